This design comes from an exercise in tuning for small area on the open sky130 flow, not from production work. At most, simulation tests tie the RTL to the original design; equivalence was not proved. Order is by start time. A run may have started before the one above it ended, and the first run may already hold edits. The series may have gaps, and a smaller design here may also do less where the tests do not look. For run 12, only the layout was checked, not whether the RTL still works. Power and IR drop assume default switching activity.

--- design/flow/design.v ---
module alu_pipe (
  input  logic        clk,
  input  logic [4:0]  sel,
  input  logic [31:0] data1,
  input  logic [31:0] data2,
  output logic [31:0] result
);
  logic [4:0]  sel_q;
  logic [31:0] data1_q, data2_q, alu_y;
  always_ff @(posedge clk) begin
    sel_q   <= sel;
    data1_q <= data1;
    data2_q <= data2;
    result  <= alu_y;
  end
  alu u_alu (.sel(sel_q), .data1(data1_q), .data2(data2_q), .result(alu_y));
endmodule

module alu (
  input  logic [4:0]  sel,      
  input  logic [31:0] data1,    
  input  logic [31:0] data2,    
  output logic [31:0] result    
);
  always_comb begin
    unique case (sel)
      5'd0: result = $signed(data1) + $signed(data2);   
      5'd1: result = $signed(data1) - $signed(data2);   
      5'd2: result = data1 & data2;                     
      5'd3: result = data1 | data2;                     
      5'd4: result = data1 ^ data2;                     
      5'd5: result = data1 << 1;                        
      5'd6: result = data1 >> 1;                        
      5'd7: result = $signed(data1) >>> 1;              
      5'd8: result = (data1 > data2) ? 32'd1 : 32'd0;   
      5'd9: result = (data2 > data1) ? 32'd1 : 32'd0;   
      default: result = 32'd0;                          
    endcase
  end
endmodule
--- design/flow/run.sh ---
#!/bin/bash
# synth_recipe.tcl (not shown) runs the flow's synth.tcl, then flattens the netlist and writes it again
# the make line also repeats each setting of config.mk as NAME=value (left out here)
make -C /OpenROAD-flow-scripts/flow DESIGN_CONFIG=/design/flow/config.mk WORK_HOME=/design/flow/orfs CLKGATE_MAP_FILE= SYNTH_SCRIPT=/design/flow/synth_recipe.tcl finish
--- design/flow/config.mk ---
export PLATFORM = sky130hd
export DESIGN_NAME = alu_pipe
export DESIGN_NICKNAME = alu_pipe
export VERILOG_FILES = /design/flow/design.v
export SDC_FILE = /design/flow/constraint.sdc
export NUM_CORES = 4
export LEC_CHECK = 0
export CAP_MARGIN = 20
export CORE_MARGIN = 2
export CORE_UTILIZATION = 40
export SLEW_MARGIN = 20
--- design/flow/constraint.sdc ---
create_clock -name core_clock -period 4.0 [get_ports {clk}]
set_input_delay 0.8000 -clock core_clock [delete_from_list [all_inputs] [get_ports {clk}]]
set_output_delay 0.8000 -clock core_clock [all_outputs]
set_load 0.01 [all_outputs]
==> results.toml, run 1 <==
[synthesis]
synthCells = 1010
yosysTopAreaCell = "dfxtp_1"
avgSynthCellArea_sq_um = 7.964
synthesis.nets = 1211
ys_seq_area_share_pct = 25.14
synth_flop_cell = "dfxtp_1"
ys_top_cells_by_area = "dfxtp_1 (25%), ha_1 (20%), a21oi_1 (7.7%)"
synth-edff-count = 0
ys_warn_count = 2
mappedNetlistArea_sq_um = 8044
synth_top_area_share_pct = 25.14
ys_types = 78
async_flop_share_pct = 0
synth-seq-cells = 101

[critical_path]
crit_family = "compound AO/OA/AOI/OAI gates"
critPathBufInv = 2
endpoint_kind = "flop"
r2r_setup_slack_ps = 620
path_class = "reg -> reg"
crit_chain = "inv_1 -> ha_1 -> inv_1 -> fa_1 -> nor2b_1 -> o311ai_1 -> a31oi_1 -> o31ai_1 -> a21oi_1 -> a311o_1 -> a211oi_1 -> mux2i_1 -> nand3_1"
critPathSlowestCell = "a311o_1"
crit_start = "data1_q[0]"
rr_endpoint = "result[28]"
cp.depth = 13
arrival_ps = 3680
crit_path_start_kind = "flop"
crit_path_end = "result[28]"
path_max_fanout = 4
r2r_cells = 13
r2r_start = "data1_q[0]"
crit_top_cell = "inv_1"
max_stage_delay_ps = 420
crit_required_ps = 4300

[power]
leakage_nw = 4.140
p_sw_share_pct = 31.73
p_int_w = 0.002051
power_density_nw_per_um2 = 314.3
p_comb_share_pct = 29.5
clock_power_share_pct = 32.9
peakVddDrop_mv = 0.1899
seqPwrFrac_pct = 37.6
p_switching_w = 0.0009533

[clocking]
clk_path_buf_depth = 2
root_buffer = "clkbuf_16"
ctsHtreeMaxLevel = 3
post-cts-setup-buffer-count = 0
clock-sinks = 101
path_clk_slew_ps = 70
insertion_delay_ps = 360
tritoncts = "yes"
numCtsBuffers = 9
hold_buffers = 0
cts_resized = 0

[layout]
drive_above_1_share_pct = 4.634
final_nets = 1276
final_common_cell = "ha_1"
n_antenna_cell = 0
fillers = 1977
final_cell_mix = "ha_1 (129), a21oi_1 (123), clkdlybuf4s50_1 (101), dfxtp_1 (100), inv_1 (98)"
final_area_sq_um = 9558
syn_to_final_growth_pct = 18.82
layout.cells.non_filler = 1344

[routing]
routed_wl_mm = 23.94
vias_per_cell = 5.575
routed-via-count = 7493
post-route-drc-count = 0
postRouteAntennaNets = 0
wl_per_cell_um = 17.81
drt_iter0_drc = 789
first_pass_iters = 6

[floorplanning]
die_y_um = 145.8
die_x_um = 145.8
pin_count = 102
rows = 51
dieArea_sq_um = 21260
start_util_pct = 41.06
core_area_sq_um = 19590

[job]
cap_violations = 0

[timing]
finalSetupViolCount = 0
tns_ps = 0
worst_hold_slack_ps = 597.5
worstMarginPinSlew_ps = 1135
max_slew_margin_pct = 24.35
drv_slew = 0
max_freq_ghz = 0.2959
finalCriticalPeriod_ps = 3379
setup_ws_ps = 620.5
hold_viol = 0
rsz0062_at_grt = "no"
skew_ps = 9.565
finalCritPeriodShare_pct = 84.49

[worst_hold_path]
hp-class = "reg -> reg"

[global_routing]
grt.overflow.total = 0
gr-usage-all-layers_pct = 22.33
grt_start_max_net_pins = 65
grt_pass1_vias = 7079
antenna_found_initial = 0
grt_pass1_wl_mm = 38.56

[placement]
gp_congestion = 0.9091
post_dp_cell_area_sq_um = 9224
place.port_buffers = 101
pre_cts_ws_ps = 714.1
dp_hpwl_mm = 17.66
place_inst = 1329

[run_status]
status = "no timing/DRC/antenna violations"
==> flip-flops by register name, indices dropped and copies added, names as in the netlist <==
| name | cells |
|---|---|
| data2_q | 32 |
| data1_q | 32 |
| sel_q | 5 |
| result | 32 |
==> cell type report <==
| type | instances | area, sq um | area share [%] |
|---|---|---|---|
| Multi-Input combinational cell | 751 | 5413 | 56.63 |
| Sequential cell | 101 | 2026 | 21.19 |
| Timing Repair Buffer | 108 | 1064 | 11.13 |
| Inverter | 104 | 390.4 | 4.084 |
| Tap cell | 265 | 331.6 | 3.469 |
| Clock buffer | 12 | 266.5 | 2.788 |
| Clock inverter | 3 | 67.56 | 0.7069 |
==> worst register-to-register path, cell delays in order (launching register included) <==
cell	delay, ps
dfxtp_1	340
inv_1	90
ha_1	190
inv_1	60
fa_1	400
nor2b_1	170
o311ai_1	390
a31oi_1	220
o31ai_1	360
a21oi_1	250
a311o_1	420
a211oi_1	260
mux2i_1	110
nand3_1	80
==> how the worst min path moves through the flow <==
stage                 from    endpoint  slack, ps  depth (start not counted)
2_1_floorplan   data1_q[2]   result[1]        510                          2
3_3_place_gp   data1_q[10]   result[9]        560                          2
3_5_place_dp   data1_q[14]  result[13]        580                          2
4_1_cts        data1_q[15]  result[14]        600                          2
5_1_grt        data1_q[15]  result[14]        630                          2
6_report       data1_q[14]  result[13]        600                          2
==> cell usage after synthesis (6+ instances only) <==
library cell / number
ha_1: 129
a21oi_1: 123
dfxtp_1: 101
inv_1: 98
o21ai_0: 74
nor2_1: 67
nand2_1: 52
clkbuf_1: 37
mux2i_1: 26
xnor2_1: 26
o22ai_1: 23
nor3_1: 20
o21bai_1: 16
a211oi_1: 12
o21ai_1: 12
nor2b_1: 11
a31oi_1: 10
buf_2: 10
nand2b_1: 10
nand3_1: 9
o31ai_1: 9
o211ai_1: 8
a221oi_1: 7
buf_1: 6
nand4_1: 6
nor4_1: 6
==> cells by family (layout without fill, tap and decap cells) <==
logic type	Yosys count	count (layout)	share of synthesized area, %
xor+xnor	27	27	2.940
fa+ha+maj	131	131	20.56
buf+inv	158	227	7.575
mux	29	29	3.655
flops	101	101	25.14
compound gates	352	352	27.28
simple gates	212	212	12.85
==> power by group through the flow <==
stage	sequential, W	clock, W	combinational (W)
2_1_floorplan	0.00114	0	0.000578
4_1_cts	0.00113	0.00101	0.000875
5_1_grt	0.00114	0.00105	0.000974
3_5_place_dp	0.00115	0	0.000868
6_report	0.00113	0.000988	0.000885
3_3_place_gp	0.00115	0	0.000874
==> layer usage <==
layer | vias to the layer above | GRT usage [%] | routed length (um) | part of all wire, %
li1 | 3691 | - | - | -
met1 | 3527 | 32.44 | 11790 | 49
met2 | 244 | 34.17 | 10390 | 43
met3 | 31 | 3.260 | 1285 | 5.4
met4 | 0 | 6.520 | 475 | 2.0
met5 | - | 0 | 0 | 0
==> through the flow <==
step / power (W) / util [%]
2_1_floorplan: 0.001721 / -
3_3_place_gp: 0.002028 / 47.08
3_5_place_dp: 0.002021 / 47.08
4_1_cts: 0.003018 / 48.79
5_1_grt: 0.003163 / 48.79
6_report: 0.003004 / 48.79
==> run 2: changes to the inputs <==
==> design/flow/design.v (replaced) <==
module alu_pipe (
  input  logic        clk,
  input  logic [4:0]  sel,
  input  logic [31:0] data1,
  input  logic [31:0] data2,
  output logic [31:0] result
);
  logic [4:0]  sel_q;
  logic [31:0] data1_q, data2_q, alu_y;
  always_ff @(posedge clk) begin
    sel_q   <= sel;
    data1_q <= data1;
    data2_q <= data2;
    result  <= alu_y;
  end
  alu u_alu (.sel(sel_q), .data1(data1_q), .data2(data2_q), .result(alu_y));
endmodule

module alu (
  input  logic [4:0]  sel,
  input  logic [31:0] data1,
  input  logic [31:0] data2,
  output logic [31:0] result
);
  logic lo, arith, inv, cin, s_and, s_or, s_xor, s_shl, s_shr, s_sra, s_gt, s_lt;
  assign lo    = (sel[4:3] == 2'b00);
  assign arith = lo & (sel[2:1] == 2'b00);             
  assign s_and = lo & (sel[2:0] == 3'd2);
  assign s_or  = lo & (sel[2:0] == 3'd3);
  assign s_xor = lo & (sel[2:0] == 3'd4);
  assign s_shl = lo & (sel[2:0] == 3'd5);
  assign s_shr = lo & sel[2] & sel[1];                  
  assign s_sra = lo & (sel[2:0] == 3'd7);
  assign s_gt  = (sel == 5'd8);
  assign s_lt  = (sel == 5'd9);
  assign inv   = (sel == 5'd1) | s_gt | s_lt;
  assign cin   = (sel == 5'd1) | s_lt;
  logic [31:0] a, x, p, g;
  assign a = data1;
  assign x = data2 ^ {32{inv}};
  assign p = a ^ x;
  assign g = a & x;
  localparam int K = 4;
  localparam int NB = 32 / K;
  logic [32:0] c;
  logic [NB:0] cb;
  assign cb[0] = cin;
  genvar i, j;
  generate
    for (i = 0; i < NB; i++) begin : blk
      logic [K-1:0] gc;   
      logic [K-1:0] pc;   
      for (j = 0; j < K; j++) begin : bit_
        if (j == 0) begin
          assign gc[j] = g[i*K];
          assign pc[j] = p[i*K];
        end else begin
          assign gc[j] = g[i*K+j] | (p[i*K+j] & gc[j-1]);
          assign pc[j] = p[i*K+j] & pc[j-1];
        end
      end
      assign cb[i+1] = gc[K-1] | (pc[K-1] & cb[i]);
      assign c[i*K] = cb[i];
      for (j = 1; j < K; j++) begin : rip
        assign c[i*K+j] = g[i*K+j-1] | (p[i*K+j-1] & c[i*K+j-1]);
      end
    end
  endgenerate
  assign c[32] = cb[NB];
  logic [31:0] sum, lg, sh;
  assign sum = p ^ c[31:0];
  assign lg  = ({32{s_and}} & (data1 & data2)) | ({32{s_or}} & (data1 | data2)) | ({32{s_xor}} & p);
  assign sh  = ({32{s_shl}} & {a[30:0], 1'b0}) | ({32{s_shr}} & {a[31] & s_sra, a[31:1]});
  logic cmp;
  assign cmp = (s_gt & c[32]) | (s_lt & ~c[32]);
  assign result = ({32{arith}} & sum) | lg | sh | {31'd0, cmp};
endmodule
==> run 2 against run 1 <==
Now fails the layout checks on negative setup slack; cell area down 22%; first-iteration DRC count down 75%; routed wire length down 44%; critical path type unchanged; largest cell class unchanged; highest routed layer unchanged.
==> results.toml, run 2 <==
[run_status]
status = "failed layout checks"
failed_checks = "negative setup slack"

[synthesis]
synth-edff-count = 0
synthCells = 474
synth.most_common_cell = "dfxtp_1"
async_flop_share_pct = 0
synthesis.nets = 600
ys_top_cells_by_area = "dfxtp_1 (40%), fa_1 (9.6%), ha_1 (8.0%)"
ys_types = 43
synth_top_area_share_pct = 40.24
ys_warn_count = 1
mappedNetlistArea_sq_um = 5025
post_synth_most_frequent_cells = "dfxtp_1 (101), a21oi_1 (39), nor2_1 (38)"
synth_flop_cell = "dfxtp_1"
synth-seq-cells = 101
avgSynthCellArea_sq_um = 10.60
ys_seq_area_share_pct = 40.24
yosysTopAreaCell = "dfxtp_1"

[routing]
post-route-drc-count = 0
routed-via-count = 4253
wl_per_cell_um = 16.30
dr.max_layer_used = "met4"
vias_per_cell = 5.212
wl_met2_mm = 6.301
route.met3.wl_um = 641
wl_met1_mm = 6.153
postRouteAntennaNets = 0
routed_wl_mm = 13.30
first_pass_iters = 4
drt_iter0_drc = 200

[global_routing]
grt_start_max_net_pins = 61
grt_pass1_wl_mm = 21.47
grt_pass1_vias = 4221
grt.overflow.total = 0
antenna_found_initial = 0
gr-usage-all-layers_pct = 20.84

[critical_path]
path_class = "reg -> reg"
crit_required_ps = 4250
arrival_ps = 4410
path_max_fanout = 7
endpoint_kind = "flop"
crit_path_start_kind = "flop"

[timing]
hold_viol = 0
worstMarginPinSlew_ps = 983.8
rsz0062_at_grt = "yes"
max_slew_margin_pct = 33.91
skew_ps = 8.722
finalCriticalPeriod_ps = 4162
setup_ws_ps = -162.4
tns_ps = -621.2
finalSetupViolCount = 9
finalCritPeriodShare_pct = 104.1
worst_hold_slack_ps = 548.5
max_freq_ghz = 0.2402
drv_slew = 0

[floorplanning]
dieArea_sq_um = 13470
core_area_sq_um = 12160
pin_count = 102
rows = 40
die_x_um = 116.1
start_util_pct = 41.32
die_y_um = 116.1

[clocking]
clock-sinks = 101
insertion_delay_ps = 360
clk_path_buf_depth = 2
root_buffer = "clkbuf_16"
ctsHtreeMaxLevel = 3
hold_buffers = 0
path_clk_slew_ps = 60
tritoncts = "yes"
numCtsBuffers = 9

[placement]
post_dp_cell_area_sq_um = 6795
place_inst = 788
gp_congestion = 0.8828
dp_hpwl_mm = 9.429
place.port_buffers = 101

[layout]
n_antenna_cell = 0
top_regs = "data1_q (32), data2_q (32), result (32)"
drive_above_1_share_pct = 25.46
final_nets = 772
final_area_sq_um = 7485
syn_to_final_growth_pct = 48.95
final_cell_mix = "clkdlybuf4s50_1 (101), dfxtp_1 (98), buf_4 (79), nor2_1 (36), a21oi_1 (33)"
layout.cells.non_filler = 816
final_common_cell = "clkdlybuf4s50_1"

[power]
power_density_nw_per_um2 = 362.2
leakage_nw = 3.116
peakVddDrop_mv = 0.3165

[worst_hold_path]
hp-class = "reg -> reg"

[job]
cap_violations = 0
-- run 2: cell count changes after synthesis, sizes merged, moves of 23 or more --
cell and delta:
ha -97, xnor2 -26, nand2 -35, xor2 +31, a21oi -85, o22ai -23, nor2 -29, inv -93
o21ai -73
-- run 2: final cells by class --
cell class	instances	area, sq um
clock buffer	11	242.7
clock inverter	2	60.06
fill	989	4677
inverter	9	33.78
multi-input combinational	340	3214
sequential	101	2026
tap	168	210.2
timing repair buffer	185	1698
-- run 2: cell families after synthesis --
group                      share of synthesized area, %
AOI/OAI and AO/OA                                 18.23
DFF                                               40.24
and+or+nand+nor                                   9.661
adders and majority gates                         19.12
buffers and inverters                             2.589
xor gates and xnor gates                          5.578
muxes                                             4.582
-- run 2: path summary, 6_finish.rpt --
check,end,from,cells after the start,slack (ps)
setup reg to reg,result[27],sel_q[2],20,-160
setup / recovery,result[27],sel_q[2],20,-160
hold reg to reg,result[30],data1_q[31],2,550
hold / removal,result[30],data1_q[31],2,550
-- run 2: critical path: stages (launching register included) --
cell      delay [ps]
dfxtp_2          320
or3_4            400
nor2_4           140
buf_12           150
buf_8            150
xor2_2           180
ha_4             230
buf_4            130
nand4_1          120
or2_4            160
o22a_1           140
buf_4            110
o211ai_2         100
nand2b_4         110
inv_2             40
fa_2             380
fa_2             360
fa_2             340
a32o_1           240
a221oi_2         170
nand2_1           70
-- run 2: repair_timing --
action / in CTS / in global routing
buffers inserted: 10 / 4
endpoints found under the setup margin: 13 / 16
pin swaps: 29 / 31
resized for setup: 30 / 29
gates cloned: 1 / 0
-- run 2: report_power, final --
part	total, W	switching [W]	internal, W
clock network	0.000897	0.000344	0.000554
logic	0.000680	0.000287	0.000394
registers	0.00113	0.0000623	0.00107
total	0.00271	0.000693	0.00202
-- run 2: stage by stage --
stage / setup WS [ps] / utilization (%) / power, W
after floorplan: -291.2 / - / 0.001461
after global placement: -326.5 / 55.87 / 0.001756
after detailed placement: -428.9 / 55.87 / 0.001764
after CTS: -215.5 / 60.06 / 0.002696
after global routing: -345.1 / 61.54 / 0.002852
final: -162.4 / 61.54 / 0.002711
-- run 2: routing by layer --
metal  GRT usage, %  vias to the layer above
met5              0                        -
met4          6.905                        0
met3          4.759                       14
met2          32.87                       98
met1          28.42                     2037
li1               -                     2104
==> run 3: changes to the inputs <==
--- a/design/flow/config.mk
+++ b/design/flow/config.mk
@@ -7,2 +7,3 @@
 export LEC_CHECK = 0
+export ABC_AREA = 1
 export CAP_MARGIN = 20
==> run 3 against run 2 <==
Still fails the layout checks on negative setup slack; sequential power about the same; first-iteration DRC count increased by 19%; core utilization decreased by 2.1 points; synthesized area decreased by 2.0%; largest power group unchanged.
==> results.toml, run 3 <==
[timing]
setup_ws_ps = -130.8
finalCritPeriodShare_pct = 103.3
worst_hold_slack_ps = 512.1
finalCriticalPeriod_ps = 4131
skew_ps = 7.538
hold_viol = 0
finalSetupViolCount = 3
rsz0062_at_grt = "yes"
worstMarginPinSlew_ps = 1037
drv_slew = 0
max_slew_margin_pct = 30.44
max_freq_ghz = 0.2421

[synthesis]
mappedNetlistArea_sq_um = 4926
synthesis.nets = 645
ys_seq_area_share_pct = 41.05
ys_types = 35
ys_top_cells_by_area = "dfxtp_1 (41%), fa_1 (9.8%), ha_1 (8.1%)"
synthCells = 519
synth-edff-count = 0
ys_warn_count = 1
synth_top_area_share_pct = 41.05
post_synth_most_frequent_cells = "dfxtp_1 (101), nand2_1 (63), o21ai_0 (40)"
async_flop_share_pct = 0
synth_flop_cell = "dfxtp_1"
avgSynthCellArea_sq_um = 9.491
synth.most_common_cell = "dfxtp_1"
yosysTopAreaCell = "dfxtp_1"
synth-seq-cells = 101

[power]
peakVddDrop_mv = 0.2673
p_int_w = 0.001964
p_switching_w = 0.0006951
clock_power_share_pct = 35.0
seqPwrFrac_pct = 42.5
power_density_nw_per_um2 = 372.3
p_sw_share_pct = 26.14
leakage_nw = 2.944
p_comb_share_pct = 22.4

[routing]
postRouteAntennaNets = 0
drt_iter0_drc = 238
vias_per_cell = 5.267
post-route-drc-count = 0
routed_wl_mm = 13.31
first_pass_iters = 4
wl_per_cell_um = 16.37
routed-via-count = 4282

[critical_path]
crit_path_start_kind = "flop"
crit_required_ps = 4230
path_max_fanout = 5
path_class = "reg -> reg"
endpoint_kind = "flop"
arrival_ps = 4360

[global_routing]
grt.overflow.total = 0
grt_start_max_net_pins = 34
grt_pass1_wl_mm = 21.11
gr-usage-all-layers_pct = 20.70
antenna_found_initial = 0
grt_pass1_vias = 4283

[clocking]
root_buffer = "clkbuf_16"
ctsHtreeMaxLevel = 3
hold_buffers = 0
tritoncts = "yes"
insertion_delay_ps = 350
clk_path_buf_depth = 2
clock-sinks = 101
path_clk_slew_ps = 70
numCtsBuffers = 9

[layout]
final_common_cell = "clkdlybuf4s50_1"
final_cell_mix = "clkdlybuf4s50_1 (101), dfxtp_1 (97), nand2_1 (57), buf_4 (42), o21ai_0 (39)"
n_antenna_cell = 0
top_regs = "data1_q (32), data2_q (32), result (32)"
final_area_sq_um = 7141
fillers = 1035
drive_above_1_share_pct = 20.72
final_nets = 787
final_core_util_pct = 59.45
syn_to_final_growth_pct = 44.96

[floorplanning]
die_y_um = 115.0
rows = 40
dieArea_sq_um = 13220
die_x_um = 115.0
start_util_pct = 41.01
pin_count = 102
core_area_sq_um = 12010

[run_status]
status = "failed layout checks"
failed_checks = "negative setup slack"

[placement]
pre_cts_ws_ps = -266.5
post_dp_cell_area_sq_um = 6461
dp_hpwl_mm = 9.427
place.port_buffers = 101
gp_congestion = 0.8466

[job]
cap_violations = 0

[worst_hold_path]
hp-class = "reg -> reg"
[run 3: cell types whose count changed after synthesis, moves of 10 or more]
cell | before | now
mux2i_1 | 23 | 0
o21ai_0 | 13 | 40
a21oi_1 | 39 | 19
a31oi_1 | 0 | 10
a221oi_1 | 4 | 15
nor2_1 | 38 | 18
nand2_1 | 17 | 63
inv_1 | 9 | 39
nand2_2 | 0 | 13
o2111ai_1 | 0 | 11
o32ai_1 | 22 | 0
nand3_1 | 8 | 37
a221o_1 | 22 | 0
[run 3: power by group through the flow]
stage | clock (W) | sequential (W) | combinational [W]
floorplan | 0 | 0.00115 | 0.000284
global placement | 0 | 0.00115 | 0.000525
detailed placement | 0 | 0.00115 | 0.000535
CTS | 0.000951 | 0.00113 | 0.000554
global route | 0.000993 | 0.00114 | 0.000657
finish | 0.000931 | 0.00113 | 0.000597
[run 3: kinds of logic after synthesis]
family / Yosys count / share of synthesized area, %
AND/OR/NAND/NOR: 142 / 13.21
buffers and inverters: 57 / 4.445
AO/OA/AOI/OAI: 124 / 16.48
XOR/XNOR: 39 / 6.934
adder cells (fa/ha/maj): 56 / 17.88
flip-flops: 101 / 41.05
[run 3: cell type report]
type	instances	area [sq um]	area share (%)
multi-input combinational	361	3025	42.37
clock buffer	10	239.0	3.347
clock inverter	6	86.33	1.209
sequential	101	2032	28.46
inverter	40	157.7	2.208
timing repair buffer	148	1416	19.84
tap	147	183.9	2.576
[run 3: worst max-delay path, stage by stage, from the launching register on]
cell and delay (ps):
dfxtp_4 370, nor2_4 100, inv_2 50, o22ai_4 140, buf_12 150, buf_12 150, xor2_4 200, ha_4 240
nand2_2 60, nor2_1 50, nand2_2 60, nand3_2 80, nand2_2 80, nand2_2 60, nand2_2 60, nand2_2 50
nand2_2 60, nand2_2 60, nand2_2 60, nand2_2 60, nand2_2 80, nand2_4 60, fa_2 370, fa_2 410
fa_2 390, or2_4 230, a32oi_2 210, nand3_1 100
[run 3: timing repair]
item / in CTS / in global routing
gates resized for setup: 19 / 37
pin swaps: 24 / 22
setup endpoints to repair: 5 / 12
cloned: 1 / 0
buffers inserted: 2 / 4
[run 3: layer usage]
layer  track usage, %  wire length, um  vias up  share of wire, %
li1                 -                -     2102                 -
met1            27.08             5791     2040                44
met2            34.12             6470      130                49
met3            4.692              855       10               6.4
met4            6.586              192        0               1.4
met5                0                0        -                 0
[run 3: path summary, 6_finish.rpt]
| kind | startpoint | end | slack, ps | cells after the start |
|---|---|---|---|---|
| worst min register to register | data2_q[23] | result[23] | 510 | 2 |
| worst max register to register | sel_q[0] | result[27] | -130 | 27 |
| worst min-delay path | data2_q[23] | result[23] | 510 | 2 |
| worst max-delay path | sel_q[0] | result[27] | -130 | 27 |
[run 3: metrics by stage]
step / instances / setup TNS (ps) / total power, W
3_5_place_dp: 790 / -731.0 / 0.001684
6_report: 813 / -232.9 / 0.002659
3_3_place_gp: 790 / -407.9 / 0.001673
5_1_grt: 813 / -1125 / 0.002790
2_1_floorplan: 519 / -51.78 / 0.001434
4_1_cts: 809 / -581.1 / 0.002632
==> run 4: changes to the inputs <==
==> design/flow/flow/run.sh (new file) <==
#!/bin/bash
# Own layout flow: the standard ORFS flow with a few make-variable overrides.
#  - ADDER_MAP_FILE empty: no full/half-adder cell extraction; ABC maps the adder logic.
#  - port buffers use the smallest buffer (buf_1) instead of the resizer's pick.
#  - power/area recovery after global routing.
set -euo pipefail
bash standard.sh \
  ADDER_MAP_FILE= \
  "BUFFER_PORTS_ARGS=-buffer_cell sky130_fd_sc_hd__buf_1" \
  RECOVER_POWER=100 \
  finish > standard_flow.log 2>&1
==> design/flow/standard.sh (new file) <==
#!/bin/bash
# synth_recipe.tcl (not shown) runs the flow's synth.tcl, then flattens the netlist and writes it again
# the make line also repeats each setting of config.mk as NAME=value (left out here)
make -C /OpenROAD-flow-scripts/flow DESIGN_CONFIG=/design/flow/config.mk WORK_HOME=/design/flow/orfs CLKGATE_MAP_FILE= SYNTH_SCRIPT=/design/flow/synth_recipe.tcl "${@:-finish}"
removed: design/flow/run.sh
==> run 4 against run 3 <==
The run now finishes clean; sequential power about the same; clock power decreased by 9.3%; critical path depth decreased by 2; flip-flop and latch count is the same; setup slack better by 630 ps; first-iteration DRC count rose by 40%; routed wire length grew 5.5%; fmax up 18%; critical path type unchanged.
==> results.toml, run 4 <==
[layout]
multi_input_area_sq_um = 2725
syn_to_final_growth_pct = 15.94
drive_above_1_share_pct = 10.68
final_common_cell = "nand2_1"
final_nets = 870
n_antenna_cell = 0
seqCellArea_sq_um = 2022
top_regs = "data1_q (32), data2_q (32), result (32)"
final_cell_mix = "nand2_1 (146), dfxtp_1 (101), buf_1 (101), inv_1 (75), nand3_1 (66)"
fillers = 1293

[routing]
postRouteAntennaNets = 0
post-route-drc-count = 0
first_pass_iters = 5
drt_iter0_drc = 333
routed-via-count = 5036
routed_wl_mm = 14.04
wl_per_cell_um = 14.37
vias_per_cell = 5.155

[synthesis]
post_synth_most_frequent_cells = "nand2_1 (142), dfxtp_1 (101), inv_1 (75)"
mappedNetlistArea_sq_um = 5196
avgSynthCellArea_sq_um = 7.444
ys_types = 47
synthesis.nets = 768
yosysTopAreaCell = "dfxtp_1"
synthCells = 698
synth-edff-count = 0
async_flop_share_pct = 0
synth.most_common_cell = "nand2_1"
ys_top_cells_by_area = "dfxtp_1 (39%), nand2_1 (10%), nand3_1 (6.4%)"
ys_seq_area_share_pct = 38.91
synth_flop_cell = "dfxtp_1"
ys_warn_count = 1
synth-seq-cells = 101
synth_top_area_share_pct = 38.91

[placement]
pre_cts_ws_ps = 587.2
place.port_buffers = 101
dp_hpwl_mm = 10.37
gp_congestion = 0.9485

[run_status]
status = "no timing/DRC/antenna violations"

[clocking]
cts_resized = 0
insertion_delay_ps = 350
tritoncts = "yes"
post-cts-setup-buffer-count = 0
hold_buffers = 0
root_buffer = "clkbuf_16"
clock-sinks = 101
numCtsBuffers = 9
path_clk_slew_ps = 70
clk_path_buf_depth = 2
ctsHtreeMaxLevel = 3

[power]
p_switching_w = 0.0006742
peakVddDrop_mv = 0.2309
leakage_nw = 2.712
p_int_w = 0.001711
p_sw_share_pct = 28.27
seqPwrFrac_pct = 46.7
clock_power_share_pct = 35.4
power.total_w = 0.002385
p_comb_share_pct = 17.9
power_density_nw_per_um2 = 395.9

[global_routing]
grt_start_max_net_pins = 36
grt_pass1_vias = 5077
grt_pass1_wl_mm = 23.65
gr-usage-all-layers_pct = 20.93
grt.overflow.total = 0
antenna_found_initial = 0

[timing]
hold_viol = 0
finalCriticalPeriod_ps = 3503
drv_slew = 0
tns_ps = 0
max_freq_ghz = 0.2855
setup_ws_ps = 497.3
worst_hold_slack_ps = 532.5
finalSetupViolCount = 0
rsz0062_at_grt = "no"
finalCritPeriodShare_pct = 87.57
skew_ps = 6.404
max_slew_margin_pct = 47.41
worstMarginPinSlew_ps = 785.9

[critical_path]
critPathSlowestCell = "nand2_8"
path_max_fanout = 35
arrival_ps = 3770
crit_family = "simple AND/OR/NAND/NOR gates"
endpoint_kind = "flop"
path_class = "reg -> reg"
max_stage_delay_ps = 400
critPathBufInv = 0
crit_required_ps = 4270
crit_path_start_kind = "flop"

[floorplanning]
pin_count = 102
die_y_um = 118.0
die_x_um = 118.0
rows = 41
core_area_sq_um = 12670
dieArea_sq_um = 13920
start_util_pct = 41.01

[job]
cap_violations = 0

[worst_hold_path]
hp-class = "in -> reg"
==> run 4: worst paths after layout <==
path         slack, ps  cells past startpoint  startpoint     endpoint
max                500                     25    sel_q[1]    result[0]
min                530                      1   data1[17]  data1_q[17]
max reg2reg        500                     25    sel_q[1]    result[0]
min reg2reg        570                      2  data1_q[9]    result[9]
==> run 4: metal layers <==
metal | track usage, % | vias up | wire (um)
met5 | 0 | - | 0
met2 | 35.07 | 170 | 6440
met3 | 4.360 | 33 | 837
met1 | 25.57 | 2283 | 6315
li1 | - | 2550 | -
met4 | 10.02 | 0 | 448
==> run 4: layout make-up <==
class	instances	share of cell area (%)
multi-input cells	496	45.23
clock buffers	13	4.652
well taps	172	3.572
repair buffers	112	7.664
clock inverters	3	0.2908
flip-flops and latches	101	33.56
inverters	80	5.026
==> run 4: worst reg2reg max path, cell delays in order, from the launching register on <==
cell and delay (ps):
dfxtp_1 370, nor2_2 190, nand3_2 310, nand2_8 400, nand2_1 130, nand3_1 130, nand2_1 110, nor2_1 110
nand2_1 70, nand2_2 100, nand3_2 70, nand2_1 100, nand2_2 70, nand2_2 70, nand2_2 60, nand2_2 70
nand2_1 60, nand2_2 80, nand2_2 50, nand2_1 100, nand2_1 80, nand2_2 70, nand2_1 90, o21ai_0 310
nand4_1 130, o2111ai_1 100
==> run 4: per-stage QoR <==
stage          cells  util (%)  instance area, sq um
3_3_place_gp     961     45.28                  5737
6_report         977     47.55                  6025
2_1_floorplan    698         -                  5196
5_1_grt          977     47.55                  6025
3_5_place_dp     961     45.28                  5737
4_1_cts          977     47.63                  6035
==> run 4: power by group through the flow <==
stage	Clock (W)	Sequential (W)	Combinational, W
after floorplan	0	0.00114	0.000308
after global placement	0	0.00113	0.000421
after detailed placement	0	0.00113	0.000425
after CTS	0.000870	0.00111	0.000428
after global routing	0.000903	0.00112	0.000486
final	0.000844	0.00111	0.000428
==> run 4: cell families (layout without fill, tap and decap cells) <==
kind of cell | count (synthesis) | count (layout) | share of synthesized area (%)
buffers and inverters | 101 | 208 | 8.500
adders and majority gates | 3 | 3 | 0.5779
DFF | 101 | 101 | 38.91
AOI/OAI and AO/OA | 152 | 152 | 18.06
and+or+nand+nor | 313 | 313 | 28.65
xor gates and xnor gates | 28 | 28 | 5.297
==> run 5: changes to the inputs <==
==> design/flow/design.v (replaced) <==
module alu_pipe (
  input  logic        clk,
  input  logic [4:0]  sel,
  input  logic [31:0] data1,
  input  logic [31:0] data2,
  output logic [31:0] result
);
  logic [4:0]  sel_q;
  logic [31:0] data1_q, data2_q, alu_y;
  always_ff @(posedge clk) begin
    sel_q   <= sel;
    data1_q <= data1;
    data2_q <= data2;
    result  <= alu_y;
  end
  alu u_alu (.sel(sel_q), .data1(data1_q), .data2(data2_q), .result(alu_y));
endmodule

module alu (
  input  logic [4:0]  sel,
  input  logic [31:0] data1,
  input  logic [31:0] data2,
  output logic [31:0] result
);
  logic lo, arith, inv, cin, e_p, e_g, s_shl, s_shr, s_sra, s_gt, s_lt;
  assign lo    = (sel[4:3] == 2'b00);
  assign arith = lo & ~sel[2] & ~sel[1];               
  assign e_g   = lo & ~sel[2] & sel[1];                
  assign e_p   = lo & ((~sel[2] & sel[1] & sel[0]) | (sel[2] & ~sel[1] & ~sel[0]));  
  assign s_shl = lo & sel[2] & ~sel[1] & sel[0];       
  assign s_shr = lo & sel[2] & sel[1];                 
  assign s_sra = sel[0];                               
  assign s_gt  = (sel == 5'd8);
  assign s_lt  = (sel == 5'd9);
  assign inv   = (lo & ~sel[2] & ~sel[1] & sel[0]) | s_gt | s_lt;    
  assign cin   = (lo & ~sel[2] & ~sel[1] & sel[0]) | s_lt;           
  logic [31:0] a, x, p, g;
  assign a = data1;
  assign x = data2 ^ {32{inv}};
  assign p = a ^ x;
  assign g = a & x;
  localparam int NB = 8;
  function automatic int S(input int k);
    case (k)
      0: S = 0;  1: S = 3;  2: S = 7;  3: S = 11; 4: S = 16;
      5: S = 21; 6: S = 26; 7: S = 30; default: S = 32;
    endcase
  endfunction
  logic [32:0] c;
  logic [NB:0] cb;
  assign cb[0] = cin;
  genvar i, j;
  generate
    for (i = 0; i < NB; i++) begin : blk
      assign c[S(i)] = cb[i];
      for (j = S(i); j < S(i+1); j++) begin : rip
        if (j + 1 < S(i+1)) assign c[j+1] = g[j] | (p[j] & c[j]);
      end
      if (i == 0) begin : first
        assign cb[i+1] = g[S(i+1)-1] | (p[S(i+1)-1] & c[S(i+1)-1]);
      end else begin : skip
        logic [S(i+1)-S(i)-1:0] gc, pc;
        for (j = 0; j < S(i+1)-S(i); j++) begin : grp
          if (j == 0) begin
            assign gc[j] = g[S(i)];
            assign pc[j] = p[S(i)];
          end else begin
            assign gc[j] = g[S(i)+j] | (p[S(i)+j] & gc[j-1]);
            assign pc[j] = p[S(i)+j] & pc[j-1];
          end
        end
        assign cb[i+1] = gc[S(i+1)-S(i)-1] | (pc[S(i+1)-S(i)-1] & cb[i]);
      end
    end
  endgenerate
  assign c[32] = cb[NB];
  logic [31:0] s, u, v;
  logic cmp;
  assign s = p ^ c[31:0];
  assign u = ({32{e_p}} & p) | ({32{e_g}} & g);
  assign v = ({32{s_shl}} & {a[30:0], 1'b0}) | ({32{s_shr}} & {a[31] & s_sra, a[31:1]});
  assign cmp = (s_gt & c[32]) | (s_lt & ~c[32]);
  assign result = ({32{arith}} & s) | u | v | {31'd0, cmp};
endmodule
==> run 5 against run 4 <==
Critical path type unchanged; non-clock buffer count decreased by 4; hold slack is essentially flat; synthesized area is 8.8% lower; count of clock-buffer cells in the layout decreased by 1; largest power group unchanged; sequential share of layout area is 2.8 points higher; highest routed layer unchanged; still clean; fmax rose by 3.8%; synthesized cell count fell by 11%.
==> results.toml, run 5 <==
[routing]
routed_wl_mm = 11.13
post-route-drc-count = 0
vias_per_cell = 4.928
drt_iter0_drc = 259
routed-via-count = 4282
postRouteAntennaNets = 0
wl_per_cell_um = 12.81
first_pass_iters = 5

[layout]
final_nets = 791
drive_above_1_share_pct = 8.264
layout.cells.non_filler = 869
final_area_sq_um = 5558
n_antenna_cell = 0
final_cell_mix = "nand2_1 (136), dfxtp_1 (101), buf_1 (101), inv_1 (88), nor2_1 (58)"
final_common_cell = "nand2_1"
syn_to_final_growth_pct = 17.33
top_regs = "data1_q (32), data2_q (32), result (32)"

[synthesis]
async_flop_share_pct = 0
ys_seq_area_share_pct = 42.68
synth.most_common_cell = "nand2_1"
synth-edff-count = 0
post_synth_most_frequent_cells = "nand2_1 (131), dfxtp_1 (101), inv_1 (88)"
avgSynthCellArea_sq_um = 7.653
yosysTopAreaCell = "dfxtp_1"
ys_top_cells_by_area = "dfxtp_1 (43%), nand2_1 (10%), inv_1 (7.0%)"
synth_flop_cell = "dfxtp_1"
synth_top_area_share_pct = 42.68
ys_warn_count = 1
synthCells = 619
synthesis.nets = 689
mappedNetlistArea_sq_um = 4737
ys_types = 42
synth-seq-cells = 101

[clocking]
hold_buffers = 0
tritoncts = "yes"
numCtsBuffers = 9
clk_path_buf_depth = 2
ctsHtreeMaxLevel = 3
insertion_delay_ps = 350
path_clk_slew_ps = 70
clock-sinks = 101
cts_resized = 0
post-cts-setup-buffer-count = 0
root_buffer = "clkbuf_16"

[timing]
finalSetupViolCount = 0
hold_viol = 0
finalCritPeriodShare_pct = 84.35
drv_slew = 0
tns_ps = 0
worstMarginPinSlew_ps = 1171
skew_ps = 9.400
finalCriticalPeriod_ps = 3374
max_slew_margin_pct = 21.65
rsz0062_at_grt = "no"
setup_ws_ps = 625.9
max_freq_ghz = 0.2964

[critical_path]
crit_required_ps = 4240
r2r_start = "sel_q[0]"
arrival_ps = 3610
path_max_fanout = 20
endpoint_kind = "flop"
critPathSlowestCell = "nand2_4"
max_stage_delay_ps = 370
critPathBufInv = 1
crit_start = "sel_q[0]"
crit_top_cell = "nand2_1"
crit_path_start_kind = "flop"
crit_family = "simple AND/OR/NAND/NOR gates"
path_class = "reg -> reg"
r2r_setup_slack_ps = 630

[global_routing]
grt_util_met3_pct = 4.446
gr-usage-all-layers_pct = 17.76
grt.overflow.total = 0
met1_usage_pct = 23.24
grt.busiest_layer = "met2"
grt_pass1_vias = 4007
antenna_found_initial = 0
gr-usage-met2_pct = 27.58
grt_start_max_net_pins = 27
grt_pass1_wl_mm = 18.10

[power]
leakage_nw = 2.506
peakVddDrop_mv = 0.2888
power_density_nw_per_um2 = 443.5

[placement]
place_inst = 853
dp_hpwl_mm = 8.143
post_dp_cell_area_sq_um = 5245
gp_congestion = 0.8720
pre_cts_ws_ps = 747.9
place.port_buffers = 101

[floorplanning]
die_x_um = 112.8
dieArea_sq_um = 12730
die_y_um = 112.8
pin_count = 102
core_area_sq_um = 11470
start_util_pct = 41.31
rows = 39

[job]
cap_violations = 0

[worst_hold_path]
min_from = "data1[13]"
hp-class = "in -> reg"

[run_status]
status = "no timing/DRC/antenna violations"
[run 5: cell types whose count changed in the layout (fill, tap and decap cells not counted), moves of 13 or more]
cell	before	now
nand3_1	66	35
o21ai_0	41	4
or2_2	15	2
xnor2_1	2	24
xor2_1	22	5
inv_1	75	88
nor2_1	42	58
[run 5: worst register-to-register path: cells and delay by family, from the launching register on]
family	cells	cell delay [ps]
flip-flops	1	350
AND/OR/NAND/NOR	30	2880
buffers and inverters	1	60
[run 5: path summary, 6_finish.rpt]
check / to / depth (start not counted)
worst max register to register: result[25] / 31
worst min-delay path: data1_q[13] / 1
worst max-delay path: result[25] / 31
worst min register to register: result[15] / 2
[run 5: cells by family after synthesis]
kind of cell | Yosys count | synth area share, %
xor+xnor | 37 | 8.347
compound gates | 109 | 15.40
buf+inv | 114 | 9.905
simple gates | 258 | 23.67
flops | 101 | 42.68
[run 5: stage by stage]
stage / utilization, % / hold WS, ps / power, W
final: 48.47 / 532.6 / 0.002465
after floorplan: - / 462.0 / 0.001427
after detailed placement: 45.74 / 540.3 / 0.001530
after CTS: 48.65 / 518.2 / 0.002499
after global routing: 48.47 / 523.7 / 0.002592
after global placement: 45.74 / 534.8 / 0.001523
[run 5: layer usage]
layer | wire length [um] | part of all wire, %
met5 | 0 | 0
met4 | 255 | 2.3
met3 | 763 | 6.9
met2 | 5094 | 46
met1 | 5020 | 45
[run 5: layout make-up]
class                      instances  area, sq um
fill                            1141         5909
multi-input combinational        404         2231
tap                              143        178.9
sequential                       101         2022
inverter                          97        364.1
clock inverter                     4        77.57
clock buffer                      12        256.5
timing repair buffer             108        427.9
[run 5: report_power, final]
| part | leakage (nW) | switching, W | internal (W) |
|---|---|---|---|
| combinational | 1.50 | 0.000259 | 0.000148 |
| sequential | 0.845 | 0.0000276 | 0.00107 |
| clock | 0.164 | 0.000374 | 0.000587 |
| total | 2.51 | 0.000660 | 0.00180 |
==> run 6: changes to the inputs <==
==> design/flow/flow/run.sh (replaced) <==
#!/bin/bash
# Own layout flow: the standard ORFS flow (standard.sh) with these changes:
#  - synthesis: the standard flow's synthesis script, with ABC mapping by flow/abc.script
#    (flow/synth_abc.tcl) and no full/half-adder cell extraction (ADDER_MAP_FILE empty);
#  - port buffers are the smallest buffer, buf_1;
#  - clock tree from clkbuf_8 cells, without dummy loads;
#  - power (and so area) recovery after global routing.
# Each tool's full output is in the ORFS logs under orfs/logs/; make's output is in standard_flow.log.
set -euo pipefail
here=$(pwd)
export OWN_ABC_SCRIPT=$here/flow/abc.script
bash standard.sh \
  SYNTH_SCRIPT=$here/flow/synth_abc.tcl \
  ADDER_MAP_FILE= \
  "BUFFER_PORTS_ARGS=-buffer_cell sky130_fd_sc_hd__buf_1" \
  "CTS_ARGS=-sink_clustering_enable -repair_clock_nets -buf_list sky130_fd_sc_hd__clkbuf_8 -root_buf sky130_fd_sc_hd__clkbuf_8 -dont_use_dummy_load" \
  RECOVER_POWER=100 \
  finish > standard_flow.log 2>&1
==> design/flow/flow/abc.script (new file) <==
strash
dch -f
map -B 0.9
topo
stime -c
==> design/flow/flow/synth_abc.tcl (new file) <==
# The standard flow's synthesis script (synth_recipe.tcl), with ABC's technology-mapping script
# replaced by the one named in OWN_ABC_SCRIPT.
proc synth {args} { yosys synth -nofsm -noshare {*}$args }

proc abc {args} {
  set i [lsearch -exact $args -script]
  if { $i >= 0 && [info exists ::env(OWN_ABC_SCRIPT)] } {
    lset args [expr {$i + 1}] $::env(OWN_ABC_SCRIPT)
  }
  puts "abc wrapper: abc $args"
  yosys abc {*}$args
}
source $::env(SCRIPTS_DIR)/synth.tcl
# left out here: clear keep_hierarchy, flatten, clean up, hide names made inside functions, write 1_2_yosys.v
--- a/design/flow/config.mk
+++ b/design/flow/config.mk
@@ -7,3 +7,2 @@
 export LEC_CHECK = 0
-export ABC_AREA = 1
 export CAP_MARGIN = 20
==> run 6 against run 5 <==
Still clean; synthesized area down 5.9%; register-to-register slack worse by 140 ps; count of clock-buffer cells in the layout down 3; routed wire length down 2.3%; total power down 19%; critical endpoint is now result[0]; highest routed layer unchanged.
==> results.toml, run 6 <==
[timing]
finalCritPeriodShare_pct = 87.91
worstMarginPinSlew_ps = 995.7
finalSetupViolCount = 0
worst_hold_slack_ps = 488.0
drv_slew = 0
max_freq_ghz = 0.2844
finalCriticalPeriod_ps = 3516
hold_viol = 0
tns_ps = 0
max_slew_margin_pct = 33.21
skew_ps = 33.31

[clocking]
root_buffer = "clkbuf_8"
ctsHtreeMaxLevel = 3
clk_path_buf_depth = 2
clock-sinks = 101
tritoncts = "yes"
numCtsBuffers = 9
hold_buffers = 0
insertion_delay_ps = 390
path_clk_slew_ps = 100

[layout]
top_regs = "data1_q (32), data2_q (32), result (32)"
drive_above_1_share_pct = 3.217
layout.cells.non_filler = 855
final_cell_mix = "nand2_1 (144), dfxtp_1 (101), buf_1 (101), clkinv_1 (89), nor2_1 (64)"
syn_to_final_growth_pct = 16.62
final_nets = 787
final_common_cell = "nand2_1"
seqCellArea_sq_um = 2022
fillers = 1133
multi_input_area_sq_um = 2111
n_antenna_cell = 0
final_core_util_pct = 47.95

[synthesis]
synth_simple_gate_area_share_pct = 23.41
synthCells = 597
mappedNetlistArea_sq_um = 4457
synth-compound-area-share_pct = 16.45
ys_top_cells_by_area = "dfxtp_1 (45%), nand2_1 (12%), clkinv_1 (7.5%)"
synth-seq-cells = 101
synth_mux_area_share_pct = 0
synth-edff-count = 0
avgSynthCellArea_sq_um = 7.465
synthesis.nets = 667
synth.most_common_cell = "nand2_1"
synthAdderAreaFrac_pct = 0
ys_seq_area_share_pct = 45.37
async_flop_share_pct = 0
post_synth_most_frequent_cells = "nand2_1 (145), dfxtp_1 (101), clkinv_1 (89)"
yosysTopAreaCell = "dfxtp_1"
ys_warn_count = 1
ys_types = 21
synth-xor-area-share_pct = 7.271
synth_flop_cell = "dfxtp_1"
synth_top_area_share_pct = 45.37
synth_top_family_by_area = "simple AND/OR/NAND/NOR gates"

[critical_path]
path_class = "reg -> reg"
path_max_fanout = 14
endpoint_kind = "flop"
rr_endpoint = "result[0]"
arrival_ps = 3820
max_stage_delay_ps = 370
critPathBufInv = 3
r2r_start = "sel_q[0]"
critPathSlowestCell = "dfxtp_1"
crit_chain = "clkinv_1 -> nor2_1 -> nand2_1 -> nand2_4 -> buf_4 -> xnor2_1 -> nand2_1 -> clkinv_1 -> nor2_1 -> nand2_1 -> nor3_1 -> nand2_1 -> nand2_1 -> nand2_1 -> nand2_1 -> nand2_1 -> nand2_1 -> nand2_1 -> nand2_1 -> nand2_1 -> o21ai_1 -> nand3_1 -> a21o_2 -> nand3_1"
crit_top_cell = "nand2_1"
crit_required_ps = 4310
r2r_cells = 24
crit_family = "simple AND/OR/NAND/NOR gates"
crit_path_start_kind = "flop"
crit_start = "sel_q[0]"
r2r_setup_slack_ps = 480

[floorplanning]
dieArea_sq_um = 12000
rows = 38
die_y_um = 109.6
die_x_um = 109.6
pin_count = 102
core_area_sq_um = 10840
start_util_pct = 41.11

[global_routing]
gr-usage-all-layers_pct = 19.18
grt.overflow.total = 0
met1_usage_pct = 22.78
grt.busiest_layer = "met2"
grt_util_met3_pct = 6.106
grt_start_max_net_pins = 33
grt_pass1_wl_mm = 17.71
grt_pass1_vias = 3945
antenna_found_initial = 0
gr-usage-met2_pct = 31.79

[routing]
first_pass_iters = 5
drt_iter0_drc = 169
postRouteAntennaNets = 0
routed_wl_mm = 10.88
routed-via-count = 4241
wl_per_cell_um = 12.73
vias_per_cell = 4.960
post-route-drc-count = 0

[worst_hold_path]
min_from = "data1[5]"
holdPathEnd = "data1_q[5]"
hp-class = "in -> reg"
worstHoldPathCells = 1

[placement]
place.port_buffers = 101
dp_hpwl_mm = 7.929
place_inst = 846
gp_congestion = 0.8385

[power]
peakVddDrop_mv = 0.2322
leakage_nw = 2.035
power_density_nw_per_um2 = 382.0

[run_status]
status = "no timing/DRC/antenna violations"

[job]
cap_violations = 0
## run 6: cell types whose count changed after synthesis, sizes merged, moves of 2 or more
| cell | change |
|---|---|
| inv | -94 |
| nand4 | +2 |
| o22ai | -2 |
| o21ai | +4 |
| o221ai | -4 |
| buf | -4 |
| clkbuf | -13 |
| nor2 | +5 |
| o211ai | +4 |
| clkinv | +86 |
| a221oi | +3 |
| nand2 | -6 |
## run 6: cells by family after synthesis
kind of cell	after synthesis
flip-flops	101
XOR/XNOR	37
AND/OR/NAND/NOR	259
buffers and inverters	89
AO/OA/AOI/OAI	111
## run 6: repair_timing
action                                  4_1_cts  5_1_grt
gates resized for setup                       0        2
endpoints found under the setup margin        0        5
setup buffers                                 0        0
## run 6: worst max path at each step
stage            endpoint  slack [ps]  cells past startpoint
2_1_floorplan  result[31]         160                     24
3_3_place_gp    result[0]         550                     23
5_1_grt         result[0]          -2                     27
4_1_cts         result[0]         260                     23
3_5_place_dp   result[31]         310                     25
6_report        result[0]         480                     24
## run 6: per-stage QoR
stage	power [W]	worst slack (ps)	area, sq um
finish	0.001985	483.6	5197
global route	0.002113	-1.801	5197
floorplan	0.001399	163.7	4457
CTS	0.002009	261.9	5200
detailed placement	0.001509	309.6	5076
global placement	0.001501	545.7	5076
## run 6: area by class of cell
type | count | share of cell area (%)
Tap cell | 140 | 3.370
Inverter | 89 | 6.428
Sequential cell | 101 | 38.90
Clock buffer | 9 | 2.383
Multi-Input combinational cell | 407 | 40.61
Timing Repair Buffer | 109 | 8.305
## run 6: routing by layer
layer	vias up	wire (um)	part of all wire, %
met5	-	0	0
met4	0	232	2.1
met3	24	786	7.2
met2	136	5153	47
met1	1863	4712	43
li1	2218	-	-
## run 6: where the power goes
group	internal, W	switching, W	total, W
Combinational	0.000140	0.000251	0.000391
Sequential	0.00107	0.0000269	0.00110
Clock	0.000202	0.000296	0.000498
Total	0.00141	0.000575	0.00199
==> run 7: changes to the inputs <==
==> design/flow/design.v (replaced) <==
module alu_pipe (
  input  logic        clk,
  input  logic [4:0]  sel,
  input  logic [31:0] data1,
  input  logic [31:0] data2,
  output logic [31:0] result
);
  logic [4:0]  sel_q;
  logic [31:0] data1_q, data2_q, alu_y;
  always_ff @(posedge clk) begin
    sel_q   <= sel;
    data1_q <= data1;
    data2_q <= data2;
    result  <= alu_y;
  end
  alu u_alu (.sel(sel_q), .data1(data1_q), .data2(data2_q), .result(alu_y));
endmodule

module alu (
  input  logic [4:0]  sel,
  input  logic [31:0] data1,
  input  logic [31:0] data2,
  output logic [31:0] result
);
  logic [31:0] a, b;
  assign a = data1;
  assign b = data2;
  logic lo, arith, inv, cin, cinn, e_pn, e_gn, s_shl, s_shr, s_sra, s_gt, s_lt;
  assign lo    = ~sel[4] & ~sel[3];
  assign arith = lo & ~sel[2] & ~sel[1];                  
  assign e_gn  = ~(lo & ~sel[2] & sel[1]);                
  assign e_pn  = ~(lo & ((~sel[2] & sel[1] & sel[0]) | (sel[2] & ~sel[1] & ~sel[0])));   
  assign s_shl = lo & sel[2] & ~sel[1] & sel[0];          
  assign s_shr = lo & sel[2] & sel[1];                    
  assign s_sra = lo & sel[2] & sel[1] & sel[0];           
  assign s_gt  = ~sel[4] & sel[3] & ~sel[2] & ~sel[1] & ~sel[0];   
  assign s_lt  = ~sel[4] & sel[3] & ~sel[2] & ~sel[1] & sel[0];    
  assign inv   = ~sel[4] & ~sel[2] & ~sel[1] & (sel[3] | sel[0]);   
  assign cin   = ~sel[4] & ~sel[2] & ~sel[1] & sel[0];              
  assign cinn  = ~cin;
  logic n1, n2, n3, n4, n5, n6, n7, n8, n9, n10, n11, n12;
  logic n13, n14, n15, n16, n17, n18, n19, n20, n21, n22, n23, n24;
  logic n25, n26, n27, n28, n29, n30, n31, n32, n33, n34, n35, n36;
  logic n37, n38, n39, n40, n41, n42, n43, n44, n45, n46, n47, n48;
  logic n49, n50, n51, n52, n53, n54, n55, n56, n57, n58, n59, n60;
  logic n61, n62, n63, n64, n65, n66, n67, n68, n69, n70, n71, n72;
  logic n73, n74, n75, n76, n77, n78, n79, n80, n81, n82, n83, n84;
  logic n85, n86, n87, n88, n89, n90, n91, n92, n93, n94, n95, n96;
  logic n97, n98, n99, n100, n101, n102, n103, n104, n105, n106, n107, n108;
  logic n109, n110, n111, n112, n113, n114, n115, n116, n117, n118, n119, n120;
  logic n121, n122, n123, n124, n125, n126, n127, n128, n129, n130, n131, n132;
  logic n133, n134, n135, n136, n137, n138, n139, n140, n141, n142, n143, n144;
  logic n145, n146, n147, n148, n149, n150, n151, n152, n153, n154, n155, n156;
  logic n157, n158, n159, n160, n161, n162, n163, n164, n165, n166, n167, n168;
  logic n169, n170, n171, n172, n173, n174, n175, n176, n177, n178, n179, n180;
  logic n181, n182, n183, n184, n185, n186, n187, n188, n189, n190, n191, n192;
  logic n193, n194, n195, n196, n197, n198, n199, n200, n201, n202, n203, n204;
  logic n205, n206, n207, n208, n209, n210, n211, n212, n213, n214, n215, n216;
  logic n217, n218, n219, n220, n221, n222, n223, n224, n226, n227, n229, n230;
  logic n232, n233, n235, n236, n238, n239, n241, n242, n244, n245, n247, n248;
  logic n250, n251, n253, n254, n256, n257, n259, n260, n262, n263, n265, n266;
  logic n268, n269, n271, n272, n274, n275, n277, n278, n280, n281, n283, n284;
  logic n286, n287, n289, n290, n292, n293, n295, n296, n298, n299, n301, n302;
  logic n304, n305, n307, n308, n310, n311, n313, n314, n316, n317;
  alu_xor2 g1 (.A(b[0]), .B(inv), .Y(n1));
  alu_xnor2 g2 (.A(a[0]), .B(n1), .Y(n2));
  alu_nand2 g3 (.A(a[0]), .B(n1), .Y(n3));
  alu_xor2 g4 (.A(b[1]), .B(inv), .Y(n4));
  alu_xnor2 g5 (.A(a[1]), .B(n4), .Y(n5));
  alu_nand2 g6 (.A(a[1]), .B(n4), .Y(n6));
  alu_xor2 g7 (.A(b[2]), .B(inv), .Y(n7));
  alu_xnor2 g8 (.A(a[2]), .B(n7), .Y(n8));
  alu_nand2 g9 (.A(a[2]), .B(n7), .Y(n9));
  alu_xor2 g10 (.A(b[3]), .B(inv), .Y(n10));
  alu_xnor2 g11 (.A(a[3]), .B(n10), .Y(n11));
  alu_nand2 g12 (.A(a[3]), .B(n10), .Y(n12));
  alu_xor2 g13 (.A(b[4]), .B(inv), .Y(n13));
  alu_xnor2 g14 (.A(a[4]), .B(n13), .Y(n14));
  alu_nand2 g15 (.A(a[4]), .B(n13), .Y(n15));
  alu_xor2 g16 (.A(b[5]), .B(inv), .Y(n16));
  alu_xnor2 g17 (.A(a[5]), .B(n16), .Y(n17));
  alu_nand2 g18 (.A(a[5]), .B(n16), .Y(n18));
  alu_xor2 g19 (.A(b[6]), .B(inv), .Y(n19));
  alu_xnor2 g20 (.A(a[6]), .B(n19), .Y(n20));
  alu_nand2 g21 (.A(a[6]), .B(n19), .Y(n21));
  alu_xor2 g22 (.A(b[7]), .B(inv), .Y(n22));
  alu_xnor2 g23 (.A(a[7]), .B(n22), .Y(n23));
  alu_nand2 g24 (.A(a[7]), .B(n22), .Y(n24));
  alu_xor2 g25 (.A(b[8]), .B(inv), .Y(n25));
  alu_xnor2 g26 (.A(a[8]), .B(n25), .Y(n26));
  alu_nand2 g27 (.A(a[8]), .B(n25), .Y(n27));
  alu_xor2 g28 (.A(b[9]), .B(inv), .Y(n28));
  alu_xnor2 g29 (.A(a[9]), .B(n28), .Y(n29));
  alu_nand2 g30 (.A(a[9]), .B(n28), .Y(n30));
  alu_xor2 g31 (.A(b[10]), .B(inv), .Y(n31));
  alu_xnor2 g32 (.A(a[10]), .B(n31), .Y(n32));
  alu_nand2 g33 (.A(a[10]), .B(n31), .Y(n33));
  alu_xor2 g34 (.A(b[11]), .B(inv), .Y(n34));
  alu_xnor2 g35 (.A(a[11]), .B(n34), .Y(n35));
  alu_nand2 g36 (.A(a[11]), .B(n34), .Y(n36));
  alu_xor2 g37 (.A(b[12]), .B(inv), .Y(n37));
  alu_xnor2 g38 (.A(a[12]), .B(n37), .Y(n38));
  alu_nand2 g39 (.A(a[12]), .B(n37), .Y(n39));
  alu_xor2 g40 (.A(b[13]), .B(inv), .Y(n40));
  alu_xnor2 g41 (.A(a[13]), .B(n40), .Y(n41));
  alu_nand2 g42 (.A(a[13]), .B(n40), .Y(n42));
  alu_xor2 g43 (.A(b[14]), .B(inv), .Y(n43));
  alu_xnor2 g44 (.A(a[14]), .B(n43), .Y(n44));
  alu_nand2 g45 (.A(a[14]), .B(n43), .Y(n45));
  alu_xor2 g46 (.A(b[15]), .B(inv), .Y(n46));
  alu_xnor2 g47 (.A(a[15]), .B(n46), .Y(n47));
  alu_nand2 g48 (.A(a[15]), .B(n46), .Y(n48));
  alu_xor2 g49 (.A(b[16]), .B(inv), .Y(n49));
  alu_xnor2 g50 (.A(a[16]), .B(n49), .Y(n50));
  alu_nand2 g51 (.A(a[16]), .B(n49), .Y(n51));
  alu_xor2 g52 (.A(b[17]), .B(inv), .Y(n52));
  alu_xnor2 g53 (.A(a[17]), .B(n52), .Y(n53));
  alu_nand2 g54 (.A(a[17]), .B(n52), .Y(n54));
  alu_xor2 g55 (.A(b[18]), .B(inv), .Y(n55));
  alu_xnor2 g56 (.A(a[18]), .B(n55), .Y(n56));
  alu_nand2 g57 (.A(a[18]), .B(n55), .Y(n57));
  alu_xor2 g58 (.A(b[19]), .B(inv), .Y(n58));
  alu_xnor2 g59 (.A(a[19]), .B(n58), .Y(n59));
  alu_nand2 g60 (.A(a[19]), .B(n58), .Y(n60));
  alu_xor2 g61 (.A(b[20]), .B(inv), .Y(n61));
  alu_xnor2 g62 (.A(a[20]), .B(n61), .Y(n62));
  alu_nand2 g63 (.A(a[20]), .B(n61), .Y(n63));
  alu_xor2 g64 (.A(b[21]), .B(inv), .Y(n64));
  alu_xnor2 g65 (.A(a[21]), .B(n64), .Y(n65));
  alu_nand2 g66 (.A(a[21]), .B(n64), .Y(n66));
  alu_xor2 g67 (.A(b[22]), .B(inv), .Y(n67));
  alu_xnor2 g68 (.A(a[22]), .B(n67), .Y(n68));
  alu_nand2 g69 (.A(a[22]), .B(n67), .Y(n69));
  alu_xor2 g70 (.A(b[23]), .B(inv), .Y(n70));
  alu_xnor2 g71 (.A(a[23]), .B(n70), .Y(n71));
  alu_nand2 g72 (.A(a[23]), .B(n70), .Y(n72));
  alu_xor2 g73 (.A(b[24]), .B(inv), .Y(n73));
  alu_xnor2 g74 (.A(a[24]), .B(n73), .Y(n74));
  alu_nand2 g75 (.A(a[24]), .B(n73), .Y(n75));
  alu_xor2 g76 (.A(b[25]), .B(inv), .Y(n76));
  alu_xnor2 g77 (.A(a[25]), .B(n76), .Y(n77));
  alu_nand2 g78 (.A(a[25]), .B(n76), .Y(n78));
  alu_xor2 g79 (.A(b[26]), .B(inv), .Y(n79));
  alu_xnor2 g80 (.A(a[26]), .B(n79), .Y(n80));
  alu_nand2 g81 (.A(a[26]), .B(n79), .Y(n81));
  alu_xor2 g82 (.A(b[27]), .B(inv), .Y(n82));
  alu_xnor2 g83 (.A(a[27]), .B(n82), .Y(n83));
  alu_nand2 g84 (.A(a[27]), .B(n82), .Y(n84));
  alu_xor2 g85 (.A(b[28]), .B(inv), .Y(n85));
  alu_xnor2 g86 (.A(a[28]), .B(n85), .Y(n86));
  alu_nand2 g87 (.A(a[28]), .B(n85), .Y(n87));
  alu_xor2 g88 (.A(b[29]), .B(inv), .Y(n88));
  alu_xnor2 g89 (.A(a[29]), .B(n88), .Y(n89));
  alu_nand2 g90 (.A(a[29]), .B(n88), .Y(n90));
  alu_xor2 g91 (.A(b[30]), .B(inv), .Y(n91));
  alu_xnor2 g92 (.A(a[30]), .B(n91), .Y(n92));
  alu_nand2 g93 (.A(a[30]), .B(n91), .Y(n93));
  alu_xor2 g94 (.A(b[31]), .B(inv), .Y(n94));
  alu_xnor2 g95 (.A(a[31]), .B(n94), .Y(n95));
  alu_nand2 g96 (.A(a[31]), .B(n94), .Y(n96));
  alu_oai21 g97 (.A1(n2), .A2(cinn), .B1(n3), .Y(n97));
  alu_inv g98 (.A(n97), .Y(n98));
  alu_oai21 g99 (.A1(n5), .A2(n98), .B1(n6), .Y(n99));
  alu_oai21 g100 (.A1(n11), .A2(n9), .B1(n12), .Y(n100));
  alu_nor2 g101 (.A(n11), .B(n8), .Y(n101));
  alu_oai21 g102 (.A1(n17), .A2(n15), .B1(n18), .Y(n102));
  alu_nor2 g103 (.A(n17), .B(n14), .Y(n103));
  alu_oai21 g104 (.A1(n23), .A2(n21), .B1(n24), .Y(n104));
  alu_nor2 g105 (.A(n23), .B(n20), .Y(n105));
  alu_oai21 g106 (.A1(n29), .A2(n27), .B1(n30), .Y(n106));
  alu_nor2 g107 (.A(n29), .B(n26), .Y(n107));
  alu_oai21 g108 (.A1(n35), .A2(n33), .B1(n36), .Y(n108));
  alu_nor2 g109 (.A(n35), .B(n32), .Y(n109));
  alu_oai21 g110 (.A1(n41), .A2(n39), .B1(n42), .Y(n110));
  alu_nor2 g111 (.A(n41), .B(n38), .Y(n111));
  alu_oai21 g112 (.A1(n47), .A2(n45), .B1(n48), .Y(n112));
  alu_nor2 g113 (.A(n47), .B(n44), .Y(n113));
  alu_oai21 g114 (.A1(n53), .A2(n51), .B1(n54), .Y(n114));
  alu_nor2 g115 (.A(n53), .B(n50), .Y(n115));
  alu_oai21 g116 (.A1(n59), .A2(n57), .B1(n60), .Y(n116));
  alu_nor2 g117 (.A(n59), .B(n56), .Y(n117));
  alu_oai21 g118 (.A1(n65), .A2(n63), .B1(n66), .Y(n118));
  alu_nor2 g119 (.A(n65), .B(n62), .Y(n119));
  alu_oai21 g120 (.A1(n71), .A2(n69), .B1(n72), .Y(n120));
  alu_nor2 g121 (.A(n71), .B(n68), .Y(n121));
  alu_oai21 g122 (.A1(n77), .A2(n75), .B1(n78), .Y(n122));
  alu_nor2 g123 (.A(n77), .B(n74), .Y(n123));
  alu_oai21 g124 (.A1(n83), .A2(n81), .B1(n84), .Y(n124));
  alu_nor2 g125 (.A(n83), .B(n80), .Y(n125));
  alu_oai21 g126 (.A1(n89), .A2(n87), .B1(n90), .Y(n126));
  alu_nor2 g127 (.A(n89), .B(n86), .Y(n127));
  alu_oai21 g128 (.A1(n95), .A2(n93), .B1(n96), .Y(n128));
  alu_nor2 g129 (.A(n95), .B(n92), .Y(n129));
  alu_aoi21 g130 (.A1(n101), .A2(n99), .B1(n100), .Y(n130));
  alu_aoi21 g131 (.A1(n105), .A2(n102), .B1(n104), .Y(n131));
  alu_nand2 g132 (.A(n105), .B(n103), .Y(n132));
  alu_aoi21 g133 (.A1(n109), .A2(n106), .B1(n108), .Y(n133));
  alu_nand2 g134 (.A(n109), .B(n107), .Y(n134));
  alu_aoi21 g135 (.A1(n113), .A2(n110), .B1(n112), .Y(n135));
  alu_nand2 g136 (.A(n113), .B(n111), .Y(n136));
  alu_aoi21 g137 (.A1(n117), .A2(n114), .B1(n116), .Y(n137));
  alu_nand2 g138 (.A(n117), .B(n115), .Y(n138));
  alu_aoi21 g139 (.A1(n121), .A2(n118), .B1(n120), .Y(n139));
  alu_nand2 g140 (.A(n121), .B(n119), .Y(n140));
  alu_aoi21 g141 (.A1(n125), .A2(n122), .B1(n124), .Y(n141));
  alu_nand2 g142 (.A(n125), .B(n123), .Y(n142));
  alu_aoi21 g143 (.A1(n129), .A2(n126), .B1(n128), .Y(n143));
  alu_nand2 g144 (.A(n129), .B(n127), .Y(n144));
  alu_oai21 g145 (.A1(n132), .A2(n130), .B1(n131), .Y(n145));
  alu_oai21 g146 (.A1(n136), .A2(n133), .B1(n135), .Y(n146));
  alu_nor2 g147 (.A(n136), .B(n134), .Y(n147));
  alu_oai21 g148 (.A1(n140), .A2(n137), .B1(n139), .Y(n148));
  alu_nor2 g149 (.A(n140), .B(n138), .Y(n149));
  alu_oai21 g150 (.A1(n144), .A2(n141), .B1(n143), .Y(n150));
  alu_nor2 g151 (.A(n144), .B(n142), .Y(n151));
  alu_aoi21 g152 (.A1(n147), .A2(n145), .B1(n146), .Y(n152));
  alu_aoi21 g153 (.A1(n151), .A2(n148), .B1(n150), .Y(n153));
  alu_nand2 g154 (.A(n151), .B(n149), .Y(n154));
  alu_oai21 g155 (.A1(n154), .A2(n152), .B1(n153), .Y(n155));
  alu_inv g156 (.A(n152), .Y(n156));
  alu_aoi21 g157 (.A1(n149), .A2(n156), .B1(n148), .Y(n157));
  alu_inv g158 (.A(n145), .Y(n158));
  alu_oai21 g159 (.A1(n134), .A2(n158), .B1(n133), .Y(n159));
  alu_oai21 g160 (.A1(n138), .A2(n152), .B1(n137), .Y(n160));
  alu_oai21 g161 (.A1(n142), .A2(n157), .B1(n141), .Y(n161));
  alu_inv g162 (.A(n130), .Y(n162));
  alu_aoi21 g163 (.A1(n103), .A2(n162), .B1(n102), .Y(n163));
  alu_aoi21 g164 (.A1(n107), .A2(n145), .B1(n106), .Y(n164));
  alu_aoi21 g165 (.A1(n111), .A2(n159), .B1(n110), .Y(n165));
  alu_aoi21 g166 (.A1(n115), .A2(n156), .B1(n114), .Y(n166));
  alu_aoi21 g167 (.A1(n119), .A2(n160), .B1(n118), .Y(n167));
  alu_inv g168 (.A(n157), .Y(n168));
  alu_aoi21 g169 (.A1(n123), .A2(n168), .B1(n122), .Y(n169));
  alu_aoi21 g170 (.A1(n127), .A2(n161), .B1(n126), .Y(n170));
  alu_inv g171 (.A(n99), .Y(n171));
  alu_oai21 g172 (.A1(n8), .A2(n171), .B1(n9), .Y(n172));
  alu_oai21 g173 (.A1(n14), .A2(n130), .B1(n15), .Y(n173));
  alu_oai21 g174 (.A1(n20), .A2(n163), .B1(n21), .Y(n174));
  alu_oai21 g175 (.A1(n26), .A2(n158), .B1(n27), .Y(n175));
  alu_oai21 g176 (.A1(n32), .A2(n164), .B1(n33), .Y(n176));
  alu_inv g177 (.A(n159), .Y(n177));
  alu_oai21 g178 (.A1(n38), .A2(n177), .B1(n39), .Y(n178));
  alu_oai21 g179 (.A1(n44), .A2(n165), .B1(n45), .Y(n179));
  alu_oai21 g180 (.A1(n50), .A2(n152), .B1(n51), .Y(n180));
  alu_oai21 g181 (.A1(n56), .A2(n166), .B1(n57), .Y(n181));
  alu_inv g182 (.A(n160), .Y(n182));
  alu_oai21 g183 (.A1(n62), .A2(n182), .B1(n63), .Y(n183));
  alu_oai21 g184 (.A1(n68), .A2(n167), .B1(n69), .Y(n184));
  alu_oai21 g185 (.A1(n74), .A2(n157), .B1(n75), .Y(n185));
  alu_oai21 g186 (.A1(n80), .A2(n169), .B1(n81), .Y(n186));
  alu_inv g187 (.A(n161), .Y(n187));
  alu_oai21 g188 (.A1(n86), .A2(n187), .B1(n87), .Y(n188));
  alu_oai21 g189 (.A1(n92), .A2(n170), .B1(n93), .Y(n189));
  alu_xnor2 g190 (.A(n2), .B(cin), .Y(n190));
  alu_xnor2 g191 (.A(n5), .B(n97), .Y(n191));
  alu_xnor2 g192 (.A(n8), .B(n99), .Y(n192));
  alu_xnor2 g193 (.A(n11), .B(n172), .Y(n193));
  alu_xor2 g194 (.A(n14), .B(n130), .Y(n194));
  alu_xnor2 g195 (.A(n17), .B(n173), .Y(n195));
  alu_xor2 g196 (.A(n20), .B(n163), .Y(n196));
  alu_xnor2 g197 (.A(n23), .B(n174), .Y(n197));
  alu_xnor2 g198 (.A(n26), .B(n145), .Y(n198));
  alu_xnor2 g199 (.A(n29), .B(n175), .Y(n199));
  alu_xor2 g200 (.A(n32), .B(n164), .Y(n200));
  alu_xnor2 g201 (.A(n35), .B(n176), .Y(n201));
  alu_xnor2 g202 (.A(n38), .B(n159), .Y(n202));
  alu_xnor2 g203 (.A(n41), .B(n178), .Y(n203));
  alu_xor2 g204 (.A(n44), .B(n165), .Y(n204));
  alu_xnor2 g205 (.A(n47), .B(n179), .Y(n205));
  alu_xor2 g206 (.A(n50), .B(n152), .Y(n206));
  alu_xnor2 g207 (.A(n53), .B(n180), .Y(n207));
  alu_xor2 g208 (.A(n56), .B(n166), .Y(n208));
  alu_xnor2 g209 (.A(n59), .B(n181), .Y(n209));
  alu_xnor2 g210 (.A(n62), .B(n160), .Y(n210));
  alu_xnor2 g211 (.A(n65), .B(n183), .Y(n211));
  alu_xor2 g212 (.A(n68), .B(n167), .Y(n212));
  alu_xnor2 g213 (.A(n71), .B(n184), .Y(n213));
  alu_xor2 g214 (.A(n74), .B(n157), .Y(n214));
  alu_xnor2 g215 (.A(n77), .B(n185), .Y(n215));
  alu_xor2 g216 (.A(n80), .B(n169), .Y(n216));
  alu_xnor2 g217 (.A(n83), .B(n186), .Y(n217));
  alu_xnor2 g218 (.A(n86), .B(n161), .Y(n218));
  alu_xnor2 g219 (.A(n89), .B(n188), .Y(n219));
  alu_xor2 g220 (.A(n92), .B(n170), .Y(n220));
  alu_xnor2 g221 (.A(n95), .B(n189), .Y(n221));
  alu_mux2 g222 (.A0(s_lt), .A1(s_gt), .S(n155), .X(n222));
  alu_oai22 g223 (.A1(e_pn), .A2(n2), .B1(e_gn), .B2(n3), .Y(n223));
  alu_aoi221 g224 (.A1(arith), .A2(n190), .B1(s_shr), .B2(a[1]), .C1(n222), .Y(n224));
  alu_nand2b g225 (.A_N(n223), .B(n224), .Y(result[0]));
  alu_oai22 g226 (.A1(e_pn), .A2(n5), .B1(e_gn), .B2(n6), .Y(n226));
  alu_aoi222 g227 (.A1(arith), .A2(n191), .B1(s_shl), .B2(a[0]), .C1(s_shr), .C2(a[2]), .Y(n227));
  alu_nand2b g228 (.A_N(n226), .B(n227), .Y(result[1]));
  alu_oai22 g229 (.A1(e_pn), .A2(n8), .B1(e_gn), .B2(n9), .Y(n229));
  alu_aoi222 g230 (.A1(arith), .A2(n192), .B1(s_shl), .B2(a[1]), .C1(s_shr), .C2(a[3]), .Y(n230));
  alu_nand2b g231 (.A_N(n229), .B(n230), .Y(result[2]));
  alu_oai22 g232 (.A1(e_pn), .A2(n11), .B1(e_gn), .B2(n12), .Y(n232));
  alu_aoi222 g233 (.A1(arith), .A2(n193), .B1(s_shl), .B2(a[2]), .C1(s_shr), .C2(a[4]), .Y(n233));
  alu_nand2b g234 (.A_N(n232), .B(n233), .Y(result[3]));
  alu_oai22 g235 (.A1(e_pn), .A2(n14), .B1(e_gn), .B2(n15), .Y(n235));
  alu_aoi222 g236 (.A1(arith), .A2(n194), .B1(s_shl), .B2(a[3]), .C1(s_shr), .C2(a[5]), .Y(n236));
  alu_nand2b g237 (.A_N(n235), .B(n236), .Y(result[4]));
  alu_oai22 g238 (.A1(e_pn), .A2(n17), .B1(e_gn), .B2(n18), .Y(n238));
  alu_aoi222 g239 (.A1(arith), .A2(n195), .B1(s_shl), .B2(a[4]), .C1(s_shr), .C2(a[6]), .Y(n239));
  alu_nand2b g240 (.A_N(n238), .B(n239), .Y(result[5]));
  alu_oai22 g241 (.A1(e_pn), .A2(n20), .B1(e_gn), .B2(n21), .Y(n241));
  alu_aoi222 g242 (.A1(arith), .A2(n196), .B1(s_shl), .B2(a[5]), .C1(s_shr), .C2(a[7]), .Y(n242));
  alu_nand2b g243 (.A_N(n241), .B(n242), .Y(result[6]));
  alu_oai22 g244 (.A1(e_pn), .A2(n23), .B1(e_gn), .B2(n24), .Y(n244));
  alu_aoi222 g245 (.A1(arith), .A2(n197), .B1(s_shl), .B2(a[6]), .C1(s_shr), .C2(a[8]), .Y(n245));
  alu_nand2b g246 (.A_N(n244), .B(n245), .Y(result[7]));
  alu_oai22 g247 (.A1(e_pn), .A2(n26), .B1(e_gn), .B2(n27), .Y(n247));
  alu_aoi222 g248 (.A1(arith), .A2(n198), .B1(s_shl), .B2(a[7]), .C1(s_shr), .C2(a[9]), .Y(n248));
  alu_nand2b g249 (.A_N(n247), .B(n248), .Y(result[8]));
  alu_oai22 g250 (.A1(e_pn), .A2(n29), .B1(e_gn), .B2(n30), .Y(n250));
  alu_aoi222 g251 (.A1(arith), .A2(n199), .B1(s_shl), .B2(a[8]), .C1(s_shr), .C2(a[10]), .Y(n251));
  alu_nand2b g252 (.A_N(n250), .B(n251), .Y(result[9]));
  alu_oai22 g253 (.A1(e_pn), .A2(n32), .B1(e_gn), .B2(n33), .Y(n253));
  alu_aoi222 g254 (.A1(arith), .A2(n200), .B1(s_shl), .B2(a[9]), .C1(s_shr), .C2(a[11]), .Y(n254));
  alu_nand2b g255 (.A_N(n253), .B(n254), .Y(result[10]));
  alu_oai22 g256 (.A1(e_pn), .A2(n35), .B1(e_gn), .B2(n36), .Y(n256));
  alu_aoi222 g257 (.A1(arith), .A2(n201), .B1(s_shl), .B2(a[10]), .C1(s_shr), .C2(a[12]), .Y(n257));
  alu_nand2b g258 (.A_N(n256), .B(n257), .Y(result[11]));
  alu_oai22 g259 (.A1(e_pn), .A2(n38), .B1(e_gn), .B2(n39), .Y(n259));
  alu_aoi222 g260 (.A1(arith), .A2(n202), .B1(s_shl), .B2(a[11]), .C1(s_shr), .C2(a[13]), .Y(n260));
  alu_nand2b g261 (.A_N(n259), .B(n260), .Y(result[12]));
  alu_oai22 g262 (.A1(e_pn), .A2(n41), .B1(e_gn), .B2(n42), .Y(n262));
  alu_aoi222 g263 (.A1(arith), .A2(n203), .B1(s_shl), .B2(a[12]), .C1(s_shr), .C2(a[14]), .Y(n263));
  alu_nand2b g264 (.A_N(n262), .B(n263), .Y(result[13]));
  alu_oai22 g265 (.A1(e_pn), .A2(n44), .B1(e_gn), .B2(n45), .Y(n265));
  alu_aoi222 g266 (.A1(arith), .A2(n204), .B1(s_shl), .B2(a[13]), .C1(s_shr), .C2(a[15]), .Y(n266));
  alu_nand2b g267 (.A_N(n265), .B(n266), .Y(result[14]));
  alu_oai22 g268 (.A1(e_pn), .A2(n47), .B1(e_gn), .B2(n48), .Y(n268));
  alu_aoi222 g269 (.A1(arith), .A2(n205), .B1(s_shl), .B2(a[14]), .C1(s_shr), .C2(a[16]), .Y(n269));
  alu_nand2b g270 (.A_N(n268), .B(n269), .Y(result[15]));
  alu_oai22 g271 (.A1(e_pn), .A2(n50), .B1(e_gn), .B2(n51), .Y(n271));
  alu_aoi222 g272 (.A1(arith), .A2(n206), .B1(s_shl), .B2(a[15]), .C1(s_shr), .C2(a[17]), .Y(n272));
  alu_nand2b g273 (.A_N(n271), .B(n272), .Y(result[16]));
  alu_oai22 g274 (.A1(e_pn), .A2(n53), .B1(e_gn), .B2(n54), .Y(n274));
  alu_aoi222 g275 (.A1(arith), .A2(n207), .B1(s_shl), .B2(a[16]), .C1(s_shr), .C2(a[18]), .Y(n275));
  alu_nand2b g276 (.A_N(n274), .B(n275), .Y(result[17]));
  alu_oai22 g277 (.A1(e_pn), .A2(n56), .B1(e_gn), .B2(n57), .Y(n277));
  alu_aoi222 g278 (.A1(arith), .A2(n208), .B1(s_shl), .B2(a[17]), .C1(s_shr), .C2(a[19]), .Y(n278));
  alu_nand2b g279 (.A_N(n277), .B(n278), .Y(result[18]));
  alu_oai22 g280 (.A1(e_pn), .A2(n59), .B1(e_gn), .B2(n60), .Y(n280));
  alu_aoi222 g281 (.A1(arith), .A2(n209), .B1(s_shl), .B2(a[18]), .C1(s_shr), .C2(a[20]), .Y(n281));
  alu_nand2b g282 (.A_N(n280), .B(n281), .Y(result[19]));
  alu_oai22 g283 (.A1(e_pn), .A2(n62), .B1(e_gn), .B2(n63), .Y(n283));
  alu_aoi222 g284 (.A1(arith), .A2(n210), .B1(s_shl), .B2(a[19]), .C1(s_shr), .C2(a[21]), .Y(n284));
  alu_nand2b g285 (.A_N(n283), .B(n284), .Y(result[20]));
  alu_oai22 g286 (.A1(e_pn), .A2(n65), .B1(e_gn), .B2(n66), .Y(n286));
  alu_aoi222 g287 (.A1(arith), .A2(n211), .B1(s_shl), .B2(a[20]), .C1(s_shr), .C2(a[22]), .Y(n287));
  alu_nand2b g288 (.A_N(n286), .B(n287), .Y(result[21]));
  alu_oai22 g289 (.A1(e_pn), .A2(n68), .B1(e_gn), .B2(n69), .Y(n289));
  alu_aoi222 g290 (.A1(arith), .A2(n212), .B1(s_shl), .B2(a[21]), .C1(s_shr), .C2(a[23]), .Y(n290));
  alu_nand2b g291 (.A_N(n289), .B(n290), .Y(result[22]));
  alu_oai22 g292 (.A1(e_pn), .A2(n71), .B1(e_gn), .B2(n72), .Y(n292));
  alu_aoi222 g293 (.A1(arith), .A2(n213), .B1(s_shl), .B2(a[22]), .C1(s_shr), .C2(a[24]), .Y(n293));
  alu_nand2b g294 (.A_N(n292), .B(n293), .Y(result[23]));
  alu_oai22 g295 (.A1(e_pn), .A2(n74), .B1(e_gn), .B2(n75), .Y(n295));
  alu_aoi222 g296 (.A1(arith), .A2(n214), .B1(s_shl), .B2(a[23]), .C1(s_shr), .C2(a[25]), .Y(n296));
  alu_nand2b g297 (.A_N(n295), .B(n296), .Y(result[24]));
  alu_oai22 g298 (.A1(e_pn), .A2(n77), .B1(e_gn), .B2(n78), .Y(n298));
  alu_aoi222 g299 (.A1(arith), .A2(n215), .B1(s_shl), .B2(a[24]), .C1(s_shr), .C2(a[26]), .Y(n299));
  alu_nand2b g300 (.A_N(n298), .B(n299), .Y(result[25]));
  alu_oai22 g301 (.A1(e_pn), .A2(n80), .B1(e_gn), .B2(n81), .Y(n301));
  alu_aoi222 g302 (.A1(arith), .A2(n216), .B1(s_shl), .B2(a[25]), .C1(s_shr), .C2(a[27]), .Y(n302));
  alu_nand2b g303 (.A_N(n301), .B(n302), .Y(result[26]));
  alu_oai22 g304 (.A1(e_pn), .A2(n83), .B1(e_gn), .B2(n84), .Y(n304));
  alu_aoi222 g305 (.A1(arith), .A2(n217), .B1(s_shl), .B2(a[26]), .C1(s_shr), .C2(a[28]), .Y(n305));
  alu_nand2b g306 (.A_N(n304), .B(n305), .Y(result[27]));
  alu_oai22 g307 (.A1(e_pn), .A2(n86), .B1(e_gn), .B2(n87), .Y(n307));
  alu_aoi222 g308 (.A1(arith), .A2(n218), .B1(s_shl), .B2(a[27]), .C1(s_shr), .C2(a[29]), .Y(n308));
  alu_nand2b g309 (.A_N(n307), .B(n308), .Y(result[28]));
  alu_oai22 g310 (.A1(e_pn), .A2(n89), .B1(e_gn), .B2(n90), .Y(n310));
  alu_aoi222 g311 (.A1(arith), .A2(n219), .B1(s_shl), .B2(a[28]), .C1(s_shr), .C2(a[30]), .Y(n311));
  alu_nand2b g312 (.A_N(n310), .B(n311), .Y(result[29]));
  alu_oai22 g313 (.A1(e_pn), .A2(n92), .B1(e_gn), .B2(n93), .Y(n313));
  alu_aoi222 g314 (.A1(arith), .A2(n220), .B1(s_shl), .B2(a[29]), .C1(s_shr), .C2(a[31]), .Y(n314));
  alu_nand2b g315 (.A_N(n313), .B(n314), .Y(result[30]));
  alu_oai22 g316 (.A1(e_pn), .A2(n95), .B1(e_gn), .B2(n96), .Y(n316));
  alu_aoi222 g317 (.A1(arith), .A2(n221), .B1(s_shl), .B2(a[30]), .C1(s_sra), .C2(a[31]), .Y(n317));
  alu_nand2b g318 (.A_N(n316), .B(n317), .Y(result[31]));
endmodule
module alu_xor2 (input logic A, B, output logic Y);
  assign Y = A ^ B;
endmodule
module alu_xnor2 (input logic A, B, output logic Y);
  assign Y = ~(A ^ B);
endmodule
module alu_nand2 (input logic A, B, output logic Y);
  assign Y = ~(A & B);
endmodule
module alu_nor2 (input logic A, B, output logic Y);
  assign Y = ~(A | B);
endmodule
module alu_inv (input logic A, output logic Y);
  assign Y = ~A;
endmodule
module alu_aoi21 (input logic A1, A2, B1, output logic Y);
  assign Y = ~((A1 & A2) | B1);
endmodule
module alu_oai21 (input logic A1, A2, B1, output logic Y);
  assign Y = ~((A1 | A2) & B1);
endmodule
module alu_oai22 (input logic A1, A2, B1, B2, output logic Y);
  assign Y = ~((A1 | A2) & (B1 | B2));
endmodule
module alu_aoi221 (input logic A1, A2, B1, B2, C1, output logic Y);
  assign Y = ~((A1 & A2) | (B1 & B2) | C1);
endmodule
module alu_aoi222 (input logic A1, A2, B1, B2, C1, C2, output logic Y);
  assign Y = ~((A1 & A2) | (B1 & B2) | (C1 & C2));
endmodule
module alu_nand2b (input logic A_N, B, output logic Y);
  assign Y = A_N | ~B;
endmodule
module alu_mux2 (input logic A0, A1, S, output logic X);
  assign X = S ? A1 : A0;
endmodule
--- a/design/flow/flow/run.sh
+++ b/design/flow/flow/run.sh
@@ -2,4 +2,5 @@
 # Own layout flow: the standard ORFS flow (standard.sh) with these changes:
-#  - synthesis: the standard flow's synthesis script, with ABC mapping by flow/abc.script
-#    (flow/synth_abc.tcl) and no full/half-adder cell extraction (ADDER_MAP_FILE empty);
+#  - synthesis (flow/synth_cells.tcl): the standard flow's synthesis script, except that the ALU's gate
+#    modules are mapped one-to-one onto sky130hd cells (flow/cells_map.v) before Yosys's synth,
+#    ABC maps the rest with flow/abc.script, and no full/half-adder cells are extracted;
 #  - port buffers are the smallest buffer, buf_1;
@@ -11,4 +12,5 @@
 export OWN_ABC_SCRIPT=$here/flow/abc.script
+export OWN_CELL_MAP=$here/flow/cells_map.v
 bash standard.sh \
-  SYNTH_SCRIPT=$here/flow/synth_abc.tcl \
+  SYNTH_SCRIPT=$here/flow/synth_cells.tcl \
   ADDER_MAP_FILE= \
==> design/flow/flow/cells_map.v (new file) <==
// Generated by gen/gen2.py map: maps the ALU's gate modules (alu_*) onto sky130hd cells.
module alu_xor2 (input A, B, output Y);
  sky130_fd_sc_hd__xor2_1 _TECHMAP_REPLACE_ (.A(A), .B(B), .X(Y));
endmodule
module alu_xnor2 (input A, B, output Y);
  sky130_fd_sc_hd__xnor2_1 _TECHMAP_REPLACE_ (.A(A), .B(B), .Y(Y));
endmodule
module alu_nand2 (input A, B, output Y);
  sky130_fd_sc_hd__nand2_1 _TECHMAP_REPLACE_ (.A(A), .B(B), .Y(Y));
endmodule
module alu_nor2 (input A, B, output Y);
  sky130_fd_sc_hd__nor2_1 _TECHMAP_REPLACE_ (.A(A), .B(B), .Y(Y));
endmodule
module alu_inv (input A, output Y);
  sky130_fd_sc_hd__inv_1 _TECHMAP_REPLACE_ (.A(A), .Y(Y));
endmodule
module alu_aoi21 (input A1, A2, B1, output Y);
  sky130_fd_sc_hd__a21oi_1 _TECHMAP_REPLACE_ (.A1(A1), .A2(A2), .B1(B1), .Y(Y));
endmodule
module alu_oai21 (input A1, A2, B1, output Y);
  sky130_fd_sc_hd__o21ai_1 _TECHMAP_REPLACE_ (.A1(A1), .A2(A2), .B1(B1), .Y(Y));
endmodule
module alu_oai22 (input A1, A2, B1, B2, output Y);
  sky130_fd_sc_hd__o22ai_1 _TECHMAP_REPLACE_ (.A1(A1), .A2(A2), .B1(B1), .B2(B2), .Y(Y));
endmodule
module alu_aoi22 (input A1, A2, B1, B2, output Y);
  sky130_fd_sc_hd__a22oi_1 _TECHMAP_REPLACE_ (.A1(A1), .A2(A2), .B1(B1), .B2(B2), .Y(Y));
endmodule
module alu_aoi221 (input A1, A2, B1, B2, C1, output Y);
  sky130_fd_sc_hd__a221oi_1 _TECHMAP_REPLACE_ (.A1(A1), .A2(A2), .B1(B1), .B2(B2), .C1(C1), .Y(Y));
endmodule
module alu_aoi222 (input A1, A2, B1, B2, C1, C2, output Y);
  sky130_fd_sc_hd__a222oi_1 _TECHMAP_REPLACE_ (.A1(A1), .A2(A2), .B1(B1), .B2(B2), .C1(C1), .C2(C2), .Y(Y));
endmodule
module alu_nand2b (input A_N, B, output Y);
  sky130_fd_sc_hd__nand2b_1 _TECHMAP_REPLACE_ (.A_N(A_N), .B(B), .Y(Y));
endmodule
module alu_mux2 (input A0, A1, S, output X);
  sky130_fd_sc_hd__mux2_1 _TECHMAP_REPLACE_ (.A0(A0), .A1(A1), .S(S), .X(X));
endmodule
==> design/flow/flow/synth_cells.tcl (new file) <==
# The standard flow's synthesis script (synth_recipe.tcl) with two changes for this design:
#  - before Yosys's first synth pass, the ALU's gate modules (alu_xor2, alu_oai21, ...) are
#    mapped one-to-one onto the sky130hd cells of the same function (OWN_CELL_MAP), so the
#    hand-built adder and output multiplexer keep their structure;
#  - ABC maps the remaining logic (the operation decode) with the script in OWN_ABC_SCRIPT.
set ::own_cells_mapped 0
proc synth {args} {
  if { !$::own_cells_mapped } {
    set ::own_cells_mapped 1
    yosys techmap -map $::env(OWN_CELL_MAP) alu
  }
  yosys synth -nofsm -noshare {*}$args
}
proc abc {args} {
  set i [lsearch -exact $args -script]
  if { $i >= 0 && [info exists ::env(OWN_ABC_SCRIPT)] } {
    lset args [expr {$i + 1}] $::env(OWN_ABC_SCRIPT)
  }
  puts "abc wrapper: abc $args"
  yosys abc {*}$args
}
source $::env(SCRIPTS_DIR)/synth.tcl
# left out here: clear keep_hierarchy, flatten, clean up, hide names made inside functions, write 1_2_yosys.v
removed: design/flow/flow/synth_abc.tcl
==> run 7 against run 6 <==
Sequential share of layout area increased by 1.2 points; critical path depth decreased by 5; synthesized cell count decreased by 26%; die area decreased by 4.8%; critical endpoint is now result[29]; global-route usage decreased by 1.2 points; combinational power increased by 23%; first-iteration DRC count increased by 67%; core utilization increased by 0.91 points.
==> results.toml, run 7 <==
[floorplanning]
dieArea_sq_um = 11430
start_util_pct = 41.03
die_y_um = 106.9
die_x_um = 106.9
pin_count = 102
rows = 37
core_area_sq_um = 10320

[layout]
final_area_sq_um = 5044
multi_input_area_sq_um = 2190
top_regs = "data1_q (32), data2_q (32), result (32)"
final_cell_mix = "dfxtp_1 (101), buf_1 (101), xnor2_1 (54), nand2_1 (47), xor2_1 (42)"
n_antenna_cell = 0
fillers = 1010
final_nets = 639
drive_above_1_share_pct = 4.938
seqCellArea_sq_um = 2022
syn_to_final_growth_pct = 19.08

[timing]
worst_hold_slack_ps = 522.7
skew_ps = 20.05
worstMarginPinSlew_ps = 588.8
hold_viol = 0
tns_ps = 0
max_slew_margin_pct = 60.71
finalSetupViolCount = 0
finalCriticalPeriod_ps = 3627
finalCritPeriodShare_pct = 90.67
setup_ws_ps = 373.4
max_freq_ghz = 0.2757
drv_slew = 0

[clocking]
insertion_delay_ps = 360
ctsHtreeMaxLevel = 3
tritoncts = "yes"
clock-sinks = 101
path_clk_slew_ps = 80
numCtsBuffers = 9
clk_path_buf_depth = 2
root_buffer = "clkbuf_8"
hold_buffers = 0

[synthesis]
avgSynthCellArea_sq_um = 9.539
synth_top_area_share_pct = 47.74
synthesis.nets = 514
synth_flop_cell = "dfxtp_1"
ys_seq_area_share_pct = 47.74
ys_warn_count = 1
synth.most_common_cell = "dfxtp_1"
ys_top_cells_by_area = "dfxtp_1 (48%), xnor2_1 (11%), xor2_1 (8.7%)"
post_synth_most_frequent_cells = "dfxtp_1 (101), xnor2_1 (54), nand2_1 (48)"
yosysTopAreaCell = "dfxtp_1"
synth-seq-cells = 101
async_flop_share_pct = 0
mappedNetlistArea_sq_um = 4235
synthCells = 444
ys_types = 16
synth-edff-count = 0

[placement]
pre_cts_ws_ps = 53.10
post_dp_cell_area_sq_um = 4892
gp_congestion = 0.8120
dp_hpwl_mm = 6.950
place.port_buffers = 101

[critical_path]
crit_path_start_kind = "flop"
path_class = "reg -> reg"
r2r_start = "sel_q[2]"
r2r_cells = 19
r2r_setup_slack_ps = 370
crit_required_ps = 4220
endpoint_kind = "flop"
path_max_fanout = 4
rr_endpoint = "result[29]"
arrival_ps = 3850
crit_start = "sel_q[2]"

[routing]
post-route-drc-count = 0
wl_per_cell_um = 14.11
drt_iter0_drc = 283
routed-via-count = 3661
first_pass_iters = 5
postRouteAntennaNets = 0
routed_wl_mm = 9.920
vias_per_cell = 5.208

[power]
power.total_w = 0.002087
power_density_nw_per_um2 = 413.8
leakage_nw = 1.966
peakVddDrop_mv = 0.2399

[worst_hold_path]
min_from = "data2[19]"
holdPathEnd = "data2_q[19]"
worstHoldPathCells = 1
hp-class = "in -> reg"

[global_routing]
grt_start_max_net_pins = 33
antenna_found_initial = 0
grt.overflow.total = 0
gr-usage-all-layers_pct = 17.95
grt_pass1_wl_mm = 16.30
grt_pass1_vias = 3662

[job]
cap_violations = 0

[run_status]
status = "no timing/DRC/antenna violations"
==> run 7: changes by cell type after synthesis, sizes merged, moves of 24 or more <==
cell	change
xnor2	+24
clkinv	-84
nand3	-34
nor2	-40
o21ai	+30
nand2	-97
xor2	+35
nand2b	+32
a222oi	+31
==> run 7: timing repair <==
item	in CTS	in global routing
setup endpoints to repair	0	11
buffers inserted	0	1
gates resized for setup	0	3
==> run 7: power by group <==
| group | switching, W | internal [W] | leakage, nW | total (W) |
|---|---|---|---|---|
| registers | 0.0000431 | 0.00107 | 0.846 | 0.00112 |
| logic | 0.000276 | 0.000206 | 1.06 | 0.000482 |
| clock network | 0.000285 | 0.000202 | 0.0647 | 0.000487 |
==> run 7: worst max-delay path by stage <==
stage,end,slack (ps),cells past startpoint
after detailed placement,result[31],50,19
after global placement,result[31],150,19
after floorplan,result[31],30,19
after CTS,result[31],20,19
after global routing,result[23],-8,18
final,result[29],370,19
==> run 7: cell type report <==
type                            count  share of cell area (%)
Sequential cell                   101                   40.09
Inverter                           14                   1.042
Timing Repair Buffer              114                   9.625
Clock buffer                        9                   2.456
Multi-Input combinational cell    329                   43.41
Tap cell                          136                   3.374
==> run 7: per-stage QoR <==
step | util, % | instances
global route | 48.85 | 703
detailed placement | 47.39 | 693
CTS | 48.59 | 702
global placement | 47.39 | 693
floorplan | - | 444
finish | 48.85 | 703
==> run 7: layer usage <==
metal  part of all wire (%)  routed length [um]  global-route usage [%]  vias up
met1                     42                4199                   19.87     1694
met4                    1.6                 157                   7.792        0
met2                     51                5018                   32.30      119
met3                    5.5                 544                   4.620       13
met5                      0                   0                       0        -
li1                       -                   -                       -     1835
==> run 7: critical path, cell delays in order (launching register included) <==
cell	delay [ps]
dfxtp_1	350
nor2_1	180
nand3_1	200
nand2_4	150
xor2_1	230
xnor2_1	150
o21ai_1	220
inv_1	60
o21ai_1	240
a21oi_1	150
o21ai_1	210
a21oi_2	100
inv_1	90
a21oi_2	80
o21ai_1	290
inv_1	90
o21ai_1	150
xnor2_1	90
a222oi_1	350
nand2b_1	110
==> run 7: cells by family (layout without fill, tap and decap cells) <==
family	Yosys count	in the layout	synth area share (%)
compound gates	122	122	19.11
mux	1	1	0.2659
buf+inv	14	137	1.241
xor+xnor	96	96	19.85
flops	101	101	47.74
simple gates	110	110	11.79
==> run 8: changes to the inputs <==
--- a/design/flow/config.mk
+++ b/design/flow/config.mk
@@ -10,2 +10,3 @@
 export CORE_UTILIZATION = 40
+export SETUP_SLACK_MARGIN = -0.3
 export SLEW_MARGIN = 20
==> run 8 against run 7 <==
Combinational power barely moved; clock power rose by 2%; sequential power barely moved; synthesized cell count did not move.
==> results.toml, run 8 <==
[power]
power.total_w = 0.002095
power_density_nw_per_um2 = 418.4
peakVddDrop_mv = 0.1594
leakage_nw = 1.952

[synthesis]
synth_flop_cell = "dfxtp_1"
ys_top_cells_by_area = "dfxtp_1 (48%), xnor2_1 (11%), xor2_1 (8.7%)"
synth-edff-count = 0
yosysTopAreaCell = "dfxtp_1"
ys_types = 16
synth.most_common_cell = "dfxtp_1"
synthesis.nets = 514
ys_seq_area_share_pct = 47.74
synthCells = 444
mappedNetlistArea_sq_um = 4235
synth-seq-cells = 101
post_synth_most_frequent_cells = "dfxtp_1 (101), xnor2_1 (54), nand2_1 (48)"
synth_top_area_share_pct = 47.74
ys_warn_count = 1
avgSynthCellArea_sq_um = 9.539
async_flop_share_pct = 0

[clocking]
clock-sinks = 101
path_clk_slew_ps = 90
root_buffer = "clkbuf_8"
insertion_delay_ps = 360
post-cts-setup-buffer-count = 0
tritoncts = "yes"
ctsHtreeMaxLevel = 3
numCtsBuffers = 9
clk_path_buf_depth = 2

[critical_path]
r2r_start = "sel_q[2]"
path_class = "reg -> reg"
path_max_fanout = 11
crit_start = "sel_q[2]"
crit_required_ps = 4240
arrival_ps = 3990
max_stage_delay_ps = 340
critPathSlowestCell = "dfxtp_1"
crit_family = "compound AO/OA/AOI/OAI gates"
crit_top_cell = "o21ai_1"
critPathBufInv = 2
crit_path_start_kind = "flop"
endpoint_kind = "flop"
crit_chain = "nor2_1 -> nand3_1 -> nand2_2 -> buf_4 -> xor2_1 -> xnor2_1 -> o21ai_1 -> a21oi_1 -> o21ai_1 -> a21oi_1 -> inv_1 -> a21oi_2 -> o21ai_1 -> a21oi_2 -> o21ai_1 -> xnor2_1 -> a222oi_1 -> nand2b_1"

[placement]
dp_hpwl_mm = 7.201
place_inst = 692
post_dp_cell_area_sq_um = 4880
gp_congestion = 0.7991
place.port_buffers = 101

[floorplanning]
die_y_um = 106.9
die_x_um = 106.9
dieArea_sq_um = 11430
pin_count = 102
start_util_pct = 41.03
core_area_sq_um = 10320
rows = 37

[layout]
final_cell_mix = "dfxtp_1 (101), buf_1 (101), xnor2_1 (54), nand2_1 (47), xor2_1 (42)"
drive_above_1_share_pct = 4.425
layout.cells.non_filler = 701
top_regs = "data1_q (32), data2_q (32), result (32)"
final_area_sq_um = 5007
final_nets = 637
n_antenna_cell = 0
fillers = 1027
syn_to_final_growth_pct = 18.23

[routing]
first_pass_iters = 9
routed_wl_mm = 10.07
wl_per_cell_um = 14.36
postRouteAntennaNets = 0
post-route-drc-count = 0
drt_iter0_drc = 355
routed-via-count = 3695
vias_per_cell = 5.271

[timing]
finalCriticalPeriod_ps = 3747
finalCritPeriodShare_pct = 93.69
max_slew_margin_pct = 71.22
finalSetupViolCount = 0
worstMarginPinSlew_ps = 427.2
drv_slew = 0
hold_viol = 0
max_freq_ghz = 0.2669
worst_hold_slack_ps = 519.5
skew_ps = 18.13
tns_ps = 0

[global_routing]
gr-usage-all-layers_pct = 18.02
grt_pass1_vias = 3621
antenna_found_initial = 0
grt_start_max_net_pins = 33
grt_pass1_wl_mm = 16.16
grt.overflow.total = 0

[worst_hold_path]
min_from = "data1[30]"
hp-class = "in -> reg"

[job]
cap_violations = 0

[run_status]
status = "no timing/DRC/antenna violations"
==> run 8: cell types whose count changed in the layout (fill, tap and decap cells not counted), sizes merged <==
cell  before  now
buf      113  111
==> run 8: cell families (layout without fill, tap and decap cells) <==
family | count (synthesis) | in the layout | synth area share (%)
mux | 1 | 1 | 0.2659
compound gates | 122 | 122 | 19.11
xor+xnor | 96 | 96 | 19.85
simple gates | 110 | 110 | 11.79
buf+inv | 14 | 135 | 1.241
flops | 101 | 101 | 47.74
==> run 8: cell type report <==
| type | instances | area (sq um) | share of cell area (%) |
|---|---|---|---|
| multi-input cells | 329 | 2181 | 43.55 |
| flip-flops and latches | 101 | 2022 | 40.38 |
| well taps | 136 | 170.2 | 3.398 |
| repair buffers | 112 | 457.9 | 9.145 |
| inverters | 14 | 52.55 | 1.049 |
| clock buffers | 9 | 123.9 | 2.474 |
==> run 8: metal layers <==
metal	GRT usage (%)	part of all wire, %	vias up
li1	-	-	1846
met1	20.60	41	1711
met2	32.17	51	124
met3	4.438	6.1	14
met4	7.143	1.7	0
met5	0	0	-
==> run 8: through the flow <==
stage / utilization (%) / setup WS [ps]
floorplan: - / -179.1
global placement: 47.27 / 236.1
detailed placement: 47.27 / 140.8
CTS: 48.47 / 103.9
global route: 48.50 / -228.1
finish: 48.50 / 252.6
==> run 8: worst paths after layout <==
| kind | slack (ps) | cells past startpoint | endpoint |
|---|---|---|---|
| setup reg to reg | 250 | 18 | result[31] |
| hold / removal | 520 | 1 | data1_q[30] |
| setup / recovery | 250 | 18 | result[31] |
| hold reg to reg | 580 | 2 | result[1] |
==> run 8: timing repair <==
| action | in CTS | in global routing |
|---|---|---|
| hold buffers | 0 | 0 |
| gates resized for setup | 0 | 2 |
| endpoints found under the setup margin | 0 | 2 |
==> run 8: worst register-to-register path: stages (launching register included) <==
cell	delay, ps
dfxtp_1	340
nor2_1	170
nand3_1	160
nand2_2	190
buf_4	260
xor2_1	250
xnor2_1	240
o21ai_1	150
a21oi_1	160
o21ai_1	90
a21oi_1	240
inv_1	100
a21oi_2	250
o21ai_1	160
a21oi_2	210
o21ai_1	100
xnor2_1	150
a222oi_1	340
nand2b_1	80
==> run 8: where the power goes <==
group,switching [W],total (W),internal (W)
registers,0.0000426,0.00112,0.00107
clock network,0.000297,0.000499,0.000202
logic,0.000276,0.000479,0.000204
==> run 9: changes to the inputs <==
--- a/design/flow/design.v
+++ b/design/flow/design.v
@@ -58,8 +58,6 @@
   logic n205, n206, n207, n208, n209, n210, n211, n212, n213, n214, n215, n216;
-  logic n217, n218, n219, n220, n221, n222, n223, n224, n226, n227, n229, n230;
-  logic n232, n233, n235, n236, n238, n239, n241, n242, n244, n245, n247, n248;
-  logic n250, n251, n253, n254, n256, n257, n259, n260, n262, n263, n265, n266;
-  logic n268, n269, n271, n272, n274, n275, n277, n278, n280, n281, n283, n284;
-  logic n286, n287, n289, n290, n292, n293, n295, n296, n298, n299, n301, n302;
-  logic n304, n305, n307, n308, n310, n311, n313, n314, n316, n317;
+  logic n217, n218, n219, n220, n221, n222, n223, n225, n227, n229, n231, n233;
+  logic n235, n237, n239, n241, n243, n245, n247, n249, n251, n253, n255, n257;
+  logic n259, n261, n263, n265, n267, n269, n271, n273, n275, n277, n279, n281;
+  logic n283, n285;
   alu_xor2 g1 (.A(b[0]), .B(inv), .Y(n1));
@@ -286,98 +284,66 @@
   alu_mux2 g222 (.A0(s_lt), .A1(s_gt), .S(n155), .X(n222));
-  alu_oai22 g223 (.A1(e_pn), .A2(n2), .B1(e_gn), .B2(n3), .Y(n223));
-  alu_aoi221 g224 (.A1(arith), .A2(n190), .B1(s_shr), .B2(a[1]), .C1(n222), .Y(n224));
-  alu_nand2b g225 (.A_N(n223), .B(n224), .Y(result[0]));
-  alu_oai22 g226 (.A1(e_pn), .A2(n5), .B1(e_gn), .B2(n6), .Y(n226));
-  alu_aoi222 g227 (.A1(arith), .A2(n191), .B1(s_shl), .B2(a[0]), .C1(s_shr), .C2(a[2]), .Y(n227));
-  alu_nand2b g228 (.A_N(n226), .B(n227), .Y(result[1]));
-  alu_oai22 g229 (.A1(e_pn), .A2(n8), .B1(e_gn), .B2(n9), .Y(n229));
-  alu_aoi222 g230 (.A1(arith), .A2(n192), .B1(s_shl), .B2(a[1]), .C1(s_shr), .C2(a[3]), .Y(n230));
-  alu_nand2b g231 (.A_N(n229), .B(n230), .Y(result[2]));
-  alu_oai22 g232 (.A1(e_pn), .A2(n11), .B1(e_gn), .B2(n12), .Y(n232));
-  alu_aoi222 g233 (.A1(arith), .A2(n193), .B1(s_shl), .B2(a[2]), .C1(s_shr), .C2(a[4]), .Y(n233));
-  alu_nand2b g234 (.A_N(n232), .B(n233), .Y(result[3]));
-  alu_oai22 g235 (.A1(e_pn), .A2(n14), .B1(e_gn), .B2(n15), .Y(n235));
-  alu_aoi222 g236 (.A1(arith), .A2(n194), .B1(s_shl), .B2(a[3]), .C1(s_shr), .C2(a[5]), .Y(n236));
-  alu_nand2b g237 (.A_N(n235), .B(n236), .Y(result[4]));
-  alu_oai22 g238 (.A1(e_pn), .A2(n17), .B1(e_gn), .B2(n18), .Y(n238));
-  alu_aoi222 g239 (.A1(arith), .A2(n195), .B1(s_shl), .B2(a[4]), .C1(s_shr), .C2(a[6]), .Y(n239));
-  alu_nand2b g240 (.A_N(n238), .B(n239), .Y(result[5]));
-  alu_oai22 g241 (.A1(e_pn), .A2(n20), .B1(e_gn), .B2(n21), .Y(n241));
-  alu_aoi222 g242 (.A1(arith), .A2(n196), .B1(s_shl), .B2(a[5]), .C1(s_shr), .C2(a[7]), .Y(n242));
-  alu_nand2b g243 (.A_N(n241), .B(n242), .Y(result[6]));
-  alu_oai22 g244 (.A1(e_pn), .A2(n23), .B1(e_gn), .B2(n24), .Y(n244));
-  alu_aoi222 g245 (.A1(arith), .A2(n197), .B1(s_shl), .B2(a[6]), .C1(s_shr), .C2(a[8]), .Y(n245));
-  alu_nand2b g246 (.A_N(n244), .B(n245), .Y(result[7]));
-  alu_oai22 g247 (.A1(e_pn), .A2(n26), .B1(e_gn), .B2(n27), .Y(n247));
-  alu_aoi222 g248 (.A1(arith), .A2(n198), .B1(s_shl), .B2(a[7]), .C1(s_shr), .C2(a[9]), .Y(n248));
-  alu_nand2b g249 (.A_N(n247), .B(n248), .Y(result[8]));
-  alu_oai22 g250 (.A1(e_pn), .A2(n29), .B1(e_gn), .B2(n30), .Y(n250));
-  alu_aoi222 g251 (.A1(arith), .A2(n199), .B1(s_shl), .B2(a[8]), .C1(s_shr), .C2(a[10]), .Y(n251));
-  alu_nand2b g252 (.A_N(n250), .B(n251), .Y(result[9]));
-  alu_oai22 g253 (.A1(e_pn), .A2(n32), .B1(e_gn), .B2(n33), .Y(n253));
-  alu_aoi222 g254 (.A1(arith), .A2(n200), .B1(s_shl), .B2(a[9]), .C1(s_shr), .C2(a[11]), .Y(n254));
-  alu_nand2b g255 (.A_N(n253), .B(n254), .Y(result[10]));
-  alu_oai22 g256 (.A1(e_pn), .A2(n35), .B1(e_gn), .B2(n36), .Y(n256));
-  alu_aoi222 g257 (.A1(arith), .A2(n201), .B1(s_shl), .B2(a[10]), .C1(s_shr), .C2(a[12]), .Y(n257));
-  alu_nand2b g258 (.A_N(n256), .B(n257), .Y(result[11]));
-  alu_oai22 g259 (.A1(e_pn), .A2(n38), .B1(e_gn), .B2(n39), .Y(n259));
-  alu_aoi222 g260 (.A1(arith), .A2(n202), .B1(s_shl), .B2(a[11]), .C1(s_shr), .C2(a[13]), .Y(n260));
-  alu_nand2b g261 (.A_N(n259), .B(n260), .Y(result[12]));
-  alu_oai22 g262 (.A1(e_pn), .A2(n41), .B1(e_gn), .B2(n42), .Y(n262));
-  alu_aoi222 g263 (.A1(arith), .A2(n203), .B1(s_shl), .B2(a[12]), .C1(s_shr), .C2(a[14]), .Y(n263));
-  alu_nand2b g264 (.A_N(n262), .B(n263), .Y(result[13]));
-  alu_oai22 g265 (.A1(e_pn), .A2(n44), .B1(e_gn), .B2(n45), .Y(n265));
-  alu_aoi222 g266 (.A1(arith), .A2(n204), .B1(s_shl), .B2(a[13]), .C1(s_shr), .C2(a[15]), .Y(n266));
-  alu_nand2b g267 (.A_N(n265), .B(n266), .Y(result[14]));
-  alu_oai22 g268 (.A1(e_pn), .A2(n47), .B1(e_gn), .B2(n48), .Y(n268));
-  alu_aoi222 g269 (.A1(arith), .A2(n205), .B1(s_shl), .B2(a[14]), .C1(s_shr), .C2(a[16]), .Y(n269));
-  alu_nand2b g270 (.A_N(n268), .B(n269), .Y(result[15]));
-  alu_oai22 g271 (.A1(e_pn), .A2(n50), .B1(e_gn), .B2(n51), .Y(n271));
-  alu_aoi222 g272 (.A1(arith), .A2(n206), .B1(s_shl), .B2(a[15]), .C1(s_shr), .C2(a[17]), .Y(n272));
-  alu_nand2b g273 (.A_N(n271), .B(n272), .Y(result[16]));
-  alu_oai22 g274 (.A1(e_pn), .A2(n53), .B1(e_gn), .B2(n54), .Y(n274));
-  alu_aoi222 g275 (.A1(arith), .A2(n207), .B1(s_shl), .B2(a[16]), .C1(s_shr), .C2(a[18]), .Y(n275));
-  alu_nand2b g276 (.A_N(n274), .B(n275), .Y(result[17]));
-  alu_oai22 g277 (.A1(e_pn), .A2(n56), .B1(e_gn), .B2(n57), .Y(n277));
-  alu_aoi222 g278 (.A1(arith), .A2(n208), .B1(s_shl), .B2(a[17]), .C1(s_shr), .C2(a[19]), .Y(n278));
-  alu_nand2b g279 (.A_N(n277), .B(n278), .Y(result[18]));
-  alu_oai22 g280 (.A1(e_pn), .A2(n59), .B1(e_gn), .B2(n60), .Y(n280));
-  alu_aoi222 g281 (.A1(arith), .A2(n209), .B1(s_shl), .B2(a[18]), .C1(s_shr), .C2(a[20]), .Y(n281));
-  alu_nand2b g282 (.A_N(n280), .B(n281), .Y(result[19]));
-  alu_oai22 g283 (.A1(e_pn), .A2(n62), .B1(e_gn), .B2(n63), .Y(n283));
-  alu_aoi222 g284 (.A1(arith), .A2(n210), .B1(s_shl), .B2(a[19]), .C1(s_shr), .C2(a[21]), .Y(n284));
-  alu_nand2b g285 (.A_N(n283), .B(n284), .Y(result[20]));
-  alu_oai22 g286 (.A1(e_pn), .A2(n65), .B1(e_gn), .B2(n66), .Y(n286));
-  alu_aoi222 g287 (.A1(arith), .A2(n211), .B1(s_shl), .B2(a[20]), .C1(s_shr), .C2(a[22]), .Y(n287));
-  alu_nand2b g288 (.A_N(n286), .B(n287), .Y(result[21]));
-  alu_oai22 g289 (.A1(e_pn), .A2(n68), .B1(e_gn), .B2(n69), .Y(n289));
-  alu_aoi222 g290 (.A1(arith), .A2(n212), .B1(s_shl), .B2(a[21]), .C1(s_shr), .C2(a[23]), .Y(n290));
-  alu_nand2b g291 (.A_N(n289), .B(n290), .Y(result[22]));
-  alu_oai22 g292 (.A1(e_pn), .A2(n71), .B1(e_gn), .B2(n72), .Y(n292));
-  alu_aoi222 g293 (.A1(arith), .A2(n213), .B1(s_shl), .B2(a[22]), .C1(s_shr), .C2(a[24]), .Y(n293));
-  alu_nand2b g294 (.A_N(n292), .B(n293), .Y(result[23]));
-  alu_oai22 g295 (.A1(e_pn), .A2(n74), .B1(e_gn), .B2(n75), .Y(n295));
-  alu_aoi222 g296 (.A1(arith), .A2(n214), .B1(s_shl), .B2(a[23]), .C1(s_shr), .C2(a[25]), .Y(n296));
-  alu_nand2b g297 (.A_N(n295), .B(n296), .Y(result[24]));
-  alu_oai22 g298 (.A1(e_pn), .A2(n77), .B1(e_gn), .B2(n78), .Y(n298));
-  alu_aoi222 g299 (.A1(arith), .A2(n215), .B1(s_shl), .B2(a[24]), .C1(s_shr), .C2(a[26]), .Y(n299));
-  alu_nand2b g300 (.A_N(n298), .B(n299), .Y(result[25]));
-  alu_oai22 g301 (.A1(e_pn), .A2(n80), .B1(e_gn), .B2(n81), .Y(n301));
-  alu_aoi222 g302 (.A1(arith), .A2(n216), .B1(s_shl), .B2(a[25]), .C1(s_shr), .C2(a[27]), .Y(n302));
-  alu_nand2b g303 (.A_N(n301), .B(n302), .Y(result[26]));
-  alu_oai22 g304 (.A1(e_pn), .A2(n83), .B1(e_gn), .B2(n84), .Y(n304));
-  alu_aoi222 g305 (.A1(arith), .A2(n217), .B1(s_shl), .B2(a[26]), .C1(s_shr), .C2(a[28]), .Y(n305));
-  alu_nand2b g306 (.A_N(n304), .B(n305), .Y(result[27]));
-  alu_oai22 g307 (.A1(e_pn), .A2(n86), .B1(e_gn), .B2(n87), .Y(n307));
-  alu_aoi222 g308 (.A1(arith), .A2(n218), .B1(s_shl), .B2(a[27]), .C1(s_shr), .C2(a[29]), .Y(n308));
-  alu_nand2b g309 (.A_N(n307), .B(n308), .Y(result[28]));
-  alu_oai22 g310 (.A1(e_pn), .A2(n89), .B1(e_gn), .B2(n90), .Y(n310));
-  alu_aoi222 g311 (.A1(arith), .A2(n219), .B1(s_shl), .B2(a[28]), .C1(s_shr), .C2(a[30]), .Y(n311));
-  alu_nand2b g312 (.A_N(n310), .B(n311), .Y(result[29]));
-  alu_oai22 g313 (.A1(e_pn), .A2(n92), .B1(e_gn), .B2(n93), .Y(n313));
-  alu_aoi222 g314 (.A1(arith), .A2(n220), .B1(s_shl), .B2(a[29]), .C1(s_shr), .C2(a[31]), .Y(n314));
-  alu_nand2b g315 (.A_N(n313), .B(n314), .Y(result[30]));
-  alu_oai22 g316 (.A1(e_pn), .A2(n95), .B1(e_gn), .B2(n96), .Y(n316));
-  alu_aoi222 g317 (.A1(arith), .A2(n221), .B1(s_shl), .B2(a[30]), .C1(s_sra), .C2(a[31]), .Y(n317));
-  alu_nand2b g318 (.A_N(n316), .B(n317), .Y(result[31]));
+  alu_aoi221 g223 (.A1(arith), .A2(n190), .B1(s_shr), .B2(a[1]), .C1(n222), .Y(n223));
+  alu_oai221 g224 (.A1(e_pn), .A2(n2), .B1(e_gn), .B2(n3), .C1(n223), .Y(result[0]));
+  alu_aoi222 g225 (.A1(arith), .A2(n191), .B1(s_shl), .B2(a[0]), .C1(s_shr), .C2(a[2]), .Y(n225));
+  alu_oai221 g226 (.A1(e_pn), .A2(n5), .B1(e_gn), .B2(n6), .C1(n225), .Y(result[1]));
+  alu_aoi222 g227 (.A1(arith), .A2(n192), .B1(s_shl), .B2(a[1]), .C1(s_shr), .C2(a[3]), .Y(n227));
+  alu_oai221 g228 (.A1(e_pn), .A2(n8), .B1(e_gn), .B2(n9), .C1(n227), .Y(result[2]));
+  alu_aoi222 g229 (.A1(arith), .A2(n193), .B1(s_shl), .B2(a[2]), .C1(s_shr), .C2(a[4]), .Y(n229));
+  alu_oai221 g230 (.A1(e_pn), .A2(n11), .B1(e_gn), .B2(n12), .C1(n229), .Y(result[3]));
+  alu_aoi222 g231 (.A1(arith), .A2(n194), .B1(s_shl), .B2(a[3]), .C1(s_shr), .C2(a[5]), .Y(n231));
+  alu_oai221 g232 (.A1(e_pn), .A2(n14), .B1(e_gn), .B2(n15), .C1(n231), .Y(result[4]));
+  alu_aoi222 g233 (.A1(arith), .A2(n195), .B1(s_shl), .B2(a[4]), .C1(s_shr), .C2(a[6]), .Y(n233));
+  alu_oai221 g234 (.A1(e_pn), .A2(n17), .B1(e_gn), .B2(n18), .C1(n233), .Y(result[5]));
+  alu_aoi222 g235 (.A1(arith), .A2(n196), .B1(s_shl), .B2(a[5]), .C1(s_shr), .C2(a[7]), .Y(n235));
+  alu_oai221 g236 (.A1(e_pn), .A2(n20), .B1(e_gn), .B2(n21), .C1(n235), .Y(result[6]));
+  alu_aoi222 g237 (.A1(arith), .A2(n197), .B1(s_shl), .B2(a[6]), .C1(s_shr), .C2(a[8]), .Y(n237));
+  alu_oai221 g238 (.A1(e_pn), .A2(n23), .B1(e_gn), .B2(n24), .C1(n237), .Y(result[7]));
+  alu_aoi222 g239 (.A1(arith), .A2(n198), .B1(s_shl), .B2(a[7]), .C1(s_shr), .C2(a[9]), .Y(n239));
+  alu_oai221 g240 (.A1(e_pn), .A2(n26), .B1(e_gn), .B2(n27), .C1(n239), .Y(result[8]));
+  alu_aoi222 g241 (.A1(arith), .A2(n199), .B1(s_shl), .B2(a[8]), .C1(s_shr), .C2(a[10]), .Y(n241));
+  alu_oai221 g242 (.A1(e_pn), .A2(n29), .B1(e_gn), .B2(n30), .C1(n241), .Y(result[9]));
+  alu_aoi222 g243 (.A1(arith), .A2(n200), .B1(s_shl), .B2(a[9]), .C1(s_shr), .C2(a[11]), .Y(n243));
+  alu_oai221 g244 (.A1(e_pn), .A2(n32), .B1(e_gn), .B2(n33), .C1(n243), .Y(result[10]));
+  alu_aoi222 g245 (.A1(arith), .A2(n201), .B1(s_shl), .B2(a[10]), .C1(s_shr), .C2(a[12]), .Y(n245));
+  alu_oai221 g246 (.A1(e_pn), .A2(n35), .B1(e_gn), .B2(n36), .C1(n245), .Y(result[11]));
+  alu_aoi222 g247 (.A1(arith), .A2(n202), .B1(s_shl), .B2(a[11]), .C1(s_shr), .C2(a[13]), .Y(n247));
+  alu_oai221 g248 (.A1(e_pn), .A2(n38), .B1(e_gn), .B2(n39), .C1(n247), .Y(result[12]));
+  alu_aoi222 g249 (.A1(arith), .A2(n203), .B1(s_shl), .B2(a[12]), .C1(s_shr), .C2(a[14]), .Y(n249));
+  alu_oai221 g250 (.A1(e_pn), .A2(n41), .B1(e_gn), .B2(n42), .C1(n249), .Y(result[13]));
+  alu_aoi222 g251 (.A1(arith), .A2(n204), .B1(s_shl), .B2(a[13]), .C1(s_shr), .C2(a[15]), .Y(n251));
+  alu_oai221 g252 (.A1(e_pn), .A2(n44), .B1(e_gn), .B2(n45), .C1(n251), .Y(result[14]));
+  alu_aoi222 g253 (.A1(arith), .A2(n205), .B1(s_shl), .B2(a[14]), .C1(s_shr), .C2(a[16]), .Y(n253));
+  alu_oai221 g254 (.A1(e_pn), .A2(n47), .B1(e_gn), .B2(n48), .C1(n253), .Y(result[15]));
+  alu_aoi222 g255 (.A1(arith), .A2(n206), .B1(s_shl), .B2(a[15]), .C1(s_shr), .C2(a[17]), .Y(n255));
+  alu_oai221 g256 (.A1(e_pn), .A2(n50), .B1(e_gn), .B2(n51), .C1(n255), .Y(result[16]));
+  alu_aoi222 g257 (.A1(arith), .A2(n207), .B1(s_shl), .B2(a[16]), .C1(s_shr), .C2(a[18]), .Y(n257));
+  alu_oai221 g258 (.A1(e_pn), .A2(n53), .B1(e_gn), .B2(n54), .C1(n257), .Y(result[17]));
+  alu_aoi222 g259 (.A1(arith), .A2(n208), .B1(s_shl), .B2(a[17]), .C1(s_shr), .C2(a[19]), .Y(n259));
+  alu_oai221 g260 (.A1(e_pn), .A2(n56), .B1(e_gn), .B2(n57), .C1(n259), .Y(result[18]));
+  alu_aoi222 g261 (.A1(arith), .A2(n209), .B1(s_shl), .B2(a[18]), .C1(s_shr), .C2(a[20]), .Y(n261));
+  alu_oai221 g262 (.A1(e_pn), .A2(n59), .B1(e_gn), .B2(n60), .C1(n261), .Y(result[19]));
+  alu_aoi222 g263 (.A1(arith), .A2(n210), .B1(s_shl), .B2(a[19]), .C1(s_shr), .C2(a[21]), .Y(n263));
+  alu_oai221 g264 (.A1(e_pn), .A2(n62), .B1(e_gn), .B2(n63), .C1(n263), .Y(result[20]));
+  alu_aoi222 g265 (.A1(arith), .A2(n211), .B1(s_shl), .B2(a[20]), .C1(s_shr), .C2(a[22]), .Y(n265));
+  alu_oai221 g266 (.A1(e_pn), .A2(n65), .B1(e_gn), .B2(n66), .C1(n265), .Y(result[21]));
+  alu_aoi222 g267 (.A1(arith), .A2(n212), .B1(s_shl), .B2(a[21]), .C1(s_shr), .C2(a[23]), .Y(n267));
+  alu_oai221 g268 (.A1(e_pn), .A2(n68), .B1(e_gn), .B2(n69), .C1(n267), .Y(result[22]));
+  alu_aoi222 g269 (.A1(arith), .A2(n213), .B1(s_shl), .B2(a[22]), .C1(s_shr), .C2(a[24]), .Y(n269));
+  alu_oai221 g270 (.A1(e_pn), .A2(n71), .B1(e_gn), .B2(n72), .C1(n269), .Y(result[23]));
+  alu_aoi222 g271 (.A1(arith), .A2(n214), .B1(s_shl), .B2(a[23]), .C1(s_shr), .C2(a[25]), .Y(n271));
+  alu_oai221 g272 (.A1(e_pn), .A2(n74), .B1(e_gn), .B2(n75), .C1(n271), .Y(result[24]));
+  alu_aoi222 g273 (.A1(arith), .A2(n215), .B1(s_shl), .B2(a[24]), .C1(s_shr), .C2(a[26]), .Y(n273));
+  alu_oai221 g274 (.A1(e_pn), .A2(n77), .B1(e_gn), .B2(n78), .C1(n273), .Y(result[25]));
+  alu_aoi222 g275 (.A1(arith), .A2(n216), .B1(s_shl), .B2(a[25]), .C1(s_shr), .C2(a[27]), .Y(n275));
+  alu_oai221 g276 (.A1(e_pn), .A2(n80), .B1(e_gn), .B2(n81), .C1(n275), .Y(result[26]));
+  alu_aoi222 g277 (.A1(arith), .A2(n217), .B1(s_shl), .B2(a[26]), .C1(s_shr), .C2(a[28]), .Y(n277));
+  alu_oai221 g278 (.A1(e_pn), .A2(n83), .B1(e_gn), .B2(n84), .C1(n277), .Y(result[27]));
+  alu_aoi222 g279 (.A1(arith), .A2(n218), .B1(s_shl), .B2(a[27]), .C1(s_shr), .C2(a[29]), .Y(n279));
+  alu_oai221 g280 (.A1(e_pn), .A2(n86), .B1(e_gn), .B2(n87), .C1(n279), .Y(result[28]));
+  alu_aoi222 g281 (.A1(arith), .A2(n219), .B1(s_shl), .B2(a[28]), .C1(s_shr), .C2(a[30]), .Y(n281));
+  alu_oai221 g282 (.A1(e_pn), .A2(n89), .B1(e_gn), .B2(n90), .C1(n281), .Y(result[29]));
+  alu_aoi222 g283 (.A1(arith), .A2(n220), .B1(s_shl), .B2(a[29]), .C1(s_shr), .C2(a[31]), .Y(n283));
+  alu_oai221 g284 (.A1(e_pn), .A2(n92), .B1(e_gn), .B2(n93), .C1(n283), .Y(result[30]));
+  alu_aoi222 g285 (.A1(arith), .A2(n221), .B1(s_shl), .B2(a[30]), .C1(s_sra), .C2(a[31]), .Y(n285));
+  alu_oai221 g286 (.A1(e_pn), .A2(n95), .B1(e_gn), .B2(n96), .C1(n285), .Y(result[31]));
 endmodule
@@ -404,5 +370,2 @@
 endmodule
-module alu_oai22 (input logic A1, A2, B1, B2, output logic Y);
-  assign Y = ~((A1 | A2) & (B1 | B2));
-endmodule
 module alu_aoi221 (input logic A1, A2, B1, B2, C1, output logic Y);
@@ -413,4 +376,4 @@
 endmodule
-module alu_nand2b (input logic A_N, B, output logic Y);
-  assign Y = A_N | ~B;
+module alu_oai221 (input logic A1, A2, B1, B2, C1, output logic Y);
+  assign Y = ~((A1 | A2) & (B1 | B2) & C1);
 endmodule
--- a/design/flow/flow/cells_map.v
+++ b/design/flow/flow/cells_map.v
@@ -37,2 +37,5 @@
 endmodule
+module alu_oai221 (input A1, A2, B1, B2, C1, output Y);
+  sky130_fd_sc_hd__o221ai_1 _TECHMAP_REPLACE_ (.A1(A1), .A2(A2), .B1(B1), .B2(B2), .C1(C1), .Y(Y));
+endmodule
 module alu_mux2 (input A0, A1, S, output X);
--- a/design/flow/config.mk
+++ b/design/flow/config.mk
@@ -10,3 +10,2 @@
 export CORE_UTILIZATION = 40
-export SETUP_SLACK_MARGIN = -0.3
 export SLEW_MARGIN = 20
==> run 9 against run 8 <==
Final cell count shrank 4.6%; cell area shrank 0.77%; register-to-register slack lost 20 ps; sequential power is essentially flat; via count shrank 3.1%; non-clock buffer count is the same; combinational power grew 3%; largest power group unchanged; highest routed layer unchanged.
==> results.toml, run 9 <==
[run_status]
status = "no timing/DRC/antenna violations"

[routing]
first_pass_iters = 6
post-route-drc-count = 0
routed_wl_mm = 10.02
routed-via-count = 3579
drt_iter0_drc = 280
wl_per_cell_um = 14.98
vias_per_cell = 5.350
postRouteAntennaNets = 0

[global_routing]
grt_pass1_vias = 3406
grt.overflow.total = 0
gr-usage-all-layers_pct = 17.78
antenna_found_initial = 0
grt_start_max_net_pins = 33
grt_pass1_wl_mm = 15.92

[synthesis]
synth_top_area_share_pct = 49.13
synthCells = 412
yosysTopAreaCell = "dfxtp_1"
mappedNetlistArea_sq_um = 4115
ys_types = 15
synth-edff-count = 0
synth-seq-cells = 101
avgSynthCellArea_sq_um = 9.988
synthesis.nets = 482
synth_flop_cell = "dfxtp_1"
synth.most_common_cell = "dfxtp_1"
ys_warn_count = 1
ys_seq_area_share_pct = 49.13
ys_top_cells_by_area = "dfxtp_1 (49%), xnor2_1 (11%), xor2_1 (8.9%)"
post_synth_most_frequent_cells = "dfxtp_1 (101), xnor2_1 (54), nand2_1 (48)"
async_flop_share_pct = 0

[floorplanning]
rows = 37
die_y_um = 105.4
core_area_sq_um = 10140
pin_count = 102
die_x_um = 105.4
dieArea_sq_um = 11120
start_util_pct = 40.59

[clocking]
path_clk_slew_ps = 90
insertion_delay_ps = 360
root_buffer = "clkbuf_8"
clk_path_buf_depth = 2
hold_buffers = 0
numCtsBuffers = 9
tritoncts = "yes"
clock-sinks = 101
ctsHtreeMaxLevel = 3

[timing]
drv_slew = 0
hold_viol = 0
max_slew_margin_pct = 26.32
worst_hold_slack_ps = 517.3
finalSetupViolCount = 0
max_freq_ghz = 0.2655
finalCriticalPeriod_ps = 3767
worstMarginPinSlew_ps = 1104
finalCritPeriodShare_pct = 94.17
skew_ps = 23.55

[critical_path]
path_max_fanout = 16
rr_endpoint = "result[27]"
r2r_setup_slack_ps = 230
crit_path_start_kind = "flop"
path_class = "reg -> reg"
crit_path_end = "result[27]"
r2r_cells = 19
crit_required_ps = 4200
arrival_ps = 3970
crit_start = "sel_q[2]"
endpoint_kind = "flop"
r2r_start = "sel_q[2]"

[placement]
gp_congestion = 0.8189
place.port_buffers = 101
post_dp_cell_area_sq_um = 4770
dp_hpwl_mm = 6.963

[layout]
final_nets = 605
final_area_sq_um = 4969
drive_above_1_share_pct = 6.754
final_cell_mix = "dfxtp_1 (101), buf_1 (101), xnor2_1 (50), nand2_1 (47), xor2_1 (42)"
fillers = 989
top_regs = "data1_q (32), data2_q (32), result (32)"
syn_to_final_growth_pct = 20.74
n_antenna_cell = 0

[job]
cap_violations = 0

[worst_hold_path]
hp-class = "in -> reg"

[power]
peakVddDrop_mv = 0.1798
power_density_nw_per_um2 = 423.2
leakage_nw = 1.852
==> run 9: cell count changes after synthesis <==
cell	change
o22ai_1	-32
nand2b_1	-32
o221ai_1	+32
==> run 9: critical path: stages (launching register included) <==
cell,delay [ps]
dfxtp_1,350
nor2_2,200
nand3_2,190
nand2_8,150
buf_6,220
xor2_1,280
xnor2_2,200
o21ai_1,160
a21oi_1,210
o21ai_1,100
a21oi_2,150
inv_1,80
a21oi_1,190
buf_4,150
inv_1,40
a21oi_1,200
o21ai_1,100
xnor2_1,140
a222oi_1,340
o221ai_1,180
==> run 9: cell families (layout without fill, tap and decap cells) <==
group / count (synthesis) / count (layout) / synth area share, %
compound gates: 122 / 122 / 21.62
xor+xnor: 96 / 96 / 20.43
buf+inv: 14 / 135 / 1.277
flops: 101 / 101 / 49.13
mux: 1 / 1 / 0.2736
simple gates: 78 / 78 / 7.266
==> run 9: worst min path at each step <==
stage | from | end | slack [ps] | cells after the start
after floorplan | data1_q[0] | result[0] | 520 | 2
after global routing | data1[8] | data1_q[8] | 500 | 1
after global placement | data1_q[31] | result[31] | 560 | 2
after detailed placement | data1_q[12] | result[11] | 570 | 2
after CTS | data1[8] | data1_q[8] | 500 | 1
final | data1[8] | data1_q[8] | 520 | 1
==> run 9: through the flow <==
stage | std cells | power (W) | TNS (ps) | util, % | worst slack, ps
after floorplan | 412 | 0.001483 | 0 | - | 52.47
after global placement | 659 | 0.001603 | 0 | 47.04 | 211.8
after detailed placement | 659 | 0.001609 | 0 | 47.04 | 44.60
after CTS | 668 | 0.002106 | 0 | 48.27 | 17.38
after global routing | 669 | 0.002222 | -92.90 | 49.01 | -40.60
final | 669 | 0.002103 | 0 | 49.01 | 233.2
==> run 9: timing repair <==
item | in CTS | in global routing
endpoints found under the setup margin | 0 | 13
resized for setup | 0 | 12
buffers inserted | 0 | 1
==> run 9: cell type report <==
cell class                      count  area (sq um)  share of cell area [%]
Clock buffer                        9         123.9                   2.493
Timing Repair Buffer              112         465.4                   9.368
Multi-Input combinational cell    297          2135                   42.96
Sequential cell                   101          2022                   40.70
Inverter                           14         52.55                   1.058
Tap cell                          136         170.2                   3.425
==> run 9: per-layer routing <==
layer / wire length (um) / track usage [%]
met1: 4331 / 22.17
met2: 4923 / 29.95
met3: 578 / 3.649
met4: 187 / 7.143
met5: 0 / 0
==> run 9: where the power goes <==
part | leakage, nW | internal [W] | switching [W]
logic | 0.941 | 0.000209 | 0.000282
registers | 0.846 | 0.00107 | 0.0000448
clock network | 0.0647 | 0.000202 | 0.000290
total | 1.85 | 0.00149 | 0.000617
==> run 10: changes to the inputs <==
--- a/design/flow/design.v
+++ b/design/flow/design.v
@@ -62,98 +62,98 @@
   logic n283, n285;
-  alu_xor2 g1 (.A(b[0]), .B(inv), .Y(n1));
-  alu_xnor2 g2 (.A(a[0]), .B(n1), .Y(n2));
-  alu_nand2 g3 (.A(a[0]), .B(n1), .Y(n3));
-  alu_xor2 g4 (.A(b[1]), .B(inv), .Y(n4));
-  alu_xnor2 g5 (.A(a[1]), .B(n4), .Y(n5));
-  alu_nand2 g6 (.A(a[1]), .B(n4), .Y(n6));
-  alu_xor2 g7 (.A(b[2]), .B(inv), .Y(n7));
-  alu_xnor2 g8 (.A(a[2]), .B(n7), .Y(n8));
-  alu_nand2 g9 (.A(a[2]), .B(n7), .Y(n9));
-  alu_xor2 g10 (.A(b[3]), .B(inv), .Y(n10));
-  alu_xnor2 g11 (.A(a[3]), .B(n10), .Y(n11));
-  alu_nand2 g12 (.A(a[3]), .B(n10), .Y(n12));
-  alu_xor2 g13 (.A(b[4]), .B(inv), .Y(n13));
-  alu_xnor2 g14 (.A(a[4]), .B(n13), .Y(n14));
-  alu_nand2 g15 (.A(a[4]), .B(n13), .Y(n15));
-  alu_xor2 g16 (.A(b[5]), .B(inv), .Y(n16));
-  alu_xnor2 g17 (.A(a[5]), .B(n16), .Y(n17));
-  alu_nand2 g18 (.A(a[5]), .B(n16), .Y(n18));
-  alu_xor2 g19 (.A(b[6]), .B(inv), .Y(n19));
-  alu_xnor2 g20 (.A(a[6]), .B(n19), .Y(n20));
-  alu_nand2 g21 (.A(a[6]), .B(n19), .Y(n21));
-  alu_xor2 g22 (.A(b[7]), .B(inv), .Y(n22));
-  alu_xnor2 g23 (.A(a[7]), .B(n22), .Y(n23));
-  alu_nand2 g24 (.A(a[7]), .B(n22), .Y(n24));
-  alu_xor2 g25 (.A(b[8]), .B(inv), .Y(n25));
-  alu_xnor2 g26 (.A(a[8]), .B(n25), .Y(n26));
-  alu_nand2 g27 (.A(a[8]), .B(n25), .Y(n27));
-  alu_xor2 g28 (.A(b[9]), .B(inv), .Y(n28));
-  alu_xnor2 g29 (.A(a[9]), .B(n28), .Y(n29));
-  alu_nand2 g30 (.A(a[9]), .B(n28), .Y(n30));
-  alu_xor2 g31 (.A(b[10]), .B(inv), .Y(n31));
-  alu_xnor2 g32 (.A(a[10]), .B(n31), .Y(n32));
-  alu_nand2 g33 (.A(a[10]), .B(n31), .Y(n33));
-  alu_xor2 g34 (.A(b[11]), .B(inv), .Y(n34));
-  alu_xnor2 g35 (.A(a[11]), .B(n34), .Y(n35));
-  alu_nand2 g36 (.A(a[11]), .B(n34), .Y(n36));
-  alu_xor2 g37 (.A(b[12]), .B(inv), .Y(n37));
-  alu_xnor2 g38 (.A(a[12]), .B(n37), .Y(n38));
-  alu_nand2 g39 (.A(a[12]), .B(n37), .Y(n39));
-  alu_xor2 g40 (.A(b[13]), .B(inv), .Y(n40));
-  alu_xnor2 g41 (.A(a[13]), .B(n40), .Y(n41));
-  alu_nand2 g42 (.A(a[13]), .B(n40), .Y(n42));
-  alu_xor2 g43 (.A(b[14]), .B(inv), .Y(n43));
-  alu_xnor2 g44 (.A(a[14]), .B(n43), .Y(n44));
-  alu_nand2 g45 (.A(a[14]), .B(n43), .Y(n45));
-  alu_xor2 g46 (.A(b[15]), .B(inv), .Y(n46));
-  alu_xnor2 g47 (.A(a[15]), .B(n46), .Y(n47));
-  alu_nand2 g48 (.A(a[15]), .B(n46), .Y(n48));
-  alu_xor2 g49 (.A(b[16]), .B(inv), .Y(n49));
-  alu_xnor2 g50 (.A(a[16]), .B(n49), .Y(n50));
-  alu_nand2 g51 (.A(a[16]), .B(n49), .Y(n51));
-  alu_xor2 g52 (.A(b[17]), .B(inv), .Y(n52));
-  alu_xnor2 g53 (.A(a[17]), .B(n52), .Y(n53));
-  alu_nand2 g54 (.A(a[17]), .B(n52), .Y(n54));
-  alu_xor2 g55 (.A(b[18]), .B(inv), .Y(n55));
-  alu_xnor2 g56 (.A(a[18]), .B(n55), .Y(n56));
-  alu_nand2 g57 (.A(a[18]), .B(n55), .Y(n57));
-  alu_xor2 g58 (.A(b[19]), .B(inv), .Y(n58));
-  alu_xnor2 g59 (.A(a[19]), .B(n58), .Y(n59));
-  alu_nand2 g60 (.A(a[19]), .B(n58), .Y(n60));
-  alu_xor2 g61 (.A(b[20]), .B(inv), .Y(n61));
-  alu_xnor2 g62 (.A(a[20]), .B(n61), .Y(n62));
-  alu_nand2 g63 (.A(a[20]), .B(n61), .Y(n63));
-  alu_xor2 g64 (.A(b[21]), .B(inv), .Y(n64));
-  alu_xnor2 g65 (.A(a[21]), .B(n64), .Y(n65));
-  alu_nand2 g66 (.A(a[21]), .B(n64), .Y(n66));
-  alu_xor2 g67 (.A(b[22]), .B(inv), .Y(n67));
-  alu_xnor2 g68 (.A(a[22]), .B(n67), .Y(n68));
-  alu_nand2 g69 (.A(a[22]), .B(n67), .Y(n69));
-  alu_xor2 g70 (.A(b[23]), .B(inv), .Y(n70));
-  alu_xnor2 g71 (.A(a[23]), .B(n70), .Y(n71));
-  alu_nand2 g72 (.A(a[23]), .B(n70), .Y(n72));
-  alu_xor2 g73 (.A(b[24]), .B(inv), .Y(n73));
-  alu_xnor2 g74 (.A(a[24]), .B(n73), .Y(n74));
-  alu_nand2 g75 (.A(a[24]), .B(n73), .Y(n75));
-  alu_xor2 g76 (.A(b[25]), .B(inv), .Y(n76));
-  alu_xnor2 g77 (.A(a[25]), .B(n76), .Y(n77));
-  alu_nand2 g78 (.A(a[25]), .B(n76), .Y(n78));
-  alu_xor2 g79 (.A(b[26]), .B(inv), .Y(n79));
-  alu_xnor2 g80 (.A(a[26]), .B(n79), .Y(n80));
-  alu_nand2 g81 (.A(a[26]), .B(n79), .Y(n81));
-  alu_xor2 g82 (.A(b[27]), .B(inv), .Y(n82));
-  alu_xnor2 g83 (.A(a[27]), .B(n82), .Y(n83));
-  alu_nand2 g84 (.A(a[27]), .B(n82), .Y(n84));
-  alu_xor2 g85 (.A(b[28]), .B(inv), .Y(n85));
-  alu_xnor2 g86 (.A(a[28]), .B(n85), .Y(n86));
-  alu_nand2 g87 (.A(a[28]), .B(n85), .Y(n87));
-  alu_xor2 g88 (.A(b[29]), .B(inv), .Y(n88));
-  alu_xnor2 g89 (.A(a[29]), .B(n88), .Y(n89));
-  alu_nand2 g90 (.A(a[29]), .B(n88), .Y(n90));
-  alu_xor2 g91 (.A(b[30]), .B(inv), .Y(n91));
-  alu_xnor2 g92 (.A(a[30]), .B(n91), .Y(n92));
-  alu_nand2 g93 (.A(a[30]), .B(n91), .Y(n93));
-  alu_xor2 g94 (.A(b[31]), .B(inv), .Y(n94));
-  alu_xnor2 g95 (.A(a[31]), .B(n94), .Y(n95));
-  alu_nand2 g96 (.A(a[31]), .B(n94), .Y(n96));
+  alu_xor2 g1 (.A(a[0]), .B(b[0]), .Y(n1));
+  alu_xnor2 g2 (.A(n1), .B(inv), .Y(n2));
+  alu_nand2 g3 (.A(a[0]), .B(n2), .Y(n3));
+  alu_xor2 g4 (.A(a[1]), .B(b[1]), .Y(n4));
+  alu_xnor2 g5 (.A(n4), .B(inv), .Y(n5));
+  alu_nand2 g6 (.A(a[1]), .B(n5), .Y(n6));
+  alu_xor2 g7 (.A(a[2]), .B(b[2]), .Y(n7));
+  alu_xnor2 g8 (.A(n7), .B(inv), .Y(n8));
+  alu_nand2 g9 (.A(a[2]), .B(n8), .Y(n9));
+  alu_xor2 g10 (.A(a[3]), .B(b[3]), .Y(n10));
+  alu_xnor2 g11 (.A(n10), .B(inv), .Y(n11));
+  alu_nand2 g12 (.A(a[3]), .B(n11), .Y(n12));
+  alu_xor2 g13 (.A(a[4]), .B(b[4]), .Y(n13));
+  alu_xnor2 g14 (.A(n13), .B(inv), .Y(n14));
+  alu_nand2 g15 (.A(a[4]), .B(n14), .Y(n15));
+  alu_xor2 g16 (.A(a[5]), .B(b[5]), .Y(n16));
+  alu_xnor2 g17 (.A(n16), .B(inv), .Y(n17));
+  alu_nand2 g18 (.A(a[5]), .B(n17), .Y(n18));
+  alu_xor2 g19 (.A(a[6]), .B(b[6]), .Y(n19));
+  alu_xnor2 g20 (.A(n19), .B(inv), .Y(n20));
+  alu_nand2 g21 (.A(a[6]), .B(n20), .Y(n21));
+  alu_xor2 g22 (.A(a[7]), .B(b[7]), .Y(n22));
+  alu_xnor2 g23 (.A(n22), .B(inv), .Y(n23));
+  alu_nand2 g24 (.A(a[7]), .B(n23), .Y(n24));
+  alu_xor2 g25 (.A(a[8]), .B(b[8]), .Y(n25));
+  alu_xnor2 g26 (.A(n25), .B(inv), .Y(n26));
+  alu_nand2 g27 (.A(a[8]), .B(n26), .Y(n27));
+  alu_xor2 g28 (.A(a[9]), .B(b[9]), .Y(n28));
+  alu_xnor2 g29 (.A(n28), .B(inv), .Y(n29));
+  alu_nand2 g30 (.A(a[9]), .B(n29), .Y(n30));
+  alu_xor2 g31 (.A(a[10]), .B(b[10]), .Y(n31));
+  alu_xnor2 g32 (.A(n31), .B(inv), .Y(n32));
+  alu_nand2 g33 (.A(a[10]), .B(n32), .Y(n33));
+  alu_xor2 g34 (.A(a[11]), .B(b[11]), .Y(n34));
+  alu_xnor2 g35 (.A(n34), .B(inv), .Y(n35));
+  alu_nand2 g36 (.A(a[11]), .B(n35), .Y(n36));
+  alu_xor2 g37 (.A(a[12]), .B(b[12]), .Y(n37));
+  alu_xnor2 g38 (.A(n37), .B(inv), .Y(n38));
+  alu_nand2 g39 (.A(a[12]), .B(n38), .Y(n39));
+  alu_xor2 g40 (.A(a[13]), .B(b[13]), .Y(n40));
+  alu_xnor2 g41 (.A(n40), .B(inv), .Y(n41));
+  alu_nand2 g42 (.A(a[13]), .B(n41), .Y(n42));
+  alu_xor2 g43 (.A(a[14]), .B(b[14]), .Y(n43));
+  alu_xnor2 g44 (.A(n43), .B(inv), .Y(n44));
+  alu_nand2 g45 (.A(a[14]), .B(n44), .Y(n45));
+  alu_xor2 g46 (.A(a[15]), .B(b[15]), .Y(n46));
+  alu_xnor2 g47 (.A(n46), .B(inv), .Y(n47));
+  alu_nand2 g48 (.A(a[15]), .B(n47), .Y(n48));
+  alu_xor2 g49 (.A(a[16]), .B(b[16]), .Y(n49));
+  alu_xnor2 g50 (.A(n49), .B(inv), .Y(n50));
+  alu_nand2 g51 (.A(a[16]), .B(n50), .Y(n51));
+  alu_xor2 g52 (.A(a[17]), .B(b[17]), .Y(n52));
+  alu_xnor2 g53 (.A(n52), .B(inv), .Y(n53));
+  alu_nand2 g54 (.A(a[17]), .B(n53), .Y(n54));
+  alu_xor2 g55 (.A(a[18]), .B(b[18]), .Y(n55));
+  alu_xnor2 g56 (.A(n55), .B(inv), .Y(n56));
+  alu_nand2 g57 (.A(a[18]), .B(n56), .Y(n57));
+  alu_xor2 g58 (.A(a[19]), .B(b[19]), .Y(n58));
+  alu_xnor2 g59 (.A(n58), .B(inv), .Y(n59));
+  alu_nand2 g60 (.A(a[19]), .B(n59), .Y(n60));
+  alu_xor2 g61 (.A(a[20]), .B(b[20]), .Y(n61));
+  alu_xnor2 g62 (.A(n61), .B(inv), .Y(n62));
+  alu_nand2 g63 (.A(a[20]), .B(n62), .Y(n63));
+  alu_xor2 g64 (.A(a[21]), .B(b[21]), .Y(n64));
+  alu_xnor2 g65 (.A(n64), .B(inv), .Y(n65));
+  alu_nand2 g66 (.A(a[21]), .B(n65), .Y(n66));
+  alu_xor2 g67 (.A(a[22]), .B(b[22]), .Y(n67));
+  alu_xnor2 g68 (.A(n67), .B(inv), .Y(n68));
+  alu_nand2 g69 (.A(a[22]), .B(n68), .Y(n69));
+  alu_xor2 g70 (.A(a[23]), .B(b[23]), .Y(n70));
+  alu_xnor2 g71 (.A(n70), .B(inv), .Y(n71));
+  alu_nand2 g72 (.A(a[23]), .B(n71), .Y(n72));
+  alu_xor2 g73 (.A(a[24]), .B(b[24]), .Y(n73));
+  alu_xnor2 g74 (.A(n73), .B(inv), .Y(n74));
+  alu_nand2 g75 (.A(a[24]), .B(n74), .Y(n75));
+  alu_xor2 g76 (.A(a[25]), .B(b[25]), .Y(n76));
+  alu_xnor2 g77 (.A(n76), .B(inv), .Y(n77));
+  alu_nand2 g78 (.A(a[25]), .B(n77), .Y(n78));
+  alu_xor2 g79 (.A(a[26]), .B(b[26]), .Y(n79));
+  alu_xnor2 g80 (.A(n79), .B(inv), .Y(n80));
+  alu_nand2 g81 (.A(a[26]), .B(n80), .Y(n81));
+  alu_xor2 g82 (.A(a[27]), .B(b[27]), .Y(n82));
+  alu_xnor2 g83 (.A(n82), .B(inv), .Y(n83));
+  alu_nand2 g84 (.A(a[27]), .B(n83), .Y(n84));
+  alu_xor2 g85 (.A(a[28]), .B(b[28]), .Y(n85));
+  alu_xnor2 g86 (.A(n85), .B(inv), .Y(n86));
+  alu_nand2 g87 (.A(a[28]), .B(n86), .Y(n87));
+  alu_xor2 g88 (.A(a[29]), .B(b[29]), .Y(n88));
+  alu_xnor2 g89 (.A(n88), .B(inv), .Y(n89));
+  alu_nand2 g90 (.A(a[29]), .B(n89), .Y(n90));
+  alu_xor2 g91 (.A(a[30]), .B(b[30]), .Y(n91));
+  alu_xnor2 g92 (.A(n91), .B(inv), .Y(n92));
+  alu_nand2 g93 (.A(a[30]), .B(n92), .Y(n93));
+  alu_xor2 g94 (.A(a[31]), .B(b[31]), .Y(n94));
+  alu_xnor2 g95 (.A(n94), .B(inv), .Y(n95));
+  alu_nand2 g96 (.A(a[31]), .B(n95), .Y(n96));
   alu_oai21 g97 (.A1(n2), .A2(cinn), .B1(n3), .Y(n97));
==> run 10 against run 9 <==
Combinational power up 5.7%; register-to-register slack better by 80 ps; routed wire length down 1.4%; global-route usage down 0.42 points; synthesized cell count unchanged; final cell count up 0.75%; cell area down 0.40%; still clean on timing, DRC and antenna.
==> results.toml, run 10 <==
[layout]
final_area_sq_um = 4949
final_core_util_pct = 48.81
final_cell_mix = "dfxtp_1 (101), buf_1 (101), xnor2_1 (51), nand2_1 (47), xor2_1 (42)"
top_regs = "data1_q (32), data2_q (32), result (32)"
drive_above_1_share_pct = 5.762
final_nets = 610
n_antenna_cell = 0
syn_to_final_growth_pct = 20.25

[synthesis]
synthCells = 412
synth_mux_area_share_pct = 0.2736
yosysTopAreaCell = "dfxtp_1"
ys_types = 15
synthesis.nets = 482
mappedNetlistArea_sq_um = 4115
avgSynthCellArea_sq_um = 9.988
synth-seq-cells = 101
ys_top_cells_by_area = "dfxtp_1 (49%), xnor2_1 (11%), xor2_1 (8.9%)"
synth_flop_cell = "dfxtp_1"
synth_simple_gate_area_share_pct = 7.267
synth-xor-area-share_pct = 20.43
post_synth_most_frequent_cells = "dfxtp_1 (101), xnor2_1 (54), nand2_1 (48)"
synthAdderAreaFrac_pct = 0
ys_seq_area_share_pct = 49.13
synth_top_area_share_pct = 49.13
synth_top_family_by_area = "compound AO/OA/AOI/OAI gates"
synth-edff-count = 0
synth-compound-area-share_pct = 21.62
ys_warn_count = 1
synth.most_common_cell = "dfxtp_1"
async_flop_share_pct = 0

[critical_path]
path_max_fanout = 10
arrival_ps = 3900
crit_required_ps = 4220
crit_path_start_kind = "flop"
r2r_cells = 18
r2r_start = "sel_q[2]"
path_class = "reg -> reg"
r2r_setup_slack_ps = 320
endpoint_kind = "flop"
rr_endpoint = "result[15]"

[global_routing]
grt_pass1_wl_mm = 15.41
grt.overflow.total = 0
grt_pass1_vias = 3295
gr-usage-all-layers_pct = 17.36
grt_start_max_net_pins = 33
antenna_found_initial = 0

[floorplanning]
core_area_sq_um = 10140
dieArea_sq_um = 11120
pin_count = 102
die_x_um = 105.4
die_y_um = 105.4
rows = 37
start_util_pct = 40.59

[placement]
place.port_buffers = 101
dp_hpwl_mm = 6.779
gp_congestion = 0.7879
post_dp_cell_area_sq_um = 4757

[timing]
finalCritPeriodShare_pct = 92.07
drv_slew = 0
finalCriticalPeriod_ps = 3683
skew_ps = 17.56
hold_viol = 0
finalSetupViolCount = 0
worstMarginPinSlew_ps = 502.3
worst_hold_slack_ps = 524.1
tns_ps = 0
max_freq_ghz = 0.2715
rsz0062_at_grt = "no"
max_slew_margin_pct = 66.28

[routing]
first_pass_iters = 13
routed-via-count = 3616
postRouteAntennaNets = 0
vias_per_cell = 5.365
post-route-drc-count = 0
wl_per_cell_um = 14.66
routed_wl_mm = 9.879
drt_iter0_drc = 367

[clocking]
path_clk_slew_ps = 80
clk_path_buf_depth = 2
ctsHtreeMaxLevel = 3
hold_buffers = 0
numCtsBuffers = 9
clock-sinks = 101
insertion_delay_ps = 360
root_buffer = "clkbuf_8"
tritoncts = "yes"

[power]
leakage_nw = 1.805
peakVddDrop_mv = 0.1894
power_density_nw_per_um2 = 430.2

[worst_hold_path]
holdPathEnd = "data2_q[7]"
min_from = "data2[7]"
hp-class = "in -> reg"
worstHoldPathCells = 1

[job]
cap_violations = 0

[run_status]
status = "no timing/DRC/antenna violations"
[run 10: logic make-up after synthesis]
group | count (synthesis)
AOI/OAI and AO/OA | 122
xor gates and xnor gates | 96
buffers and inverters | 14
muxes | 1
and+or+nand+nor | 78
DFF | 101
[run 10: area by class of cell]
type	count	area, sq um
flip-flops and latches	101	2022
clock buffers	9	123.9
inverters	14	52.55
multi-input cells	297	2085
fillers	1004	5190
repair buffers	117	495.5
well taps	136	170.2
[run 10: worst max-delay path by stage]
stage	depth (start not counted)	startpoint	slack [ps]	endpoint
2_1_floorplan	18	sel_q[2]	80	result[31]
3_3_place_gp	19	sel_q[2]	310	result[27]
3_5_place_dp	19	sel_q[4]	110	result[27]
4_1_cts	19	sel_q[4]	80	result[27]
5_1_grt	17	sel_q[4]	10	result[31]
6_report	18	sel_q[2]	320	result[15]
[run 10: power by group]
group / internal (W) / switching, W
combinational: 0.000218 / 0.000302
clock: 0.000202 / 0.000288
sequential: 0.00108 / 0.0000433
total: 0.00150 / 0.000634
[run 10: through the flow]
| stage | cells | worst slack (ps) | total power (W) |
|---|---|---|---|
| 2_1_floorplan | 412 | 75.79 | 0.001515 |
| 3_3_place_gp | 659 | 310.5 | 0.001642 |
| 3_5_place_dp | 659 | 113.3 | 0.001651 |
| 4_1_cts | 668 | 84.49 | 0.002145 |
| 5_1_grt | 674 | 10.11 | 0.002251 |
| 6_report | 674 | 317.3 | 0.002129 |
[run 10: metal layers]
| metal | GRT usage [%] | up-vias | part of all wire, % |
|---|---|---|---|
| met5 | 0 | - | 0 |
| met4 | 6.667 | 0 | 1.3 |
| met3 | 3.649 | 13 | 8.0 |
| met2 | 27.79 | 171 | 47 |
| met1 | 22.93 | 1655 | 44 |
| li1 | - | 1777 | - |
[run 10: repair_timing]
item | in CTS | in global routing
setup endpoints to repair | 0 | 7
resized for setup | 0 | 6
setup buffers | 0 | 6
[run 10: worst max-delay path: stages (launching register included)]
cell	delay, ps
dfxtp_1	340
nor2_1	190
nand3_1	190
nand2_4	200
xnor2_2	160
nand2_1	100
o21ai_1	140
inv_1	60
o21ai_1	280
a21oi_2	150
o21ai_1	200
clkbuf_1	200
inv_1	70
o21ai_1	260
a21oi_1	140
o21ai_0	240
xnor2_1	100
a222oi_1	350
o221ai_1	180
==> run 11: changes to the inputs <==
--- a/design/flow/config.mk
+++ b/design/flow/config.mk
@@ -10,2 +10,3 @@
 export CORE_UTILIZATION = 40
+export SETUP_SLACK_MARGIN = -0.3
 export SLEW_MARGIN = 20
==> run 11 against run 10 <==
Count of clock-buffer cells in the layout is the same; cell area fell by 1.6%; fmax fell by 3.7%; synthesized area did not move; clock power is essentially flat; core utilization shrank 0.77 points; setup slack worse by 140 ps; clock skew is 0.72 ps lower; sequential power hardly changed; largest power group unchanged.
==> results.toml, run 11 <==
[run_status]
status = "no timing/DRC/antenna violations"

[synthesis]
avgSynthCellArea_sq_um = 9.988
synth.most_common_cell = "dfxtp_1"
mappedNetlistArea_sq_um = 4115
synthAdderAreaFrac_pct = 0
ys_seq_area_share_pct = 49.13
ys_top_cells_by_area = "dfxtp_1 (49%), xnor2_1 (11%), xor2_1 (8.9%)"
async_flop_share_pct = 0
post_synth_most_frequent_cells = "dfxtp_1 (101), xnor2_1 (54), nand2_1 (48)"
synth_top_area_share_pct = 49.13
synth-xor-area-share_pct = 20.43
synth-edff-count = 0
synthesis.nets = 482
yosysTopAreaCell = "dfxtp_1"
synth-seq-cells = 101
synth-compound-area-share_pct = 21.62
synthCells = 412
ys_warn_count = 1
synth_simple_gate_area_share_pct = 7.267
synth_mux_area_share_pct = 0.2736
synth_flop_cell = "dfxtp_1"
ys_types = 15
synth_top_family_by_area = "compound AO/OA/AOI/OAI gates"

[routing]
post-route-drc-count = 0
routed_wl_mm = 9.761
drt_iter0_drc = 305
postRouteAntennaNets = 0
routed-via-count = 3533
vias_per_cell = 5.305
wl_per_cell_um = 14.66
first_pass_iters = 9

[layout]
final_cell_mix = "dfxtp_1 (101), buf_1 (101), xnor2_1 (54), nand2_1 (47), xor2_1 (42)"
n_antenna_cell = 0
drive_above_1_share_pct = 3.962
fillers = 1003
top_regs = "data1_q (32), data2_q (32), result (32)"
syn_to_final_growth_pct = 18.36
final_nets = 602

[floorplanning]
pin_count = 102
core_area_sq_um = 10140
die_y_um = 105.4
start_util_pct = 40.59
rows = 37
die_x_um = 105.4
dieArea_sq_um = 11120

[global_routing]
grt.overflow.total = 0
gr-usage-all-layers_pct = 17.35
antenna_found_initial = 0
grt_pass1_vias = 3222
grt_start_max_net_pins = 33
grt_pass1_wl_mm = 15.50

[clocking]
path_clk_slew_ps = 80
root_buffer = "clkbuf_8"
cts_resized = 0
insertion_delay_ps = 360
hold_buffers = 0
post-cts-setup-buffer-count = 0
clock-sinks = 101
numCtsBuffers = 9
tritoncts = "yes"
clk_path_buf_depth = 2
ctsHtreeMaxLevel = 3

[critical_path]
r2r_setup_slack_ps = 180
endpoint_kind = "flop"
path_class = "reg -> reg"
critPathSlowestCell = "dfxtp_1"
critPathBufInv = 3
max_stage_delay_ps = 380
arrival_ps = 4050
crit_chain = "clkinv_1 -> nand3_1 -> nand2_2 -> xnor2_1 -> o21ai_1 -> inv_1 -> o21ai_1 -> a21oi_1 -> o21ai_1 -> a21oi_1 -> inv_1 -> a21oi_1 -> o21ai_1 -> a21oi_1 -> o21ai_1 -> xnor2_1 -> a222oi_1 -> o221ai_1"
rr_endpoint = "result[31]"
crit_family = "compound AO/OA/AOI/OAI gates"
cp.depth = 18
r2r_start = "sel_q[4]"
crit_path_start_kind = "flop"
crit_top_cell = "o21ai_1"
path_max_fanout = 4
crit_start = "sel_q[4]"
crit_path_end = "result[31]"
r2r_cells = 18
crit_required_ps = 4230

[power]
peakVddDrop_mv = 0.1616
leakage_nw = 1.754
power_density_nw_per_um2 = 436.2

[timing]
max_freq_ghz = 0.2615
worstMarginPinSlew_ps = 824.4
hold_viol = 0
max_slew_margin_pct = 44.91
finalCritPeriodShare_pct = 95.62
skew_ps = 16.84
finalSetupViolCount = 0
finalCriticalPeriod_ps = 3825
worst_hold_slack_ps = 525.6
tns_ps = 0
drv_slew = 0

[worst_hold_path]
hp-class = "in -> reg"
min_from = "data2[24]"
worstHoldPathCells = 1

[placement]
place.port_buffers = 101
gp_congestion = 0.8422
dp_hpwl_mm = 6.915

[job]
cap_violations = 0
-- run 11: cell counts after synthesis --
Identical to the previous run, type by type.
-- run 11: cell families after synthesis --
logic type | Yosys count
compound gates | 122
flops | 101
xor+xnor | 96
simple gates | 78
buf+inv | 14
mux | 1
-- run 11: worst min-delay path by stage --
stage / end
2_1_floorplan: result[0]
3_3_place_gp: result[0]
4_1_cts: data2_q[24]
6_report: data2_q[24]
5_1_grt: data2_q[5]
3_5_place_dp: result[0]
-- run 11: cell type report --
cell class	count	area, sq um	share of cell area [%]
flip-flops and latches	101	2022	41.51
clock buffers	9	123.9	2.543
repair buffers	109	439.2	9.016
inverters	14	52.55	1.079
well taps	136	170.2	3.493
multi-input cells	297	2063	42.36
-- run 11: through the flow --
stage | total power, W | setup WS (ps) | utilization (%) | area (sq um) | instances
after floorplan | 0.001515 | -164.0 | - | 4118 | 412
after global placement | 0.001644 | 414.2 | 46.72 | 4737 | 657
after detailed placement | 0.001654 | 214.5 | 46.82 | 4747 | 657
after CTS | 0.002148 | 189.5 | 48.04 | 4871 | 666
after global routing | 0.002249 | -239.6 | 48.04 | 4871 | 666
final | 0.002125 | 175.3 | 48.04 | 4871 | 666
-- run 11: metal layers --
| metal | GRT usage [%] | vias to the layer above | routed length, um |
|---|---|---|---|
| met3 | 3.401 | 12 | 581 |
| met4 | 5.810 | 0 | 148 |
| met5 | 0 | - | 0 |
| met2 | 29.17 | 135 | 4781 |
| met1 | 22.23 | 1618 | 4249 |
| li1 | - | 1768 | - |
-- run 11: where the power goes --
group	leakage [nW]	total (W)	internal, W	switching [W]
Sequential	0.846	0.00112	0.00108	0.0000428
Clock	0.0647	0.000492	0.000202	0.000290
Combinational	0.844	0.000515	0.000215	0.000300
==> run 12: changes to the inputs <==
--- a/design/flow/design.v
+++ b/design/flow/design.v
@@ -37,4 +37,4 @@
   assign s_lt  = ~sel[4] & sel[3] & ~sel[2] & ~sel[1] & sel[0];    
-  assign inv   = ~sel[4] & ~sel[2] & ~sel[1] & (sel[3] | sel[0]);   
-  assign cin   = ~sel[4] & ~sel[2] & ~sel[1] & sel[0];              
+  assign inv   = sel[3] | (sel[0] & ~sel[1]);
+  assign cin   = sel[0];
   assign cinn  = ~cin;
--- a/design/flow/config.mk
+++ b/design/flow/config.mk
@@ -10,3 +10,2 @@
 export CORE_UTILIZATION = 40
-export SETUP_SLACK_MARGIN = -0.3
 export SLEW_MARGIN = 20
==> run 12 against run 11 <==
Clock skew up 10 ps; die area about the same; total power grew 2.0%; critical endpoint unchanged.
==> results.toml, run 12 <==
[routing]
routed_wl_mm = 9.659
dr.max_layer_used = "met4"
routed-via-count = 3544
post-route-drc-count = 0
wl_per_cell_um = 14.50
first_pass_iters = 7
postRouteAntennaNets = 0
vias_per_cell = 5.321
drt_iter0_drc = 353
wl_met2_mm = 4.713
wl_met1_mm = 4.140
route.met3.wl_um = 737

[synthesis]
synthCells = 412
async_flop_share_pct = 0
ys_warn_count = 1
synth-seq-cells = 101
synth.most_common_cell = "dfxtp_1"
ys_top_cells_by_area = "dfxtp_1 (49%), xnor2_1 (11%), xor2_1 (8.9%)"
synth_top_area_share_pct = 49.16
synth-edff-count = 0
yosysTopAreaCell = "dfxtp_1"
ys_types = 14
post_synth_most_frequent_cells = "dfxtp_1 (101), xnor2_1 (54), nand2_1 (49)"
avgSynthCellArea_sq_um = 9.982
mappedNetlistArea_sq_um = 4113
synthesis.nets = 482
synth_flop_cell = "dfxtp_1"
ys_seq_area_share_pct = 49.16

[critical_path]
path_max_fanout = 10
endpoint_kind = "flop"
path_class = "reg -> reg"
crit_required_ps = 4210
crit_path_start_kind = "flop"
arrival_ps = 3850

[timing]
tns_ps = 0
worstMarginPinSlew_ps = 978.5
finalCriticalPeriod_ps = 3638
finalCritPeriodShare_pct = 90.94
max_freq_ghz = 0.2749
rsz0062_at_grt = "no"
skew_ps = 27.11
finalSetupViolCount = 0
max_slew_margin_pct = 34.36
drv_slew = 0
hold_viol = 0

[power]
leakage_nw = 1.822
power_density_nw_per_um2 = 440.2
peakVddDrop_mv = 0.1881

[floorplanning]
dieArea_sq_um = 11110
pin_count = 102
die_x_um = 105.4
start_util_pct = 40.57
rows = 37
die_y_um = 105.4
core_area_sq_um = 10140

[global_routing]
gr-usage-all-layers_pct = 17.55
grt.overflow.total = 0
grt_pass1_wl_mm = 15.61
grt_pass1_vias = 3412
grt_start_max_net_pins = 33
antenna_found_initial = 0

[job]
cap_violations = 0

[layout]
fillers = 989
final_nets = 602
drive_above_1_share_pct = 5.472
final_core_util_pct = 48.55
top_regs = "data1_q (32), data2_q (32), result (32)"
final_cell_mix = "dfxtp_1 (101), buf_1 (101), nand2_1 (48), xnor2_1 (46), xor2_1 (42)"
syn_to_final_growth_pct = 19.68
n_antenna_cell = 0

[clocking]
root_buffer = "clkbuf_8"
path_clk_slew_ps = 100
clock-sinks = 101
hold_buffers = 0
ctsHtreeMaxLevel = 3
post-cts-setup-buffer-count = 0
clk_path_buf_depth = 2
numCtsBuffers = 9
insertion_delay_ps = 370
tritoncts = "yes"

[worst_hold_path]
hp-class = "in -> reg"

[run_status]
status = "no timing/DRC/antenna violations"

[placement]
place.port_buffers = 101
gp_congestion = 0.8198
dp_hpwl_mm = 6.527
[run 12: area by class of cell]
cell class | count | area (sq um) | share of cell area (%)
clock buffers | 9 | 123.9 | 2.517
flip-flops and latches | 101 | 2022 | 41.08
well taps | 136 | 170.2 | 3.457
repair buffers | 109 | 431.7 | 8.770
inverters | 14 | 52.55 | 1.068
multi-input cells | 297 | 2122 | 43.11
[run 12: per-layer routing]
layer  track usage (%)  up-vias
met5                 0        -
met4             5.524        0
met3             5.566        6
met2             29.49      159
met1             21.34     1620
li1                  -     1759
[run 12: logic make-up after synthesis]
logic type | count (synthesis) | synth area share, %
AO/OA/AOI/OAI | 122 | 21.63
flip-flops | 101 | 49.16
XOR/XNOR | 96 | 20.44
AND/OR/NAND/NOR | 78 | 7.210
buffers and inverters | 14 | 1.278
multiplexers | 1 | 0.2738
[run 12: timing repair]
| action | in CTS | in global routing |
|---|---|---|
| resized for setup | 0 | 11 |
| setup endpoints to repair | 0 | 8 |
| hold endpoints to repair | 0 | 0 |
[run 12: path summary, 6_finish.rpt]
kind	startpoint	end	slack (ps)	cells past startpoint
max reg2reg	sel_q[1]	result[31]	360	18
min	data2[23]	data2_q[23]	510	1
max	sel_q[1]	result[31]	360	18
min reg2reg	data1_q[5]	result[5]	590	2
[run 12: where the power goes]
group / internal [W] / leakage [nW] / total [W] / switching [W]
registers: 0.00108 / 0.846 / 0.00112 / 0.0000428
logic: 0.000233 / 0.912 / 0.000560 / 0.000326
clock network: 0.000202 / 0.0647 / 0.000488 / 0.000285
[run 12: critical path: stages, from the launching register on]
cell	delay, ps
dfxtp_1	440
clkinv_1	120
nand2_1	150
nand2_4	130
buf_4	240
xnor2_1	230
nand2_1	140
o21ai_1	80
a21oi_1	190
o21ai_1	70
a21oi_1	210
inv_1	110
a21oi_2	240
o21ai_1	140
a21oi_1	230
o21ai_1	110
xnor2_1	150
a222oi_1	340
o221ai_1	160
[run 12: stage by stage]
stage	cells	instance area [sq um]	total power (W)	setup slack, ps	hold slack (ps)
after floorplan	412	4120	0.001551	114.8	520.5
after global placement	657	4735	0.001680	346.2	566.3
after detailed placement	657	4735	0.001687	165.6	563.5
after CTS	666	4858	0.002180	131.8	496.1
after global routing	666	4922	0.002308	8.940	480.3
final	666	4922	0.002167	362.5	513.8
==> run 13: changes to the inputs <==
==> design/flow/design.v (replaced) <==
module alu_pipe (
  input  logic        clk,
  input  logic [4:0]  sel,
  input  logic [31:0] data1,
  input  logic [31:0] data2,
  output logic [31:0] result
);
  logic [4:0]  sel_q;
  logic [31:0] data1_q, data2_q, alu_y;
  always_ff @(posedge clk) begin
    sel_q   <= sel;
    data1_q <= data1;
    data2_q <= data2;
    result  <= alu_y;
  end
  alu u_alu (.sel(sel_q), .data1(data1_q), .data2(data2_q), .result(alu_y));
endmodule

module alu (
  input  logic [4:0]  sel,
  input  logic [31:0] data1,
  input  logic [31:0] data2,
  output logic [31:0] result
);
  logic [31:0] a, b;
  assign a = data1;
  assign b = data2;
  logic lo, arith, inv, cin, cinn, e_pn, e_gn, s_shl, s_shr, s_sra, s_gt, s_lt;
  assign lo    = ~sel[4] & ~sel[3];
  assign arith = lo & ~sel[2] & ~sel[1];                  
  assign e_gn  = ~(lo & ~sel[2] & sel[1]);                
  assign e_pn  = ~(lo & ((~sel[2] & sel[1] & sel[0]) | (sel[2] & ~sel[1] & ~sel[0])));   
  assign s_shl = lo & sel[2] & ~sel[1] & sel[0];          
  assign s_shr = lo & sel[2] & sel[1];                    
  assign s_sra = lo & sel[2] & sel[1] & sel[0];           
  assign s_gt  = ~sel[4] & sel[3] & ~sel[2] & ~sel[1] & ~sel[0];   
  assign s_lt  = ~sel[4] & sel[3] & ~sel[2] & ~sel[1] & sel[0];    
  assign inv   = sel[3] | (sel[0] & ~sel[1]);
  assign cin   = sel[0];
  assign cinn  = ~cin;
  logic n1, n2, n3, n4, n5, n6, n7, n8, n9, n10, n11, n12;
  logic n13, n14, n15, n16, n17, n18, n19, n20, n21, n22, n23, n24;
  logic n25, n26, n27, n28, n29, n30, n31, n32, n33, n34, n35, n36;
  logic n37, n38, n39, n40, n41, n42, n43, n44, n45, n46, n47, n48;
  logic n49, n50, n51, n52, n53, n54, n55, n56, n57, n58, n59, n60;
  logic n61, n62, n63, n64, n65, n66, n67, n68, n69, n70, n71, n72;
  logic n73, n74, n75, n76, n77, n78, n79, n80, n81, n82, n83, n84;
  logic n85, n86, n87, n88, n89, n90, n91, n92, n93, n94, n95, n96;
  logic n97, n98, n99, n100, n101, n102, n103, n104, n105, n106, n107, n108;
  logic n109, n110, n111, n112, n113, n114, n115, n116, n117, n118, n119, n120;
  logic n121, n122, n123, n124, n125, n126, n127, n128, n129, n130, n131, n132;
  logic n133, n134, n135, n136, n137, n138, n139, n140, n141, n142, n143, n144;
  logic n145, n146, n147, n148, n149, n150, n151, n152, n153, n154, n155, n156;
  logic n157, n158, n159, n160, n161, n162, n163, n164, n165, n166, n167, n168;
  logic n169, n170, n171, n172, n173, n174, n175, n176, n177, n178, n179, n180;
  logic n181, n182, n183, n184, n185, n186, n187, n188, n189, n190, n191, n192;
  logic n193, n194, n195, n196, n197, n198, n199, n200, n201, n202, n203, n204;
  logic n205, n206, n207, n208, n209, n210, n211, n212, n213, n214, n215, n216;
  logic n217, n218, n219, n220, n221, n222, n224, n226, n228, n230, n232, n234;
  logic n236, n238, n240, n242, n244, n246, n248, n250, n252, n254, n256, n258;
  logic n260, n262, n264, n266, n268, n270, n272, n274, n276, n278, n280, n282;
  logic n284;
  alu_xor2 g1 (.A(a[0]), .B(b[0]), .Y(n1));
  alu_xnor2 g2 (.A(n1), .B(inv), .Y(n2));
  alu_nand2 g3 (.A(a[0]), .B(n2), .Y(n3));
  alu_xor2 g4 (.A(a[1]), .B(b[1]), .Y(n4));
  alu_xnor2 g5 (.A(n4), .B(inv), .Y(n5));
  alu_nand2 g6 (.A(a[1]), .B(n5), .Y(n6));
  alu_xor2 g7 (.A(a[2]), .B(b[2]), .Y(n7));
  alu_xnor2 g8 (.A(n7), .B(inv), .Y(n8));
  alu_nand2 g9 (.A(a[2]), .B(n8), .Y(n9));
  alu_xor2 g10 (.A(a[3]), .B(b[3]), .Y(n10));
  alu_xnor2 g11 (.A(n10), .B(inv), .Y(n11));
  alu_nand2 g12 (.A(a[3]), .B(n11), .Y(n12));
  alu_xor2 g13 (.A(a[4]), .B(b[4]), .Y(n13));
  alu_xnor2 g14 (.A(n13), .B(inv), .Y(n14));
  alu_nand2 g15 (.A(a[4]), .B(n14), .Y(n15));
  alu_xor2 g16 (.A(a[5]), .B(b[5]), .Y(n16));
  alu_xnor2 g17 (.A(n16), .B(inv), .Y(n17));
  alu_nand2 g18 (.A(a[5]), .B(n17), .Y(n18));
  alu_xor2 g19 (.A(a[6]), .B(b[6]), .Y(n19));
  alu_xnor2 g20 (.A(n19), .B(inv), .Y(n20));
  alu_nand2 g21 (.A(a[6]), .B(n20), .Y(n21));
  alu_xor2 g22 (.A(a[7]), .B(b[7]), .Y(n22));
  alu_xnor2 g23 (.A(n22), .B(inv), .Y(n23));
  alu_nand2 g24 (.A(a[7]), .B(n23), .Y(n24));
  alu_xor2 g25 (.A(a[8]), .B(b[8]), .Y(n25));
  alu_xnor2 g26 (.A(n25), .B(inv), .Y(n26));
  alu_nand2 g27 (.A(a[8]), .B(n26), .Y(n27));
  alu_xor2 g28 (.A(a[9]), .B(b[9]), .Y(n28));
  alu_xnor2 g29 (.A(n28), .B(inv), .Y(n29));
  alu_nand2 g30 (.A(a[9]), .B(n29), .Y(n30));
  alu_xor2 g31 (.A(a[10]), .B(b[10]), .Y(n31));
  alu_xnor2 g32 (.A(n31), .B(inv), .Y(n32));
  alu_nand2 g33 (.A(a[10]), .B(n32), .Y(n33));
  alu_xor2 g34 (.A(a[11]), .B(b[11]), .Y(n34));
  alu_xnor2 g35 (.A(n34), .B(inv), .Y(n35));
  alu_nand2 g36 (.A(a[11]), .B(n35), .Y(n36));
  alu_xor2 g37 (.A(a[12]), .B(b[12]), .Y(n37));
  alu_xnor2 g38 (.A(n37), .B(inv), .Y(n38));
  alu_nand2 g39 (.A(a[12]), .B(n38), .Y(n39));
  alu_xor2 g40 (.A(a[13]), .B(b[13]), .Y(n40));
  alu_xnor2 g41 (.A(n40), .B(inv), .Y(n41));
  alu_nand2 g42 (.A(a[13]), .B(n41), .Y(n42));
  alu_xor2 g43 (.A(a[14]), .B(b[14]), .Y(n43));
  alu_xnor2 g44 (.A(n43), .B(inv), .Y(n44));
  alu_nand2 g45 (.A(a[14]), .B(n44), .Y(n45));
  alu_xor2 g46 (.A(a[15]), .B(b[15]), .Y(n46));
  alu_xnor2 g47 (.A(n46), .B(inv), .Y(n47));
  alu_nand2 g48 (.A(a[15]), .B(n47), .Y(n48));
  alu_xor2 g49 (.A(a[16]), .B(b[16]), .Y(n49));
  alu_xnor2 g50 (.A(n49), .B(inv), .Y(n50));
  alu_nand2 g51 (.A(a[16]), .B(n50), .Y(n51));
  alu_xor2 g52 (.A(a[17]), .B(b[17]), .Y(n52));
  alu_xnor2 g53 (.A(n52), .B(inv), .Y(n53));
  alu_nand2 g54 (.A(a[17]), .B(n53), .Y(n54));
  alu_xor2 g55 (.A(a[18]), .B(b[18]), .Y(n55));
  alu_xnor2 g56 (.A(n55), .B(inv), .Y(n56));
  alu_nand2 g57 (.A(a[18]), .B(n56), .Y(n57));
  alu_xor2 g58 (.A(a[19]), .B(b[19]), .Y(n58));
  alu_xnor2 g59 (.A(n58), .B(inv), .Y(n59));
  alu_nand2 g60 (.A(a[19]), .B(n59), .Y(n60));
  alu_xor2 g61 (.A(a[20]), .B(b[20]), .Y(n61));
  alu_xnor2 g62 (.A(n61), .B(inv), .Y(n62));
  alu_nand2 g63 (.A(a[20]), .B(n62), .Y(n63));
  alu_xor2 g64 (.A(a[21]), .B(b[21]), .Y(n64));
  alu_xnor2 g65 (.A(n64), .B(inv), .Y(n65));
  alu_nand2 g66 (.A(a[21]), .B(n65), .Y(n66));
  alu_xor2 g67 (.A(a[22]), .B(b[22]), .Y(n67));
  alu_xnor2 g68 (.A(n67), .B(inv), .Y(n68));
  alu_nand2 g69 (.A(a[22]), .B(n68), .Y(n69));
  alu_xor2 g70 (.A(a[23]), .B(b[23]), .Y(n70));
  alu_xnor2 g71 (.A(n70), .B(inv), .Y(n71));
  alu_nand2 g72 (.A(a[23]), .B(n71), .Y(n72));
  alu_xor2 g73 (.A(a[24]), .B(b[24]), .Y(n73));
  alu_xnor2 g74 (.A(n73), .B(inv), .Y(n74));
  alu_nand2 g75 (.A(a[24]), .B(n74), .Y(n75));
  alu_xor2 g76 (.A(a[25]), .B(b[25]), .Y(n76));
  alu_xnor2 g77 (.A(n76), .B(inv), .Y(n77));
  alu_nand2 g78 (.A(a[25]), .B(n77), .Y(n78));
  alu_xor2 g79 (.A(a[26]), .B(b[26]), .Y(n79));
  alu_xnor2 g80 (.A(n79), .B(inv), .Y(n80));
  alu_nand2 g81 (.A(a[26]), .B(n80), .Y(n81));
  alu_xor2 g82 (.A(a[27]), .B(b[27]), .Y(n82));
  alu_xnor2 g83 (.A(n82), .B(inv), .Y(n83));
  alu_nand2 g84 (.A(a[27]), .B(n83), .Y(n84));
  alu_xor2 g85 (.A(a[28]), .B(b[28]), .Y(n85));
  alu_xnor2 g86 (.A(n85), .B(inv), .Y(n86));
  alu_nand2 g87 (.A(a[28]), .B(n86), .Y(n87));
  alu_xor2 g88 (.A(a[29]), .B(b[29]), .Y(n88));
  alu_xnor2 g89 (.A(n88), .B(inv), .Y(n89));
  alu_nand2 g90 (.A(a[29]), .B(n89), .Y(n90));
  alu_xor2 g91 (.A(a[30]), .B(b[30]), .Y(n91));
  alu_xnor2 g92 (.A(n91), .B(inv), .Y(n92));
  alu_nand2 g93 (.A(a[30]), .B(n92), .Y(n93));
  alu_xor2 g94 (.A(a[31]), .B(b[31]), .Y(n94));
  alu_xnor2 g95 (.A(n94), .B(inv), .Y(n95));
  alu_nand2 g96 (.A(a[31]), .B(n95), .Y(n96));
  alu_oa21 g97 (.A1(n2), .A2(cinn), .B1(n3), .X(n97));
  alu_oai21 g98 (.A1(n5), .A2(n97), .B1(n6), .Y(n98));
  alu_oai21 g99 (.A1(n11), .A2(n9), .B1(n12), .Y(n99));
  alu_nor2 g100 (.A(n11), .B(n8), .Y(n100));
  alu_oai21 g101 (.A1(n17), .A2(n15), .B1(n18), .Y(n101));
  alu_nor2 g102 (.A(n17), .B(n14), .Y(n102));
  alu_oai21 g103 (.A1(n23), .A2(n21), .B1(n24), .Y(n103));
  alu_nor2 g104 (.A(n23), .B(n20), .Y(n104));
  alu_oai21 g105 (.A1(n29), .A2(n27), .B1(n30), .Y(n105));
  alu_nor2 g106 (.A(n29), .B(n26), .Y(n106));
  alu_oai21 g107 (.A1(n35), .A2(n33), .B1(n36), .Y(n107));
  alu_nor2 g108 (.A(n35), .B(n32), .Y(n108));
  alu_oai21 g109 (.A1(n41), .A2(n39), .B1(n42), .Y(n109));
  alu_nor2 g110 (.A(n41), .B(n38), .Y(n110));
  alu_oai21 g111 (.A1(n47), .A2(n45), .B1(n48), .Y(n111));
  alu_nor2 g112 (.A(n47), .B(n44), .Y(n112));
  alu_oai21 g113 (.A1(n53), .A2(n51), .B1(n54), .Y(n113));
  alu_nor2 g114 (.A(n53), .B(n50), .Y(n114));
  alu_oai21 g115 (.A1(n59), .A2(n57), .B1(n60), .Y(n115));
  alu_nor2 g116 (.A(n59), .B(n56), .Y(n116));
  alu_oai21 g117 (.A1(n65), .A2(n63), .B1(n66), .Y(n117));
  alu_nor2 g118 (.A(n65), .B(n62), .Y(n118));
  alu_oai21 g119 (.A1(n71), .A2(n69), .B1(n72), .Y(n119));
  alu_nor2 g120 (.A(n71), .B(n68), .Y(n120));
  alu_oai21 g121 (.A1(n77), .A2(n75), .B1(n78), .Y(n121));
  alu_nor2 g122 (.A(n77), .B(n74), .Y(n122));
  alu_oai21 g123 (.A1(n83), .A2(n81), .B1(n84), .Y(n123));
  alu_nor2 g124 (.A(n83), .B(n80), .Y(n124));
  alu_oai21 g125 (.A1(n89), .A2(n87), .B1(n90), .Y(n125));
  alu_nor2 g126 (.A(n89), .B(n86), .Y(n126));
  alu_oai21 g127 (.A1(n95), .A2(n93), .B1(n96), .Y(n127));
  alu_nor2 g128 (.A(n95), .B(n92), .Y(n128));
  alu_aoi21 g129 (.A1(n100), .A2(n98), .B1(n99), .Y(n129));
  alu_aoi21 g130 (.A1(n104), .A2(n101), .B1(n103), .Y(n130));
  alu_nand2 g131 (.A(n104), .B(n102), .Y(n131));
  alu_aoi21 g132 (.A1(n108), .A2(n105), .B1(n107), .Y(n132));
  alu_nand2 g133 (.A(n108), .B(n106), .Y(n133));
  alu_aoi21 g134 (.A1(n112), .A2(n109), .B1(n111), .Y(n134));
  alu_nand2 g135 (.A(n112), .B(n110), .Y(n135));
  alu_aoi21 g136 (.A1(n116), .A2(n113), .B1(n115), .Y(n136));
  alu_nand2 g137 (.A(n116), .B(n114), .Y(n137));
  alu_aoi21 g138 (.A1(n120), .A2(n117), .B1(n119), .Y(n138));
  alu_nand2 g139 (.A(n120), .B(n118), .Y(n139));
  alu_aoi21 g140 (.A1(n124), .A2(n121), .B1(n123), .Y(n140));
  alu_nand2 g141 (.A(n124), .B(n122), .Y(n141));
  alu_aoi21 g142 (.A1(n128), .A2(n125), .B1(n127), .Y(n142));
  alu_nand2 g143 (.A(n128), .B(n126), .Y(n143));
  alu_oai21 g144 (.A1(n131), .A2(n129), .B1(n130), .Y(n144));
  alu_oai21 g145 (.A1(n135), .A2(n132), .B1(n134), .Y(n145));
  alu_nor2 g146 (.A(n135), .B(n133), .Y(n146));
  alu_oai21 g147 (.A1(n139), .A2(n136), .B1(n138), .Y(n147));
  alu_nor2 g148 (.A(n139), .B(n137), .Y(n148));
  alu_oai21 g149 (.A1(n143), .A2(n140), .B1(n142), .Y(n149));
  alu_nor2 g150 (.A(n143), .B(n141), .Y(n150));
  alu_aoi21 g151 (.A1(n146), .A2(n144), .B1(n145), .Y(n151));
  alu_aoi21 g152 (.A1(n150), .A2(n147), .B1(n149), .Y(n152));
  alu_nand2 g153 (.A(n150), .B(n148), .Y(n153));
  alu_oai21 g154 (.A1(n153), .A2(n151), .B1(n152), .Y(n154));
  alu_inv g155 (.A(n151), .Y(n155));
  alu_aoi21 g156 (.A1(n148), .A2(n155), .B1(n147), .Y(n156));
  alu_inv g157 (.A(n144), .Y(n157));
  alu_oai21 g158 (.A1(n133), .A2(n157), .B1(n132), .Y(n158));
  alu_oai21 g159 (.A1(n137), .A2(n151), .B1(n136), .Y(n159));
  alu_oai21 g160 (.A1(n141), .A2(n156), .B1(n140), .Y(n160));
  alu_inv g161 (.A(n129), .Y(n161));
  alu_aoi21 g162 (.A1(n102), .A2(n161), .B1(n101), .Y(n162));
  alu_aoi21 g163 (.A1(n106), .A2(n144), .B1(n105), .Y(n163));
  alu_aoi21 g164 (.A1(n110), .A2(n158), .B1(n109), .Y(n164));
  alu_aoi21 g165 (.A1(n114), .A2(n155), .B1(n113), .Y(n165));
  alu_aoi21 g166 (.A1(n118), .A2(n159), .B1(n117), .Y(n166));
  alu_inv g167 (.A(n156), .Y(n167));
  alu_aoi21 g168 (.A1(n122), .A2(n167), .B1(n121), .Y(n168));
  alu_aoi21 g169 (.A1(n126), .A2(n160), .B1(n125), .Y(n169));
  alu_inv g170 (.A(n98), .Y(n170));
  alu_oai21 g171 (.A1(n8), .A2(n170), .B1(n9), .Y(n171));
  alu_oai21 g172 (.A1(n14), .A2(n129), .B1(n15), .Y(n172));
  alu_oai21 g173 (.A1(n20), .A2(n162), .B1(n21), .Y(n173));
  alu_oai21 g174 (.A1(n26), .A2(n157), .B1(n27), .Y(n174));
  alu_oai21 g175 (.A1(n32), .A2(n163), .B1(n33), .Y(n175));
  alu_inv g176 (.A(n158), .Y(n176));
  alu_oai21 g177 (.A1(n38), .A2(n176), .B1(n39), .Y(n177));
  alu_oai21 g178 (.A1(n44), .A2(n164), .B1(n45), .Y(n178));
  alu_oai21 g179 (.A1(n50), .A2(n151), .B1(n51), .Y(n179));
  alu_oai21 g180 (.A1(n56), .A2(n165), .B1(n57), .Y(n180));
  alu_inv g181 (.A(n159), .Y(n181));
  alu_oai21 g182 (.A1(n62), .A2(n181), .B1(n63), .Y(n182));
  alu_oai21 g183 (.A1(n68), .A2(n166), .B1(n69), .Y(n183));
  alu_oai21 g184 (.A1(n74), .A2(n156), .B1(n75), .Y(n184));
  alu_oai21 g185 (.A1(n80), .A2(n168), .B1(n81), .Y(n185));
  alu_inv g186 (.A(n160), .Y(n186));
  alu_oai21 g187 (.A1(n86), .A2(n186), .B1(n87), .Y(n187));
  alu_oai21 g188 (.A1(n92), .A2(n169), .B1(n93), .Y(n188));
  alu_xnor2 g189 (.A(n2), .B(cin), .Y(n189));
  alu_xor2 g190 (.A(n5), .B(n97), .Y(n190));
  alu_xnor2 g191 (.A(n8), .B(n98), .Y(n191));
  alu_xnor2 g192 (.A(n11), .B(n171), .Y(n192));
  alu_xor2 g193 (.A(n14), .B(n129), .Y(n193));
  alu_xnor2 g194 (.A(n17), .B(n172), .Y(n194));
  alu_xor2 g195 (.A(n20), .B(n162), .Y(n195));
  alu_xnor2 g196 (.A(n23), .B(n173), .Y(n196));
  alu_xnor2 g197 (.A(n26), .B(n144), .Y(n197));
  alu_xnor2 g198 (.A(n29), .B(n174), .Y(n198));
  alu_xor2 g199 (.A(n32), .B(n163), .Y(n199));
  alu_xnor2 g200 (.A(n35), .B(n175), .Y(n200));
  alu_xnor2 g201 (.A(n38), .B(n158), .Y(n201));
  alu_xnor2 g202 (.A(n41), .B(n177), .Y(n202));
  alu_xor2 g203 (.A(n44), .B(n164), .Y(n203));
  alu_xnor2 g204 (.A(n47), .B(n178), .Y(n204));
  alu_xor2 g205 (.A(n50), .B(n151), .Y(n205));
  alu_xnor2 g206 (.A(n53), .B(n179), .Y(n206));
  alu_xor2 g207 (.A(n56), .B(n165), .Y(n207));
  alu_xnor2 g208 (.A(n59), .B(n180), .Y(n208));
  alu_xnor2 g209 (.A(n62), .B(n159), .Y(n209));
  alu_xnor2 g210 (.A(n65), .B(n182), .Y(n210));
  alu_xor2 g211 (.A(n68), .B(n166), .Y(n211));
  alu_xnor2 g212 (.A(n71), .B(n183), .Y(n212));
  alu_xor2 g213 (.A(n74), .B(n156), .Y(n213));
  alu_xnor2 g214 (.A(n77), .B(n184), .Y(n214));
  alu_xor2 g215 (.A(n80), .B(n168), .Y(n215));
  alu_xnor2 g216 (.A(n83), .B(n185), .Y(n216));
  alu_xnor2 g217 (.A(n86), .B(n160), .Y(n217));
  alu_xnor2 g218 (.A(n89), .B(n187), .Y(n218));
  alu_xor2 g219 (.A(n92), .B(n169), .Y(n219));
  alu_xnor2 g220 (.A(n95), .B(n188), .Y(n220));
  alu_mux2 g221 (.A0(s_lt), .A1(s_gt), .S(n154), .X(n221));
  alu_aoi221 g222 (.A1(arith), .A2(n189), .B1(s_shr), .B2(a[1]), .C1(n221), .Y(n222));
  alu_oai221 g223 (.A1(e_pn), .A2(n2), .B1(e_gn), .B2(n3), .C1(n222), .Y(result[0]));
  alu_aoi222 g224 (.A1(arith), .A2(n190), .B1(s_shl), .B2(a[0]), .C1(s_shr), .C2(a[2]), .Y(n224));
  alu_oai221 g225 (.A1(e_pn), .A2(n5), .B1(e_gn), .B2(n6), .C1(n224), .Y(result[1]));
  alu_aoi222 g226 (.A1(arith), .A2(n191), .B1(s_shl), .B2(a[1]), .C1(s_shr), .C2(a[3]), .Y(n226));
  alu_oai221 g227 (.A1(e_pn), .A2(n8), .B1(e_gn), .B2(n9), .C1(n226), .Y(result[2]));
  alu_aoi222 g228 (.A1(arith), .A2(n192), .B1(s_shl), .B2(a[2]), .C1(s_shr), .C2(a[4]), .Y(n228));
  alu_oai221 g229 (.A1(e_pn), .A2(n11), .B1(e_gn), .B2(n12), .C1(n228), .Y(result[3]));
  alu_aoi222 g230 (.A1(arith), .A2(n193), .B1(s_shl), .B2(a[3]), .C1(s_shr), .C2(a[5]), .Y(n230));
  alu_oai221 g231 (.A1(e_pn), .A2(n14), .B1(e_gn), .B2(n15), .C1(n230), .Y(result[4]));
  alu_aoi222 g232 (.A1(arith), .A2(n194), .B1(s_shl), .B2(a[4]), .C1(s_shr), .C2(a[6]), .Y(n232));
  alu_oai221 g233 (.A1(e_pn), .A2(n17), .B1(e_gn), .B2(n18), .C1(n232), .Y(result[5]));
  alu_aoi222 g234 (.A1(arith), .A2(n195), .B1(s_shl), .B2(a[5]), .C1(s_shr), .C2(a[7]), .Y(n234));
  alu_oai221 g235 (.A1(e_pn), .A2(n20), .B1(e_gn), .B2(n21), .C1(n234), .Y(result[6]));
  alu_aoi222 g236 (.A1(arith), .A2(n196), .B1(s_shl), .B2(a[6]), .C1(s_shr), .C2(a[8]), .Y(n236));
  alu_oai221 g237 (.A1(e_pn), .A2(n23), .B1(e_gn), .B2(n24), .C1(n236), .Y(result[7]));
  alu_aoi222 g238 (.A1(arith), .A2(n197), .B1(s_shl), .B2(a[7]), .C1(s_shr), .C2(a[9]), .Y(n238));
  alu_oai221 g239 (.A1(e_pn), .A2(n26), .B1(e_gn), .B2(n27), .C1(n238), .Y(result[8]));
  alu_aoi222 g240 (.A1(arith), .A2(n198), .B1(s_shl), .B2(a[8]), .C1(s_shr), .C2(a[10]), .Y(n240));
  alu_oai221 g241 (.A1(e_pn), .A2(n29), .B1(e_gn), .B2(n30), .C1(n240), .Y(result[9]));
  alu_aoi222 g242 (.A1(arith), .A2(n199), .B1(s_shl), .B2(a[9]), .C1(s_shr), .C2(a[11]), .Y(n242));
  alu_oai221 g243 (.A1(e_pn), .A2(n32), .B1(e_gn), .B2(n33), .C1(n242), .Y(result[10]));
  alu_aoi222 g244 (.A1(arith), .A2(n200), .B1(s_shl), .B2(a[10]), .C1(s_shr), .C2(a[12]), .Y(n244));
  alu_oai221 g245 (.A1(e_pn), .A2(n35), .B1(e_gn), .B2(n36), .C1(n244), .Y(result[11]));
  alu_aoi222 g246 (.A1(arith), .A2(n201), .B1(s_shl), .B2(a[11]), .C1(s_shr), .C2(a[13]), .Y(n246));
  alu_oai221 g247 (.A1(e_pn), .A2(n38), .B1(e_gn), .B2(n39), .C1(n246), .Y(result[12]));
  alu_aoi222 g248 (.A1(arith), .A2(n202), .B1(s_shl), .B2(a[12]), .C1(s_shr), .C2(a[14]), .Y(n248));
  alu_oai221 g249 (.A1(e_pn), .A2(n41), .B1(e_gn), .B2(n42), .C1(n248), .Y(result[13]));
  alu_aoi222 g250 (.A1(arith), .A2(n203), .B1(s_shl), .B2(a[13]), .C1(s_shr), .C2(a[15]), .Y(n250));
  alu_oai221 g251 (.A1(e_pn), .A2(n44), .B1(e_gn), .B2(n45), .C1(n250), .Y(result[14]));
  alu_aoi222 g252 (.A1(arith), .A2(n204), .B1(s_shl), .B2(a[14]), .C1(s_shr), .C2(a[16]), .Y(n252));
  alu_oai221 g253 (.A1(e_pn), .A2(n47), .B1(e_gn), .B2(n48), .C1(n252), .Y(result[15]));
  alu_aoi222 g254 (.A1(arith), .A2(n205), .B1(s_shl), .B2(a[15]), .C1(s_shr), .C2(a[17]), .Y(n254));
  alu_oai221 g255 (.A1(e_pn), .A2(n50), .B1(e_gn), .B2(n51), .C1(n254), .Y(result[16]));
  alu_aoi222 g256 (.A1(arith), .A2(n206), .B1(s_shl), .B2(a[16]), .C1(s_shr), .C2(a[18]), .Y(n256));
  alu_oai221 g257 (.A1(e_pn), .A2(n53), .B1(e_gn), .B2(n54), .C1(n256), .Y(result[17]));
  alu_aoi222 g258 (.A1(arith), .A2(n207), .B1(s_shl), .B2(a[17]), .C1(s_shr), .C2(a[19]), .Y(n258));
  alu_oai221 g259 (.A1(e_pn), .A2(n56), .B1(e_gn), .B2(n57), .C1(n258), .Y(result[18]));
  alu_aoi222 g260 (.A1(arith), .A2(n208), .B1(s_shl), .B2(a[18]), .C1(s_shr), .C2(a[20]), .Y(n260));
  alu_oai221 g261 (.A1(e_pn), .A2(n59), .B1(e_gn), .B2(n60), .C1(n260), .Y(result[19]));
  alu_aoi222 g262 (.A1(arith), .A2(n209), .B1(s_shl), .B2(a[19]), .C1(s_shr), .C2(a[21]), .Y(n262));
  alu_oai221 g263 (.A1(e_pn), .A2(n62), .B1(e_gn), .B2(n63), .C1(n262), .Y(result[20]));
  alu_aoi222 g264 (.A1(arith), .A2(n210), .B1(s_shl), .B2(a[20]), .C1(s_shr), .C2(a[22]), .Y(n264));
  alu_oai221 g265 (.A1(e_pn), .A2(n65), .B1(e_gn), .B2(n66), .C1(n264), .Y(result[21]));
  alu_aoi222 g266 (.A1(arith), .A2(n211), .B1(s_shl), .B2(a[21]), .C1(s_shr), .C2(a[23]), .Y(n266));
  alu_oai221 g267 (.A1(e_pn), .A2(n68), .B1(e_gn), .B2(n69), .C1(n266), .Y(result[22]));
  alu_aoi222 g268 (.A1(arith), .A2(n212), .B1(s_shl), .B2(a[22]), .C1(s_shr), .C2(a[24]), .Y(n268));
  alu_oai221 g269 (.A1(e_pn), .A2(n71), .B1(e_gn), .B2(n72), .C1(n268), .Y(result[23]));
  alu_aoi222 g270 (.A1(arith), .A2(n213), .B1(s_shl), .B2(a[23]), .C1(s_shr), .C2(a[25]), .Y(n270));
  alu_oai221 g271 (.A1(e_pn), .A2(n74), .B1(e_gn), .B2(n75), .C1(n270), .Y(result[24]));
  alu_aoi222 g272 (.A1(arith), .A2(n214), .B1(s_shl), .B2(a[24]), .C1(s_shr), .C2(a[26]), .Y(n272));
  alu_oai221 g273 (.A1(e_pn), .A2(n77), .B1(e_gn), .B2(n78), .C1(n272), .Y(result[25]));
  alu_aoi222 g274 (.A1(arith), .A2(n215), .B1(s_shl), .B2(a[25]), .C1(s_shr), .C2(a[27]), .Y(n274));
  alu_oai221 g275 (.A1(e_pn), .A2(n80), .B1(e_gn), .B2(n81), .C1(n274), .Y(result[26]));
  alu_aoi222 g276 (.A1(arith), .A2(n216), .B1(s_shl), .B2(a[26]), .C1(s_shr), .C2(a[28]), .Y(n276));
  alu_oai221 g277 (.A1(e_pn), .A2(n83), .B1(e_gn), .B2(n84), .C1(n276), .Y(result[27]));
  alu_aoi222 g278 (.A1(arith), .A2(n217), .B1(s_shl), .B2(a[27]), .C1(s_shr), .C2(a[29]), .Y(n278));
  alu_oai221 g279 (.A1(e_pn), .A2(n86), .B1(e_gn), .B2(n87), .C1(n278), .Y(result[28]));
  alu_aoi222 g280 (.A1(arith), .A2(n218), .B1(s_shl), .B2(a[28]), .C1(s_shr), .C2(a[30]), .Y(n280));
  alu_oai221 g281 (.A1(e_pn), .A2(n89), .B1(e_gn), .B2(n90), .C1(n280), .Y(result[29]));
  alu_aoi222 g282 (.A1(arith), .A2(n219), .B1(s_shl), .B2(a[29]), .C1(s_shr), .C2(a[31]), .Y(n282));
  alu_oai221 g283 (.A1(e_pn), .A2(n92), .B1(e_gn), .B2(n93), .C1(n282), .Y(result[30]));
  alu_aoi222 g284 (.A1(arith), .A2(n220), .B1(s_shl), .B2(a[30]), .C1(s_sra), .C2(a[31]), .Y(n284));
  alu_oai221 g285 (.A1(e_pn), .A2(n95), .B1(e_gn), .B2(n96), .C1(n284), .Y(result[31]));
endmodule
module alu_xor2 (input logic A, B, output logic Y);
  assign Y = A ^ B;
endmodule
module alu_xnor2 (input logic A, B, output logic Y);
  assign Y = ~(A ^ B);
endmodule
module alu_nand2 (input logic A, B, output logic Y);
  assign Y = ~(A & B);
endmodule
module alu_nor2 (input logic A, B, output logic Y);
  assign Y = ~(A | B);
endmodule
module alu_inv (input logic A, output logic Y);
  assign Y = ~A;
endmodule
module alu_aoi21 (input logic A1, A2, B1, output logic Y);
  assign Y = ~((A1 & A2) | B1);
endmodule
module alu_oai21 (input logic A1, A2, B1, output logic Y);
  assign Y = ~((A1 | A2) & B1);
endmodule
module alu_oa21 (input logic A1, A2, B1, output logic X);
  assign X = (A1 | A2) & B1;
endmodule
module alu_aoi221 (input logic A1, A2, B1, B2, C1, output logic Y);
  assign Y = ~((A1 & A2) | (B1 & B2) | C1);
endmodule
module alu_aoi222 (input logic A1, A2, B1, B2, C1, C2, output logic Y);
  assign Y = ~((A1 & A2) | (B1 & B2) | (C1 & C2));
endmodule
module alu_oai221 (input logic A1, A2, B1, B2, C1, output logic Y);
  assign Y = ~((A1 | A2) & (B1 | B2) & C1);
endmodule
module alu_mux2 (input logic A0, A1, S, output logic X);
  assign X = S ? A1 : A0;
endmodule
--- a/design/flow/flow/cells_map.v
+++ b/design/flow/flow/cells_map.v
@@ -22,2 +22,5 @@
 endmodule
+module alu_oa21 (input A1, A2, B1, output X);
+  sky130_fd_sc_hd__o21a_1 _TECHMAP_REPLACE_ (.A1(A1), .A2(A2), .B1(B1), .X(X));
+endmodule
 module alu_oai22 (input A1, A2, B1, B2, output Y);
--- a/design/flow/config.mk
+++ b/design/flow/config.mk
@@ -10,2 +10,3 @@
 export CORE_UTILIZATION = 40
+export SETUP_SLACK_MARGIN = -0.3
 export SLEW_MARGIN = 20
==> run 13 against run 12 <==
Still clean; sequential power hardly changed; die area hardly changed; first-iteration DRC count is 34% lower; non-clock buffer count is 2 higher; hold slack better by 4.5 ps; critical path depth is 1 lower; flip-flop and latch count stayed put; synthesized cell count is 0.24% lower; critical endpoint is now result[23]; largest cell class unchanged.
==> results.toml, run 13 <==
[run_status]
status = "no timing/DRC/antenna violations"

[timing]
hold_viol = 0
worst_hold_slack_ps = 518.2
finalSetupViolCount = 0
finalCriticalPeriod_ps = 3848
max_freq_ghz = 0.2599
max_slew_margin_pct = 37.19
finalCritPeriodShare_pct = 96.19
worstMarginPinSlew_ps = 936.3
skew_ps = 19.07
drv_slew = 0
setup_ws_ps = 152.4

[routing]
wl_met2_mm = 4.627
wl_per_cell_um = 14.63
route.met3.wl_um = 602
vias_per_cell = 5.318
wl_met1_mm = 4.314
post-route-drc-count = 0
drt_iter0_drc = 234
routed_wl_mm = 9.759
first_pass_iters = 6
postRouteAntennaNets = 0
routed-via-count = 3547
dr.max_layer_used = "met4"

[global_routing]
gr-usage-all-layers_pct = 18.03
grt_pass1_vias = 3499
antenna_found_initial = 0
grt_start_max_net_pins = 33
grt_pass1_wl_mm = 15.99
grt.overflow.total = 0

[layout]
top_regs = "data1_q (32), data2_q (32), result (32)"
syn_to_final_growth_pct = 18.29
final_cell_mix = "dfxtp_1 (101), buf_1 (101), xnor2_1 (53), nand2_1 (48), xor2_1 (43)"
n_antenna_cell = 0
final_nets = 603
drive_above_1_share_pct = 3.955

[critical_path]
arrival_ps = 4070
crit_required_ps = 4230
crit_path_start_kind = "flop"
path_class = "reg -> reg"
endpoint_kind = "flop"
path_max_fanout = 8

[clocking]
tritoncts = "yes"
insertion_delay_ps = 360
post-cts-setup-buffer-count = 0
root_buffer = "clkbuf_8"
numCtsBuffers = 9
clk_path_buf_depth = 2
ctsHtreeMaxLevel = 3
hold_buffers = 0
path_clk_slew_ps = 90
clock-sinks = 101
cts_resized = 0

[synthesis]
synth-xor-area-share_pct = 20.45
mappedNetlistArea_sq_um = 4111
synth-seq-cells = 101
post_synth_most_frequent_cells = "dfxtp_1 (101), xnor2_1 (53), nand2_1 (49)"
ys_seq_area_share_pct = 49.18
synthCells = 411
synthesis.nets = 481
synth-edff-count = 0
synth-compound-area-share_pct = 21.70
synth_flop_cell = "dfxtp_1"
synth_top_area_share_pct = 49.18
ys_types = 15
avgSynthCellArea_sq_um = 10.00
synth_simple_gate_area_share_pct = 7.212
ys_warn_count = 1
async_flop_share_pct = 0
synth_top_family_by_area = "compound AO/OA/AOI/OAI gates"
ys_top_cells_by_area = "dfxtp_1 (49%), xnor2_1 (11%), xor2_1 (9.2%)"
synthAdderAreaFrac_pct = 0
synth_mux_area_share_pct = 0.2739
yosysTopAreaCell = "dfxtp_1"
synth.most_common_cell = "dfxtp_1"

[power]
leakage_nw = 1.780
power_density_nw_per_um2 = 444.3
peakVddDrop_mv = 0.2247

[floorplanning]
rows = 37
core_area_sq_um = 10140
start_util_pct = 40.55
pin_count = 102
die_x_um = 105.4
die_y_um = 105.4
dieArea_sq_um = 11110

[placement]
gp_congestion = 0.8471
dp_hpwl_mm = 6.732
place.port_buffers = 101
pre_cts_ws_ps = 246.7

[worst_hold_path]
hp-class = "in -> reg"

[job]
cap_violations = 0
run 13: cell count changes in the layout (fill, tap and decap cells not counted), sizes merged:
cell and change:
xnor2 -1, xor2 +1, clkbuf -1, inv -1
o21ai -1, buf +3, o21a +1
run 13: path summary, 6_finish.rpt:
check / start / to / slack, ps / depth (start not counted)
max: sel_q[1] / result[23] / 150 / 17
min reg2reg: data1_q[13] / result[12] / 590 / 2
min: data1[11] / data1_q[11] / 520 / 1
max reg2reg: sel_q[1] / result[23] / 150 / 17
run 13: final cells by class:
cell class	count	area [sq um]
Multi-Input combinational cell	297	2048
Clock buffer	9	123.9
Fill cell	962	5275
Timing Repair Buffer	111	450.4
Sequential cell	101	2022
Tap cell	136	170.2
Inverter	13	48.80
run 13: power breakdown:
| part | internal [W] | total, W | switching [W] |
|---|---|---|---|
| Sequential | 0.00108 | 0.00112 | 0.0000433 |
| Clock | 0.000202 | 0.000488 | 0.000286 |
| Combinational | 0.000231 | 0.000553 | 0.000322 |
run 13: cells by family after synthesis:
| family | Yosys count |
|---|---|
| muxes | 1 |
| xor gates and xnor gates | 96 |
| buffers and inverters | 13 |
| and+or+nand+nor | 78 |
| DFF | 101 |
| AOI/OAI and AO/OA | 122 |
run 13: through the flow:
step	power [W]	cell area, sq um	instances	setup TNS, ps	util, %
4_1_cts	0.002188	4867	667	0	48.01
2_1_floorplan	0.001550	4114	411	-206.7	-
5_1_grt	0.002301	4863	667	-1084	47.97
3_5_place_dp	0.001694	4743	658	0	46.79
3_3_place_gp	0.001686	4743	658	0	46.79
6_report	0.002161	4863	667	0	47.97
run 13: worst max-delay path, stage by stage (launching register included):
cell	delay, ps
dfxtp_1	440
clkinv_1	110
nand2_1	110
nand2_2	170
xnor2_1	350
nand2_1	130
o21a_1	140
o21ai_1	250
a21oi_1	130
o21ai_1	300
a21oi_1	150
buf_4	160
o21ai_0	340
a21oi_1	170
o21ai_1	170
xnor2_1	80
a222oi_1	330
o221ai_1	180
run 13: layer usage:
layer  global-route usage, %  vias to the layer above
met5                       0                        -
met2                   29.59                      122
met1                   22.29                     1641
met3                   4.143                       20
met4                   8.667                        0
li1                        -                     1764

## re-timing with driven ports
In the flow no input, the clock included, has a driving cell. The finished layouts below were timed again as built, in two steps.
Step 1 (the two cells are an assumption about what drives the block):
set clk [get_ports {clk}]
set_driving_cell -lib_cell sky130_fd_sc_hd__clkbuf_16 $clk
set_driving_cell -lib_cell sky130_fd_sc_hd__buf_2 [delete_from_list [all_inputs] $clk]
Step 2, shift: input delay + t, output delay - t, t = (earliest + latest rising clock arrival at the registers) / 2. This alone moves slack from input paths to output paths.
a / b / c = ideal / step 1 / step 2; a / b = the first two.
run	t (ns)	setup WS [ns]	clock arrival spread, ns	slew at the worst register clock pin (ns)
run 1	0.397	0.621 / 0.621 / 0.621	0.010 / 0.010	0.07 / 0.07
run 2	0.394	-0.162 / -0.162 / -0.162	0.009 / 0.009	0.06 / 0.06
run 3	0.390	-0.131 / -0.131 / -0.131	0.007 / 0.007	0.07 / 0.07
run 4	0.390	0.497 / 0.497 / 0.497	0.007 / 0.007	0.07 / 0.07
run 5	0.391	0.626 / 0.626 / 0.626	0.010 / 0.009	0.07 / 0.07
run 6	0.410	0.484 / 0.484 / 0.484	0.033 / 0.034	0.10 / 0.10
run 7	0.383	0.373 / 0.373 / 0.373	0.020 / 0.020	0.09 / 0.09
run 8	0.385	0.253 / 0.253 / 0.253	0.019 / 0.019	0.09 / 0.09
run 9	0.384	0.233 / 0.233 / 0.233	0.024 / 0.024	0.09 / 0.09
run 10	0.383	0.317 / 0.317 / 0.317	0.018 / 0.018	0.08 / 0.08
run 11	0.382	0.175 / 0.175 / 0.175	0.016 / 0.017	0.09 / 0.09
run 12	0.385	0.362 / 0.362 / 0.362	0.028 / 0.027	0.10 / 0.10
run 13	0.388	0.152 / 0.152 / 0.152	0.019 / 0.019	0.09 / 0.09
